This design comes from an exercise in tuning for small area on the open sky130 flow, not from production work. RTL that was checked went through simulation tests only; none was proved equivalent to the original. Runs are listed by start time; runs that overlapped did not see each other's results, and the first one shown may already differ from the original design. The series may have gaps, and a smaller design here may also do less where the tests do not look. For runs 1 to 3 and 5 to 7, only the layout was checked, not whether the RTL still works. Power figures rest on the tool's default switching activity, not on a simulated workload.

==> flow/design.v <==
`timescale 1ns / 1ps
module mega_alu # (
		parameter  [10 - 1:0]CORE_TYPE = 10'b0111111111
		)(
	input [15:0]inst,
	input [4:0]rda,
	input [15:0]rd,
	input [4:0]rra,
	input [15:0]rr,
	output reg [15:0]R,
	input [7:0]sreg_in,
	output reg[7:0]sreg_out
);
(* use_dsp = "yes" *)
wire [15:0]mul_result_u_int = rd * rr;
wire signed [7:0]mul_s_a = rd;
wire signed [7:0]mul_s_b = rr;
wire signed [8:0]mul_su_b = {1'b0, rr};
(* use_dsp = "yes" *)
wire signed [15:0]mul_result_s_int = mul_s_a * mul_s_b;
(* use_dsp = "yes" *)
wire signed [15:0]mul_result_s_u_int = mul_s_a * mul_su_b;
wire in_addr_1_and_2_equal = rda == rra;
wire RD_8_IS_ZERO = &(~R[7:0]);
wire RD_16_IS_ZERO = &(~R);
always @ *
begin
	sreg_out = sreg_in;
	R = 16'h0000;
	casex({CORE_TYPE, inst})
		{10'bxxxxxxxxx1, 		16'b001011xxxxxxxxxx}: 
		begin
			R[7:0] = rr[7:0];
		end
		{10'bxxxx1xxxxx, 	16'b00000001xxxxxxxx}: 
		begin
			R = rr;
		end
		{10'bxxxx1xxxxx, 	16'b100111xxxxxxxxxx}:
		begin
			R = mul_result_u_int;
			sreg_out[0] = R[15];
			sreg_out[1] = RD_16_IS_ZERO;
		end
		{10'bxxxx1xxxxx, 	16'b00000010xxxxxxxx}:
		begin
			R = mul_result_s_int;
			sreg_out[0] = R[15];
			sreg_out[1] = RD_16_IS_ZERO;
		end
		{10'bxxxx1xxxxx, 	16'b000000110xxx0xxx}:
		begin
			R = mul_result_s_u_int;
			sreg_out[0] = R[15];
			sreg_out[1] = RD_16_IS_ZERO;
		end
		{10'bxxxx1xxxxx, 	16'b000000110xxx1xxx}:
		begin
			{sreg_out[0], R} = {mul_result_u_int, 1'b0};
			sreg_out[1] = RD_16_IS_ZERO;
		end
		{10'bxxxx1xxxxx, 	16'b000000111xxx0xxx}:
		begin
			{sreg_out[0], R} = {mul_result_s_int, 1'b0};
			sreg_out[1] = RD_16_IS_ZERO;
		end
		{10'bxxxx1xxxxx, 	16'b000000111xxx1xxx}:
		begin
			{sreg_out[0], R} = {mul_result_s_u_int, 1'b0};
			sreg_out[1] = RD_16_IS_ZERO;
		end
		{10'bxxxxxxxxx1, 		16'b000110xxxxxxxxxx}: 
		begin
			R[7:0] = rd[7:0] - rr[7:0];
			sreg_out[0] = |{(~rd[7] & rr[7]), (rr[7] & R[7]), (R[7] & ~rd[7])};
			sreg_out[5] = |{(~rd[3] & rr[3]), (rr[3] & R[3]), (R[3] & ~rd[3])};
			sreg_out[3] = |{(&{rd[7], ~rr[7], ~R[7]}), (&{~rd[7], rr[7], R[7]})};
			sreg_out[2] = R[7];
			sreg_out[4] = sreg_out[2] ^ sreg_out[3];
			sreg_out[1] = RD_8_IS_ZERO;
		end
		{10'bxxxxxxxxx1, 		16'b000010xxxxxxxxxx}: 
		begin
			R[7:0] = rd[7:0] - rr[7:0] - sreg_in[0];
			sreg_out[0] = |{(~rd[7] & rr[7]), (rr[7] & R[7]), (R[7] & ~rd[7])};
			sreg_out[5] = |{(~rd[3] & rr[3]), (rr[3] & R[3]), (R[3] & ~rd[3])};
			sreg_out[3] = |{(&{rd[7], ~rr[7], ~R[7]}), (&{~rd[7], rr[7], R[7]})};
			sreg_out[2] = R[7];
			sreg_out[4] = sreg_out[2] ^ sreg_out[3];
			sreg_out[1] = &{~R[7:0], sreg_in[1]};
		end
		{10'bxxxxxxxxx1, 		16'b000011xxxxxxxxxx}:
		begin
			R[7:0] = rd[7:0] + rr[7:0];
			sreg_out[2] = R[7];
			sreg_out[1] = RD_8_IS_ZERO;
			if(in_addr_1_and_2_equal)
			begin  
				sreg_out[0] = rd[7];
				sreg_out[5] = rd[3];
				sreg_out[3] = sreg_out[2] ^ sreg_out[0];
				sreg_out[4] = sreg_out[2] ^ sreg_out[3];
			end
			else
			begin  
				sreg_out[0] = |{(rd[7] & rr[7]), (rr[7] & ~R[7]), (~R[7] & rd[7])};
				sreg_out[5] = |{(rd[3] & rr[3]), (rr[3] & ~R[3]), (~R[3] & rd[3])};
				sreg_out[3] = |{(&{rd[7], rr[7], ~R[7]}), (&{~rd[7], ~rr[7], R[7]})};
				sreg_out[4] = sreg_out[2] ^ sreg_out[3];
			end
		end
		{10'bxxxxxxxxx1, 		16'b000111xxxxxxxxxx}: 
		begin
			R[7:0] = rd[7:0] + rr[7:0] + {7'h0, sreg_in[0]};
			sreg_out[2] = R[7];
			sreg_out[1] = RD_8_IS_ZERO;
			if(in_addr_1_and_2_equal)
			begin  
				sreg_out[0] = rd[7];
				sreg_out[5] = rd[3];
				sreg_out[3] = sreg_out[2] ^ sreg_out[0];
				sreg_out[4] = sreg_out[2] ^ sreg_out[3];
			end
			else
			begin  
				sreg_out[0] = |{(rd[7] & rr[7]), (rr[7] & ~R[7]), (~R[7] & rd[7])};
				sreg_out[5] = |{(rd[3] & rr[3]), (rr[3] & ~R[3]), (~R[3] & rd[3])};
				sreg_out[3] = |{(&{rd[7], rr[7], ~R[7]}), (&{~rd[7], ~rr[7], R[7]})};
				sreg_out[4] = sreg_out[2] ^ sreg_out[3];
			end
		end
		{10'bxxxxxxxxx1, 		16'b001000xxxxxxxxxx}:
		begin  
			R[7:0] = rd[7:0] & rr[7:0];
			sreg_out[3] = 1'b0;
			sreg_out[2] = R[7];
			sreg_out[4] = sreg_out[2] ^ sreg_out[3];
			sreg_out[1] = RD_8_IS_ZERO;
		end
		{10'bxxxxxxxxx1, 		16'b001001xxxxxxxxxx}:
		begin
			R[7:0] = rd[7:0] ^ rr[7:0];
			sreg_out[3] = 1'b0;
			sreg_out[2] = R[7];
			sreg_out[4] = sreg_out[2] ^ sreg_out[3];
			sreg_out[1] = RD_8_IS_ZERO;
		end
		{10'bxxxxxxxxx1, 		16'b001010xxxxxxxxxx}:
		begin
			R[7:0] = rd[7:0] | rr[7:0];
			sreg_out[3] = 1'b0;
			sreg_out[2] = R[7];
			sreg_out[4] = sreg_out[2] ^ sreg_out[3];
			sreg_out[1] = RD_8_IS_ZERO;
		end
		{10'bxxxxxxxx1x, 		16'b0101xxxxxxxxxxxx}:
		begin
			R[7:0] = rd[7:0] - {inst[11:8], inst[3:0]};
			sreg_out[0] = |{(~rd[7] & inst[11]), (inst[11] & R[7]), (R[7] & ~rd[7])};
			sreg_out[5] = |{(~rd[3] & inst[3]), (inst[3] & R[3]), (R[3] & ~rd[3])};
			sreg_out[3] = |{(&{rd[7], ~inst[11], ~R[7]}), (&{~rd[7], inst[11], R[7]})};
			sreg_out[2] = R[7];
			sreg_out[4] = sreg_out[2] ^ sreg_out[3];
			sreg_out[1] = RD_8_IS_ZERO;
		end
		{10'bxxxxxxxx1x, 		16'b0100xxxxxxxxxxxx}:
		begin
			R[7:0] = rd[7:0] - {inst[11:8], inst[3:0]} - {7'h00, sreg_in[0]};
			sreg_out[0] = |{(~rd[7] & inst[11]), (inst[11] & R[7]), (R[7] & ~rd[7])};
			sreg_out[5] = |{(~rd[3] & inst[3]), (inst[3] & R[3]), (R[3] & ~rd[3])};
			sreg_out[3] = |{(&{rd[7], ~inst[11], ~R[7]}), (&{~rd[7], inst[11], R[7]})};
			sreg_out[2] = R[7];
			sreg_out[4] = sreg_out[2] ^ sreg_out[3];
			sreg_out[1] = &{~R[7:0], sreg_in[1]};
		end
		{10'bxxxxxxxx1x, 		16'b0110xxxxxxxxxxxx}:
		begin
			R[7:0] = rd | {inst[11:8], inst[3:0]};
			sreg_out[3] = 1'b0;
			sreg_out[2] = R[7];
			sreg_out[4] = sreg_out[2] ^ sreg_out[3];
			sreg_out[1] = RD_8_IS_ZERO;
		end
		{10'bxxxxxxxx1x, 		16'b0111xxxxxxxxxxxx}:
		begin
			R[7:0] = rd & {inst[11:8], inst[3:0]};
			sreg_out[3] = 1'b0;
			sreg_out[2] = R[7];
			sreg_out[4] = sreg_out[2] ^ sreg_out[3];
			sreg_out[1] = RD_8_IS_ZERO;
		end
		{10'bxxxxxxxx1x, 		16'b1001010xxxxx0000}:
		begin
			R[7:0] = 8'hFF - rd[7:0];
			sreg_out[0] = 1'b1;
			sreg_out[3] = 1'b0;
			sreg_out[2] = R[7];
			sreg_out[4] = sreg_out[2] ^ sreg_out[3];
			sreg_out[1] = RD_8_IS_ZERO;
		end
		{10'bxxxxxxxx1x, 		16'b1001010xxxxx0001}:
		begin
			R[7:0] = 8'h00 - rd[7:0];
			sreg_out[0] = |R[7:0];
			sreg_out[5] = R[3] | ~rd[3];
			sreg_out[3] = &{R[7], ~R[6:0]};
			sreg_out[2] = R[7];
			sreg_out[4] = sreg_out[2] ^ sreg_out[3];
			sreg_out[1] = RD_8_IS_ZERO;
		end
		{10'bxxxxxxxx1x, 		16'b1001010xxxxx0010}:
		begin
			R[7:0] = {rd[3:0] , rd[7:4]};
		end
		{10'bxxxxxxxx1x, 		16'b1001010xxxxx0011}:
		begin
			R[7:0] = rd[7:0] + 8'd1;
			sreg_out[3] = &{R[7], ~R[6:0]};
			sreg_out[2] = R[7];
			sreg_out[4] = sreg_out[2] ^ sreg_out[3];
			sreg_out[1] = RD_8_IS_ZERO;
		end
		{10'bxxxxxxxx1x, 		16'b1001010xxxxx1010}:
		begin
			R[7:0] = rd[7:0] - 8'd1;
			sreg_out[3] = &{~R[7], R[6:0]};
			sreg_out[2] = R[7];
			sreg_out[4] = sreg_out[2] ^ sreg_out[3];
			sreg_out[1] = RD_8_IS_ZERO;
		end
		{10'bxxxxxxxx1x, 		16'b1001010xxxxx0101}:
		begin
			R[7:0] = {rd[7], rd[7:1]};
			sreg_out[0] = rd[0];
			sreg_out[2] = R[7];
			sreg_out[3] = sreg_out[2] ^ sreg_out[0];
			sreg_out[4] = sreg_out[2] ^ sreg_out[3];
			sreg_out[1] = RD_8_IS_ZERO;
		end
		{10'bxxxxxxxxx1, 		16'b1001010xxxxx0110}:
		begin
			R[7:0] = {1'b0, rd[7:1]};
			sreg_out[0] = rd[0];
			sreg_out[2] = 1'b0;
			sreg_out[3] = sreg_out[2] ^ sreg_out[0];
			sreg_out[4] = sreg_out[2] ^ sreg_out[3];
			sreg_out[1] = RD_8_IS_ZERO;
		end
		{10'bxxxxxxxxx1, 		16'b1001010xxxxx0111}:
		begin
			R[7:0] = {sreg_in[0], rd[7:1]};
			sreg_out[0] = rd[0];
			sreg_out[2] = R[7];
			sreg_out[3] = sreg_out[2] ^ sreg_out[0];
			sreg_out[4] = sreg_out[2] ^ sreg_out[3];
			sreg_out[1] = RD_8_IS_ZERO;
		end
		{10'bxxxxxxxxx1, 		16'b000101xxxxxxxxxx}:
		begin
			R[7:0] = rd[7:0] - rr[7:0];
			sreg_out[0] = |{(~rd[7] & rr[7]), (rr[7] & R[7]), (R[7] & ~rd[7])};
			sreg_out[5] = |{(~rd[3] & rr[3]), (rr[3] & R[3]), (R[3] & ~rd[3])};
			sreg_out[3] = |{(&{rd[7], ~rr[7], ~R[7]}), (&{~rd[7], rr[7], R[7]})};
			sreg_out[2] = R[7];
			sreg_out[4] = sreg_out[2] ^ sreg_out[3];
			sreg_out[1] = RD_8_IS_ZERO;
		end
		{10'bxxxxxxxxx1, 		16'b000001xxxxxxxxxx}:
		begin
			R[7:0] = rd[7:0] - rr[7:0] - {7'h00, sreg_in[0]};
			sreg_out[0] = |{(~rd[7] & rr[7]), (rr[7] & R[7]), (R[7] & ~rd[7])};
			sreg_out[5] = |{(~rd[3] & rr[3]), (rr[3] & R[3]), (R[3] & ~rd[3])};
			sreg_out[3] = |{(&{rd[7], ~rr[7], ~R[7]}), (&{~rd[7], rr[7], R[7]})};
			sreg_out[2] = R[7];
			sreg_out[4] = sreg_out[2] ^ sreg_out[3];
			sreg_out[1] = &{~R[7:0], sreg_in[1]};
		end
		{10'bxxxxxxxx1x, 		16'b0011xxxxxxxxxxxx}:
		begin
			R[7:0] = rd[7:0] - {inst[11:8], inst[3:0]};
			sreg_out[0] = |{(~rd[7] & inst[11]), (inst[11] & R[7]), (R[7] & ~rd[7])};
			sreg_out[5] = |{(~rd[3] & inst[3]), (inst[3] & R[3]), (R[3] & ~rd[3])};
			sreg_out[3] = |{(&{rd[7], ~inst[11], ~R[7]}), (&{~rd[7], inst[11], R[7]})};
			sreg_out[2] = R[7];
			sreg_out[4] = sreg_out[2] ^ sreg_out[3];
			sreg_out[1] = RD_8_IS_ZERO;
		end
		{10'bxxxxxxxx1x, 		16'b10010100xxxx1000}:
		begin
			sreg_out[inst[6:4]] = ~inst[7];
		end
		{10'bxxxxxx1xxx, 		16'b10010110xxxxxxxx}:
		begin
			R = {1'b0, rd} + {inst[7:6], inst[3:0]};
			sreg_out[0] = ~R[15] & rd[15];
			sreg_out[3] = R[15] & ~rd[15];
			sreg_out[2] = R[15];
			sreg_out[4] = sreg_out[2] ^ sreg_out[3];
			sreg_out[1] = RD_16_IS_ZERO;
		end
		{10'bxxxxxx1xxx, 		16'b10010111xxxxxxxx}:
		begin
			R = {1'b0, rd} - {inst[7:6], inst[3:0]};
			sreg_out[0] = R[15] & ~rd[15];
			sreg_out[3] = ~R[15] & rd[15];
			sreg_out[2] = R[15];
			sreg_out[4] = sreg_out[2] ^ sreg_out[3];
			sreg_out[1] = RD_16_IS_ZERO;
		end
		{10'bxxxxxxxxx1, 		16'b1110xxxxxxxxxxxx}:
		begin
			R[7:0] = {inst[11:8], inst[3:0]};
		end
		{10'bxxxxxxxx1x, 		16'b1111100xxxxx0xxx}:
		begin
			if(sreg_in[6])
				R[7:0] = rd[7:0] | (2 ** inst[2:0]);
			else
				R[7:0] = rd[7:0] & ~(2 ** inst[2:0]);
		end
		{10'bxxxxxxxx1x, 		16'b1111101xxxxx0xxx}:
		begin
			sreg_out[6] = rd[inst[2:0]];
		end
	endcase
end
endmodule
`timescale 1ns / 1ps
module mega_regs #
	(
	parameter PLATFORM = "XILINX",
	parameter REGISTERED_OUTPUTS = "FALSE"
	)(
	input rst,
	input clk,
	input [4:0]rs1a,
	output reg[15:0]rs1,
	input rs1m,
	input [4:0]rs2a,
	output reg[15:0]rs2,
	input rs2m,
	input [4:0]rda,
	input [15:0]rd,
	input rdw,
	input rdm
	);
generate
if(PLATFORM == "XILINX")
begin
reg [7:0]REGL[0:15];
reg [7:0]REGH[0:15];
wire [3:0]rda_int = rdm ? rda[3:0] : rda[4:1];
wire [3:0]rs1a_int = rs1m ? rs1a[3:0] : rs1a[4:1];
wire [3:0]rs2a_int = rs2m ? rs2a[3:0] : rs2a[4:1];
wire rd_rw_l_int = rdw & ~rdm & ~rda[0];
wire rd_rw_h_int = rdw & ~rdm & rda[0];
always @ (posedge clk)
begin
	case({rdw, rdm, rda[0]})
	3'b100, 3'b110, 3'b111: REGL[rda_int] <= rd[7:0];
	endcase
	case({rdw, rdm, rda[0]})
	3'b101: REGH[rda_int] <= rd[7:0];
	3'b110, 3'b111: REGH[rda_int] <= rd[15:8];
	endcase
end
reg [15:0]REG_1_REG;
reg [15:0]REG_2_REG;
always @ (posedge clk)
begin
	if(REGISTERED_OUTPUTS == "TRUE")
	begin
		REG_1_REG = {REGH[rs1a_int], REGL[rs1a_int]};
		REG_2_REG = {REGH[rs2a_int], REGL[rs2a_int]};
	end
end
always @ *
begin
	if(REGISTERED_OUTPUTS == "TRUE")
	begin
		casex({rs1m, rs1a[0]})
		2'b00: rs1 = {8'h00, REG_1_REG[7:0]};
		2'b01: rs1 = {8'h00, REG_1_REG[15:8]};
		2'b1x: rs1 = REG_1_REG;
		endcase
		casex({rs2m, rs2a[0]})
		2'b00: rs2 = {8'h00, REG_2_REG[7:0]};
		2'b01: rs2 = {8'h00, REG_2_REG[15:8]};
		2'b1x: rs2 = REG_2_REG;
		endcase
	end
	else
	begin
		casex({rs1m, rs1a[0]})
		2'b00: rs1 = {8'h00, REGL[rs1a_int]};
		2'b01: rs1 = {8'h00, REGH[rs1a_int]};
		2'b1x: rs1 = {REGH[rs1a_int], REGL[rs1a_int]};
		endcase
		casex({rs2m, rs2a[0]})
		2'b00: rs2 = {8'h00, REGL[rs2a_int]};
		2'b01: rs2 = {8'h00, REGH[rs2a_int]};
		2'b1x: rs2 = {REGH[rs2a_int], REGL[rs2a_int]};
		endcase
	end
end
end
endgenerate
endmodule
`timescale 1ns / 1ps
module watchdog # (
		parameter CNT_WIDTH = 0
		)(
		input rst,
		input clk,
		input wdt_clk,
		input wdt_rst_in,
		output wdt_rst_out);
reg [CNT_WIDTH:0]wdt_cnt;
reg reset;
reg reset_n;
reg wdt_reset;
reg wdt_reset_n;
reg wdt_rst_out_int;
assign wdt_rst_out = CNT_WIDTH != 0 ? (rst | wdt_rst_out_int) : rst;
always @ (posedge rst or posedge wdt_rst_in)
begin
	if(CNT_WIDTH != 0)
	begin
		if(rst)
			reset <= 1'b0;
		else
			reset <= ~reset_n;
	end
end
always @ (posedge rst or posedge wdt_clk)
begin
	if(CNT_WIDTH != 0)
	begin
		if(rst)
		begin
			reset_n <= 1'b0;
			wdt_reset <=1'b0;
			wdt_cnt <= 'h0000;
		end
		else if(reset != reset_n)
		begin
			reset_n <= reset;
			wdt_cnt <= 'h0000;
		end
		else if(wdt_clk)
		begin
			if(wdt_cnt[CNT_WIDTH])
			begin
				wdt_reset <= ~wdt_reset_n;
				wdt_cnt <= 'h0000;
			end
			else
				wdt_cnt <= wdt_cnt + 1;
		end
	end
end
always @ (posedge rst or posedge clk)
begin
	if(CNT_WIDTH != 0)
	begin
		wdt_rst_out_int <= 1'b0;
		if(rst)
			wdt_reset_n <= 1'b1;
		else if(wdt_reset != wdt_reset_n)
		begin
			wdt_reset_n <= wdt_reset;
			wdt_rst_out_int <= 1'b1;
		end
	end
end
endmodule
module int_encoder # (
		parameter VECTOR_INT_TABLE_SIZE = 0
		)(
		input rst,
		input clk,
		input [((VECTOR_INT_TABLE_SIZE == 0) ? 0 : VECTOR_INT_TABLE_SIZE-1):0]int_sig_in,
		output int_request,
		output reg[((VECTOR_INT_TABLE_SIZE > 127) ? 7 :
					(VECTOR_INT_TABLE_SIZE > 63) ? 6 :
					(VECTOR_INT_TABLE_SIZE > 31) ? 5 :
					(VECTOR_INT_TABLE_SIZE > 15) ? 4 :
					(VECTOR_INT_TABLE_SIZE > 7) ? 3 :
					(VECTOR_INT_TABLE_SIZE > 3) ? 2 :
					(VECTOR_INT_TABLE_SIZE > 1) ? 1 : 0) : 0]int_vect
		);
integer j;
always @ (posedge rst or posedge clk)
begin
	if(VECTOR_INT_TABLE_SIZE != 0)
	begin
		if(rst)
			int_vect <= 0;
		else
		begin
			int_vect <= 0;
			for (j=VECTOR_INT_TABLE_SIZE-1; j>=0; j=j-1)
			if (int_sig_in[j]) 
				int_vect <= j+1;
		end
	end
end
assign int_request = (int_vect != 0 && VECTOR_INT_TABLE_SIZE != 'h0);
endmodule
module mega #(
	parameter PLATFORM = "XILINX",
	parameter  [10 - 1:0]CORE_TYPE = 10'b0111111111,
	parameter ROM_ADDR_WIDTH = 16,
	parameter RAM_ADDR_WIDTH = 16,
	parameter WATCHDOG_CNT_WIDTH = 0,
	parameter VECTOR_INT_TABLE_SIZE = 0
	)(
	input rst,
	output sys_rst_out,
	input clk,
	input clk_wdt,
	input hold,
	output reg[ROM_ADDR_WIDTH - 1:0]pgm_addr,
	input [15:0]pgm_data,
	output reg [RAM_ADDR_WIDTH - 1:0]data_addr,
	output reg [7:0]data_out,
	output reg data_write,
	input [7:0]data_in,
	output reg data_read,
	output reg [5:0]io_addr,
	output reg [7:0]io_out,
	output reg io_write,
	input [7:0]io_in,
	output reg io_read,
	input [(VECTOR_INT_TABLE_SIZE == 0 ? 0 : VECTOR_INT_TABLE_SIZE - 1):0]int_sig,
	output reg [(VECTOR_INT_TABLE_SIZE == 0 ? 0 : VECTOR_INT_TABLE_SIZE - 1):0]int_rst
    );
reg wdt_rst_out;
wire core_rst;
assign sys_rst_out = core_rst;
reg [RAM_ADDR_WIDTH - 1:0]data_addr_int;
reg [7:0]data_out_int;
reg data_write_int;
reg [7:0]data_in_int;
reg data_read_int;
reg [5:0]io_addr_int;
reg [7:0]io_out_int;
reg io_write_int;
reg [7:0]io_in_int;
reg io_read_int;
reg [1:0]state_cnt;
reg [7:0]SREG;
reg [RAM_ADDR_WIDTH - 1:0]SP;
reg [7:0]EIND;
reg [7:0]RAMPZ;
reg [7:0]RAMPY;
reg [7:0]RAMPX;
reg [7:0]RAMPD;
reg [7:0]ramp_bits;
reg [ROM_ADDR_WIDTH - 1:0]PC;
wire [ROM_ADDR_WIDTH:0]PC_x_2 = pgm_addr << 1;
wire [7:0]sreg_out;
reg [15:0]pgm_data_registered;
reg [15:0]pgm_data_int;
reg lsb_lpm_r_p_reg;
reg [4:0]rs1a;
reg [4:0]rs2a;
reg [4:0]rda;
reg [15:0]alu_rs1;
reg [15:0]alu_rs2;
wire [15:0]alu_rd;
wire [15:0]reg_rs1;
reg reg_rs1m;
wire [15:0]reg_rs2;
reg reg_rs2m;
reg [15:0]reg_rd;
reg reg_rdw;
reg reg_rdm;
reg skip_next_clock;
reg [7:0]PC_TMP_H;
wire [ROM_ADDR_WIDTH - 1:0]PC_PLUS_ONE = PC + 1;
wire [ROM_ADDR_WIDTH - 1:0]PC_MINUS_ONE = PC - 1;
wire [RAM_ADDR_WIDTH - 1:0]SP_PLUS_ONE = SP + 1;
reg [ROM_ADDR_WIDTH - 1:0]PC_PLUS_RJMP_RCALL;
reg [ROM_ADDR_WIDTH - 1:0]PC_PLUS_COND_BRANCH;
reg cnt_rst;
reg cnt_rst_n;
reg [15:0]pdr_n;
reg unlock_int_registered_step_2;
wire execute	= (~skip_next_clock & ~cnt_rst);
localparam int_bus_size = (VECTOR_INT_TABLE_SIZE > 127) ? 8 :
							(VECTOR_INT_TABLE_SIZE > 63) ? 7 :
							(VECTOR_INT_TABLE_SIZE > 31) ? 6 :
							(VECTOR_INT_TABLE_SIZE > 15) ? 5 :
							(VECTOR_INT_TABLE_SIZE > 7) ? 4 :
							(VECTOR_INT_TABLE_SIZE > 3) ? 3 :
							(VECTOR_INT_TABLE_SIZE > 1) ? 2 : 1;
wire [int_bus_size - 1 : 0]current_int_vect_request;
reg [int_bus_size - 1 : 0]current_int_vect_registered;
wire int_request;
reg int_registered;
int_encoder # (
	.VECTOR_INT_TABLE_SIZE(VECTOR_INT_TABLE_SIZE)
	)int_encoder_inst(
	.rst(core_rst),
	.clk(clk),
	.int_sig_in(int_sig),
	.int_request(int_request),
	.int_vect(current_int_vect_request)
	);
reg [ROM_ADDR_WIDTH - 1:0]PC_SNAPSHOOT;
always @ *
begin
	pgm_data_int = pgm_data;
	int_registered = 1'b0;
	int_rst = 1'b0;
	if(VECTOR_INT_TABLE_SIZE != 0)
	begin
		if(~skip_next_clock & ~cnt_rst)
		begin
			case({unlock_int_registered_step_2, int_request, sreg_out[7], state_cnt})
				{3'b011, 2'h0}: 
				begin
					current_int_vect_registered = current_int_vect_request;
					pgm_data_int = 16'b1001010000001110;
					int_registered = 1'b1;
					int_rst = 1'b1 << (current_int_vect_request - 1);
					PC_SNAPSHOOT = PC;
				end
				{3'b111, 2'h1}: 
				begin
					pgm_data_int = {current_int_vect_registered, 1'b0};
					int_registered = 1'b1;
				end
			endcase
		end
	end
end
always @ (posedge clk)
begin
	if(cnt_rst)
	begin
		if(ROM_ADDR_WIDTH > 16)
		begin
			EIND <= 8'h00;
			RAMPZ <= 8'h00;
			RAMPY <= 8'h00;
			RAMPX <= 8'h00;
			RAMPD <= 8'h00;
		end
	end
	else
	case({data_addr_int, data_write_int})
		{24'h058, 1'b1}: if(ROM_ADDR_WIDTH > 16) RAMPD <= data_out_int;
		{24'h059, 1'b1}: if(ROM_ADDR_WIDTH > 16) RAMPX <= data_out_int;
		{24'h05A, 1'b1}: if(ROM_ADDR_WIDTH > 16) RAMPY <= data_out_int;
		{24'h05B, 1'b1}: if(ROM_ADDR_WIDTH > 16) RAMPZ <= data_out_int;
		{24'h05C, 1'b1}: if(ROM_ADDR_WIDTH > 16) EIND <= data_out_int;
	endcase
	case({io_addr_int, io_write_int})
		{6'h38, 1'b1}: if(ROM_ADDR_WIDTH > 16) RAMPD <= io_out_int;
		{6'h39, 1'b1}: if(ROM_ADDR_WIDTH > 16) RAMPX <= io_out_int;
		{6'h3A, 1'b1}: if(ROM_ADDR_WIDTH > 16) RAMPY <= io_out_int;
		{6'h3B, 1'b1}: if(ROM_ADDR_WIDTH > 16) RAMPZ <= io_out_int;
		{6'h3C, 1'b1}: if(ROM_ADDR_WIDTH > 16) EIND <= io_out_int;
	endcase
end
always @ *
begin
	alu_rs1 = reg_rs1;
	alu_rs2 = reg_rs2;
	data_addr = data_addr_int;
	data_out = data_out_int;
	data_write = data_write_int;
	data_read = data_read_int;
	data_in_int = data_in;
	case(data_addr_int)
		24'h058: if(ROM_ADDR_WIDTH > 16) data_in_int = RAMPD[7:0];
		24'h059: if(ROM_ADDR_WIDTH > 16) data_in_int = RAMPX[7:0];
		24'h05A: if(ROM_ADDR_WIDTH > 16) data_in_int = RAMPY[7:0];
		24'h05B: if(ROM_ADDR_WIDTH > 16) data_in_int = RAMPZ[7:0];
		24'h05C: if(ROM_ADDR_WIDTH > 16) data_in_int = EIND[7:0];
		24'h05D: data_in_int = SP[7:0];
		24'h05E: 
		begin
			if(RAM_ADDR_WIDTH > 8)
				data_in_int = SP[RAM_ADDR_WIDTH - 1:8];
		end
		24'h05F: data_in_int = SREG;
	endcase
	io_addr = io_addr_int;
	io_out = io_out_int;
	io_write = io_write_int;
	io_read = io_read_int;
	io_in_int = io_in;
	case(io_addr_int)
		6'h38: if(ROM_ADDR_WIDTH > 16) io_in_int = RAMPD[7:0];
		6'h39: if(ROM_ADDR_WIDTH > 16) io_in_int = RAMPX[7:0];
		6'h3A: if(ROM_ADDR_WIDTH > 16) io_in_int = RAMPY[7:0];
		6'h3B: if(ROM_ADDR_WIDTH > 16) io_in_int = RAMPZ[7:0];
		6'h3C: if(ROM_ADDR_WIDTH > 16) io_in_int = EIND[7:0];
		6'h3D: io_in_int = SP[7:0];
		6'h3E: 
		begin
			if(RAM_ADDR_WIDTH > 8)
				io_in_int = SP[RAM_ADDR_WIDTH - 1:8];
		end
		'h3F: io_in_int = SREG;
	endcase
	casex({execute, state_cnt, CORE_TYPE, pgm_data_registered})
		{1'b1, 2'h0, {10'bxxxxxx1xxx, 		16'b1001000xxxxx0000}},
		{1'b1, 2'h0, {10'bxxxxxxx0xx, 	16'b10100xxxxxxxxxxx}},
		{1'b1, 2'h0, {10'bxxxxxx1xxx, 		16'b1001000xxxxx1111}},
		{1'b1, 2'h0, {10'bxxxxxx1xxx, 		16'b10x0xx0xxxxxxxxx}},
		{1'b1, 2'h0, {10'bxxxxxx1xxx, 		16'b1001000xxxxx1100}},
		{1'b1, 2'h0, {10'bxxxxxx1xxx, 		16'b1001000xxxxx1101}},
		{1'b1, 2'h0, {10'bxxxxxx1xxx, 		16'b1001000xxxxxx001}},
		{1'b1, 2'h0, {10'bxxxxxx1xxx, 		16'b1001000xxxxx1110}},
		{1'b1, 2'h0, {10'bxxxxxx1xxx, 		16'b1001000xxxxxx010}}: reg_rd = data_in_int;
		{1'b1, 2'h2, {10'bxxxxxx1xxx, 		16'b1001000xxxxx1101}},
		{1'b1, 2'h1, {10'bxxxxxx1xxx, 		16'b1001001xxxxx1101}}: 
		begin
			if(ROM_ADDR_WIDTH > 16)
				{ramp_bits, reg_rd} = {RAMPX, reg_rs2} + 1;
			else
				reg_rd = reg_rs2 + 1;
		end
		{1'b1, 2'h2, {10'bxxxxxx1xxx, 		16'b1001000xxxxxx001}},
		{1'b1, 2'h1, {10'bxxxxxx1xxx, 		16'b1001001xxxxxx001}}: 
		begin
			if(ROM_ADDR_WIDTH > 16)
				{ramp_bits, reg_rd} = {pgm_data_registered[3] ? RAMPY : RAMPZ, reg_rs2} + 1;
			else
				reg_rd = reg_rs2 + 1;
		end
		{1'b1, 2'h1, {10'bxxxx1xxxxx, 	16'b1001000xxxxx01x1}}: 
		begin
			if(ROM_ADDR_WIDTH > 16)
				{ramp_bits, reg_rd} = {RAMPZ, reg_rs2} + 1;
			else
				reg_rd = reg_rs2 + 1;
		end
		{1'b1, 2'h2, {10'bxxxxxx1xxx, 		16'b1001000xxxxx1110}},
		{1'b1, 2'h2, {10'bxxxxxx1xxx, 		16'b1001001xxxxx1110}}: 
		begin
			if(ROM_ADDR_WIDTH > 16)
				{ramp_bits, reg_rd} = {RAMPX, reg_rs2} - 1;
			else
				reg_rd = reg_rs2 - 1;
		end
		{1'b1, 2'h2, {10'bxxxxxx1xxx, 		16'b1001000xxxxxx010}},
		{1'b1, 2'h2, {10'bxxxxxx1xxx, 		16'b1001001xxxxxx010}}: 
		begin
			if(ROM_ADDR_WIDTH > 16)
				{ramp_bits, reg_rd} = {pgm_data_registered[3] ? RAMPY : RAMPZ, reg_rs2} - 1;
			else
				reg_rd = reg_rs2 - 1;
		end
		{1'b1, 2'h0, {10'bxxxxxxxx1x, 		16'b10110xxxxxxxxxxx}}: reg_rd = io_in_int;
		{1'b1, 2'h2, {10'bxxxxxx1xxx, 		16'b1001000xxxxx01x0}},
		{1'b1, 2'h2, {10'bxxxxxxx1xx, 		16'b10010101110x1000}}: reg_rd = reg_rs2[0] ? pgm_data_int[15:8] : pgm_data_int[7:0];
		{1'b1, 2'h2, {10'bxxxx1xxxxx, 	16'b1001000xxxxx01x1}}: reg_rd = lsb_lpm_r_p_reg ? pgm_data_int[15:8] : pgm_data_int[7:0];
		default: reg_rd = alu_rd;
	endcase
	casex({execute,  state_cnt, CORE_TYPE, pgm_data_registered})
		{1'b1, 2'h1, {10'bxxxxxx1xxx, 		16'b1001000xxxxx01x0}},
		{1'b1, 2'h1, {10'bxxxx1xxxxx, 	16'b1001000xxxxx01x1}},
		{1'b1, 2'h1, {10'bxxxxxxx1xx, 		16'b10010101110x1000}}: 
		begin
			if(ROM_ADDR_WIDTH > 16)
				pgm_addr = {RAMPZ, reg_rs2[15:1]};
			else
				pgm_addr = reg_rs2[15:1];
		end
		default: pgm_addr = PC;
	endcase
end
always @ (posedge clk or posedge core_rst)
begin
	if(core_rst)
	begin
		cnt_rst <= 1'b1;
		PC <= 'h000000;
		state_cnt <= 2'h0;
	end
	else
	begin
		pdr_n = pgm_data_registered;
		cnt_rst_n = cnt_rst;
		PC <= PC_PLUS_ONE;
		data_write_int <= 1'b0;
		data_read_int <= 1'b0;
		skip_next_clock <= 1'b0;
		if(state_cnt == 2'h0 && !skip_next_clock)
		begin
			pdr_n = pgm_data_int;
		end
		if(cnt_rst_n)
		begin
			cnt_rst_n = 1'b0;
			pdr_n = 16'h0000;
		end
		io_write_int <= 1'b0;
		io_read_int <= 1'b0;
		unlock_int_registered_step_2 <= 1'b0;
		rs2a <= {pdr_n[9], pdr_n[3:0]};
		rs1a <= pdr_n[8:4];
		rda <= pdr_n[8:4];
		reg_rs1m <= 1'b0;
		reg_rs2m <= 1'b0;
		reg_rdm <= 1'b0;
		reg_rdw <= 1'b0;
		state_cnt <= 2'h0;
		wdt_rst_out <= 1'b0;
		if(VECTOR_INT_TABLE_SIZE != 0)
		begin
			if(int_registered)
			begin
				unlock_int_registered_step_2 <= 1'b1;
			end
		end
		if(~skip_next_clock & ~cnt_rst_n)
		begin
			SREG <= sreg_out;
			casex({execute, state_cnt, CORE_TYPE, pdr_n})
			{1'b1, 2'h0, {10'bxxxxxxxx1x, 		16'b1001010110101000}}: wdt_rst_out <= 1'b1;
			endcase
			casex({execute, state_cnt, CORE_TYPE, pdr_n})
			{1'b1, 2'h1, {10'bxxxx1xxxxx, 	16'b1001000xxxxx01x1}}: lsb_lpm_r_p_reg <= reg_rs2[0];
			endcase
			casex({execute, state_cnt, CORE_TYPE, pdr_n})
			{1'b1, 2'h1, {10'bxxxxxxxx1x, 		16'b10111xxxxxxxxxxx}},
			{1'b1, 2'h0, {10'bxxxxxxxx1x, 		16'b10110xxxxxxxxxxx}},
			{1'b1, 2'h1, {10'bxxxxxxxx1x, 		16'b10110xxxxxxxxxxx}}: io_addr_int <= {pdr_n[10:9],pdr_n[3:0]};
			{1'b1, 2'h0, {10'bxxxxxxxx1x, 		16'b100110x0xxxxxxxx}},
			{1'b1, 2'h1, {10'bxxxxxxxx1x, 		16'b100110x0xxxxxxxx}},
			{1'b1, 2'h0, {10'bxxxxxxxx1x, 		16'b100110x1xxxxxxxx}},
			{1'b1, 2'h1, {10'bxxxxxxxx1x, 		16'b100110x1xxxxxxxx}}: io_addr_int <= pdr_n[7:3];
			endcase
			casex({execute, state_cnt, CORE_TYPE, pdr_n})
				{1'b1, 2'h1, {10'bxxxxxxxx1x, 		16'b10111xxxxxxxxxxx}}: io_out_int <= reg_rs1;
				{1'b1, 2'h1, {10'bxxxxxxxx1x, 		16'b100110x0xxxxxxxx}}:
				begin
					if(pdr_n[9])
						io_out_int <= io_in | (2 ** pdr_n[2:0]);
					else
						io_out_int <= io_in & ~(2 ** pdr_n[2:0]);
				end
			endcase
			casex({execute, state_cnt, CORE_TYPE, pdr_n})
				{1'b1, 2'h1, {10'bxxxxxxxx1x, 		16'b10110xxxxxxxxxxx}},
				{1'b1, 2'h0, {10'bxxxxxxxx1x, 		16'b100110x0xxxxxxxx}},
				{1'b1, 2'h0, {10'bxxxxxxxx1x, 		16'b100110x1xxxxxxxx}},
				{1'b1, 2'h1, {10'bxxxxxxxx1x, 		16'b100110x1xxxxxxxx}}: io_read_int <= 1'b1;
			endcase
			casex({execute, state_cnt, CORE_TYPE, pdr_n})
				{1'b1, 2'h1, {10'bxxxxxxxx1x, 		16'b10111xxxxxxxxxxx}},
				{1'b1, 2'h1, {10'bxxxxxxxx1x, 		16'b100110x0xxxxxxxx}}: io_write_int <= 1'b1;
			endcase
			casex({execute, state_cnt, CORE_TYPE, pdr_n})
				{1'b1, 2'h1, {10'bxxxxx1xxxx, 	16'b1001010xxxxx111x}}:
				begin
					if(int_registered)
						SREG[7] <= 1'b0;
				end
				{1'b1, 2'h1, {10'bxxxxxx1xxx, 		16'b1001001xxxxx0000}}:
				begin
					case(data_addr_int)
						24'h05F: SREG <= reg_rs1;
					endcase
				end
				{1'b1, 2'h3, {10'bxxxxxxxxx1, 		16'b1001010100001000}},
				{1'b1, 2'h3, {10'bxxxxxxxx1x, 		16'b1001010100011000}}:
				begin
					if(pdr_n[4])
						SREG[7] <= 1'b1;
				end
				{1'b1, 2'h1, {10'bxxxxxxxx1x, 		16'b10111xxxxxxxxxxx}}:
				begin
					case({pdr_n[10:9],pdr_n[3:0]})
						6'h3F: SREG <= reg_rs1;
					endcase
				end
				{1'b1, 2'h1, {10'bxxxxxxxx1x, 		16'b100110x0xxxxxxxx}}:
				begin
					case({pdr_n[10:9],pdr_n[3:0]})
						6'h3F: 
						begin
							if(pdr_n[9])
								SREG <= io_in_int | (2 ** pdr_n[2:0]);
							else
								SREG <= io_in_int & ~(2 ** pdr_n[2:0]);
						end
					endcase
				end
			endcase
			casex({execute, state_cnt, CORE_TYPE, pdr_n})
			{1'b1, 2'h0, {10'bxxxxxxxxx1, 		16'b1101xxxxxxxxxxxx}},
			{1'b1, 2'h1, {10'bxxxxxxxxx1, 		16'b1101xxxxxxxxxxxx}},
			{1'b1, 2'h0, {10'bxxxxx1xxxx, 	16'b1001010xxxxx111x}},
			{1'b1, 2'h1, {10'bxxxxx1xxxx, 	16'b1001010xxxxx111x}},
			{1'b1, 2'h0, {10'bxxxxxx1xxx, 		16'b10010101000x1001}},
			{1'b1, 2'h1, {10'bxxxxxx1xxx, 		16'b10010101000x1001}},
			{1'b1, 2'h1, {10'bxxxxxx1xxx, 		16'b1001001xxxxx1111}}: SP <= SP - 1;
			{1'b1, 2'h0, {10'bxxxxxxxxx1, 		16'b1001010100001000}},
			{1'b1, 2'h0, {10'bxxxxxxxx1x, 		16'b1001010100011000}},
			{1'b1, 2'h1, {10'bxxxxxxxxx1, 		16'b1001010100001000}},
			{1'b1, 2'h1, {10'bxxxxxxxx1x, 		16'b1001010100011000}},
			{1'b1, 2'h0, {10'bxxxxxx1xxx, 		16'b1001000xxxxx1111}}: SP <= SP_PLUS_ONE;
			{1'b1, 2'h1, {10'bxxxxxx1xxx, 		16'b1001001xxxxx0000}}:
			begin
				case(pgm_data_int)
					24'h005D: SP[7:0] <= reg_rs1;
					24'h005E:
					begin
						if(RAM_ADDR_WIDTH > 8)
							SP[RAM_ADDR_WIDTH - 1:8] <= reg_rs1;
					end
				endcase
			end
			{1'b1, 2'h1, {10'bxxxxxxxx1x, 		16'b10111xxxxxxxxxxx}}:
			begin
				case({pdr_n[10:9],pdr_n[3:0]})
					6'h3D: SP[7:0] <= reg_rs1;
					6'h3E: 
					begin
						if(RAM_ADDR_WIDTH > 8)
							SP[RAM_ADDR_WIDTH - 1:8] <= reg_rs1;
					end
				endcase
			end
			{1'b1, 2'h1, {10'bxxxxxxxx1x, 		16'b100110x0xxxxxxxx}}:
			begin
				case({pdr_n[10:9],pdr_n[3:0]})
					6'h3D: SP[7:0] <= io_out_int;
					6'h3E: 
					begin
						if(RAM_ADDR_WIDTH > 8)
							SP[RAM_ADDR_WIDTH - 1:8] <= io_out_int;
					end
				endcase
			end
			endcase
			casex({execute, state_cnt, CORE_TYPE, pdr_n})
				{1'b1, 2'h0, {10'bxxxx1xxxxx, 	16'b00000010xxxxxxxx}}: rs1a[4] <= 1'b1;
				{1'b1, 2'h0, {10'bxxxx1xxxxx, 	16'b000000110xxx1xxx}},
				{1'b1, 2'h0, {10'bxxxx1xxxxx, 	16'b000000111xxx0xxx}},
				{1'b1, 2'h0, {10'bxxxx1xxxxx, 	16'b000000110xxx0xxx}},
				{1'b1, 2'h0, {10'bxxxx1xxxxx, 	16'b000000111xxx1xxx}}: rs1a[4:3] <= 2'b10;
				{1'b1, 2'h0, {10'bxxxxxxxx1x, 		16'b0011xxxxxxxxxxxx}}: rs1a[4] <= 1'b1;
				{1'b1, 2'h0, {10'bxxxxxxxx1x, 		16'b0101xxxxxxxxxxxx}},
				{1'b1, 2'h0, {10'bxxxxxxxx1x, 		16'b0100xxxxxxxxxxxx}},
				{1'b1, 2'h0, {10'bxxxxxxxx1x, 		16'b0110xxxxxxxxxxxx}},
				{1'b1, 2'h0, {10'bxxxxxxxx1x, 		16'b0111xxxxxxxxxxxx}}: rs1a[4] <= 1'b1;
				{1'b1, 2'h0, {10'bxxxxxx1xxx, 		16'b10010110xxxxxxxx}},
				{1'b1, 2'h0, {10'bxxxxxx1xxx, 		16'b10010111xxxxxxxx}}: rs1a[4:2] <= 3'b111;
				{1'b1, 2'h0, {10'bxxxxxx1xxx, 		16'b10010100000x1001}},
				{1'b1, 2'h0, {10'bxxxxxx1xxx, 		16'b10010101000x1001}}: rs1a <= 5'b01111;
			endcase
			casex({execute, state_cnt, CORE_TYPE, pdr_n})
				{1'b1, 2'h0, {10'bxxxxxx1xxx, 		16'b10010110xxxxxxxx}},
				{1'b1, 2'h0, {10'bxxxxxx1xxx, 		16'b10010111xxxxxxxx}},
				{1'b1, 2'h0, {10'bxxxxxx1xxx, 		16'b10010100000x1001}},
				{1'b1, 2'h0, {10'bxxxxxx1xxx, 		16'b10010101000x1001}}: reg_rs1m <= 1'b1;
			endcase
			casex({execute, state_cnt, CORE_TYPE, pdr_n})
				{1'b1, 2'h0, {10'bxxxx1xxxxx, 	16'b00000010xxxxxxxx}}: rs2a[4] <= 1'b1;
				{1'b1, 2'h0, {10'bxxxx1xxxxx, 	16'b000000110xxx1xxx}},
				{1'b1, 2'h0, {10'bxxxx1xxxxx, 	16'b000000111xxx0xxx}},
				{1'b1, 2'h0, {10'bxxxx1xxxxx, 	16'b000000110xxx0xxx}},
				{1'b1, 2'h0, {10'bxxxx1xxxxx, 	16'b000000111xxx1xxx}}: rs2a[4:3] <= 2'b10;
				{1'b1, 2'h0, {10'bxxxxxx1xxx, 		16'b10x0xx0xxxxxxxxx}},
				{1'b1, 2'h0, {10'bxxxxxx1xxx, 		16'b10x0xx1xxxxxxxxx}},
				{1'b1, 2'h0, {10'bxxxxxx1xxx, 		16'b1001000xxxxxx001}},
				{1'b1, 2'h1, {10'bxxxxxx1xxx, 		16'b1001000xxxxxx001}},
				{1'b1, 2'h0, {10'bxxxxxx1xxx, 		16'b1001001xxxxxx001}},
				{1'b1, 2'h1, {10'bxxxxxx1xxx, 		16'b1001001xxxxxx001}},
				{1'b1, 2'h0, {10'bxxxxxx1xxx, 		16'b1001000xxxxxx010}},
				{1'b1, 2'h1, {10'bxxxxxx1xxx, 		16'b1001000xxxxxx010}},
				{1'b1, 2'h0, {10'bxxxxxx1xxx, 		16'b1001001xxxxxx010}},
				{1'b1, 2'h1, {10'bxxxxxx1xxx, 		16'b1001001xxxxxx010}}: rs2a <= {3'b111, ~pdr_n[3]};
				{1'b1, 2'h0, {10'bxxxxxx1xxx, 		16'b1001000xxxxx1100}},
				{1'b1, 2'h1, {10'bxxxxxx1xxx, 		16'b1001000xxxxx1100}},
				{1'b1, 2'h0, {10'bxxxxxx1xxx, 		16'b1001001xxxxx1100}},
				{1'b1, 2'h1, {10'bxxxxxx1xxx, 		16'b1001001xxxxx1100}},
				{1'b1, 2'h0, {10'bxxxxxx1xxx, 		16'b1001000xxxxx1101}},
				{1'b1, 2'h1, {10'bxxxxxx1xxx, 		16'b1001000xxxxx1101}},
				{1'b1, 2'h0, {10'bxxxxxx1xxx, 		16'b1001001xxxxx1101}},
				{1'b1, 2'h1, {10'bxxxxxx1xxx, 		16'b1001001xxxxx1101}},
				{1'b1, 2'h0, {10'bxxxxxx1xxx, 		16'b1001000xxxxx1110}},
				{1'b1, 2'h1, {10'bxxxxxx1xxx, 		16'b1001000xxxxx1110}},
				{1'b1, 2'h0, {10'bxxxxxx1xxx, 		16'b1001001xxxxx1110}},
				{1'b1, 2'h1, {10'bxxxxxx1xxx, 		16'b1001001xxxxx1110}}: rs2a <= 4'b1101;
				{1'b1, 2'h0, {10'bxxxxxx1xxx, 		16'b1001000xxxxx01x0}},
				{1'b1, 2'h1, {10'bxxxxxx1xxx, 		16'b1001000xxxxx01x0}},
				{1'b1, 2'h0, {10'bxxxx1xxxxx, 	16'b1001000xxxxx01x1}},
				{1'b1, 2'h1, {10'bxxxx1xxxxx, 	16'b1001000xxxxx01x1}},
				{1'b1, 2'h0, {10'bxxxxxxx1xx, 		16'b10010101110x1000}},
				{1'b1, 2'h1, {10'bxxxxxxx1xx, 		16'b10010101110x1000}}: rs2a <= 5'b01111;
			endcase
			casex({execute, state_cnt, CORE_TYPE, pdr_n})
				{1'b1, 2'h0, {10'bxxxx1xxxxx, 	16'b00000001xxxxxxxx}},
				{1'b1, 2'h0, {10'bxxxxxx1xxx, 		16'b10x0xx0xxxxxxxxx}},
				{1'b1, 2'h0, {10'bxxxxxx1xxx, 		16'b10x0xx1xxxxxxxxx}},
				{1'b1, 2'h0, {10'bxxxxxx1xxx, 		16'b1001000xxxxxx001}},
				{1'b1, 2'h1, {10'bxxxxxx1xxx, 		16'b1001000xxxxxx001}},
				{1'b1, 2'h0, {10'bxxxxxx1xxx, 		16'b1001001xxxxxx001}},
				{1'b1, 2'h1, {10'bxxxxxx1xxx, 		16'b1001001xxxxxx001}},
				{1'b1, 2'h0, {10'bxxxxxx1xxx, 		16'b1001000xxxxxx010}},
				{1'b1, 2'h1, {10'bxxxxxx1xxx, 		16'b1001000xxxxxx010}},
				{1'b1, 2'h0, {10'bxxxxxx1xxx, 		16'b1001001xxxxxx010}},
				{1'b1, 2'h1, {10'bxxxxxx1xxx, 		16'b1001001xxxxxx010}},
				{1'b1, 2'h0, {10'bxxxxxx1xxx, 		16'b1001000xxxxx1100}},
				{1'b1, 2'h1, {10'bxxxxxx1xxx, 		16'b1001000xxxxx1100}},
				{1'b1, 2'h0, {10'bxxxxxx1xxx, 		16'b1001001xxxxx1100}},
				{1'b1, 2'h1, {10'bxxxxxx1xxx, 		16'b1001001xxxxx1100}},
				{1'b1, 2'h0, {10'bxxxxxx1xxx, 		16'b1001000xxxxx1101}},
				{1'b1, 2'h1, {10'bxxxxxx1xxx, 		16'b1001000xxxxx1101}},
				{1'b1, 2'h0, {10'bxxxxxx1xxx, 		16'b1001001xxxxx1101}},
				{1'b1, 2'h1, {10'bxxxxxx1xxx, 		16'b1001001xxxxx1101}},
				{1'b1, 2'h0, {10'bxxxxxx1xxx, 		16'b1001000xxxxx1110}},
				{1'b1, 2'h1, {10'bxxxxxx1xxx, 		16'b1001000xxxxx1110}},
				{1'b1, 2'h0, {10'bxxxxxx1xxx, 		16'b1001001xxxxx1110}},
				{1'b1, 2'h1, {10'bxxxxxx1xxx, 		16'b1001001xxxxx1110}},
				{1'b1, 2'h0, {10'bxxxxxx1xxx, 		16'b1001000xxxxx01x0}},
				{1'b1, 2'h1, {10'bxxxxxx1xxx, 		16'b1001000xxxxx01x0}},
				{1'b1, 2'h0, {10'bxxxx1xxxxx, 	16'b1001000xxxxx01x1}},
				{1'b1, 2'h1, {10'bxxxx1xxxxx, 	16'b1001000xxxxx01x1}},
				{1'b1, 2'h0, {10'bxxxxxxx1xx, 		16'b10010101110x1000}},
				{1'b1, 2'h1, {10'bxxxxxxx1xx, 		16'b10010101110x1000}}: reg_rs2m <= 1'b1;
			endcase
			casex({execute, state_cnt, CORE_TYPE, pdr_n})
				{1'b1, 2'h0, {10'bxxxxxxxxx1, 		16'b11110xxxxxxxxxxx}}:  
				begin
					if(sreg_out[pdr_n[2:0]] == ~pdr_n[10])
						skip_next_clock <= 1'b1;
				end
				{1'b1, 2'h1, {10'bxxxxxxxx1x, 		16'b000100xxxxxxxxxx}}:
				begin
					if(reg_rs1 == reg_rs2)
					begin
						casex({CORE_TYPE, pgm_data_int})
							{10'bxxxxxx1xxx, 		16'b1001000xxxxx0000},
							{10'bxxxxxx1xxx, 		16'b1001001xxxxx0000},
							{10'bxxxxx1xxxx, 	16'b1001010xxxxx110x},
							{10'bxxxxx1xxxx, 	16'b1001010xxxxx111x}: ;
							default: skip_next_clock <= 1'b1;
						endcase
					end
				end
				{1'b1, 2'h1, {10'bxxxxxxxx1x, 		16'b111111xxxxxx0xxx}}:
				begin
					if(reg_rs1[pdr_n[2:0]] == pdr_n[9])
					begin
						casex({CORE_TYPE, pgm_data_int})
							{10'bxxxxxx1xxx, 		16'b1001000xxxxx0000},
							{10'bxxxxxx1xxx, 		16'b1001001xxxxx0000},
							{10'bxxxxx1xxxx, 	16'b1001010xxxxx110x},
							{10'bxxxxx1xxxx, 	16'b1001010xxxxx111x}: ;
							default: skip_next_clock <= 1'b1;
						endcase
					end
				end
				{1'b1, 2'h1, {10'bxxxxxxxx1x, 		16'b100110x1xxxxxxxx}}:
				begin
					if(io_in_int[pdr_n[2:0]] == pdr_n[9])
					begin
						casex({CORE_TYPE, pgm_data_int})
							{10'bxxxxxx1xxx, 		16'b1001000xxxxx0000},
							{10'bxxxxxx1xxx, 		16'b1001001xxxxx0000},
							{10'bxxxxx1xxxx, 	16'b1001010xxxxx110x},
							{10'bxxxxx1xxxx, 	16'b1001010xxxxx111x}: ;
							default: skip_next_clock <= 1'b1;
						endcase
					end
				end
				{1'b1, 2'h0, {10'bxxxxxxxxx1, 		16'b1100xxxxxxxxxxxx}},
				{1'b1, 2'h1, {10'bxxxxx1xxxx, 	16'b1001010xxxxx110x}},
				{1'b1, 2'h1, {10'bxxxxxx1xxx, 		16'b10010100000x1001}},
				{1'b1, 2'h1, {10'bxxxxxxxxx1, 		16'b1101xxxxxxxxxxxx}},
				{1'b1, 2'h1, {10'bxxxxx1xxxx, 	16'b1001010xxxxx111x}},
				{1'b1, 2'h1, {10'bxxxxxx1xxx, 		16'b10010101000x1001}},
				{1'b1, 2'h3, {10'bxxxxxxxxx1, 		16'b1001010100001000}},
				{1'b1, 2'h3, {10'bxxxxxxxx1x, 		16'b1001010100011000}}: skip_next_clock <= 1'b1;
			endcase
			casex({execute, state_cnt, CORE_TYPE, pdr_n})
				{1'b1, 2'h0, {10'bxxxxxxxxx1, 		16'b1110xxxxxxxxxxxx}}: rda[4] <= 1'b1;
				{1'b1, 2'h0, {10'bxxxx1xxxxx, 	16'b100111xxxxxxxxxx}},
				{1'b1, 2'h0, {10'bxxxx1xxxxx, 	16'b00000010xxxxxxxx}},
				{1'b1, 2'h0, {10'bxxxx1xxxxx, 	16'b000000110xxx1xxx}},
				{1'b1, 2'h0, {10'bxxxx1xxxxx, 	16'b000000111xxx0xxx}},
				{1'b1, 2'h0, {10'bxxxx1xxxxx, 	16'b000000110xxx0xxx}},
				{1'b1, 2'h0, {10'bxxxx1xxxxx, 	16'b000000111xxx1xxx}},
				{1'b1, 2'h1, {10'bxxxxxxx1xx, 		16'b10010101110x1000}}: rda <= 5'h00;
				{1'b1, 2'h0, {10'bxxxxxxxx1x, 		16'b0101xxxxxxxxxxxx}},
				{1'b1, 2'h0, {10'bxxxxxxxx1x, 		16'b0100xxxxxxxxxxxx}},
				{1'b1, 2'h0, {10'bxxxxxxxx1x, 		16'b0110xxxxxxxxxxxx}},
				{1'b1, 2'h0, {10'bxxxxxxxx1x, 		16'b0111xxxxxxxxxxxx}}: rda[4] <= 1'b1;
				{1'b1, 2'h0, {10'bxxxxxx1xxx, 		16'b10010110xxxxxxxx}},
				{1'b1, 2'h0, {10'bxxxxxx1xxx, 		16'b10010111xxxxxxxx}}: rda[4:2] <= 3'b111;
				{1'b1, 2'h1, {10'bxxxxxx1xxx, 		16'b1001000xxxxxx001}},
				{1'b1, 2'h0, {10'bxxxxxx1xxx, 		16'b1001001xxxxxx001}},
				{1'b1, 2'h1, {10'bxxxxxx1xxx, 		16'b1001000xxxxxx010}},
				{1'b1, 2'h1, {10'bxxxxxx1xxx, 		16'b1001001xxxxxx010}}: rda <= {3'b111, ~pdr_n[3]};
				{1'b1, 2'h1, {10'bxxxxxx1xxx, 		16'b1001000xxxxx1101}},
				{1'b1, 2'h0, {10'bxxxxxx1xxx, 		16'b1001001xxxxx1101}},
				{1'b1, 2'h1, {10'bxxxxxx1xxx, 		16'b1001000xxxxx1110}},
				{1'b1, 2'h1, {10'bxxxxxx1xxx, 		16'b1001001xxxxx1110}}: rda <= 4'b1101;
				{1'b1, 2'h0, {10'bxxxx1xxxxx, 	16'b1001000xxxxx01x1}}: rda <= 5'b01111;
			endcase
			casex({execute, state_cnt, CORE_TYPE, pdr_n})
				{1'b1, 2'h0, {10'bxxxx1xxxxx, 	16'b00000001xxxxxxxx}},
				{1'b1, 2'h0, {10'bxxxx1xxxxx, 	16'b100111xxxxxxxxxx}},
				{1'b1, 2'h0, {10'bxxxx1xxxxx, 	16'b00000010xxxxxxxx}},
				{1'b1, 2'h0, {10'bxxxx1xxxxx, 	16'b000000110xxx1xxx}},
				{1'b1, 2'h0, {10'bxxxx1xxxxx, 	16'b000000111xxx0xxx}},
				{1'b1, 2'h0, {10'bxxxx1xxxxx, 	16'b000000110xxx0xxx}},
				{1'b1, 2'h0, {10'bxxxx1xxxxx, 	16'b000000111xxx1xxx}},
				{1'b1, 2'h0, {10'bxxxxxx1xxx, 		16'b10010110xxxxxxxx}},
				{1'b1, 2'h0, {10'bxxxxxx1xxx, 		16'b10010111xxxxxxxx}},
				{1'b1, 2'h1, {10'bxxxxxx1xxx, 		16'b1001000xxxxxx001}},
				{1'b1, 2'h0, {10'bxxxxxx1xxx, 		16'b1001001xxxxxx001}},
				{1'b1, 2'h1, {10'bxxxxxx1xxx, 		16'b1001000xxxxxx010}},
				{1'b1, 2'h1, {10'bxxxxxx1xxx, 		16'b1001001xxxxxx010}},
				{1'b1, 2'h1, {10'bxxxxxx1xxx, 		16'b1001000xxxxx1101}},
				{1'b1, 2'h0, {10'bxxxxxx1xxx, 		16'b1001001xxxxx1101}},
				{1'b1, 2'h1, {10'bxxxxxx1xxx, 		16'b1001000xxxxx1110}},
				{1'b1, 2'h1, {10'bxxxxxx1xxx, 		16'b1001001xxxxx1110}},
				{1'b1, 2'h0, {10'bxxxx1xxxxx, 	16'b1001000xxxxx01x1}}: reg_rdm <= 1'b1;
			endcase
			casex({execute, state_cnt, CORE_TYPE, pdr_n})
				{1'b1, 2'h0, {10'bxxxxxxxxx1, 		16'b1110xxxxxxxxxxxx}},
				{1'b1, 2'h0, {10'bxxxx1xxxxx, 	16'b00000001xxxxxxxx}},
				{1'b1, 2'h0, {10'bxxxx1xxxxx, 	16'b100111xxxxxxxxxx}},
				{1'b1, 2'h0, {10'bxxxx1xxxxx, 	16'b00000010xxxxxxxx}},
				{1'b1, 2'h0, {10'bxxxx1xxxxx, 	16'b000000110xxx1xxx}},
				{1'b1, 2'h0, {10'bxxxx1xxxxx, 	16'b000000111xxx0xxx}},
				{1'b1, 2'h0, {10'bxxxx1xxxxx, 	16'b000000110xxx0xxx}},
				{1'b1, 2'h0, {10'bxxxx1xxxxx, 	16'b000000111xxx1xxx}},
				{1'b1, 2'h0, {10'bxxxxxxxx1x, 		16'b1001010xxxxx0011}},
				{1'b1, 2'h0, {10'bxxxxxxxx1x, 		16'b1001010xxxxx1010}},
				{1'b1, 2'h0, {10'bxxxxxxxx1x, 		16'b1001010xxxxx0101}},
				{1'b1, 2'h0, {10'bxxxxxxxxx1, 		16'b1001010xxxxx0110}},
				{1'b1, 2'h0, {10'bxxxxxxxxx1, 		16'b1001010xxxxx0111}},
				{1'b1, 2'h0, {10'bxxxxxxxxx1, 		16'b000110xxxxxxxxxx}},
				{1'b1, 2'h0, {10'bxxxxxxxxx1, 		16'b000010xxxxxxxxxx}},
				{1'b1, 2'h0, {10'bxxxxxxxxx1, 		16'b000011xxxxxxxxxx}},
				{1'b1, 2'h0, {10'bxxxxxxxxx1, 		16'b000111xxxxxxxxxx}},
				{1'b1, 2'h0, {10'bxxxxxxxx1x, 		16'b1001010xxxxx0010}},
				{1'b1, 2'h0, {10'bxxxxxxxxx1, 		16'b001000xxxxxxxxxx}},
				{1'b1, 2'h0, {10'bxxxxxxxxx1, 		16'b001001xxxxxxxxxx}},
				{1'b1, 2'h0, {10'bxxxxxxxxx1, 		16'b001010xxxxxxxxxx}},
				{1'b1, 2'h0, {10'bxxxxxxxxx1, 		16'b001011xxxxxxxxxx}},
				{1'b1, 2'h0, {10'bxxxxxxxx1x, 		16'b1111100xxxxx0xxx}},
				{1'b1, 2'h0, {10'bxxxxxxxx1x, 		16'b0101xxxxxxxxxxxx}},
				{1'b1, 2'h0, {10'bxxxxxxxx1x, 		16'b0100xxxxxxxxxxxx}},
				{1'b1, 2'h0, {10'bxxxxxxxx1x, 		16'b0110xxxxxxxxxxxx}},
				{1'b1, 2'h0, {10'bxxxxxxxx1x, 		16'b0111xxxxxxxxxxxx}},
				{1'b1, 2'h0, {10'bxxxxxxxx1x, 		16'b1001010xxxxx0000}},
				{1'b1, 2'h0, {10'bxxxxxxxx1x, 		16'b1001010xxxxx0001}},
				{1'b1, 2'h0, {10'bxxxxxx1xxx, 		16'b10010110xxxxxxxx}},
				{1'b1, 2'h0, {10'bxxxxxx1xxx, 		16'b10010111xxxxxxxx}},
				{1'b1, 2'h1, {10'bxxxxxx1xxx, 		16'b1001000xxxxx1111}},
				{1'b1, 2'h2, {10'bxxxxxx1xxx, 		16'b1001000xxxxx0000}},
				{1'b1, 2'h1, {10'bxxxxxxx0xx, 	16'b10100xxxxxxxxxxx}},
				{1'b1, 2'h2, {10'bxxxxxx1xxx, 		16'b10x0xx0xxxxxxxxx}},
				{1'b1, 2'h1, {10'bxxxxxx1xxx, 		16'b1001000xxxxxx001}},
				{1'b1, 2'h2, {10'bxxxxxx1xxx, 		16'b1001000xxxxxx001}},
				{1'b1, 2'h0, {10'bxxxxxx1xxx, 		16'b1001001xxxxxx001}},
				{1'b1, 2'h1, {10'bxxxxxx1xxx, 		16'b1001000xxxxxx010}},
				{1'b1, 2'h2, {10'bxxxxxx1xxx, 		16'b1001000xxxxxx010}},
				{1'b1, 2'h1, {10'bxxxxxx1xxx, 		16'b1001001xxxxxx010}},
				{1'b1, 2'h2, {10'bxxxxxx1xxx, 		16'b1001000xxxxx1100}},
				{1'b1, 2'h1, {10'bxxxxxx1xxx, 		16'b1001000xxxxx1101}},
				{1'b1, 2'h2, {10'bxxxxxx1xxx, 		16'b1001000xxxxx1101}},
				{1'b1, 2'h0, {10'bxxxxxx1xxx, 		16'b1001001xxxxx1101}},
				{1'b1, 2'h1, {10'bxxxxxx1xxx, 		16'b1001000xxxxx1110}},
				{1'b1, 2'h2, {10'bxxxxxx1xxx, 		16'b1001000xxxxx1110}},
				{1'b1, 2'h1, {10'bxxxxxx1xxx, 		16'b1001001xxxxx1110}},
				{1'b1, 2'h1, {10'bxxxxxxxx1x, 		16'b10110xxxxxxxxxxx}},
				{1'b1, 2'h1, {10'bxxxxxx1xxx, 		16'b1001000xxxxx01x0}},
				{1'b1, 2'h0, {10'bxxxx1xxxxx, 	16'b1001000xxxxx01x1}},
				{1'b1, 2'h1, {10'bxxxx1xxxxx, 	16'b1001000xxxxx01x1}},
				{1'b1, 2'h1, {10'bxxxxxxx1xx, 		16'b10010101110x1000}}: reg_rdw <= 1'b1;
			endcase
			casex({execute, state_cnt, CORE_TYPE, pdr_n})
				{1'b1, 2'h0, {10'bxxxxxxxxx1, 		16'b1101xxxxxxxxxxxx}},
				{1'b1, 2'h1, {10'bxxxxxxxxx1, 		16'b1101xxxxxxxxxxxx}},
				{1'b1, 2'h0, {10'bxxxxx1xxxx, 	16'b1001010xxxxx111x}},
				{1'b1, 2'h1, {10'bxxxxx1xxxx, 	16'b1001010xxxxx111x}},
				{1'b1, 2'h0, {10'bxxxxxx1xxx, 		16'b10010101000x1001}},
				{1'b1, 2'h1, {10'bxxxxxx1xxx, 		16'b10010101000x1001}},
				{1'b1, 2'h1, {10'bxxxxxx1xxx, 		16'b1001001xxxxx1111}}: data_addr_int <= SP;
				{1'b1, 2'h0, {10'bxxxxxxxxx1, 		16'b1001010100001000}},
				{1'b1, 2'h0, {10'bxxxxxxxx1x, 		16'b1001010100011000}},
				{1'b1, 2'h1, {10'bxxxxxxxxx1, 		16'b1001010100001000}},
				{1'b1, 2'h1, {10'bxxxxxxxx1x, 		16'b1001010100011000}}: data_addr_int <= SP_PLUS_ONE;
				{1'b1, 2'h2, {10'bxxxxxxxxx1, 		16'b1001010100001000}},
				{1'b1, 2'h2, {10'bxxxxxxxx1x, 		16'b1001010100011000}}: data_addr_int <= SP;
				{1'b1, 2'h0, {10'bxxxxxx1xxx, 		16'b1001000xxxxx1111}}: data_addr_int <= SP_PLUS_ONE;
				{1'b1, 2'h1, {10'bxxxxxx1xxx, 		16'b1001000xxxxx1111}}: data_addr_int <= SP;
				{1'b1, 2'h1, {10'bxxxxxx1xxx, 		16'b1001000xxxxx0000}}: 
				begin
					if(ROM_ADDR_WIDTH > 16) 
						data_addr_int <= {RAMPD, pgm_data_int};
					else
						data_addr_int <= pgm_data_int;
				end
				{1'b1, 2'h2, {10'bxxxxxx1xxx, 		16'b1001000xxxxx0000}}: data_addr_int <= data_addr_int;
				{1'b1, 2'h0, {10'bxxxxxxx0xx, 	16'b10100xxxxxxxxxxx}}: data_addr_int <= {pdr_n[10:8], pdr_n[3:0]};
				{1'b1, 2'h1, {10'bxxxxxxx0xx, 	16'b10100xxxxxxxxxxx}}: data_addr_int <= data_addr_int;
				{1'b1, 2'h1, {10'bxxxxxx1xxx, 		16'b1001001xxxxx0000}}: 
				begin
					if(ROM_ADDR_WIDTH > 16) 
						data_addr_int <= {RAMPD, pgm_data_int};
					else
						data_addr_int <= pgm_data_int;
				end
				{1'b1, 2'h0, {10'bxxxxxxx0xx, 	16'b10101xxxxxxxxxxx}}: data_addr_int <= {pdr_n[10:8], pdr_n[3:0]};
				{1'b1, 2'h1, {10'bxxxxxx1xxx, 		16'b10x0xx0xxxxxxxxx}}:  
				begin
					if(ROM_ADDR_WIDTH > 16) 
						data_addr_int <= {pdr_n[3] ? RAMPY : RAMPZ, reg_rs2} + {pdr_n[13], pdr_n[11:10], pdr_n[2:0]};
					else
						data_addr_int <= reg_rs2 + {pdr_n[13], pdr_n[11:10], pdr_n[2:0]};
				end
				{1'b1, 2'h2, {10'bxxxxxx1xxx, 		16'b10x0xx0xxxxxxxxx}}: data_addr_int <= data_addr_int;
				{1'b1, 2'h1, {10'bxxxxxx1xxx, 		16'b10x0xx1xxxxxxxxx}}: 
				begin
					if(ROM_ADDR_WIDTH > 16) 
						data_addr_int <= {pdr_n[3] ? RAMPY : RAMPZ, reg_rs2} + {pdr_n[13], pdr_n[11:10], pdr_n[2:0]};
					else
						data_addr_int <= reg_rs2 + {pdr_n[13], pdr_n[11:10], pdr_n[2:0]};
				end
				{1'b1, 2'h1, {10'bxxxxxx1xxx, 		16'b1001000xxxxxx001}}: 
				begin
					if(ROM_ADDR_WIDTH > 16) 
						data_addr_int <= {pdr_n[3] ? RAMPY : RAMPZ, reg_rs2};
					else
						data_addr_int <= reg_rs2;
				end
				{1'b1, 2'h2, {10'bxxxxxx1xxx, 		16'b1001000xxxxxx001}}: data_addr_int <= data_addr_int;
				{1'b1, 2'h1, {10'bxxxxxx1xxx, 		16'b1001001xxxxxx001}}: 
				begin
					if(ROM_ADDR_WIDTH > 16) 
						data_addr_int <= {pdr_n[3] ? RAMPY : RAMPZ, reg_rs2};
					else
						data_addr_int <= reg_rs2;
				end
				{1'b1, 2'h1, {10'bxxxxxx1xxx, 		16'b1001000xxxxxx010}}: 
				begin
					if(ROM_ADDR_WIDTH > 16) 
						data_addr_int <= {pdr_n[3] ? RAMPY : RAMPZ, reg_rs2} - 1;
					else
						data_addr_int <= reg_rs2 - 1;
				end
				{1'b1, 2'h2, {10'bxxxxxx1xxx, 		16'b1001000xxxxxx010}}: data_addr_int <= data_addr_int;
				{1'b1, 2'h1, {10'bxxxxxx1xxx, 		16'b1001001xxxxxx010}}: 
				begin
					if(ROM_ADDR_WIDTH > 16) 
						data_addr_int <= {pdr_n[3] ? RAMPY : RAMPZ, reg_rs2} - 1;
					else
						data_addr_int <= reg_rs2 - 1;
				end
				{1'b1, 2'h2, {10'bxxxxxx1xxx, 		16'b1001001xxxxxx010}}: data_addr_int <= data_addr_int;
				{1'b1, 2'h1, {10'bxxxxxx1xxx, 		16'b1001000xxxxx1100}}: 
				begin
					if(ROM_ADDR_WIDTH > 16) 
						data_addr_int <= {RAMPX, reg_rs2};
					else
						data_addr_int <= reg_rs2;
				end
				{1'b1, 2'h2, {10'bxxxxxx1xxx, 		16'b1001000xxxxx1100}}: data_addr_int <= data_addr_int;
				{1'b1, 2'h1, {10'bxxxxxx1xxx, 		16'b1001001xxxxx1100}}: 
				begin
					if(ROM_ADDR_WIDTH > 16) 
						data_addr_int <= {RAMPX, reg_rs2};
					else
						data_addr_int <= reg_rs2;
				end
				{1'b1, 2'h1, {10'bxxxxxx1xxx, 		16'b1001000xxxxx1101}}: 
				begin
					if(ROM_ADDR_WIDTH > 16) 
						data_addr_int <= {RAMPX, reg_rs2};
					else
						data_addr_int <= reg_rs2;
				end
				{1'b1, 2'h2, {10'bxxxxxx1xxx, 		16'b1001000xxxxx1101}}: data_addr_int <= data_addr_int;
				{1'b1, 2'h1, {10'bxxxxxx1xxx, 		16'b1001001xxxxx1101}}: 
				begin
					if(ROM_ADDR_WIDTH > 16) 
						data_addr_int <= {RAMPX, reg_rs2};
					else
						data_addr_int <= reg_rs2;
				end
				{1'b1, 2'h1, {10'bxxxxxx1xxx, 		16'b1001000xxxxx1110}}: 
				begin
					if(ROM_ADDR_WIDTH > 16) 
						data_addr_int <= {RAMPX, reg_rs2} - 1;
					else
						data_addr_int <= reg_rs2 - 1;
				end
				{1'b1, 2'h2, {10'bxxxxxx1xxx, 		16'b1001000xxxxx1110}}: data_addr_int <= data_addr_int;
				{1'b1, 2'h1, {10'bxxxxxx1xxx, 		16'b1001001xxxxx1110}}: 
				begin
					if(ROM_ADDR_WIDTH > 16) 
						data_addr_int <= {RAMPX, reg_rs2} - 1;
					else
						data_addr_int <= reg_rs2 - 1;
				end
				{1'b1, 2'h2, {10'bxxxxxx1xxx, 		16'b1001001xxxxx1110}}: data_addr_int <= data_addr_int;
			endcase
			casex({execute, state_cnt, CORE_TYPE, pdr_n})
				{1'b1, 2'h0, {10'bxxxxxxxxx1, 		16'b1101xxxxxxxxxxxx}}: data_out_int <= PC;
				{1'b1, 2'h1, {10'bxxxxxxxxx1, 		16'b1101xxxxxxxxxxxx}}: data_out_int <= PC[ROM_ADDR_WIDTH - 1:8];
				{1'b1, 2'h0, {10'bxxxxx1xxxx, 	16'b1001010xxxxx111x}}: 
				begin
					data_out_int <= PC_PLUS_ONE;
					if(int_registered)
						data_out_int <= PC_SNAPSHOOT;
				end
				{1'b1, 2'h1, {10'bxxxxx1xxxx, 	16'b1001010xxxxx111x}}: data_out_int <= PC_TMP_H;
				{1'b1, 2'h0, {10'bxxxxxx1xxx, 		16'b10010101000x1001}}: data_out_int <= PC;
				{1'b1, 2'h1, {10'bxxxxxx1xxx, 		16'b10010101000x1001}}: data_out_int <= PC_TMP_H;
				{1'b1, 2'h1, {10'bxxxxxx1xxx, 		16'b1001001xxxxx1111}},
				{1'b1, 2'h1, {10'bxxxxxx1xxx, 		16'b1001001xxxxx0000}},
				{1'b1, 2'h0, {10'bxxxxxxx0xx, 	16'b10101xxxxxxxxxxx}},
				{1'b1, 2'h1, {10'bxxxxxx1xxx, 		16'b10x0xx1xxxxxxxxx}},
				{1'b1, 2'h1, {10'bxxxxxx1xxx, 		16'b1001001xxxxxx001}},
				{1'b1, 2'h2, {10'bxxxxxx1xxx, 		16'b1001001xxxxxx010}},
				{1'b1, 2'h1, {10'bxxxxxx1xxx, 		16'b1001001xxxxx1100}},
				{1'b1, 2'h1, {10'bxxxxxx1xxx, 		16'b1001001xxxxx1101}},
				{1'b1, 2'h2, {10'bxxxxxx1xxx, 		16'b1001001xxxxx1110}}: data_out_int <= reg_rs1;
			endcase
			casex({execute, state_cnt, CORE_TYPE, pdr_n})
				{1'b1, 2'h0, {10'bxxxxxxxxx1, 		16'b1101xxxxxxxxxxxx}},
				{1'b1, 2'h1, {10'bxxxxxxxxx1, 		16'b1101xxxxxxxxxxxx}},
				{1'b1, 2'h0, {10'bxxxxx1xxxx, 	16'b1001010xxxxx111x}},
				{1'b1, 2'h1, {10'bxxxxx1xxxx, 	16'b1001010xxxxx111x}},
				{1'b1, 2'h0, {10'bxxxxxx1xxx, 		16'b10010101000x1001}},
				{1'b1, 2'h1, {10'bxxxxxx1xxx, 		16'b10010101000x1001}},
				{1'b1, 2'h1, {10'bxxxxxx1xxx, 		16'b1001001xxxxx1111}},
				{1'b1, 2'h0, {10'bxxxxxxx0xx, 	16'b10101xxxxxxxxxxx}},
				{1'b1, 2'h1, {10'bxxxxxx1xxx, 		16'b10x0xx1xxxxxxxxx}},
				{1'b1, 2'h1, {10'bxxxxxx1xxx, 		16'b1001001xxxxxx001}},
				{1'b1, 2'h2, {10'bxxxxxx1xxx, 		16'b1001001xxxxxx010}},
				{1'b1, 2'h1, {10'bxxxxxx1xxx, 		16'b1001001xxxxx1100}},
				{1'b1, 2'h1, {10'bxxxxxx1xxx, 		16'b1001001xxxxx1101}},
				{1'b1, 2'h2, {10'bxxxxxx1xxx, 		16'b1001001xxxxx1110}},
				{1'b1, 2'h1, {10'bxxxxxx1xxx, 		16'b1001001xxxxx0000}}: data_write_int <= 1'b1;
			endcase
			casex({execute, state_cnt, CORE_TYPE, pdr_n})
				{1'b1, 2'h1, {10'bxxxxxxxxx1, 		16'b1001010100001000}},
				{1'b1, 2'h1, {10'bxxxxxxxx1x, 		16'b1001010100011000}},
				{1'b1, 2'h2, {10'bxxxxxxxxx1, 		16'b1001010100001000}},
				{1'b1, 2'h2, {10'bxxxxxxxx1x, 		16'b1001010100011000}},
				{1'b1, 2'h1, {10'bxxxxxx1xxx, 		16'b1001000xxxxx1111}},
				{1'b1, 2'h1, {10'bxxxxxxx0xx, 	16'b10100xxxxxxxxxxx}},
				{1'b1, 2'h2, {10'bxxxxxx1xxx, 		16'b10x0xx0xxxxxxxxx}},
				{1'b1, 2'h2, {10'bxxxxxx1xxx, 		16'b1001000xxxxxx001}},
				{1'b1, 2'h2, {10'bxxxxxx1xxx, 		16'b1001000xxxxxx010}},
				{1'b1, 2'h2, {10'bxxxxxx1xxx, 		16'b1001000xxxxx1100}},
				{1'b1, 2'h2, {10'bxxxxxx1xxx, 		16'b1001000xxxxx1101}},
				{1'b1, 2'h2, {10'bxxxxxx1xxx, 		16'b1001000xxxxx1110}},
				{1'b1, 2'h2, {10'bxxxxxx1xxx, 		16'b1001000xxxxx0000}}: data_read_int <= 1'b1;
			endcase
			casex({execute, state_cnt, CORE_TYPE, pdr_n})
				{1'b1, 2'h0, {10'bxxxxx1xxxx, 	16'b1001010xxxxx110x}},
				{1'b1, 2'h0, {10'bxxxxxx1xxx, 		16'b10010100000x1001}},
				{1'b1, 2'h0, {10'bxxxxxxxxx1, 		16'b1101xxxxxxxxxxxx}},
				{1'b1, 2'h0, {10'bxxxxx1xxxx, 	16'b1001010xxxxx111x}},
				{1'b1, 2'h0, {10'bxxxxxx1xxx, 		16'b10010101000x1001}},
				{1'b1, 2'h0, {10'bxxxxxx1xxx, 		16'b1001001xxxxx1111}},
				{1'b1, 2'h0, {10'bxxxxxxxxx1, 		16'b1001010100001000}},
				{1'b1, 2'h0, {10'bxxxxxxxx1x, 		16'b1001010100011000}},
				{1'b1, 2'h0, {10'bxxxxxx1xxx, 		16'b1001000xxxxx1111}},
				{1'b1, 2'h0, {10'bxxxxxxxx1x, 		16'b000100xxxxxxxxxx}},
				{1'b1, 2'h0, {10'bxxxxxxxx1x, 		16'b111111xxxxxx0xxx}},
				{1'b1, 2'h0, {10'bxxxxxx1xxx, 		16'b1001000xxxxx0000}},
				{1'b1, 2'h0, {10'bxxxxxxx0xx, 	16'b10100xxxxxxxxxxx}},
				{1'b1, 2'h0, {10'bxxxxxx1xxx, 		16'b1001001xxxxx0000}},
				{1'b1, 2'h0, {10'bxxxxxx1xxx, 		16'b10x0xx0xxxxxxxxx}},
				{1'b1, 2'h0, {10'bxxxxxx1xxx, 		16'b10x0xx1xxxxxxxxx}},
				{1'b1, 2'h0, {10'bxxxxxx1xxx, 		16'b1001000xxxxxx001}},
				{1'b1, 2'h0, {10'bxxxxxx1xxx, 		16'b1001001xxxxxx001}},
				{1'b1, 2'h0, {10'bxxxxxx1xxx, 		16'b1001000xxxxxx010}},
				{1'b1, 2'h0, {10'bxxxxxx1xxx, 		16'b1001001xxxxxx010}},
				{1'b1, 2'h0, {10'bxxxxxx1xxx, 		16'b1001000xxxxx1100}},
				{1'b1, 2'h0, {10'bxxxxxx1xxx, 		16'b1001001xxxxx1100}},
				{1'b1, 2'h0, {10'bxxxxxx1xxx, 		16'b1001000xxxxx1101}},
				{1'b1, 2'h0, {10'bxxxxxx1xxx, 		16'b1001001xxxxx1101}},
				{1'b1, 2'h0, {10'bxxxxxx1xxx, 		16'b1001000xxxxx1110}},
				{1'b1, 2'h0, {10'bxxxxxx1xxx, 		16'b1001001xxxxx1110}},
				{1'b1, 2'h0, {10'bxxxxxxxx1x, 		16'b10111xxxxxxxxxxx}},
				{1'b1, 2'h0, {10'bxxxxxxxx1x, 		16'b10110xxxxxxxxxxx}},
				{1'b1, 2'h0, {10'bxxxxxxxx1x, 		16'b100110x0xxxxxxxx}},
				{1'b1, 2'h0, {10'bxxxxxxxx1x, 		16'b100110x1xxxxxxxx}},
				{1'b1, 2'h0, {10'bxxxxxx1xxx, 		16'b1001000xxxxx01x0}},
				{1'b1, 2'h0, {10'bxxxx1xxxxx, 	16'b1001000xxxxx01x1}},
				{1'b1, 2'h0, {10'bxxxxxxx1xx, 		16'b10010101110x1000}}: state_cnt <= 2'h1;
				{1'b1, 2'h1, {10'bxxxxxxxxx1, 		16'b1001010100001000}},
				{1'b1, 2'h1, {10'bxxxxxxxx1x, 		16'b1001010100011000}}: state_cnt <= 2'h2;
				{1'b1, 2'h1, {10'bxxxxxxxx1x, 		16'b000100xxxxxxxxxx}}:
				begin
					if(reg_rs1 == reg_rs2)
					begin
						casex({CORE_TYPE, pgm_data_int})
						{10'bxxxxxx1xxx, 		16'b1001000xxxxx0000},
						{10'bxxxxxx1xxx, 		16'b1001001xxxxx0000},
						{10'bxxxxx1xxxx, 	16'b1001010xxxxx110x},
						{10'bxxxxx1xxxx, 	16'b1001010xxxxx111x}: state_cnt <= 2'h2;
						endcase
					end
				end
				{1'b1, 2'h1, {10'bxxxxxxxx1x, 		16'b111111xxxxxx0xxx}}:
				begin
					if(reg_rs1[pdr_n[2:0]] == pdr_n[9])
					begin
						casex({CORE_TYPE, pgm_data_int})
						{10'bxxxxxx1xxx, 		16'b1001000xxxxx0000},
						{10'bxxxxxx1xxx, 		16'b1001001xxxxx0000},
						{10'bxxxxx1xxxx, 	16'b1001010xxxxx110x},
						{10'bxxxxx1xxxx, 	16'b1001010xxxxx111x}: state_cnt <= 2'h2;
						endcase
					end
				end
				{1'b1, 2'h1, {10'bxxxxxxxx1x, 		16'b100110x1xxxxxxxx}}:
				begin
					if(io_in_int[pdr_n[2:0]] == pdr_n[9])
					begin
						casex({CORE_TYPE, pgm_data_int})
						{10'bxxxxxx1xxx, 		16'b1001000xxxxx0000},
						{10'bxxxxxx1xxx, 		16'b1001001xxxxx0000},
						{10'bxxxxx1xxxx, 	16'b1001010xxxxx110x},
						{10'bxxxxx1xxxx, 	16'b1001010xxxxx111x}: state_cnt <= 2'h2;
						endcase
					end
				end
				{1'b1, 2'h1, {10'bxxxxxx1xxx, 		16'b1001000xxxxx0000}},
				{1'b1, 2'h1, {10'bxxxxxx1xxx, 		16'b10x0xx0xxxxxxxxx}},
				{1'b1, 2'h1, {10'bxxxxxx1xxx, 		16'b1001000xxxxxx001}},
				{1'b1, 2'h1, {10'bxxxxxx1xxx, 		16'b1001000xxxxxx010}},
				{1'b1, 2'h1, {10'bxxxxxx1xxx, 		16'b1001001xxxxxx010}},
				{1'b1, 2'h1, {10'bxxxxxx1xxx, 		16'b1001000xxxxx1100}},
				{1'b1, 2'h1, {10'bxxxxxx1xxx, 		16'b1001000xxxxx1101}},
				{1'b1, 2'h1, {10'bxxxxxx1xxx, 		16'b1001000xxxxx1110}},
				{1'b1, 2'h1, {10'bxxxxxx1xxx, 		16'b1001001xxxxx1110}},
				{1'b1, 2'h1, {10'bxxxxxx1xxx, 		16'b1001000xxxxx01x0}},
				{1'b1, 2'h1, {10'bxxxx1xxxxx, 	16'b1001000xxxxx01x1}},
				{1'b1, 2'h1, {10'bxxxxxxx1xx, 		16'b10010101110x1000}}: state_cnt <= 2'h2;
				{1'b1, 2'h2, {10'bxxxxxxxxx1, 		16'b1001010100001000}},
				{1'b1, 2'h2, {10'bxxxxxxxx1x, 		16'b1001010100011000}},
				{1'b1, 2'h2, {10'bxxxxxxxx1x, 		16'b000100xxxxxxxxxx}},
				{1'b1, 2'h2, {10'bxxxxxxxx1x, 		16'b111111xxxxxx0xxx}},
				{1'b1, 2'h2, {10'bxxxxxxxx1x, 		16'b100110x1xxxxxxxx}}: state_cnt <= 2'h3;
			endcase
			casex({execute, state_cnt, CORE_TYPE, pdr_n})
				{1'b1, 2'h0, {10'bxxxxx1xxxx, 	16'b1001010xxxxx111x}}: 
				begin
					PC_TMP_H <= PC_PLUS_ONE[ROM_ADDR_WIDTH - 1:8];
					if(int_registered)
						PC_TMP_H <= PC_SNAPSHOOT[ROM_ADDR_WIDTH - 1:8];
				end
				{1'b1, 2'h0, {10'bxxxxxx1xxx, 		16'b10010101000x1001}}: PC_TMP_H <= PC[ROM_ADDR_WIDTH - 1:8];
				{1'b1, 2'h2, {10'bxxxxxxxxx1, 		16'b1001010100001000}},
				{1'b1, 2'h2, {10'bxxxxxxxx1x, 		16'b1001010100011000}}: PC_TMP_H <= data_in_int;
			endcase
			casex({execute, state_cnt, CORE_TYPE, pdr_n})
				{1'b1, 2'h0, {10'bxxxxxxxxx1, 		16'b1100xxxxxxxxxxxx}}: PC <= PC + {{ROM_ADDR_WIDTH - 11{pdr_n[11]}}, pdr_n[10:0]};
				{1'b1, 2'h0, {10'bxxxxxxxxx1, 		16'b11110xxxxxxxxxxx}}:  
				begin
					if(sreg_out[pdr_n[2:0]] == ~pdr_n[10])
						PC <= PC + {{ROM_ADDR_WIDTH - 6{pdr_n[9]}}, pdr_n[8:3]};
				end
				{1'b1, 2'h1, {10'bxxxxx1xxxx, 	16'b1001010xxxxx110x}}: PC <= {pdr_n[8:4], pdr_n[0], pgm_data_int};
				{1'b1, 2'h1, {10'bxxxxxx1xxx, 		16'b10010100000x1001}}: PC <= reg_rs1;
				{1'b1, 2'h0, {10'bxxxxxxxxx1, 		16'b1101xxxxxxxxxxxx}}:  PC <= PC;
				{1'b1, 2'h1, {10'bxxxxxxxxx1, 		16'b1101xxxxxxxxxxxx}}: PC <= PC + {{ROM_ADDR_WIDTH - 11{pdr_n[11]}}, pdr_n[10:0]};
				{1'b1, 2'h1, {10'bxxxxx1xxxx, 	16'b1001010xxxxx111x}}: PC <= {pdr_n[8:4], pdr_n[0], pgm_data_int};
				{1'b1, 2'h1, {10'bxxxxxx1xxx, 		16'b10010101000x1001}}: PC <= reg_rs1;
				{1'b1, 2'h0, {10'bxxxxxx1xxx, 		16'b1001001xxxxx1111}},
				{1'b1, 2'h0, {10'bxxxxxxxxx1, 		16'b1001010100001000}},
				{1'b1, 2'h0, {10'bxxxxxxxx1x, 		16'b1001010100011000}},
				{1'b1, 2'h1, {10'bxxxxxxxxx1, 		16'b1001010100001000}},
				{1'b1, 2'h1, {10'bxxxxxxxx1x, 		16'b1001010100011000}},
				{1'b1, 2'h2, {10'bxxxxxxxxx1, 		16'b1001010100001000}},
				{1'b1, 2'h2, {10'bxxxxxxxx1x, 		16'b1001010100011000}}: PC <= PC;
				{1'b1, 2'h3, {10'bxxxxxxxxx1, 		16'b1001010100001000}}: PC <= {PC_TMP_H, data_in_int};
				{1'b1, 2'h3, {10'bxxxxxxxx1x, 		16'b1001010100011000}}: PC <= {PC_TMP_H, data_in_int} - 1;
				{1'b1, 2'h0, {10'bxxxxxxxx1x, 		16'b000100xxxxxxxxxx}},
				{1'b1, 2'h0, {10'bxxxxxxxx1x, 		16'b111111xxxxxx0xxx}},
				{1'b1, 2'h0, {10'bxxxxxx1xxx, 		16'b1001000xxxxx1111}},
				{1'b1, 2'h1, {10'bxxxxxx1xxx, 		16'b1001000xxxxx0000}},
				{1'b1, 2'h0, {10'bxxxxxxx0xx, 	16'b10100xxxxxxxxxxx}},
				{1'b1, 2'h0, {10'bxxxxxx1xxx, 		16'b10x0xx0xxxxxxxxx}},
				{1'b1, 2'h1, {10'bxxxxxx1xxx, 		16'b10x0xx0xxxxxxxxx}},
				{1'b1, 2'h0, {10'bxxxxxx1xxx, 		16'b10x0xx1xxxxxxxxx}},
				{1'b1, 2'h0, {10'bxxxxxx1xxx, 		16'b1001000xxxxxx001}},
				{1'b1, 2'h1, {10'bxxxxxx1xxx, 		16'b1001000xxxxxx001}},
				{1'b1, 2'h0, {10'bxxxxxx1xxx, 		16'b1001001xxxxxx001}},
				{1'b1, 2'h0, {10'bxxxxxx1xxx, 		16'b1001000xxxxxx010}},
				{1'b1, 2'h1, {10'bxxxxxx1xxx, 		16'b1001000xxxxxx010}},
				{1'b1, 2'h0, {10'bxxxxxx1xxx, 		16'b1001001xxxxxx010}},
				{1'b1, 2'h1, {10'bxxxxxx1xxx, 		16'b1001001xxxxxx010}},
				{1'b1, 2'h0, {10'bxxxxxx1xxx, 		16'b1001000xxxxx1100}},
				{1'b1, 2'h1, {10'bxxxxxx1xxx, 		16'b1001000xxxxx1100}},
				{1'b1, 2'h0, {10'bxxxxxx1xxx, 		16'b1001001xxxxx1100}},
				{1'b1, 2'h0, {10'bxxxxxx1xxx, 		16'b1001000xxxxx1101}},
				{1'b1, 2'h1, {10'bxxxxxx1xxx, 		16'b1001000xxxxx1101}},
				{1'b1, 2'h0, {10'bxxxxxx1xxx, 		16'b1001001xxxxx1101}},
				{1'b1, 2'h0, {10'bxxxxxx1xxx, 		16'b1001000xxxxx1110}},
				{1'b1, 2'h1, {10'bxxxxxx1xxx, 		16'b1001000xxxxx1110}},
				{1'b1, 2'h0, {10'bxxxxxx1xxx, 		16'b1001001xxxxx1110}},
				{1'b1, 2'h1, {10'bxxxxxx1xxx, 		16'b1001001xxxxx1110}},
				{1'b1, 2'h0, {10'bxxxxxxxx1x, 		16'b10111xxxxxxxxxxx}},
				{1'b1, 2'h0, {10'bxxxxxxxx1x, 		16'b10110xxxxxxxxxxx}},
				{1'b1, 2'h0, {10'bxxxxxxxx1x, 		16'b100110x0xxxxxxxx}},
				{1'b1, 2'h0, {10'bxxxxxxxx1x, 		16'b100110x1xxxxxxxx}},
				{1'b1, 2'h0, {10'bxxxxxx1xxx, 		16'b1001000xxxxx01x0}},
				{1'b1, 2'h1, {10'bxxxxxx1xxx, 		16'b1001000xxxxx01x0}},
				{1'b1, 2'h0, {10'bxxxx1xxxxx, 	16'b1001000xxxxx01x1}},
				{1'b1, 2'h1, {10'bxxxx1xxxxx, 	16'b1001000xxxxx01x1}},
				{1'b1, 2'h0, {10'bxxxxxxx1xx, 		16'b10010101110x1000}},
				{1'b1, 2'h1, {10'bxxxxxxx1xx, 		16'b10010101110x1000}}: PC <= PC;
			endcase
		end
		pgm_data_registered <= pdr_n;
		cnt_rst <= cnt_rst_n;
	end
end
mega_alu #(
	.CORE_TYPE(CORE_TYPE)
)xmega_alu_inst(
	.inst(pgm_data_registered),
	.rda(rs1a),
	.rd(alu_rs1),
	.rra(rs2a),
	.rr(alu_rs2),
	.R(alu_rd),
	.sreg_in(SREG),
	.sreg_out(sreg_out)
);
mega_regs #(
	.PLATFORM(PLATFORM)
)xmega_regs_inst(
	.rst(core_rst),
	.clk(clk),
	.rs1a(rs1a),
	.rs1(reg_rs1),
	.rs1m(reg_rs1m),
	.rs2a(rs2a),
	.rs2(reg_rs2),
	.rs2m(reg_rs2m),
	.rda(rda),
	.rd(reg_rd),
	.rdw(reg_rdw),
	.rdm(reg_rdm)
);
watchdog # (
	.CNT_WIDTH(WATCHDOG_CNT_WIDTH)
	)wdt_inst(
	.rst(rst),
	.clk(clk),
	.wdt_clk(clk_wdt),
	.wdt_rst_in(wdt_rst_out),
	.wdt_rst_out(core_rst)
);
endmodule
`timescale 1ns / 1ps
module avr_core (
	input clk,
	input rst,
	output [15:0]pgm_addr,
	input [15:0]pgm_data,
	output [15:0]data_addr,
	output [7:0]data_out,
	output data_write,
	input [7:0]data_in,
	output data_read,
	output [5:0]io_addr,
	output [7:0]io_out,
	output io_write,
	input [7:0]io_in,
	output io_read
	);
wire sys_rst_out;
wire [0:0]int_rst;
mega # (
	.PLATFORM("XILINX"),
	.CORE_TYPE(10'b0001111111),
	.ROM_ADDR_WIDTH(16),
	.RAM_ADDR_WIDTH(16),
	.WATCHDOG_CNT_WIDTH(0),
	.VECTOR_INT_TABLE_SIZE(0)
	)core(
	.rst(rst),
	.sys_rst_out(sys_rst_out),
	.clk(clk),
	.clk_wdt(clk),
	.hold(1'b0),
	.pgm_addr(pgm_addr),
	.pgm_data(pgm_data),
	.data_addr(data_addr),
	.data_out(data_out),
	.data_write(data_write),
	.data_in(data_in),
	.data_read(data_read),
	.io_addr(io_addr),
	.io_out(io_out),
	.io_write(io_write),
	.io_in(io_in),
	.io_read(io_read),
	.int_sig(1'b0),
	.int_rst(int_rst)
	);
endmodule
==> flow/run.sh <==
#!/bin/bash
# synth_recipe.tcl (not shown) runs the flow's synth.tcl, then flattens the netlist and writes it again
# the make line also repeats each setting of config.mk as NAME=value (left out here)
make -C /OpenROAD-flow-scripts/flow DESIGN_CONFIG=/design/flow/config.mk WORK_HOME=/design/flow/orfs CLKGATE_MAP_FILE= SYNTH_SCRIPT=/design/flow/synth_recipe.tcl finish
==> flow/config.mk <==
export PLATFORM = sky130hd
export DESIGN_NAME = avr_core
export DESIGN_NICKNAME = avr_core
export VERILOG_FILES = /design/flow/design.v
export SDC_FILE = /design/flow/constraint.sdc
export NUM_CORES = 4
export LEC_CHECK = 0
export CAP_MARGIN = 20
export CORE_MARGIN = 2
export CORE_UTILIZATION = 40
export SLEW_MARGIN = 20
==> flow/constraint.sdc <==
create_clock -name core_clock -period 20.0 [get_ports {clk}]
set_input_delay 4.0000 -clock core_clock [delete_from_list [all_inputs] [get_ports {clk}]]
set_output_delay 4.0000 -clock core_clock [all_outputs]
set_load 0.01 [all_outputs]
==> results of run 1 <==
==> worst max-delay path by stage <==
stage | to | cells after the start | from | slack (ns)
6_report | core.PC[0] | 37 | core.reg_rs2m | 7.08
5_1_grt | core.PC[0] | 36 | core.reg_rs2m | 6.88
4_1_cts | core.PC[0] | 37 | core.reg_rs2m | 7.49
3_5_place_dp | core.PC[0] | 36 | core.reg_rs2m | 7.56
3_3_place_gp | core.PC[3] | 37 | core.reg_rs2m | 7.72
2_1_floorplan | pgm_addr[0] | 11 | pgm_data[15] | 9.77
==> critical path: cells and delay by family, from the launching register on <==
family	cells	cell delay (ns)
AOI/OAI and AO/OA	12	3.68
xor gates and xnor gates	3	0.74
buffers and inverters	7	2.48
adders and majority gates	7	2.68
muxes	1	0.82
and+or+nand+nor	7	1.98
DFF	1	0.33
==> kinds of logic after synthesis <==
logic type,count (synthesis)
compound gates,1596
xor+xnor,219
fa+ha+maj,423
buf+inv,805
flops,386
mux,297
other cells,1
simple gates,1672
==> where the power goes <==
part	internal, W	switching (W)
registers	0.000989	0.0000770
clock network	0.000505	0.000415
logic	0.00186	0.00339
total	0.00335	0.00388
==> cell usage after synthesis (23+ instances only) <==
cell type | n | share of area
a211oi_1 | 62 | 0.010
a21o_1 | 51 | 0.0083
a21oi_1 | 320 | 0.035
a221oi_1 | 53 | 0.010
a22oi_1 | 41 | 0.0067
a2bb2oi_1 | 23 | 0.0044
a31oi_1 | 46 | 0.0062
and2_1 | 31 | 0.0042
and3_1 | 54 | 0.0073
buf_1 | 37 | 0.0030
buf_2 | 58 | 0.0063
clkbuf_1 | 250 | 0.020
edfxtp_1 | 367 | 0.24
fa_1 | 194 | 0.084
ha_1 | 227 | 0.062
inv_1 | 405 | 0.033
mux2_2 | 47 | 0.011
mux2i_1 | 227 | 0.049
nand2_1 | 446 | 0.036
nand2b_1 | 57 | 0.0077
nand3_1 | 136 | 0.015
nand4_1 | 44 | 0.0060
nor2_1 | 441 | 0.036
nor2b_1 | 48 | 0.0065
nor3_1 | 149 | 0.016
nor3b_1 | 32 | 0.0052
nor4_1 | 53 | 0.0072
o2111ai_1 | 24 | 0.0046
o211ai_1 | 66 | 0.011
o21a_1 | 33 | 0.0054
o21ai_0 | 276 | 0.030
o21ai_1 | 26 | 0.0028
o21bai_1 | 35 | 0.0057
o221ai_1 | 95 | 0.018
o22a_1 | 25 | 0.0048
o22ai_1 | 113 | 0.015
or2_2 | 34 | 0.0046
or3_1 | 49 | 0.0067
xnor2_1 | 148 | 0.028
xor2_1 | 64 | 0.012
==> layer usage <==
metal  part of all wire  wire [um]
met1               0.38      92700
met2               0.41      99500
met3               0.13      31000
met4              0.075      18100
met5            0.00015         35
==> area by class of cell <==
class | instances | area (um2)
Antenna cell | 5 | 12.5
Clock buffer | 54 | 1240
Clock inverter | 37 | 334
Fill cell | 11300 | 64100
Inverter | 425 | 1600
Multi-Input combinational cell | 4208 | 31400
Sequential cell | 386 | 11500
Tap cell | 1512 | 1890
Timing Repair Buffer | 265 | 2250
==> through the flow <==
stage / worst slack (ns) / instances / instance area (um2) / utilization
after floorplan: 9.77 / 5399 / 46100 / -
after global placement: 7.72 / 6795 / 48600 / 0.425
after detailed placement: 7.56 / 6796 / 48600 / 0.425
after CTS: 7.49 / 6887 / 50200 / 0.439
after global routing: 6.88 / 6887 / 50200 / 0.439
final: 7.08 / 6892 / 50200 / 0.439
==> flow_summary.ini, run 1 <==
[synth]
yosysSeqAreaShare = 0.250
synth-compound-area-share = 0.240
synth_xor_area_frac = 0.0437
postSynthNetCount = 5854
synth_enable_flop_cells = 367
yosysUniqueCellTypes = 122
avgSynthCellArea_um2 = 8.53
ys_warn_count = 5
syn_area_um2 = 46100
synthAdderAreaFrac = 0.146
synth_seq_cells = 386
synth-simple-area-share = 0.177
synthFlopType = edfxtp_1
synth_top_family_by_area = compound AO/OA/AOI/OAI gates
synth_cells = 5399
ys_async_sr_fraction = 0.0492
synthMuxAreaShare = 0.0699

[sta]
relSlewSlack = 0.148
hold_ws_ns = 0.717
min_period_over_period = 0.646
rsz0062_at_grt = no
fmax_mhz = 77.4
finalSetupTns_ns = 0
min_period_ns = 12.92
slew_violations = 0
clock_skew_ns = 0.0272
worst_slew_pin_slew_ns = 1.28
setup_viol = 0
hold_viol_final = 0

[route]
num_vias = 48200
drcViolationCount = 0
routedWlPerCell_um = 35.0
first_pass_iters = 7
drt_iter0_drc = 7893
ant_nets = 0
viasPerCell = 7.00
drt-total-wl_um = 241000

[cts]
cts_buffers = 49
cts-root-buf = clkbuf_16
post_cts_buffers = 0
cts_tree = yes
worst_skew_pair.late_latency_ns = 0.67
cts_resized = 0
holdBufCountCts = 0
cts.sinks = 386
h-tree-depth = 2
clock_path_buffers = 3
clkTransAtPathRegs_ns = 0.07

[grt]
globalRoute.totalOverflow = 0
antenna_found_initial = 5
grt_max_degree = 112
grt_pass1_wl_um = 341000
globalRouteMet3Util = 0.111
grt_pass1_vias = 45500
grt-busiest-layer = met2
track_usage = 0.398
met2_usage = 0.584
met1_usage = 0.522

[worst_setup_path]
r2r_start = core.reg_rs2m
reg2reg_slack_ns = 7.08
arrival_ns = 13.46
max_stage_delay_ns = 0.82
crit_slowest_cell = mux2i_1
path_max_fanout = 55
cp-start-kind = flop
crit_required_ns = 20.55
worstSetupPathType = flop to flop
rr_worst_depth = 37
end_kind = flop
regToRegEndpoint = core.PC[0]

[die]
dieArea_um2 = 118000
fp.dieH_um = 343
initial_utilization = 0.403
rows = 124
io_pins = 92
die-width_um = 343
core_area_um2 = 114000

[finish]
nets = 5790
reg.largest.list = core.xmega_regs_inst.genblk1.REGH x128, core.xmega_regs_inst.genblk1.REGL x128
layout_commonest_cell = nand2_1
final_layout_size_suffix_gt1_frac = 0.0830
syn2layout_area_growth_pct = 8.99
layout_common_cells = nand2_1, nor2_1, inv_1

[pwr]
ir_worst_vdd_v = 0.000164
p_leak_nw = 19.3
powerDensity_nw_per_um2 = 144
totalPowerFinal_w = 0.00724

[placement]
dp_hpwl_um = 177000
gp_congestion = 1.06
port_buffers = 91

[run_status]
status = complete, no violations

[min_path]
hold_path_class = flop to flop
min_to = core.SP[10]
hold_depth = 2
hp-start = core.io_out_int[2]

[run]
cap_viol_max_count = 0
==> run 2: changes to the inputs <==
==> flow/design.v (replaced) <==
`timescale 1ns / 1ps
module mega_alu (
	input [15:0]inst,
	input [15:0]rd,
	input [15:0]rr,
	output reg [15:0]R,
	input [7:0]sreg_in,
	output reg [7:0]sreg_out
);
wire [7:0]a = rd[7:0];
wire [7:0]b = rr[7:0];
wire [7:0]K = {inst[11:8], inst[3:0]};
wire g00 = inst[15:10] == 6'b000000;
wire i_movw   = inst[15:8] == 8'b00000001;
wire i_muls   = inst[15:8] == 8'b00000010;
wire i_mulx   = inst[15:8] == 8'b00000011;	 
wire i_mul    = inst[15:10] == 6'b100111;
wire i_cpc    = inst[15:10] == 6'b000001;
wire i_sbc    = inst[15:10] == 6'b000010;
wire i_add    = inst[15:10] == 6'b000011;
wire i_cp     = inst[15:10] == 6'b000101;
wire i_sub    = inst[15:10] == 6'b000110;
wire i_adc    = inst[15:10] == 6'b000111;
wire i_and    = inst[15:10] == 6'b001000;
wire i_eor    = inst[15:10] == 6'b001001;
wire i_or     = inst[15:10] == 6'b001010;
wire i_mov    = inst[15:10] == 6'b001011;
wire i_cpi    = inst[15:12] == 4'b0011;
wire i_sbci   = inst[15:12] == 4'b0100;
wire i_subi   = inst[15:12] == 4'b0101;
wire i_ori    = inst[15:12] == 4'b0110;
wire i_andi   = inst[15:12] == 4'b0111;
wire i_ldi    = inst[15:12] == 4'b1110;
wire g1op     = inst[15:9] == 7'b1001010;
wire i_com    = g1op & inst[3:0] == 4'b0000;
wire i_neg    = g1op & inst[3:0] == 4'b0001;
wire i_swap   = g1op & inst[3:0] == 4'b0010;
wire i_inc    = g1op & inst[3:0] == 4'b0011;
wire i_asr    = g1op & inst[3:0] == 4'b0101;
wire i_lsr    = g1op & inst[3:0] == 4'b0110;
wire i_ror    = g1op & inst[3:0] == 4'b0111;
wire i_dec    = g1op & inst[3:0] == 4'b1010;
wire i_sex    = inst[15:8] == 8'b10010100 & inst[3:0] == 4'b1000;
wire i_adiw   = inst[15:8] == 8'b10010110;
wire i_sbiw   = inst[15:8] == 8'b10010111;
wire i_bld    = inst[15:9] == 7'b1111100 & ~inst[3];
wire i_bst    = inst[15:9] == 7'b1111101 & ~inst[3];
wire i_mulall = i_muls | i_mulx | i_mul;
wire i_frac   = i_mulx & (inst[7] | inst[3]);
wire sgn_a    = i_muls | i_mulx & (inst[7] | ~inst[3]);
wire sgn_b    = i_muls | i_mulx & inst[7] & ~inst[3];
wire signed [8:0]ma = {sgn_a & a[7], a};
wire signed [8:0]mb = {sgn_b & b[7], b};
wire signed [17:0]mp = ma * mb;
wire [15:0]prod = mp[15:0];
wire [15:0]mres = i_frac ? {prod[14:0], 1'b0} : prod;
wire imm   = i_cpi | i_sbci | i_subi;
wire sub   = i_sub | i_sbc | i_cp | i_cpc | imm | i_neg | i_dec;
wire usec  = i_adc | i_sbc | i_cpc | i_sbci;
wire cin   = usec & sreg_in[0];
wire [7:0]x = i_neg ? 8'h00 : a;
wire [7:0]y = imm ? K : (i_inc | i_dec) ? 8'h01 : i_neg ? a : b;
wire [7:0]yy = sub ? ~y : y;
wire [7:0]s8 = x + yy + {7'h0, cin ^ sub};
wire aC = sub ^ ((x[7] & yy[7]) | (x[7] & ~s8[7]) | (yy[7] & ~s8[7]));
wire aH = sub ^ ((x[3] & yy[3]) | (x[3] & ~s8[3]) | (yy[3] & ~s8[3]));
wire aV = (x[7] ~^ yy[7]) & (s8[7] ^ x[7]);
wire [15:0]w16 = i_sbiw ? rd - {inst[7:6], inst[3:0]} : rd + {inst[7:6], inst[3:0]};
wire [7:0]bmask = 8'h01 << inst[2:0];
wire arith = i_sub | i_sbc | i_cp | i_cpc | imm | i_add | i_adc | i_neg | i_inc | i_dec;
wire logic_op = i_and | i_eor | i_or | i_ori | i_andi;
wire shift = i_asr | i_lsr | i_ror;
always @ *
begin
	R = 16'h0000;
	if (arith) R[7:0] = s8;
	if (i_and) R[7:0] = a & b;
	if (i_eor) R[7:0] = a ^ b;
	if (i_or) R[7:0] = a | b;
	if (i_ori) R[7:0] = a | K;
	if (i_andi) R[7:0] = a & K;
	if (i_com) R[7:0] = ~a;
	if (i_mov) R[7:0] = b;
	if (i_movw) R = rr;
	if (i_ldi) R[7:0] = K;
	if (i_swap) R[7:0] = {a[3:0], a[7:4]};
	if (shift) R[7:0] = {i_asr ? a[7] : i_ror ? sreg_in[0] : 1'b0, a[7:1]};
	if (i_bld) R[7:0] = sreg_in[6] ? (a | bmask) : (a & ~bmask);
	if (i_mulall) R = mres;
	if (i_adiw | i_sbiw) R = w16;
end
wire z8 = R[7:0] == 8'h00;
wire z16 = z8 & (R[15:8] == 8'h00);
always @ *
begin
	sreg_out = sreg_in;
	if (arith) begin
		sreg_out[2] = R[7];
		sreg_out[1] = z8 & (~usec | ~(i_sbc | i_cpc | i_sbci) | sreg_in[1]);
		sreg_out[3] = aV;
		sreg_out[4] = R[7] ^ aV;
		if (~(i_inc | i_dec)) begin
			sreg_out[0] = aC;
			sreg_out[5] = i_neg ? (R[3] | ~a[3]) : aH;
		end
	end
	if (logic_op | i_com) begin
		sreg_out[3] = 1'b0;
		sreg_out[2] = R[7];
		sreg_out[4] = R[7];
		sreg_out[1] = z8;
		if (i_com) sreg_out[0] = 1'b1;
	end
	if (shift) begin
		sreg_out[0] = a[0];
		sreg_out[2] = R[7];
		sreg_out[3] = R[7] ^ a[0];
		sreg_out[4] = a[0];
		sreg_out[1] = z8;
	end
	if (i_mulall) begin
		sreg_out[0] = prod[15];
		sreg_out[1] = z16;
	end
	if (i_adiw | i_sbiw) begin
		sreg_out[0] = i_sbiw ? (R[15] & ~rd[15]) : (~R[15] & rd[15]);
		sreg_out[3] = i_sbiw ? (~R[15] & rd[15]) : (R[15] & ~rd[15]);
		sreg_out[2] = R[15];
		sreg_out[4] = R[15] ^ (i_sbiw ? (~R[15] & rd[15]) : (R[15] & ~rd[15]));
		sreg_out[1] = z16;
	end
	if (i_sex) sreg_out[inst[6:4]] = ~inst[7];
	if (i_bst) sreg_out[6] = a[inst[2:0]];
end
endmodule
`timescale 1ns / 1ps
module mega_regs (
	input clk,
	input [4:0]rs1a,
	output [15:0]rs1,
	input rs1m,
	input [4:0]rs2a,
	output [15:0]rs2,
	input rs2m,
	input [4:0]rda,
	input [15:0]rd,
	input rdw,
	input rdm
	);
reg [7:0]REGL[0:15];
reg [7:0]REGH[0:15];
wire [3:0]rda_int = rdm ? rda[3:0] : rda[4:1];
wire [3:0]rs1a_int = rs1m ? rs1a[3:0] : rs1a[4:1];
wire [3:0]rs2a_int = rs2m ? rs2a[3:0] : rs2a[4:1];
wire wl = rdw & (rdm | ~rda[0]);
wire wh = rdw & (rdm | rda[0]);
wire [7:0]dh = rdm ? rd[15:8] : rd[7:0];
genvar k;
generate
for (k = 0; k < 16; k = k + 1)
begin : pair
	always @ (posedge clk)
	begin
		if(wl && rda_int == k) REGL[k] <= rd[7:0];
		if(wh && rda_int == k) REGH[k] <= dh;
	end
end
endgenerate
reg [7:0]l1, h1, l2, h2;
integer i;
always @ *
begin
	l1 = 8'h00; h1 = 8'h00; l2 = 8'h00; h2 = 8'h00;
	for (i = 0; i < 16; i = i + 1)
	begin
		l1 = l1 | (REGL[i] & {8{rs1a_int == i}});
		h1 = h1 | (REGH[i] & {8{rs1a_int == i}});
		l2 = l2 | (REGL[i] & {8{rs2a_int == i}});
		h2 = h2 | (REGH[i] & {8{rs2a_int == i}});
	end
end
assign rs1 = {rs1m ? h1 : 8'h00, (rs1m | ~rs1a[0]) ? l1 : h1};
assign rs2 = {rs2m ? h2 : 8'h00, (rs2m | ~rs2a[0]) ? l2 : h2};
endmodule
`timescale 1ns / 1ps
module mega (
	input rst,
	input clk,
	output [15:0]pgm_addr,
	input [15:0]pgm_data,
	output [15:0]data_addr,
	output [7:0]data_out,
	output data_write,
	input [7:0]data_in,
	output data_read,
	output [5:0]io_addr,
	output [7:0]io_out,
	output io_write,
	input [7:0]io_in,
	output io_read
	);
reg cnt_rst;
reg [15:0]PC;
reg [1:0]state_cnt;
reg skip_next_clock;
reg [15:0]pgm_data_registered;
reg [4:0]rs1a;
reg [4:0]rs2a;
reg [4:0]rda;
reg reg_rs1m;
reg reg_rs2m;
reg reg_rdm;
reg reg_rdw;
reg [15:0]data_addr_int;
reg [7:0]data_out_int;
reg data_write_int;
reg data_read_int;
reg [5:0]io_addr_int;
reg [7:0]io_out_int;
reg io_write_int;
reg io_read_int;
reg [7:0]SREG;
reg [15:0]SP;
reg [7:0]PC_TMP_H;
reg lsb_lpm_r_p_reg;
wire [15:0]reg_rs1;
wire [15:0]reg_rs2;
reg [15:0]reg_rd;
wire [15:0]alu_rd;
wire [7:0]sreg_out;
assign data_addr = data_addr_int;
assign data_out = data_out_int;
assign data_write = data_write_int;
assign data_read = data_read_int;
assign io_addr = io_addr_int;
assign io_out = io_out_int;
assign io_write = io_write_int;
assign io_read = io_read_int;
wire [7:0]data_in_int = (data_addr_int == 16'h005D) ? SP[7:0] :
			(data_addr_int == 16'h005E) ? SP[15:8] :
			(data_addr_int == 16'h005F) ? SREG : data_in;
wire [7:0]io_in_int = (io_addr_int == 6'h3D) ? SP[7:0] :
			(io_addr_int == 6'h3E) ? SP[15:8] :
			(io_addr_int == 6'h3F) ? SREG : io_in;
wire execute = ~skip_next_clock & ~cnt_rst;
wire st0 = state_cnt == 2'd0;
wire st1 = state_cnt == 2'd1;
wire st2 = state_cnt == 2'd2;
wire st3 = state_cnt == 2'd3;
wire [15:0]I = cnt_rst ? 16'h0000 : (st0 & ~skip_next_clock) ? pgm_data : pgm_data_registered;
wire gld  = I[15:9] == 7'b1001000;
wire gst  = I[15:9] == 7'b1001001;
wire g1op = I[15:9] == 7'b1001010;
wire movw  = I[15:8] == 8'b00000001;
wire muls  = I[15:8] == 8'b00000010;
wire mulx  = I[15:8] == 8'b00000011;
wire mul   = I[15:10] == 6'b100111;
wire cpse  = I[15:10] == 6'b000100;
wire cpi   = I[15:12] == 4'b0011;
wire immop = (I[15:12] == 4'b0011) | (I[15:12] == 4'b0100) | (I[15:12] == 4'b0101) | (I[15:12] == 4'b0110) | (I[15:12] == 4'b0111);
wire ldi   = I[15:12] == 4'b1110;
wire ldd   = I[15:14] == 2'b10 & ~I[12] & ~I[9];
wire std   = I[15:14] == 2'b10 & ~I[12] & I[9];
wire lds   = gld & I[3:0] == 4'b0000;
wire sts   = gst & I[3:0] == 4'b0000;
wire ld_yzp = gld & I[2:0] == 3'b001;
wire st_yzp = gst & I[2:0] == 3'b001;
wire ld_yzn = gld & I[2:0] == 3'b010;
wire st_yzn = gst & I[2:0] == 3'b010;
wire lpm_r  = gld & I[3:2] == 2'b01 & ~I[0];
wire lpm_rp = gld & I[3:2] == 2'b01 & I[0];
wire ld_x   = gld & I[3:0] == 4'b1100;
wire st_x   = gst & I[3:0] == 4'b1100;
wire ld_xp  = gld & I[3:0] == 4'b1101;
wire st_xp  = gst & I[3:0] == 4'b1101;
wire ld_xn  = gld & I[3:0] == 4'b1110;
wire st_xn  = gst & I[3:0] == 4'b1110;
wire pop    = gld & I[3:0] == 4'b1111;
wire push   = gst & I[3:0] == 4'b1111;
wire alu1   = g1op & (I[3:0] == 4'b0000 | I[3:0] == 4'b0001 | I[3:0] == 4'b0010 | I[3:0] == 4'b0011 |
		I[3:0] == 4'b0101 | I[3:0] == 4'b0110 | I[3:0] == 4'b0111 | I[3:0] == 4'b1010);
wire ret    = I == 16'b1001010100001000;
wire reti   = I == 16'b1001010100011000;
wire lpm_e  = I[15:5] == 11'b10010101110 & I[3:0] == 4'b1000;
wire ijmp   = I[15:5] == 11'b10010100000 & I[3:0] == 4'b1001;
wire icall  = I[15:5] == 11'b10010101000 & I[3:0] == 4'b1001;
wire jmp    = g1op & I[3:1] == 3'b110;
wire call   = g1op & I[3:1] == 3'b111;
wire adiw   = I[15:9] == 7'b1001011;
wire cbi    = I[15:10] == 6'b100110 & ~I[8];
wire sbic   = I[15:10] == 6'b100110 & I[8];
wire in_    = I[15:11] == 5'b10110;
wire out_   = I[15:11] == 5'b10111;
wire rjmp   = I[15:12] == 4'b1100;
wire rcall  = I[15:12] == 4'b1101;
wire brch   = I[15:11] == 5'b11110;
wire bld    = I[15:9] == 7'b1111100 & ~I[3];
wire sbrc   = I[15:10] == 6'b111111 & ~I[3];
wire alu2   = I[15:10] == 6'b000010 | I[15:10] == 6'b000011 | I[15:10] == 6'b000110 |
		I[15:10] == 6'b000111 | I[15:12] == 4'b0010;	 
wire mulall = muls | mulx | mul;
wire e0 = execute & st0;
wire e1 = execute & st1;
wire e2 = execute & st2;
wire e3 = execute & st3;
wire [5:0]io_a = {I[10:9], I[3:0]};
wire next2w = (pgm_data[15:10] == 6'b100100 & pgm_data[3:0] == 4'b0000) |
		(pgm_data[15:9] == 7'b1001010 & pgm_data[3:2] == 2'b11);
wire skip_cond = (cpse & (reg_rs1[7:0] == reg_rs2[7:0])) |
		(sbrc & (reg_rs1[I[2:0]] == I[9])) |
		(sbic & (io_in_int[I[2:0]] == I[9]));
wire br_take = sreg_out[I[2:0]] == ~I[10];
wire pc_rel12 = (e0 & rjmp) | (e1 & rcall);
wire pc_rel7 = e0 & brch & br_take;
wire [15:0]pc_off = pc_rel12 ? {{4{I[11]}}, I[11:0]} : pc_rel7 ? {{9{I[9]}}, I[9:3]} : 16'h0001;
wire [15:0]pc_sum = PC + pc_off;
wire [15:0]ret_addr = {PC_TMP_H, data_in_int};
wire sp_dec = ((e0 | e1) & (rcall | call | icall)) | (e1 & push);
wire sp_inc = ((e0 | e1) & (ret | reti)) | (e0 & pop);
wire [15:0]sp_sum = SP + (sp_dec ? 16'hFFFF : 16'h0001);
wire [15:0]P = pgm_data_registered;
wire p_ptrn = (P[15:10] == 6'b100100) & (P[2:0] == 3'b010 | P[3:0] == 4'b1110);
wire ptr_disp = st1 & (ldd | std);
wire ptr_dec = (st1 & (ld_yzn | st_yzn | ld_xn | st_xn)) | (st2 & p_ptrn);
wire [15:0]ptr_sum = reg_rs2 + (ptr_disp ? {10'h000, I[13], I[11:10], I[2:0]} : ptr_dec ? 16'hFFFF : 16'h0001);
wire p_gld = P[15:9] == 7'b1001000;
wire p_ldmem = (p_gld & (P[3:0] == 4'b0000 | P[2:0] == 3'b001 | P[2:0] == 3'b010 | P[3:0] == 4'b1100 |
		P[3:0] == 4'b1101 | P[3:0] == 4'b1110 | P[3:0] == 4'b1111)) |
		(P[15:14] == 2'b10 & ~P[12] & ~P[9]);
wire p_ptrupd = (P[15:10] == 6'b100100) & (P[2:0] == 3'b001 | P[2:0] == 3'b010 | P[3:0] == 4'b1101 | P[3:0] == 4'b1110);
wire p_in = P[15:11] == 5'b10110;
wire p_lpm = (p_gld & P[3:2] == 2'b01) | (P[15:5] == 11'b10010101110 & P[3:0] == 4'b1000);
wire p_lpm_p = p_gld & P[3:2] == 2'b01 & P[0];
wire [15:0]pgm_byte_sel = (p_lpm_p ? lsb_lpm_r_p_reg : reg_rs2[0]) ? pgm_data[15:8] : pgm_data[7:0];
always @ *
begin
	reg_rd = alu_rd;
	if (st0 & p_ldmem) reg_rd = {8'h00, data_in_int};
	if (st0 & p_in) reg_rd = {8'h00, io_in_int};
	if (((st1 | st2) & p_ptrupd) | (st1 & p_lpm_p)) reg_rd = ptr_sum;
	if (st2 & p_lpm) reg_rd = {8'h00, pgm_byte_sel};
end
assign pgm_addr = (execute & st1 & p_lpm) ? {1'b0, reg_rs2[15:1]} : PC;
always @ (posedge clk or posedge rst)
begin
	if(rst)
	begin
		cnt_rst <= 1'b1;
		PC <= 16'h0000;
		state_cnt <= 2'd0;
	end
	else
	begin
		cnt_rst <= 1'b0;
		if (e1 & (jmp | call))
			PC <= pgm_data;
		else if (e1 & (ijmp | icall))
			PC <= reg_rs1;
		else if (e3 & ret)
			PC <= ret_addr;
		else if (e3 & reti)
			PC <= ret_addr - 16'h0001;
		else if ((e0 & (rcall | push | ret | reti | cpse | sbrc | pop | ldd | std | ld_yzp | st_yzp |
				ld_yzn | st_yzn | ld_x | st_x | ld_xp | st_xp | ld_xn | st_xn | out_ | in_ | cbi | sbic |
				lpm_r | lpm_rp | lpm_e)) |
			 (e1 & (ret | reti | lds | ldd | ld_yzp | ld_yzn | st_yzn | ld_x | ld_xp | ld_xn | st_xn |
				lpm_r | lpm_rp | lpm_e)) |
			 (e2 & (ret | reti)))
			PC <= PC;
		else
			PC <= pc_sum;
		if (e0 & (jmp | ijmp | rcall | call | icall | push | ret | reti | pop | cpse | sbrc | lds | sts |
				ldd | std | ld_yzp | st_yzp | ld_yzn | st_yzn | ld_x | st_x | ld_xp | st_xp | ld_xn |
				st_xn | out_ | in_ | cbi | sbic | lpm_r | lpm_rp | lpm_e))
			state_cnt <= 2'd1;
		else if ((e1 & (ret | reti | lds | ldd | ld_yzp | ld_yzn | st_yzn | ld_x | ld_xp | ld_xn | st_xn |
				lpm_r | lpm_rp | lpm_e)) |
			 (e1 & (cpse | sbrc | sbic) & skip_cond & next2w))
			state_cnt <= 2'd2;
		else if (e2 & (ret | reti | cpse | sbrc | sbic))
			state_cnt <= 2'd3;
		else
			state_cnt <= 2'd0;
	end
end
always @ (posedge clk)
begin
	if (~rst)
	begin
		pgm_data_registered <= I;
		skip_next_clock <= (e0 & brch & br_take) |
			(e1 & (cpse | sbrc | sbic) & skip_cond & ~next2w) |
			(e0 & rjmp) | (e1 & (jmp | ijmp | rcall | call | icall)) | (e3 & (ret | reti));
		rs1a <= I[8:4];
		if (e0 & (muls | immop)) rs1a[4] <= 1'b1;
		if (e0 & mulx) rs1a[4:3] <= 2'b10;
		if (e0 & adiw) rs1a[4:2] <= 3'b111;
		if (e0 & (ijmp | icall)) rs1a <= 5'b01111;
		rs2a <= {I[9], I[3:0]};
		if (e0 & muls) rs2a[4] <= 1'b1;
		if (e0 & mulx) rs2a[4:3] <= 2'b10;
		if ((e0 & (ldd | std)) | ((e0 | e1) & (ld_yzp | st_yzp | ld_yzn | st_yzn))) rs2a <= {2'b01, 2'b11, ~I[3]};
		if ((e0 | e1) & (ld_x | st_x | ld_xp | st_xp | ld_xn | st_xn)) rs2a <= 5'b01101;
		if ((e0 | e1) & (lpm_r | lpm_rp | lpm_e)) rs2a <= 5'b01111;
		rda <= I[8:4];
		if (e0 & (ldi | (immop & ~cpi))) rda[4] <= 1'b1;
		if ((e0 & (mul | muls | mulx)) | (e1 & lpm_e)) rda <= 5'h00;
		if (e0 & adiw) rda[4:2] <= 3'b111;
		if ((e1 & (ld_yzp | ld_yzn | st_yzn)) | (e0 & st_yzp)) rda <= {2'b01, 2'b11, ~I[3]};
		if ((e1 & (ld_xp | ld_xn | st_xn)) | (e0 & st_xp)) rda <= 5'b01101;
		if (e0 & lpm_rp) rda <= 5'b01111;
		reg_rs1m <= e0 & (adiw | ijmp | icall);
		reg_rs2m <= (e0 & (movw | ldd | std)) |
			((e0 | e1) & (ld_yzp | st_yzp | ld_yzn | st_yzn | ld_x | st_x | ld_xp | st_xp | ld_xn | st_xn |
				lpm_r | lpm_rp | lpm_e));
		reg_rdm <= (e0 & (movw | mulall | adiw | st_yzp | st_xp | lpm_rp)) |
			(e1 & (ld_yzp | ld_yzn | st_yzn | ld_xp | ld_xn | st_xn));
		reg_rdw <= (e0 & (ldi | movw | mulall | alu1 | alu2 | bld | (immop & ~cpi) | adiw | st_yzp | st_xp | lpm_rp)) |
			(e1 & (pop | ld_yzp | ld_yzn | st_yzn | ld_xp | ld_xn | st_xn | in_ | lpm_r | lpm_rp | lpm_e)) |
			(e2 & (lds | ldd | ld_yzp | ld_yzn | ld_x | ld_xp | ld_xn));
		data_write_int <= ((e0 | e1) & (rcall | call | icall)) |
			(e1 & (push | std | st_yzp | st_x | st_xp | sts)) | (e2 & (st_yzn | st_xn));
		data_read_int <= ((e1 | e2) & (ret | reti)) | (e1 & pop) |
			(e2 & (ldd | ld_yzp | ld_yzn | ld_x | ld_xp | ld_xn | lds));
		io_write_int <= e1 & (out_ | cbi);
		io_read_int <= (e1 & in_) | (e0 & cbi) | ((e0 | e1) & sbic);
		if (sp_dec | (e1 & pop) | (e2 & (ret | reti)))
			data_addr_int <= SP;
		else if (sp_inc)
			data_addr_int <= sp_sum;
		else if (e1 & (lds | sts))
			data_addr_int <= pgm_data;
		else if (e1 & (ld_yzp | st_yzp | ld_x | st_x | ld_xp | st_xp))
			data_addr_int <= reg_rs2;
		else if (e1 & (ldd | std | ld_yzn | st_yzn | ld_xn | st_xn))
			data_addr_int <= ptr_sum;
		if ((e0 & (rcall | icall)))
			data_out_int <= PC[7:0];
		else if (e1 & rcall)
			data_out_int <= PC[15:8];
		else if (e0 & call)
			data_out_int <= pc_sum[7:0];
		else if (e1 & (call | icall))
			data_out_int <= PC_TMP_H;
		else if ((e1 & (push | sts | std | st_yzp | st_x | st_xp)) | (e2 & (st_yzn | st_xn)))
			data_out_int <= reg_rs1[7:0];
		if ((e1 & out_) | ((e0 | e1) & in_))
			io_addr_int <= io_a;
		else if ((e0 | e1) & (cbi | sbic))
			io_addr_int <= {1'b0, I[7:3]};
		if (e1 & out_)
			io_out_int <= reg_rs1[7:0];
		else if (e1 & cbi)
			io_out_int <= I[9] ? (io_in | (8'h01 << I[2:0])) : (io_in & ~(8'h01 << I[2:0]));
		if (~skip_next_clock)
		begin
			if ((e1 & sts & (data_addr_int == 16'h005F)) | (e1 & out_ & (io_a == 6'h3F)))
				SREG <= reg_rs1[7:0];
			else if (e3 & reti)
				SREG <= {1'b1, sreg_out[6:0]};
			else
				SREG <= sreg_out;
		end
		if (sp_dec | sp_inc)
			SP <= sp_sum;
		else if ((e1 & sts & (pgm_data == 16'h005D)) | (e1 & out_ & (io_a == 6'h3D)))
			SP[7:0] <= reg_rs1[7:0];
		else if ((e1 & sts & (pgm_data == 16'h005E)) | (e1 & out_ & (io_a == 6'h3E)))
			SP[15:8] <= reg_rs1[7:0];
		if (e0 & call)
			PC_TMP_H <= pc_sum[15:8];
		else if (e0 & icall)
			PC_TMP_H <= PC[15:8];
		else if (e2 & (ret | reti))
			PC_TMP_H <= data_in_int;
		if (e1 & lpm_rp)
			lsb_lpm_r_p_reg <= reg_rs2[0];
	end
end
mega_alu alu (
	.inst(pgm_data_registered),
	.rd(reg_rs1),
	.rr(reg_rs2),
	.R(alu_rd),
	.sreg_in(SREG),
	.sreg_out(sreg_out)
);
mega_regs regs (
	.clk(clk),
	.rs1a(rs1a),
	.rs1(reg_rs1),
	.rs1m(reg_rs1m),
	.rs2a(rs2a),
	.rs2(reg_rs2),
	.rs2m(reg_rs2m),
	.rda(rda),
	.rd(reg_rd),
	.rdw(reg_rdw),
	.rdm(reg_rdm)
);
endmodule
`timescale 1ns / 1ps
module avr_core (
	input clk,
	input rst,
	output [15:0]pgm_addr,
	input [15:0]pgm_data,
	output [15:0]data_addr,
	output [7:0]data_out,
	output data_write,
	input [7:0]data_in,
	output data_read,
	output [5:0]io_addr,
	output [7:0]io_out,
	output io_write,
	input [7:0]io_in,
	output io_read
	);
mega core(
	.rst(rst),
	.clk(clk),
	.pgm_addr(pgm_addr),
	.pgm_data(pgm_data),
	.data_addr(data_addr),
	.data_out(data_out),
	.data_write(data_write),
	.data_in(data_in),
	.data_read(data_read),
	.io_addr(io_addr),
	.io_out(io_out),
	.io_write(io_write),
	.io_in(io_in),
	.io_read(io_read)
	);
endmodule
--- a/flow/config.mk
+++ b/flow/config.mk
@@ -7,2 +7,3 @@
 export LEC_CHECK = 0
+export ABC_AREA = 1
 export CAP_MARGIN = 20
==> run 2 against run 1 <==
Against the previous run: still clean on timing, DRC and antenna; setup slack worse by 0.60 ns; clock power down 5.3%; critical path depth up 23; non-clock buffer count down 106; register-to-register slack worse by 0.60 ns; clock-buffer cell count down 5; clock skew up 0.0084 ns; die area down 30%; core utilization up 1.1 points; power down 52%; sequential share of layout area up 9.4 points; synthesized cell count down 21%; critical endpoint is now core.PC[14]; largest power group unchanged.
==> flow_summary.ini, run 2 <==
[run_status]
status = complete, no violations

[pwr]
p_clk_frac = 0.249
power_frac_comb = 0.456
ir_worst_vdd_v = 0.0000806
powerDensity_nw_per_um2 = 98.1
pwr-share-seq = 0.295
p_leak_nw = 15.1
p_int_w = 0.00194
swShare = 0.445
power.switching_w = 0.00156

[sta]
relSlewSlack = 0.0654
min_period_ns = 13.52
min_period_over_period = 0.676
setup_viol = 0
clock_skew_ns = 0.0356
slew_violations = 0
fmax_mhz = 73.9
hold_viol_final = 0
finalSetupTns_ns = 0
rsz0062_at_grt = no
worst_slew_pin_slew_ns = 1.39

[grt]
grt_pass1_vias = 30500
grt_pass1_wl_um = 221000
grt_max_degree = 48
antenna_found_initial = 6
track_usage = 0.375
globalRoute.totalOverflow = 0

[placement]
place_area_um2 = 34000
port_buffers = 91
gp_congestion = 1.11
dp_hpwl_um = 124000

[synth]
ys_warn_count = 5
netlist_top_cells_area = edfxtp_1, nand2_1, nor2_1
postSynthNetCount = 4492
synthDominantCellAreaShare = 0.344
synth_enable_flop_cells = 367
yosysSeqAreaShare = 0.359
syn_area_um2 = 32000
synthFlopType = edfxtp_1
synth_cells = 4254
synth.most_common_cell = nand2_1
avgSynthCellArea_um2 = 7.52
ys_async_sr_fraction = 0.0492
ys_top_cells_by_count = nand2_1, nor2_1, inv_1
synth_seq_cells = 386
synth_top_area_cell = edfxtp_1
yosysUniqueCellTypes = 76

[die]
fp.dieH_um = 287
dieArea_um2 = 82300
die-width_um = 287
io_pins = 92
initial_utilization = 0.404
rows = 103
core_area_um2 = 79100

[cts]
clkTransAtPathRegs_ns = 0.06
cts.sinks = 386
holdBufCountCts = 0
cts_tree = yes
clock_path_buffers = 3
cts_resized = 0
post_cts_buffers = 0
worst_skew_pair.late_latency_ns = 0.63
cts_buffers = 46
h-tree-depth = 2
cts-root-buf = clkbuf_16

[run]
cap_viol_max_count = 0

[route]
drt-total-wl_um = 158000
ant_nets = 0
drt_iter0_drc = 4315
num_vias = 32700
routedWlPerCell_um = 29.0
viasPerCell = 6.01
first_pass_iters = 6
drcViolationCount = 0

[worst_setup_path]
max_stage_delay_ns = 0.62
arrival_ns = 14.00
path_max_fanout = 15
end_kind = flop
worstSetupPathType = flop to flop
cpMostUsedCell = o21ai_0
crit_slowest_cell = nand2_1
cp-start-kind = flop
crit_required_ns = 20.47

[finish]
syn2layout_area_growth_pct = 11.3
fillers = 8191
final_layout_size_suffix_gt1_frac = 0.0763
stdcell_area_um2 = 35600
multiInputGateArea_um2 = 17900
reg.largest.list = core.regs.REGH x128, core.regs.REGL x128
layout_common_cells = nand2_1, nor2_1, inv_1
seqCellArea_um2 = 11500
fin_util = 0.450
layout_commonest_cell = nand2_1
nets = 4580

[min_path]
hold_path_class = flop to flop
run 2: cell count changes after synthesis, moves of 77 or more:
cell	previous run	this run
a21oi_1	320	178
clkbuf_1	250	54
fa_1	194	71
ha_1	227	133
mux2i_1	227	0
nand2_1	446	1233
nor3_1	149	71
o221ai_1	95	14
o22ai_1	113	36
xnor2_1	148	20
run 2: worst paths after layout:
check	startpoint	end	slack [ns]	depth (start not counted)
setup / recovery	core.reg_rs2m	core.PC[14]	6.48	60
hold / removal	core.PC[0]	core.PC[0]	0.58	2
setup reg to reg	core.reg_rs2m	core.PC[14]	6.48	60
hold reg to reg	core.PC[0]	core.PC[0]	0.58	2
max in group asynchronous	rst	core.PC[10]	14.71	3
min in group asynchronous	rst	core.state_cnt[1]	4.76	3
run 2: layer usage:
layer | global-route usage | share of wire
met2 | 0.562 | 0.43
met3 | 0.0666 | 0.10
met4 | 0.213 | 0.067
met1 | 0.512 | 0.40
met5 | 0 | 0.00072
run 2: logic make-up after synthesis:
logic type               Yosys count  share of synthesized area
flip-flops                       386                      0.359
adder cells (fa/ha/maj)          204                     0.0964
AND/OR/NAND/NOR                 2206                      0.302
AO/OA/AOI/OAI                    742                      0.136
XOR/XNOR                          89                     0.0244
other                              1                   0.000117
buffers and inverters            626                     0.0821
run 2: final cells by class:
cell class | count | share of cell area
Clock inverter | 37 | 0.0101
Antenna cell | 2 | 0.000141
Clock buffer | 49 | 0.0326
Multi-Input combinational cell | 3242 | 0.503
Timing Repair Buffer | 159 | 0.0401
Sequential cell | 386 | 0.323
Tap cell | 1050 | 0.0369
Inverter | 507 | 0.0539
run 2: critical path, delay by kind of cell, from the launching register on:
family                     cells  cell delay (ns)
DFF                            1             0.61
xor gates and xnor gates       2             0.41
adders and majority gates      8             3.50
and+or+nand+nor               23             4.27
AOI/OAI and AO/OA             20             3.32
buffers and inverters          7             1.23
run 2: per-stage QoR:
step | worst slack [ns] | hold WS [ns] | cells | power [W]
after floorplan | 9.73 | 0.493 | 4254 | 0.00197
after global placement | 6.87 | 0.539 | 5341 | 0.00258
after detailed placement | 6.80 | 0.558 | 5342 | 0.00257
after CTS | 6.76 | 0.573 | 5428 | 0.00344
after global routing | 5.68 | 0.625 | 5430 | 0.00364
final | 6.48 | 0.583 | 5432 | 0.00349
run 2: power groups by stage:
| stage | sequential, W | clock [W] | combinational, W |
|---|---|---|---|
| global route | 0.00103 | 0.000901 | 0.00171 |
| CTS | 0.00103 | 0.000871 | 0.00154 |
| global placement | 0.00105 | 0 | 0.00154 |
| detailed placement | 0.00104 | 0 | 0.00153 |
| floorplan | 0.00102 | 0 | 0.000946 |
| finish | 0.00103 | 0.000870 | 0.00159 |
==> run 3: changes to the inputs <==
--- a/flow/design.v
+++ b/flow/design.v
@@ -1,2 +1,21 @@
 `timescale 1ns / 1ps
+module mega_rca #(
+	parameter W = 8
+	)(
+	input [W-1:0]a,
+	input [W-1:0]b,
+	input ci,
+	output [W-1:0]s,
+	output [W:0]c
+	);
+assign c[0] = ci;
+genvar i;
+generate
+for (i = 0; i < W; i = i + 1)
+begin : bit_
+	assign s[i] = a[i] ^ b[i] ^ c[i];
+	assign c[i + 1] = (a[i] & b[i]) | (c[i] & (a[i] ^ b[i]));
+end
+endgenerate
+endmodule
 module mega_alu (
@@ -12,3 +31,2 @@
 wire [7:0]K = {inst[11:8], inst[3:0]};
-wire g00 = inst[15:10] == 6'b000000;
 wire i_movw   = inst[15:8] == 8'b00000001;
@@ -51,9 +69,24 @@
 wire sgn_b    = i_muls | i_mulx & inst[7] & ~inst[3];
-wire signed [8:0]ma = {sgn_a & a[7], a};
-wire signed [8:0]mb = {sgn_b & b[7], b};
-wire signed [17:0]mp = ma * mb;
-wire [15:0]prod = mp[15:0];
+wire i_w      = i_adiw | i_sbiw;
+wire [7:0]row_s[0:7];
+wire [8:0]row_c[1:7];
+assign row_s[0] = a & {8{b[0]}};
+genvar i;
+generate
+for (i = 1; i < 8; i = i + 1)
+begin : mrow
+	wire [7:0]acc = {(i == 1) ? 1'b0 : row_c[i - 1][8], row_s[i - 1][7:1]};
+	mega_rca #(.W(8)) add (.a(acc), .b(a & {8{b[i]}}), .ci(1'b0), .s(row_s[i]), .c(row_c[i]));
+end
+endgenerate
+wire [15:0]umul = {row_c[7][8], row_s[7], row_s[6][0], row_s[5][0], row_s[4][0], row_s[3][0],
+		row_s[2][0], row_s[1][0], row_s[0][0]};
+wire [7:0]hi1, hi2;
+wire [8:0]hc1, hc2;
+mega_rca #(.W(8)) corra (.a(umul[15:8]), .b(~(b & {8{sgn_a & a[7]}})), .ci(1'b1), .s(hi1), .c(hc1));
+mega_rca #(.W(8)) corrb (.a(hi1), .b(~(a & {8{sgn_b & b[7]}})), .ci(1'b1), .s(hi2), .c(hc2));
+wire [15:0]prod = {hi2, umul[7:0]};
 wire [15:0]mres = i_frac ? {prod[14:0], 1'b0} : prod;
 wire imm   = i_cpi | i_sbci | i_subi;
-wire sub   = i_sub | i_sbc | i_cp | i_cpc | imm | i_neg | i_dec;
+wire sub   = i_sub | i_sbc | i_cp | i_cpc | imm | i_neg | i_dec | i_sbiw;
 wire usec  = i_adc | i_sbc | i_cpc | i_sbci;
@@ -61,9 +94,13 @@
 wire [7:0]x = i_neg ? 8'h00 : a;
-wire [7:0]y = imm ? K : (i_inc | i_dec) ? 8'h01 : i_neg ? a : b;
-wire [7:0]yy = sub ? ~y : y;
-wire [7:0]s8 = x + yy + {7'h0, cin ^ sub};
-wire aC = sub ^ ((x[7] & yy[7]) | (x[7] & ~s8[7]) | (yy[7] & ~s8[7]));
-wire aH = sub ^ ((x[3] & yy[3]) | (x[3] & ~s8[3]) | (yy[3] & ~s8[3]));
-wire aV = (x[7] ~^ yy[7]) & (s8[7] ^ x[7]);
-wire [15:0]w16 = i_sbiw ? rd - {inst[7:6], inst[3:0]} : rd + {inst[7:6], inst[3:0]};
+wire [7:0]y = imm ? K : i_w ? {2'b00, inst[7:6], inst[3:0]} : (i_inc | i_dec) ? 8'h01 : i_neg ? a : b;
+wire [7:0]s8;
+wire [8:0]c8;
+mega_rca #(.W(8)) addsub (.a(x), .b(sub ? ~y : y), .ci(cin ^ sub), .s(s8), .c(c8));
+wire aC = sub ^ c8[8];
+wire aH = sub ^ c8[4];
+wire aV = c8[8] ^ c8[7];
+wire [7:0]wh;
+wire [8:0]whc;
+mega_rca #(.W(8)) addw (.a(rd[15:8]), .b({8{i_sbiw}}), .ci(c8[8]), .s(wh), .c(whc));
+wire [15:0]w16 = {wh, s8};
 wire [7:0]bmask = 8'h01 << inst[2:0];
@@ -89,3 +126,3 @@
 	if (i_mulall) R = mres;
-	if (i_adiw | i_sbiw) R = w16;
+	if (i_w) R = w16;
 end
@@ -98,3 +135,3 @@
 		sreg_out[2] = R[7];
-		sreg_out[1] = z8 & (~usec | ~(i_sbc | i_cpc | i_sbci) | sreg_in[1]);
+		sreg_out[1] = z8 & (~(i_sbc | i_cpc | i_sbci) | sreg_in[1]);
 		sreg_out[3] = aV;
@@ -124,3 +161,3 @@
 	end
-	if (i_adiw | i_sbiw) begin
+	if (i_w) begin
 		sreg_out[0] = i_sbiw ? (R[15] & ~rd[15]) : (~R[15] & rd[15]);
@@ -249,3 +286,3 @@
 wire st3 = state_cnt == 2'd3;
-wire [15:0]I = cnt_rst ? 16'h0000 : (st0 & ~skip_next_clock) ? pgm_data : pgm_data_registered;
+wire [15:0]I = (st0 & ~skip_next_clock) ? pgm_data : pgm_data_registered;
 wire gld  = I[15:9] == 7'b1001000;
@@ -301,2 +338,7 @@
 wire mulall = muls | mulx | mul;
+wire lpm_any = lpm_r | lpm_rp | lpm_e;
+wire ptr_yz = ld_yzp | st_yzp | ld_yzn | st_yzn;
+wire ptr_x = ld_x | st_x | ld_xp | st_xp | ld_xn | st_xn;
+wire ptr_n = ld_yzn | st_yzn | ld_xn | st_xn;
+wire stack = rcall | call | icall | push | ret | reti | pop;
 wire e0 = execute & st0;
@@ -312,15 +354,32 @@
 wire br_take = sreg_out[I[2:0]] == ~I[10];
+wire pc_abs = e1 & (jmp | call | ijmp | icall);
+wire pc_ret = e3 & (ret | reti);
 wire pc_rel12 = (e0 & rjmp) | (e1 & rcall);
 wire pc_rel7 = e0 & brch & br_take;
-wire [15:0]pc_off = pc_rel12 ? {{4{I[11]}}, I[11:0]} : pc_rel7 ? {{9{I[9]}}, I[9:3]} : 16'h0001;
-wire [15:0]pc_sum = PC + pc_off;
-wire [15:0]ret_addr = {PC_TMP_H, data_in_int};
+wire pc_hold = (e0 & (rcall | push | ret | reti | cpse | sbrc | pop | ldd | std | ptr_yz | ptr_x |
+		out_ | in_ | cbi | sbic | lpm_any)) |
+	(e1 & (ret | reti | lds | ldd | ld_yzp | ld_yzn | st_yzn | ld_x | ld_xp | ld_xn | st_xn | lpm_any)) |
+	(e2 & (ret | reti));
+wire [15:0]pc_base = (e1 & (jmp | call)) ? pgm_data :
+			(e1 & (ijmp | icall)) ? reg_rs1 :
+			pc_ret ? {PC_TMP_H, data_in_int} : PC;
+wire [15:0]pc_off = pc_rel12 ? {{4{I[11]}}, I[11:0]} :
+			pc_rel7 ? {{9{I[9]}}, I[9:3]} :
+			(pc_ret & reti) ? 16'hFFFF :
+			(pc_abs | pc_ret | pc_hold) ? 16'h0000 : 16'h0001;
+wire [15:0]pc_next;
+wire [16:0]pc_c;
+mega_rca #(.W(16)) pc_add (.a(pc_base), .b(pc_off), .ci(1'b0), .s(pc_next), .c(pc_c));
 wire sp_dec = ((e0 | e1) & (rcall | call | icall)) | (e1 & push);
 wire sp_inc = ((e0 | e1) & (ret | reti)) | (e0 & pop);
-wire [15:0]sp_sum = SP + (sp_dec ? 16'hFFFF : 16'h0001);
-wire [15:0]P = pgm_data_registered;
-wire p_ptrn = (P[15:10] == 6'b100100) & (P[2:0] == 3'b010 | P[3:0] == 4'b1110);
 wire ptr_disp = st1 & (ldd | std);
-wire ptr_dec = (st1 & (ld_yzn | st_yzn | ld_xn | st_xn)) | (st2 & p_ptrn);
-wire [15:0]ptr_sum = reg_rs2 + (ptr_disp ? {10'h000, I[13], I[11:10], I[2:0]} : ptr_dec ? 16'hFFFF : 16'h0001);
+wire ptr_dec = (st1 | st2) & ptr_n;
+wire [15:0]ad_a = stack ? SP : reg_rs2;
+wire [15:0]ad_off = stack ? (sp_dec ? 16'hFFFF : 16'h0001) :
+			ptr_disp ? {10'h000, I[13], I[11:10], I[2:0]} :
+			ptr_dec ? 16'hFFFF : 16'h0001;
+wire [15:0]ad_sum;
+wire [16:0]ad_c;
+mega_rca #(.W(16)) ad_add (.a(ad_a), .b(ad_off), .ci(1'b0), .s(ad_sum), .c(ad_c));
+wire [15:0]P = pgm_data_registered;
 wire p_gld = P[15:9] == 7'b1001000;
@@ -329,3 +388,2 @@
 		(P[15:14] == 2'b10 & ~P[12] & ~P[9]);
-wire p_ptrupd = (P[15:10] == 6'b100100) & (P[2:0] == 3'b001 | P[2:0] == 3'b010 | P[3:0] == 4'b1101 | P[3:0] == 4'b1110);
 wire p_in = P[15:11] == 5'b10110;
@@ -333,3 +391,3 @@
 wire p_lpm_p = p_gld & P[3:2] == 2'b01 & P[0];
-wire [15:0]pgm_byte_sel = (p_lpm_p ? lsb_lpm_r_p_reg : reg_rs2[0]) ? pgm_data[15:8] : pgm_data[7:0];
+wire [7:0]pgm_byte_sel = (p_lpm_p ? lsb_lpm_r_p_reg : reg_rs2[0]) ? pgm_data[15:8] : pgm_data[7:0];
 always @ *
@@ -339,3 +397,3 @@
 	if (st0 & p_in) reg_rd = {8'h00, io_in_int};
-	if (((st1 | st2) & p_ptrupd) | (st1 & p_lpm_p)) reg_rd = ptr_sum;
+	if (st1 | st2) reg_rd = ad_sum;
 	if (st2 & p_lpm) reg_rd = {8'h00, pgm_byte_sel};
@@ -354,25 +412,8 @@
 		cnt_rst <= 1'b0;
-		if (e1 & (jmp | call))
-			PC <= pgm_data;
-		else if (e1 & (ijmp | icall))
-			PC <= reg_rs1;
-		else if (e3 & ret)
-			PC <= ret_addr;
-		else if (e3 & reti)
-			PC <= ret_addr - 16'h0001;
-		else if ((e0 & (rcall | push | ret | reti | cpse | sbrc | pop | ldd | std | ld_yzp | st_yzp |
-				ld_yzn | st_yzn | ld_x | st_x | ld_xp | st_xp | ld_xn | st_xn | out_ | in_ | cbi | sbic |
-				lpm_r | lpm_rp | lpm_e)) |
-			 (e1 & (ret | reti | lds | ldd | ld_yzp | ld_yzn | st_yzn | ld_x | ld_xp | ld_xn | st_xn |
-				lpm_r | lpm_rp | lpm_e)) |
-			 (e2 & (ret | reti)))
-			PC <= PC;
-		else
-			PC <= pc_sum;
-		if (e0 & (jmp | ijmp | rcall | call | icall | push | ret | reti | pop | cpse | sbrc | lds | sts |
-				ldd | std | ld_yzp | st_yzp | ld_yzn | st_yzn | ld_x | st_x | ld_xp | st_xp | ld_xn |
-				st_xn | out_ | in_ | cbi | sbic | lpm_r | lpm_rp | lpm_e))
+		PC <= pc_next;
+		if (e0 & (jmp | ijmp | stack | cpse | sbrc | lds | sts | ldd | std | ptr_yz | ptr_x |
+				out_ | in_ | cbi | sbic | lpm_any))
 			state_cnt <= 2'd1;
 		else if ((e1 & (ret | reti | lds | ldd | ld_yzp | ld_yzn | st_yzn | ld_x | ld_xp | ld_xn | st_xn |
-				lpm_r | lpm_rp | lpm_e)) |
+				lpm_any)) |
 			 (e1 & (cpse | sbrc | sbic) & skip_cond & next2w))
@@ -387,93 +428,79 @@
 begin
-	if (~rst)
+	pgm_data_registered <= I;
+	skip_next_clock <= (e0 & brch & br_take) |
+		(e1 & (cpse | sbrc | sbic) & skip_cond & ~next2w) |
+		(e0 & rjmp) | (e1 & (jmp | ijmp | rcall | call | icall)) | (e3 & (ret | reti));
+	rs1a <= I[8:4];
+	if (e0 & (muls | immop)) rs1a[4] <= 1'b1;
+	if (e0 & mulx) rs1a[4:3] <= 2'b10;
+	if (e0 & adiw) rs1a[4:2] <= 3'b111;
+	if (e0 & (ijmp | icall)) rs1a <= 5'b01111;
+	rs2a <= {I[9], I[3:0]};
+	if (e0 & muls) rs2a[4] <= 1'b1;
+	if (e0 & mulx) rs2a[4:3] <= 2'b10;
+	if ((e0 & (ldd | std)) | ((e0 | e1) & ptr_yz)) rs2a <= {2'b01, 2'b11, ~I[3]};
+	if ((e0 | e1) & ptr_x) rs2a <= 5'b01101;
+	if ((e0 | e1) & lpm_any) rs2a <= 5'b01111;
+	rda <= I[8:4];
+	if (e0 & (ldi | (immop & ~cpi))) rda[4] <= 1'b1;
+	if ((e0 & mulall) | (e1 & lpm_e)) rda <= 5'h00;
+	if (e0 & adiw) rda[4:2] <= 3'b111;
+	if ((e1 & (ld_yzp | ld_yzn | st_yzn)) | (e0 & st_yzp)) rda <= {2'b01, 2'b11, ~I[3]};
+	if ((e1 & (ld_xp | ld_xn | st_xn)) | (e0 & st_xp)) rda <= 5'b01101;
+	if (e0 & lpm_rp) rda <= 5'b01111;
+	reg_rs1m <= e0 & (adiw | ijmp | icall);
+	reg_rs2m <= (e0 & (movw | ldd | std)) | ((e0 | e1) & (ptr_yz | ptr_x | lpm_any));
+	reg_rdm <= (e0 & (movw | mulall | adiw | st_yzp | st_xp | lpm_rp)) |
+		(e1 & (ld_yzp | ld_yzn | st_yzn | ld_xp | ld_xn | st_xn));
+	reg_rdw <= (e0 & (ldi | movw | mulall | alu1 | alu2 | bld | (immop & ~cpi) | adiw | st_yzp | st_xp | lpm_rp)) |
+		(e1 & (pop | ld_yzp | ld_yzn | st_yzn | ld_xp | ld_xn | st_xn | in_ | lpm_any)) |
+		(e2 & (lds | ldd | ld_yzp | ld_yzn | ld_x | ld_xp | ld_xn));
+	data_write_int <= sp_dec | (e1 & (std | st_yzp | st_x | st_xp | sts)) | (e2 & (st_yzn | st_xn));
+	data_read_int <= ((e1 | e2) & (ret | reti)) | (e1 & pop) |
+		(e2 & (ldd | ld_yzp | ld_yzn | ld_x | ld_xp | ld_xn | lds));
+	io_write_int <= e1 & (out_ | cbi);
+	io_read_int <= (e1 & in_) | (e0 & cbi) | ((e0 | e1) & sbic);
+	if ((e0 & (rcall | icall)))
+		data_out_int <= PC[7:0];
+	else if (e1 & rcall)
+		data_out_int <= PC[15:8];
+	else if (e0 & call)
+		data_out_int <= pc_next[7:0];
+	else if (e1 & (call | icall))
+		data_out_int <= PC_TMP_H;
+	else
+		data_out_int <= reg_rs1[7:0];
+	io_addr_int <= (cbi | sbic) ? {1'b0, I[7:3]} : io_a;
+	io_out_int <= out_ ? reg_rs1[7:0] : I[9] ? (io_in | (8'h01 << I[2:0])) : (io_in & ~(8'h01 << I[2:0]));
+	lsb_lpm_r_p_reg <= reg_rs2[0];
+end
+always @ (posedge clk)
+begin
+	if (sp_dec | (e1 & pop) | (e2 & (ret | reti)) | (e1 & (ld_yzp | st_yzp | ld_x | st_x | ld_xp | st_xp)))
+		data_addr_int <= ad_a;
+	else if (sp_inc | (e1 & (ldd | std | ld_yzn | st_yzn | ld_xn | st_xn)))
+		data_addr_int <= ad_sum;
+	else if (e1 & (lds | sts))
+		data_addr_int <= pgm_data;
+	if (~skip_next_clock)
 	begin
-		pgm_data_registered <= I;
-		skip_next_clock <= (e0 & brch & br_take) |
-			(e1 & (cpse | sbrc | sbic) & skip_cond & ~next2w) |
-			(e0 & rjmp) | (e1 & (jmp | ijmp | rcall | call | icall)) | (e3 & (ret | reti));
-		rs1a <= I[8:4];
-		if (e0 & (muls | immop)) rs1a[4] <= 1'b1;
-		if (e0 & mulx) rs1a[4:3] <= 2'b10;
-		if (e0 & adiw) rs1a[4:2] <= 3'b111;
-		if (e0 & (ijmp | icall)) rs1a <= 5'b01111;
-		rs2a <= {I[9], I[3:0]};
-		if (e0 & muls) rs2a[4] <= 1'b1;
-		if (e0 & mulx) rs2a[4:3] <= 2'b10;
-		if ((e0 & (ldd | std)) | ((e0 | e1) & (ld_yzp | st_yzp | ld_yzn | st_yzn))) rs2a <= {2'b01, 2'b11, ~I[3]};
-		if ((e0 | e1) & (ld_x | st_x | ld_xp | st_xp | ld_xn | st_xn)) rs2a <= 5'b01101;
-		if ((e0 | e1) & (lpm_r | lpm_rp | lpm_e)) rs2a <= 5'b01111;
-		rda <= I[8:4];
-		if (e0 & (ldi | (immop & ~cpi))) rda[4] <= 1'b1;
-		if ((e0 & (mul | muls | mulx)) | (e1 & lpm_e)) rda <= 5'h00;
-		if (e0 & adiw) rda[4:2] <= 3'b111;
-		if ((e1 & (ld_yzp | ld_yzn | st_yzn)) | (e0 & st_yzp)) rda <= {2'b01, 2'b11, ~I[3]};
-		if ((e1 & (ld_xp | ld_xn | st_xn)) | (e0 & st_xp)) rda <= 5'b01101;
-		if (e0 & lpm_rp) rda <= 5'b01111;
-		reg_rs1m <= e0 & (adiw | ijmp | icall);
-		reg_rs2m <= (e0 & (movw | ldd | std)) |
-			((e0 | e1) & (ld_yzp | st_yzp | ld_yzn | st_yzn | ld_x | st_x | ld_xp | st_xp | ld_xn | st_xn |
-				lpm_r | lpm_rp | lpm_e));
-		reg_rdm <= (e0 & (movw | mulall | adiw | st_yzp | st_xp | lpm_rp)) |
-			(e1 & (ld_yzp | ld_yzn | st_yzn | ld_xp | ld_xn | st_xn));
-		reg_rdw <= (e0 & (ldi | movw | mulall | alu1 | alu2 | bld | (immop & ~cpi) | adiw | st_yzp | st_xp | lpm_rp)) |
-			(e1 & (pop | ld_yzp | ld_yzn | st_yzn | ld_xp | ld_xn | st_xn | in_ | lpm_r | lpm_rp | lpm_e)) |
-			(e2 & (lds | ldd | ld_yzp | ld_yzn | ld_x | ld_xp | ld_xn));
-		data_write_int <= ((e0 | e1) & (rcall | call | icall)) |
-			(e1 & (push | std | st_yzp | st_x | st_xp | sts)) | (e2 & (st_yzn | st_xn));
-		data_read_int <= ((e1 | e2) & (ret | reti)) | (e1 & pop) |
-			(e2 & (ldd | ld_yzp | ld_yzn | ld_x | ld_xp | ld_xn | lds));
-		io_write_int <= e1 & (out_ | cbi);
-		io_read_int <= (e1 & in_) | (e0 & cbi) | ((e0 | e1) & sbic);
-		if (sp_dec | (e1 & pop) | (e2 & (ret | reti)))
-			data_addr_int <= SP;
-		else if (sp_inc)
-			data_addr_int <= sp_sum;
-		else if (e1 & (lds | sts))
-			data_addr_int <= pgm_data;
-		else if (e1 & (ld_yzp | st_yzp | ld_x | st_x | ld_xp | st_xp))
-			data_addr_int <= reg_rs2;
-		else if (e1 & (ldd | std | ld_yzn | st_yzn | ld_xn | st_xn))
-			data_addr_int <= ptr_sum;
-		if ((e0 & (rcall | icall)))
-			data_out_int <= PC[7:0];
-		else if (e1 & rcall)
-			data_out_int <= PC[15:8];
-		else if (e0 & call)
-			data_out_int <= pc_sum[7:0];
-		else if (e1 & (call | icall))
-			data_out_int <= PC_TMP_H;
-		else if ((e1 & (push | sts | std | st_yzp | st_x | st_xp)) | (e2 & (st_yzn | st_xn)))
-			data_out_int <= reg_rs1[7:0];
-		if ((e1 & out_) | ((e0 | e1) & in_))
-			io_addr_int <= io_a;
-		else if ((e0 | e1) & (cbi | sbic))
-			io_addr_int <= {1'b0, I[7:3]};
-		if (e1 & out_)
-			io_out_int <= reg_rs1[7:0];
-		else if (e1 & cbi)
-			io_out_int <= I[9] ? (io_in | (8'h01 << I[2:0])) : (io_in & ~(8'h01 << I[2:0]));
-		if (~skip_next_clock)
-		begin
-			if ((e1 & sts & (data_addr_int == 16'h005F)) | (e1 & out_ & (io_a == 6'h3F)))
-				SREG <= reg_rs1[7:0];
-			else if (e3 & reti)
-				SREG <= {1'b1, sreg_out[6:0]};
-			else
-				SREG <= sreg_out;
-		end
-		if (sp_dec | sp_inc)
-			SP <= sp_sum;
-		else if ((e1 & sts & (pgm_data == 16'h005D)) | (e1 & out_ & (io_a == 6'h3D)))
-			SP[7:0] <= reg_rs1[7:0];
-		else if ((e1 & sts & (pgm_data == 16'h005E)) | (e1 & out_ & (io_a == 6'h3E)))
-			SP[15:8] <= reg_rs1[7:0];
-		if (e0 & call)
-			PC_TMP_H <= pc_sum[15:8];
-		else if (e0 & icall)
-			PC_TMP_H <= PC[15:8];
-		else if (e2 & (ret | reti))
-			PC_TMP_H <= data_in_int;
-		if (e1 & lpm_rp)
-			lsb_lpm_r_p_reg <= reg_rs2[0];
+		if ((e1 & sts & (data_addr_int == 16'h005F)) | (e1 & out_ & (io_a == 6'h3F)))
+			SREG <= reg_rs1[7:0];
+		else if (e3 & reti)
+			SREG <= {1'b1, sreg_out[6:0]};
+		else
+			SREG <= sreg_out;
 	end
+	if (sp_dec | sp_inc)
+		SP <= ad_sum;
+	else if ((e1 & sts & (pgm_data == 16'h005D)) | (e1 & out_ & (io_a == 6'h3D)))
+		SP[7:0] <= reg_rs1[7:0];
+	else if ((e1 & sts & (pgm_data == 16'h005E)) | (e1 & out_ & (io_a == 6'h3E)))
+		SP[15:8] <= reg_rs1[7:0];
+	if (e0 & call)
+		PC_TMP_H <= pc_next[15:8];
+	else if (e0 & icall)
+		PC_TMP_H <= PC[15:8];
+	else if (e2 & (ret | reti))
+		PC_TMP_H <= data_in_int;
 end
==> flow/flow/run.sh (new file) <==
#!/bin/bash
# Own layout flow: the standard flow (standard.sh) with
#  - synthesis mapped by an area-oriented ABC script (flow/synth_area.tcl),
#  - port buffers of the smallest buffer cell,
#  - clock tree from small clock buffers, without dummy loads.
# Each tool's full output goes to the ORFS logs under orfs/logs; make's own
# output goes to flow_make.log in the work folder.
set -euo pipefail
W=$(pwd)
bash "$W/standard.sh" \
  "SYNTH_SCRIPT=$W/flow/synth_area.tcl" \
  "BUFFER_PORTS_ARGS=-buffer_cell sky130_fd_sc_hd__buf_1" \
  "CTS_ARGS=-sink_clustering_enable -repair_clock_nets -dont_use_dummy_load -buf_list sky130_fd_sc_hd__clkbuf_4" \
  finish > "$W/flow_make.log" 2>&1
==> flow/flow/area.abc (new file) <==
&get -n
&st
&dch -f
&nf -R 1000 -F 8 -A 4 -p
&put
==> flow/flow/synth_area.tcl (new file) <==
# The standard synthesis (synth_recipe.tcl), with the technology mapping of
# the combinational logic done by an area-oriented ABC script (area.abc beside
# this file) in place of ORFS's delay-oriented one. Everything else, and so
# every register's name and cell type, is as in the standard synthesis.
set area_abc_script [file join [file dirname [file normalize [info script]]] area.abc]
proc synth {args} { yosys synth -nofsm -noshare {*}$args }
proc abc {args} {
  set i [lsearch -exact $args -script]
  if { $i >= 0 } {
    lset args [expr {$i + 1}] $::area_abc_script
  }
  yosys abc {*}$args
}
source $::env(SCRIPTS_DIR)/synth.tcl
# left out here: clear keep_hierarchy, flatten, clean up, hide names made inside functions, write 1_2_yosys.v
==> flow/standard.sh (new file) <==
#!/bin/bash
# synth_recipe.tcl (not shown) runs the flow's synth.tcl, then flattens the netlist and writes it again
# the make line also repeats each setting of config.mk as NAME=value (left out here)
make -C /OpenROAD-flow-scripts/flow DESIGN_CONFIG=/design/flow/config.mk WORK_HOME=/design/flow/orfs CLKGATE_MAP_FILE= SYNTH_SCRIPT=/design/flow/synth_recipe.tcl "${@:-finish}"
--- a/flow/config.mk
+++ b/flow/config.mk
@@ -7,3 +7,2 @@
 export LEC_CHECK = 0
-export ABC_AREA = 1
 export CAP_MARGIN = 20
removed: flow/run.sh
==> run 3 against run 2 <==
Against the previous run: clock-buffer cell count rose by 54; critical path depth is 17 higher; final cell count is 31% lower; hold slack worse by 0.055 ns; now fails the layout checks on negative setup slack.
==> flow_summary.ini, run 3 <==
[synth]
avgSynthCellArea_um2 = 9.90
ys_top_cells_by_count = nand2_1, edfxtp_1, nor2_1
synth.most_common_cell = nand2_1
synth_enable_flop_cells = 304
yosysUniqueCellTypes = 63
synthFlopType = edfxtp_1
postSynthNetCount = 2620
ys_warn_count = 5
synth_seq_cells = 386
synth_cells = 2448
yosysSeqAreaShare = 0.448
syn_area_um2 = 24200
synthDominantCellAreaShare = 0.376
ys_async_sr_fraction = 0.0492
synth_top_area_cell = edfxtp_1
netlist_top_cells_area = edfxtp_1, fa_1, dfxtp_1

[worst_setup_path]
path_depth = 77
worstSetupPathType = flop to flop
cp-start-kind = flop
cpMostUsedCell = fa_2
end_kind = flop
arrival_ns = 20.71
worst-path-buf-inv = 14
rr_worst_depth = 77
path_max_fanout = 6
cp_top_family = adder cells
crit_slowest_cell = fa_2
max_stage_delay_ns = 0.60
crit_required_ns = 20.57

[sta]
setup_viol = 3
fmax_mhz = 49.7
finalSetupTns_ns = -0.318
min_period_ns = 20.14
min_period_over_period = 1.01
rsz0062_at_grt = yes
relSlewSlack = 0.218
slew_violations = 0
worst_slew_pin_slew_ns = 1.17
clock_skew_ns = 0.105
worst_slack_ns = -0.140
hold_viol_final = 0

[die]
dieArea_um2 = 62600
die-width_um = 250
fp.dieH_um = 250
core_area_um2 = 60100
rows = 90
initial_utilization = 0.403
io_pins = 92

[placement]
place_area_um2 = 28200
dp_cells = 3606
gp_congestion = 1.03
dp_slack_ns = -1.15
dp_hpwl_um = 87000
port_buffers = 91

[run_status]
violatedChecks = negative setup slack
status = failed layout checks

[finish]
layout_commonest_cell = nand2_1
syn2layout_area_growth_pct = 22.1
nets = 3126
final_layout_size_suffix_gt1_frac = 0.201
fillers = 5761
layout_common_cells = nand2_1, edfxtp_1, buf_4
fin_cells = 3743
reg.largest.list = core.regs.REGH x128, core.regs.REGL x128
stdcell_area_um2 = 29600

[route]
viasPerCell = 6.63
ant_nets = 0
drt_iter0_drc = 3764
first_pass_iters = 11
routedWlPerCell_um = 30.3
drt-total-wl_um = 113000
drcViolationCount = 0
num_vias = 24800

[cts]
cts_buffers = 103
cts_tree = yes
cts.sinks = 386
h-tree-depth = 3
clkTransAtPathRegs_ns = 0.05
clock_path_buffers = 3
worst_skew_pair.late_latency_ns = 0.92
holdBufCountCts = 0
cts-root-buf = clkbuf_4

[grt]
globalRoute.totalOverflow = 0
grt_pass1_wl_um = 163000
track_usage = 0.353
antenna_found_initial = 10
grt_max_degree = 35
grt_pass1_vias = 24000

[run]
cap_viol_max_count = 0

[min_path]
hold_path_class = flop to flop
hold_depth = 1
==> run 3: final timing paths <==
| check | startpoint | end | slack (ns) |
|---|---|---|---|
| hold / removal | core.PC[3] | core.data_out_int[3] | 0.53 |
| min in group asynchronous | rst | core.PC[9] | 3.18 |
| max in group asynchronous | rst | core.PC[2] | 16.39 |
| setup / recovery | core.reg_rs2m | core.PC_TMP_H[6] | -0.14 |
| hold reg to reg | core.PC[3] | core.data_out_int[3] | 0.53 |
| setup reg to reg | core.reg_rs2m | core.PC_TMP_H[6] | -0.14 |
==> run 3: per-stage QoR <==
stage	hold WS [ns]	utilization
finish	0.527	0.492
global route	0.560	0.492
CTS	0.504	0.488
detailed placement	0.506	0.469
global placement	0.494	0.469
floorplan	0.464	-
==> run 3: repair_timing <==
item / in CTS / in global routing
setup endpoints to repair: 9 / 9
gates resized for setup: 96 / 41
setup buffers: 16 / 10
pin swaps: 50 / 25
endpoints found under the hold margin: 0 / 0
==> run 3: metal layers <==
layer / GRT usage / vias to the layer above / share of wire
li1: - / 10500 / -
met1: 0.434 / 12100 / 0.37
met2: 0.582 / 1773 / 0.47
met3: 0.0795 / 441 / 0.10
met4: 0.186 / 10 / 0.061
met5: 0 / - / 0.00071
==> run 3: cells by family (layout without fill, tap and decap cells) <==
group | Yosys count | count (layout) | synth area share
compound gates | 737 | 737 | 0.205
xor+xnor | 25 | 25 | 0.00903
fa+ha+maj | 138 | 138 | 0.103
buf+inv | 141 | 645 | 0.0218
flops | 386 | 386 | 0.448
mux | 84 | 84 | 0.0352
other cells | 1 | 10 | 0.000155
simple gates | 936 | 936 | 0.178
==> run 3: final cells by class <==
| type | count | area [um2] | share of cell area |
|---|---|---|---|
| antenna | 9 | 22.5 | 0.000761 |
| sequential | 386 | 10900 | 0.367 |
| timing repair buffer | 401 | 2790 | 0.0941 |
| tap | 782 | 978 | 0.0330 |
| clock buffer | 103 | 773 | 0.0261 |
| multi-input combinational | 1921 | 13600 | 0.460 |
| inverter | 141 | 557 | 0.0188 |
Power of run 3 is not shown: default switching activity piles up to over one toggle a cycle in this logic, so the estimate is an artifact.
==> run 4: changes to the inputs <==
--- a/flow/design.v
+++ b/flow/design.v
@@ -70,20 +70,36 @@
 wire i_w      = i_adiw | i_sbiw;
-wire [7:0]row_s[0:7];
-wire [8:0]row_c[1:7];
-assign row_s[0] = a & {8{b[0]}};
+wire [7:0]corr_a = b & {8{sgn_a & a[7]}};
+wire [7:0]corr_b = a & {8{sgn_b & b[7]}};
+wire [15:0]mrow[0:10];
 genvar i;
 generate
-for (i = 1; i < 8; i = i + 1)
-begin : mrow
-	wire [7:0]acc = {(i == 1) ? 1'b0 : row_c[i - 1][8], row_s[i - 1][7:1]};
-	mega_rca #(.W(8)) add (.a(acc), .b(a & {8{b[i]}}), .ci(1'b0), .s(row_s[i]), .c(row_c[i]));
+for (i = 0; i < 8; i = i + 1)
+begin : pp
+	assign mrow[i] = {8'h00, a & {8{b[i]}}} << i;
 end
 endgenerate
-wire [15:0]umul = {row_c[7][8], row_s[7], row_s[6][0], row_s[5][0], row_s[4][0], row_s[3][0],
-		row_s[2][0], row_s[1][0], row_s[0][0]};
-wire [7:0]hi1, hi2;
-wire [8:0]hc1, hc2;
-mega_rca #(.W(8)) corra (.a(umul[15:8]), .b(~(b & {8{sgn_a & a[7]}})), .ci(1'b1), .s(hi1), .c(hc1));
-mega_rca #(.W(8)) corrb (.a(hi1), .b(~(a & {8{sgn_b & b[7]}})), .ci(1'b1), .s(hi2), .c(hc2));
-wire [15:0]prod = {hi2, umul[7:0]};
+assign mrow[8] = {~corr_a, 8'h00};
+assign mrow[9] = {~corr_b, 8'h00};
+assign mrow[10] = 16'h0200;
+wire [15:0]l1as = ((mrow[0]) ^ (mrow[1]) ^ (mrow[2]));
+wire [15:0]l1ac = ({(((mrow[0]) & (mrow[1])) | ((mrow[2]) & ((mrow[0]) ^ (mrow[1])))), 1'b0});
+wire [15:0]l1bs = ((mrow[3]) ^ (mrow[4]) ^ (mrow[5]));
+wire [15:0]l1bc = ({(((mrow[3]) & (mrow[4])) | ((mrow[5]) & ((mrow[3]) ^ (mrow[4])))), 1'b0});
+wire [15:0]l1cs = ((mrow[6]) ^ (mrow[7]) ^ (mrow[8]));
+wire [15:0]l1cc = ({(((mrow[6]) & (mrow[7])) | ((mrow[8]) & ((mrow[6]) ^ (mrow[7])))), 1'b0});
+wire [15:0]l2ds = ((l1as) ^ (l1ac) ^ (l1bs));
+wire [15:0]l2dc = ({(((l1as) & (l1ac)) | ((l1bs) & ((l1as) ^ (l1ac)))), 1'b0});
+wire [15:0]l2es = ((l1bc) ^ (l1cs) ^ (l1cc));
+wire [15:0]l2ec = ({(((l1bc) & (l1cs)) | ((l1cc) & ((l1bc) ^ (l1cs)))), 1'b0});
+wire [15:0]l3fs = ((l2ds) ^ (l2dc) ^ (l2es));
+wire [15:0]l3fc = ({(((l2ds) & (l2dc)) | ((l2es) & ((l2ds) ^ (l2dc)))), 1'b0});
+wire [15:0]l3gs = ((l2ec) ^ (mrow[9]) ^ (mrow[10]));
+wire [15:0]l3gc = ({(((l2ec) & (mrow[9])) | ((mrow[10]) & ((l2ec) ^ (mrow[9])))), 1'b0});
+wire [15:0]l4hs = ((l3fs) ^ (l3fc) ^ (l3gs));
+wire [15:0]l4hc = ({(((l3fs) & (l3fc)) | ((l3gs) & ((l3fs) ^ (l3fc)))), 1'b0});
+wire [15:0]l5s = ((l4hs) ^ (l4hc) ^ (l3gc));
+wire [15:0]l5c = ({(((l4hs) & (l4hc)) | ((l3gc) & ((l4hs) ^ (l4hc)))), 1'b0});
+wire [15:0]prod;
+wire [16:0]prod_c;
+mega_rca #(.W(16)) mcpa (.a(l5s), .b(l5c), .ci(1'b0), .s(prod), .c(prod_c));
 wire [15:0]mres = i_frac ? {prod[14:0], 1'b0} : prod;
@@ -159,3 +175,3 @@
 		sreg_out[0] = prod[15];
-		sreg_out[1] = z16;
+		sreg_out[1] = (a == 8'h00) | (b == 8'h00);
 	end
@@ -468,3 +484,5 @@
 		data_out_int <= pc_next[7:0];
-	else if (e1 & (call | icall))
+	else if (e1 & call)
+		data_out_int <= PC[15:8];	 
+	else if (e1 & icall)
 		data_out_int <= PC_TMP_H;
@@ -499,5 +517,3 @@
 		SP[15:8] <= reg_rs1[7:0];
-	if (e0 & call)
-		PC_TMP_H <= pc_next[15:8];
-	else if (e0 & icall)
+	if (e0 & icall)
 		PC_TMP_H <= PC[15:8];
--- a/flow/flow/run.sh
+++ b/flow/flow/run.sh
@@ -4,3 +4,4 @@
 #  - port buffers of the smallest buffer cell,
-#  - clock tree from small clock buffers, without dummy loads.
+#  - clock tree from mid-size clock buffers in larger sink clusters, without
+#    dummy loads.
 # Each tool's full output goes to the ORFS logs under orfs/logs; make's own
@@ -12,3 +13,3 @@
   "BUFFER_PORTS_ARGS=-buffer_cell sky130_fd_sc_hd__buf_1" \
-  "CTS_ARGS=-sink_clustering_enable -repair_clock_nets -dont_use_dummy_load -buf_list sky130_fd_sc_hd__clkbuf_4" \
+  "CTS_ARGS=-sink_clustering_enable -repair_clock_nets -dont_use_dummy_load -buf_list sky130_fd_sc_hd__clkbuf_8 -sink_clustering_size 20 -sink_clustering_max_diameter 50" \
   finish > "$W/flow_make.log" 2>&1
--- a/flow/config.mk
+++ b/flow/config.mk
@@ -10,2 +10,3 @@
 export CORE_UTILIZATION = 40
+export GPL_TIMING_DRIVEN = 0
 export SLEW_MARGIN = 20
==> run 4 against run 3 <==
Against the previous run: the run now finishes clean; die area grew 0.90%; largest cell class unchanged; first-iteration DRC count increased by 15%; fmax grew 4.0%; critical path depth fell by 11; highest routed layer unchanged.
==> flow_summary.ini, run 4 <==
[run_status]
status = complete, no violations

[run]
cap_viol_max_count = 0

[synth]
synthDominantCellAreaShare = 0.373
synth_seq_cells = 386
ys_top_cells_by_count = edfxtp_1, nand2_1, nor2_1
postSynthNetCount = 2634
syn_area_um2 = 24500
netlist_top_cells_area = edfxtp_1, fa_1, dfxtp_1
synth_cells = 2444
ys_async_sr_fraction = 0.0492
synth_enable_flop_cells = 304
synth.most_common_cell = edfxtp_1
yosysUniqueCellTypes = 64
yosysSeqAreaShare = 0.444
synth_top_area_cell = edfxtp_1
avgSynthCellArea_um2 = 10.0
ys_warn_count = 5
synthFlopType = edfxtp_1

[cts]
clock_path_buffers = 3
h-tree-depth = 2
cts_tree = yes
cts.sinks = 386
holdBufCountCts = 0
clkTransAtPathRegs_ns = 0.10
cts_buffers = 40
cts-root-buf = clkbuf_8
worst_skew_pair.late_latency_ns = 0.69

[finish]
stdcell_area_um2 = 27900
syn2layout_area_growth_pct = 13.8
nets = 2844
reg.largest.list = core.regs.REGH x128, core.regs.REGL x128
fin_util = 0.461
layout_commonest_cell = edfxtp_1
fillers = 5678
final_layout_size_suffix_gt1_frac = 0.0886
layout_common_cells = edfxtp_1, nand2_1, nor2_1

[placement]
place_area_um2 = 27200
port_buffers = 91
dp_slack_ns = -0.329
gp_congestion = 1.02
dp_hpwl_um = 81400

[grt]
grt_pass1_wl_um = 156000
antenna_found_initial = 5
track_usage = 0.337
grt_pass1_vias = 22500
grt_max_degree = 34
globalRoute.totalOverflow = 0

[sta]
relSlewSlack = 0.133
fmax_mhz = 51.7
worst_slew_pin_slew_ns = 1.29
clock_skew_ns = 0.146
worst_slack_ns = 0.640
min_period_over_period = 0.968
slew_violations = 0
rsz0062_at_grt = no
hold_viol_final = 0
min_period_ns = 19.36
setup_viol = 0

[die]
dieArea_um2 = 63200
rows = 90
io_pins = 92
core_area_um2 = 60500
initial_utilization = 0.405
die-width_um = 251
fp.dieH_um = 251

[worst_setup_path]
end_kind = flop
crit_required_ns = 20.44
cp-start-kind = flop
rr_worst_depth = 66
arrival_ns = 19.80
cpMostUsedCell = fa_1
max_stage_delay_ns = 0.56
crit_slowest_cell = fa_1
path_max_fanout = 15
worstSetupPathType = flop to flop

[min_path]
hold_depth = 2
hold_path_class = flop to flop

[route]
drt-total-wl_um = 108000
first_pass_iters = 12
drt_iter0_drc = 4327
num_vias = 23600
drcViolationCount = 0
ant_nets = 0
routedWlPerCell_um = 31.6
viasPerCell = 6.87
## run 4: cells by family (layout without fill, tap and decap cells)
family | after synthesis | in the layout | synth area share
flops | 386 | 386 | 0.444
mux | 90 | 90 | 0.0377
compound gates | 751 | 751 | 0.211
fa+ha+maj | 156 | 156 | 0.110
buf+inv | 128 | 336 | 0.0196
xor+xnor | 26 | 26 | 0.00931
other cells | 1 | 3 | 0.000153
simple gates | 906 | 906 | 0.168
## run 4: final timing paths
kind	startpoint	end	slack, ns
min in group asynchronous	rst	core.PC[14]	3.34
max in group asynchronous	rst	core.cnt_rst	16.16
worst min-delay path	core.PC[7]	core.data_out_int[7]	0.54
worst max-delay path	core.reg_rs1m	core.PC[15]	0.64
worst min register to register	core.PC[7]	core.data_out_int[7]	0.54
worst max register to register	core.reg_rs1m	core.PC[15]	0.64
## run 4: critical path, delay by kind of cell, from the launching register on
family	cells	cell delay, ns
buf+inv	7	1.11
mux	1	0.39
xor+xnor	5	0.78
compound gates	18	4.45
simple gates	7	1.36
fa+ha+maj	28	10.50
flops	1	0.50
## run 4: through the flow
| step | setup TNS [ns] | instances | hold slack, ns |
|---|---|---|---|
| 2_1_floorplan | 0 | 2444 | 0.464 |
| 3_3_place_gp | -29.14 | 3317 | 0.504 |
| 3_5_place_dp | -0.411 | 3392 | 0.510 |
| 4_1_cts | 0 | 3432 | 0.538 |
| 5_1_grt | 0 | 3435 | 0.575 |
| 6_report | 0 | 3436 | 0.540 |
## run 4: final cells by class
cell class | instances | area [um2] | area share
antenna | 2 | 5.00 | 0.000180
inverter | 128 | 494 | 0.0177
tap | 782 | 978 | 0.0351
timing repair buffer | 168 | 1300 | 0.0466
clock buffer | 40 | 551 | 0.0198
multi-input combinational | 1930 | 13700 | 0.490
sequential | 386 | 10900 | 0.390
## run 4: what timing repair did
action,in CTS,in global routing
gates resized for setup,5,10
buffers inserted,0,2
setup endpoints to repair,2,2
## run 4: routing by layer
layer | up-vias | track usage | part of all wire
li1 | 9911 | - | -
met1 | 11500 | 0.468 | 0.39
met2 | 1894 | 0.498 | 0.42
met3 | 318 | 0.0796 | 0.13
met4 | 2 | 0.156 | 0.052
met5 | - | 0 | 0.00045
Power of run 4 is left out for the same reason.
==> run 5: changes to the inputs <==
--- a/flow/design.v
+++ b/flow/design.v
@@ -70,36 +70,4 @@
 wire i_w      = i_adiw | i_sbiw;
-wire [7:0]corr_a = b & {8{sgn_a & a[7]}};
-wire [7:0]corr_b = a & {8{sgn_b & b[7]}};
-wire [15:0]mrow[0:10];
-genvar i;
-generate
-for (i = 0; i < 8; i = i + 1)
-begin : pp
-	assign mrow[i] = {8'h00, a & {8{b[i]}}} << i;
-end
-endgenerate
-assign mrow[8] = {~corr_a, 8'h00};
-assign mrow[9] = {~corr_b, 8'h00};
-assign mrow[10] = 16'h0200;
-wire [15:0]l1as = ((mrow[0]) ^ (mrow[1]) ^ (mrow[2]));
-wire [15:0]l1ac = ({(((mrow[0]) & (mrow[1])) | ((mrow[2]) & ((mrow[0]) ^ (mrow[1])))), 1'b0});
-wire [15:0]l1bs = ((mrow[3]) ^ (mrow[4]) ^ (mrow[5]));
-wire [15:0]l1bc = ({(((mrow[3]) & (mrow[4])) | ((mrow[5]) & ((mrow[3]) ^ (mrow[4])))), 1'b0});
-wire [15:0]l1cs = ((mrow[6]) ^ (mrow[7]) ^ (mrow[8]));
-wire [15:0]l1cc = ({(((mrow[6]) & (mrow[7])) | ((mrow[8]) & ((mrow[6]) ^ (mrow[7])))), 1'b0});
-wire [15:0]l2ds = ((l1as) ^ (l1ac) ^ (l1bs));
-wire [15:0]l2dc = ({(((l1as) & (l1ac)) | ((l1bs) & ((l1as) ^ (l1ac)))), 1'b0});
-wire [15:0]l2es = ((l1bc) ^ (l1cs) ^ (l1cc));
-wire [15:0]l2ec = ({(((l1bc) & (l1cs)) | ((l1cc) & ((l1bc) ^ (l1cs)))), 1'b0});
-wire [15:0]l3fs = ((l2ds) ^ (l2dc) ^ (l2es));
-wire [15:0]l3fc = ({(((l2ds) & (l2dc)) | ((l2es) & ((l2ds) ^ (l2dc)))), 1'b0});
-wire [15:0]l3gs = ((l2ec) ^ (mrow[9]) ^ (mrow[10]));
-wire [15:0]l3gc = ({(((l2ec) & (mrow[9])) | ((mrow[10]) & ((l2ec) ^ (mrow[9])))), 1'b0});
-wire [15:0]l4hs = ((l3fs) ^ (l3fc) ^ (l3gs));
-wire [15:0]l4hc = ({(((l3fs) & (l3fc)) | ((l3gs) & ((l3fs) ^ (l3fc)))), 1'b0});
-wire [15:0]l5s = ((l4hs) ^ (l4hc) ^ (l3gc));
-wire [15:0]l5c = ({(((l4hs) & (l4hc)) | ((l3gc) & ((l4hs) ^ (l4hc)))), 1'b0});
 wire [15:0]prod;
-wire [16:0]prod_c;
-mega_rca #(.W(16)) mcpa (.a(l5s), .b(l5c), .ci(1'b0), .s(prod), .c(prod_c));
+mega_mul mul (.a(a), .b(b), .sa(sgn_a), .sb(sgn_b), .p(prod));
 wire [15:0]mres = i_frac ? {prod[14:0], 1'b0} : prod;
@@ -188,2 +156,124 @@
 endmodule
+module mega_mul (
+	input [7:0]a,
+	input [7:0]b,
+	input sa,
+	input sb,
+	output [15:0]p
+	);
+wire s1 = (a[6] & b[0]) ^ (a[5] & b[1]);
+wire c2 = (a[6] & b[0]) & (a[5] & b[1]);
+wire s3 = ((a[7] & b[0]) ^ sa) ^ (a[6] & b[1]) ^ (a[5] & b[2]);
+wire c4 = (((a[7] & b[0]) ^ sa) & (a[6] & b[1])) | ((a[5] & b[2]) & (((a[7] & b[0]) ^ sa) ^ (a[6] & b[1])));
+wire s5 = (a[4] & b[3]) ^ (a[3] & b[4]) ^ (a[2] & b[5]);
+wire c6 = ((a[4] & b[3]) & (a[3] & b[4])) | ((a[2] & b[5]) & ((a[4] & b[3]) ^ (a[3] & b[4])));
+wire s7 = ((a[7] & b[1]) ^ sa) ^ (a[6] & b[2]) ^ (a[5] & b[3]);
+wire c8 = (((a[7] & b[1]) ^ sa) & (a[6] & b[2])) | ((a[5] & b[3]) & (((a[7] & b[1]) ^ sa) ^ (a[6] & b[2])));
+wire s9 = (a[4] & b[4]) ^ (a[3] & b[5]) ^ (a[2] & b[6]);
+wire c10 = ((a[4] & b[4]) & (a[3] & b[5])) | ((a[2] & b[6]) & ((a[4] & b[4]) ^ (a[3] & b[5])));
+wire s11 = ((a[7] & b[2]) ^ sa) ^ (a[6] & b[3]) ^ (a[5] & b[4]);
+wire c12 = (((a[7] & b[2]) ^ sa) & (a[6] & b[3])) | ((a[5] & b[4]) & (((a[7] & b[2]) ^ sa) ^ (a[6] & b[3])));
+wire s13 = (a[4] & b[0]) ^ (a[3] & b[1]);
+wire c14 = (a[4] & b[0]) & (a[3] & b[1]);
+wire s15 = (a[5] & b[0]) ^ (a[4] & b[1]) ^ (a[3] & b[2]);
+wire c16 = ((a[5] & b[0]) & (a[4] & b[1])) | ((a[3] & b[2]) & ((a[5] & b[0]) ^ (a[4] & b[1])));
+wire s17 = (a[2] & b[3]) ^ (a[1] & b[4]);
+wire c18 = (a[2] & b[3]) & (a[1] & b[4]);
+wire s19 = (a[4] & b[2]) ^ (a[3] & b[3]) ^ (a[2] & b[4]);
+wire c20 = ((a[4] & b[2]) & (a[3] & b[3])) | ((a[2] & b[4]) & ((a[4] & b[2]) ^ (a[3] & b[3])));
+wire s21 = (a[1] & b[5]) ^ (a[0] & b[6]) ^ s1;
+wire c22 = ((a[1] & b[5]) & (a[0] & b[6])) | (s1 & ((a[1] & b[5]) ^ (a[0] & b[6])));
+wire s23 = (a[1] & b[6]) ^ ((a[0] & b[7]) ^ sb) ^ (sa & ~sb);
+wire c24 = ((a[1] & b[6]) & ((a[0] & b[7]) ^ sb)) | ((sa & ~sb) & ((a[1] & b[6]) ^ ((a[0] & b[7]) ^ sb)));
+wire s25 = s3 ^ s5 ^ c2;
+wire c26 = (s3 & s5) | (c2 & (s3 ^ s5));
+wire s27 = ((a[1] & b[7]) ^ sb) ^ (sa & sb) ^ s7;
+wire c28 = (((a[1] & b[7]) ^ sb) & (sa & sb)) | (s7 & (((a[1] & b[7]) ^ sb) ^ (sa & sb)));
+wire s29 = s9 ^ c4 ^ c6;
+wire c30 = (s9 & c4) | (c6 & (s9 ^ c4));
+wire s31 = (a[4] & b[5]) ^ (a[3] & b[6]) ^ ((a[2] & b[7]) ^ sb);
+wire c32 = ((a[4] & b[5]) & (a[3] & b[6])) | (((a[2] & b[7]) ^ sb) & ((a[4] & b[5]) ^ (a[3] & b[6])));
+wire s33 = s11 ^ c8 ^ c10;
+wire c34 = (s11 & c8) | (c10 & (s11 ^ c8));
+wire s35 = ((a[7] & b[3]) ^ sa) ^ (a[6] & b[4]) ^ (a[5] & b[5]);
+wire c36 = (((a[7] & b[3]) ^ sa) & (a[6] & b[4])) | ((a[5] & b[5]) & (((a[7] & b[3]) ^ sa) ^ (a[6] & b[4])));
+wire s37 = (a[4] & b[6]) ^ ((a[3] & b[7]) ^ sb) ^ c12;
+wire c38 = ((a[4] & b[6]) & ((a[3] & b[7]) ^ sb)) | (c12 & ((a[4] & b[6]) ^ ((a[3] & b[7]) ^ sb)));
+wire s39 = ((a[7] & b[4]) ^ sa) ^ (a[6] & b[5]) ^ (a[5] & b[6]);
+wire c40 = (((a[7] & b[4]) ^ sa) & (a[6] & b[5])) | ((a[5] & b[6]) & (((a[7] & b[4]) ^ sa) ^ (a[6] & b[5])));
+wire s41 = (a[3] & b[0]) ^ (a[2] & b[1]);
+wire c42 = (a[3] & b[0]) & (a[2] & b[1]);
+wire s43 = (a[2] & b[2]) ^ (a[1] & b[3]) ^ (a[0] & b[4]);
+wire c44 = ((a[2] & b[2]) & (a[1] & b[3])) | ((a[0] & b[4]) & ((a[2] & b[2]) ^ (a[1] & b[3])));
+wire s45 = (a[0] & b[5]) ^ s15 ^ s17;
+wire c46 = ((a[0] & b[5]) & s15) | (s17 & ((a[0] & b[5]) ^ s15));
+wire s47 = s19 ^ s21 ^ c16;
+wire c48 = (s19 & s21) | (c16 & (s19 ^ s21));
+wire s49 = s23 ^ s25 ^ c20;
+wire c50 = (s23 & s25) | (c20 & (s23 ^ s25));
+wire s51 = s27 ^ s29 ^ c24;
+wire c52 = (s27 & s29) | (c24 & (s27 ^ s29));
+wire s53 = s31 ^ s33 ^ c28;
+wire c54 = (s31 & s33) | (c28 & (s31 ^ s33));
+wire s55 = s35 ^ s37 ^ c32;
+wire c56 = (s35 & s37) | (c32 & (s35 ^ s37));
+wire s57 = ((a[4] & b[7]) ^ sb) ^ s39 ^ c36;
+wire c58 = (((a[4] & b[7]) ^ sb) & s39) | (c36 & (((a[4] & b[7]) ^ sb) ^ s39));
+wire s59 = ((a[7] & b[5]) ^ sa) ^ (a[6] & b[6]) ^ ((a[5] & b[7]) ^ sb);
+wire c60 = (((a[7] & b[5]) ^ sa) & (a[6] & b[6])) | (((a[5] & b[7]) ^ sb) & (((a[7] & b[5]) ^ sa) ^ (a[6] & b[6])));
+wire s61 = (a[2] & b[0]) ^ (a[1] & b[1]);
+wire c62 = (a[2] & b[0]) & (a[1] & b[1]);
+wire s63 = (a[1] & b[2]) ^ (a[0] & b[3]) ^ s41;
+wire c64 = ((a[1] & b[2]) & (a[0] & b[3])) | (s41 & ((a[1] & b[2]) ^ (a[0] & b[3])));
+wire s65 = s13 ^ s43 ^ c42;
+wire c66 = (s13 & s43) | (c42 & (s13 ^ s43));
+wire s67 = c14 ^ s45 ^ c44;
+wire c68 = (c14 & s45) | (c44 & (c14 ^ s45));
+wire s69 = c18 ^ s47 ^ c46;
+wire c70 = (c18 & s47) | (c46 & (c18 ^ s47));
+wire s71 = c22 ^ s49 ^ c48;
+wire c72 = (c22 & s49) | (c48 & (c22 ^ s49));
+wire s73 = c26 ^ s51 ^ c50;
+wire c74 = (c26 & s51) | (c50 & (c26 ^ s51));
+wire s75 = c30 ^ s53 ^ c52;
+wire c76 = (c30 & s53) | (c52 & (c30 ^ s53));
+wire s77 = c34 ^ s55 ^ c54;
+wire c78 = (c34 & s55) | (c54 & (c34 ^ s55));
+wire s79 = c38 ^ s57 ^ c56;
+wire c80 = (c38 & s57) | (c56 & (c38 ^ s57));
+wire s81 = c40 ^ s59 ^ c58;
+wire c82 = (c40 & s59) | (c58 & (c40 ^ s59));
+wire s83 = ((a[7] & b[6]) ^ sa) ^ ((a[6] & b[7]) ^ sb) ^ c60;
+wire c84 = (((a[7] & b[6]) ^ sa) & ((a[6] & b[7]) ^ sb)) | (c60 & (((a[7] & b[6]) ^ sa) ^ ((a[6] & b[7]) ^ sb)));
+wire s85 = (a[1] & b[0]) ^ (a[0] & b[1]);
+wire c86 = (a[1] & b[0]) & (a[0] & b[1]);
+wire s87 = (a[0] & b[2]) ^ s61 ^ c86;
+wire c88 = ((a[0] & b[2]) & s61) | (c86 & ((a[0] & b[2]) ^ s61));
+wire s89 = s63 ^ c62 ^ c88;
+wire c90 = (s63 & c62) | (c88 & (s63 ^ c62));
+wire s91 = s65 ^ c64 ^ c90;
+wire c92 = (s65 & c64) | (c90 & (s65 ^ c64));
+wire s93 = s67 ^ c66 ^ c92;
+wire c94 = (s67 & c66) | (c92 & (s67 ^ c66));
+wire s95 = s69 ^ c68 ^ c94;
+wire c96 = (s69 & c68) | (c94 & (s69 ^ c68));
+wire s97 = s71 ^ c70 ^ c96;
+wire c98 = (s71 & c70) | (c96 & (s71 ^ c70));
+wire s99 = s73 ^ c72 ^ c98;
+wire c100 = (s73 & c72) | (c98 & (s73 ^ c72));
+wire s101 = s75 ^ c74 ^ c100;
+wire c102 = (s75 & c74) | (c100 & (s75 ^ c74));
+wire s103 = s77 ^ c76 ^ c102;
+wire c104 = (s77 & c76) | (c102 & (s77 ^ c76));
+wire s105 = s79 ^ c78 ^ c104;
+wire c106 = (s79 & c78) | (c104 & (s79 ^ c78));
+wire s107 = s81 ^ c80 ^ c106;
+wire c108 = (s81 & c80) | (c106 & (s81 ^ c80));
+wire s109 = s83 ^ c82 ^ c108;
+wire c110 = (s83 & c82) | (c108 & (s83 ^ c82));
+wire s111 = ((a[7] & b[7]) ^ sa ^ sb) ^ c84 ^ c110;
+wire c112 = (((a[7] & b[7]) ^ sa ^ sb) & c84) | (c110 & (((a[7] & b[7]) ^ sa ^ sb) ^ c84));
+wire s113 = sa ^ c112;
+assign p = {s113, s111, s109, s107, s105, s103, s101, s99, s97, s95, s93, s91, s89, s87, s85, (a[0] & b[0])};
+endmodule
 `timescale 1ns / 1ps
--- a/flow/flow/run.sh
+++ b/flow/flow/run.sh
@@ -13,3 +13,3 @@
   "BUFFER_PORTS_ARGS=-buffer_cell sky130_fd_sc_hd__buf_1" \
-  "CTS_ARGS=-sink_clustering_enable -repair_clock_nets -dont_use_dummy_load -buf_list sky130_fd_sc_hd__clkbuf_8 -sink_clustering_size 20 -sink_clustering_max_diameter 50" \
+  "CTS_ARGS=-sink_clustering_enable -repair_clock_nets -dont_use_dummy_load -buf_list sky130_fd_sc_hd__clkbuf_8 -sink_clustering_size 16 -sink_clustering_max_diameter 50" \
   finish > "$W/flow_make.log" 2>&1
--- a/flow/config.mk
+++ b/flow/config.mk
@@ -7,3 +7,3 @@
 export LEC_CHECK = 0
-export CAP_MARGIN = 20
+export CAP_MARGIN = 10
 export CORE_MARGIN = 2
@@ -11,2 +11,2 @@
 export GPL_TIMING_DRIVEN = 0
-export SLEW_MARGIN = 20
+export SLEW_MARGIN = 10
==> run 5 against run 4 <==
Against the previous run: die area is 1.9% lower; global-route usage is 1.3 points lower; clock skew is 0.027 ns lower; synthesized area is 1.9% lower; final cell count is 1.5% lower; register-to-register slack worse by 0.08 ns; via count is 1.9% lower; critical endpoint unchanged.
==> flow_summary.ini, run 5 <==
[sta]
finalSetupTns_ns = 0
hold_viol_final = 0
min_period_over_period = 0.972
worst_slew_pin_slew_ns = 1.29
slew_violations = 0
hold_ws_ns = 0.571
min_period_ns = 19.44
relSlewSlack = 0.137
clock_skew_ns = 0.119
fmax_mhz = 51.4
rsz0062_at_grt = no
setup_viol = 0
worst_slack_ns = 0.559

[worst_setup_path]
crit_slowest_cell = nor2_2
max_stage_delay_ns = 0.82
cp-start-kind = flop
r2r_start = core.reg_rs1m
regToRegEndpoint = core.PC[15]
rr_worst_depth = 58
path_max_fanout = 16
cp-startpoint = core.reg_rs1m
cpMostUsedCell = fa_1
endpoint = core.PC[15]
arrival_ns = 19.95
reg2reg_slack_ns = 0.56
crit_required_ns = 20.51
end_kind = flop
worstSetupPathType = flop to flop

[grt]
globalRoute.totalOverflow = 0
track_usage = 0.324
grt_pass1_vias = 22200
grt_pass1_wl_um = 149000
grt_max_degree = 34
antenna_found_initial = 6

[placement]
dp_slack_ns = 0.920
dp_hpwl_um = 77400
port_buffers = 91
gp_congestion = 1.04

[synth]
synth.most_common_cell = edfxtp_1
synthMuxAreaShare = 0.0370
synth-simple-area-share = 0.168
avgSynthCellArea_um2 = 9.94
yosysUniqueCellTypes = 60
ys_top_cells_by_count = edfxtp_1, nand2_1, nor2_1
synth_xor_area_frac = 0.0128
synth_enable_flop_cells = 304
ys_async_sr_fraction = 0.0492
synthDominantCellAreaShare = 0.380
synth_cells = 2414
synth_top_family_by_area = compound AO/OA/AOI/OAI gates
synthFlopType = edfxtp_1
synth_seq_cells = 386
postSynthNetCount = 2572
synth-compound-area-share = 0.214
synthAdderAreaFrac = 0.0937
yosysSeqAreaShare = 0.453
ys_warn_count = 5
synth_top_area_cell = edfxtp_1
syn_area_um2 = 24000
netlist_top_cells_area = edfxtp_1, fa_1, dfxtp_1

[min_path]
hold_path_class = flop to flop

[finish]
layout_common_cells = edfxtp_1, nand2_1, nor2_1
layout_commonest_cell = edfxtp_1
nets = 2766
reg.largest.list = core.regs.REGH x128, core.regs.REGL x128
fillers = 5663
final_layout_size_suffix_gt1_frac = 0.0817
syn2layout_area_growth_pct = 13.0
multiInputGateArea_um2 = 13100
seqCellArea_um2 = 10900

[run_status]
status = complete, no violations

[route]
viasPerCell = 6.85
routedWlPerCell_um = 30.6
num_vias = 23200
drt_iter0_drc = 3797
ant_nets = 0
first_pass_iters = 8
drt-total-wl_um = 104000
drcViolationCount = 0

[cts]
cts_tree = yes
holdBufCountCts = 0
clock_path_buffers = 3
cts_buffers = 41
post_cts_buffers = 0
cts-root-buf = clkbuf_8
h-tree-depth = 2
clkTransAtPathRegs_ns = 0.11
worst_skew_pair.late_latency_ns = 0.69
cts_resized = 0
cts.sinks = 386

[die]
initial_utilization = 0.406
die-width_um = 249
dieArea_um2 = 62000
io_pins = 92
fp.dieH_um = 249
core_area_um2 = 59100
rows = 89

[run]
cap_viol_max_count = 0
## run 5: per-layer routing
layer | up-vias | global-route usage | part of all wire
met5 | - | 0 | 0.00018
met4 | 2 | 0.153 | 0.055
met3 | 354 | 0.0905 | 0.13
met2 | 1735 | 0.489 | 0.43
met1 | 11300 | 0.432 | 0.38
li1 | 9736 | - | -
## run 5: area by class of cell
cell class | count | share of cell area
Antenna cell | 4 | 0.000369
Clock buffer | 41 | 0.0208
Inverter | 137 | 0.0190
Multi-Input combinational cell | 1891 | 0.484
Sequential cell | 386 | 0.401
Tap cell | 773 | 0.0357
Timing Repair Buffer | 151 | 0.0401
## run 5: through the flow
step,util,std cells,area (um2)
floorplan,-,2414,24000
global placement,0.428,3278,25300
detailed placement,0.448,3334,26500
CTS,0.457,3375,27000
global route,0.459,3380,27100
finish,0.459,3383,27100
## run 5: cell families after synthesis
kind of cell	count (synthesis)
XOR/XNOR	35
AND/OR/NAND/NOR	887
buffers and inverters	137
AO/OA/AOI/OAI	757
adder cells (fa/ha/maj)	124
multiplexers	87
other	1
flip-flops	386
## run 5: how the worst min path moves through the flow
stage                     from              endpoint  slack (ns)  cells after the start
floorplan           core.PC[4]  core.data_out_int[4]        0.51                      2
global placement    core.PC[3]  core.data_out_int[3]        0.56                      2
detailed placement  core.PC[5]  core.data_out_int[5]        0.58                      2
CTS                 core.PC[5]  core.data_out_int[5]        0.58                      2
global route        core.PC[5]  core.data_out_int[5]        0.63                      2
finish              core.PC[5]  core.data_out_int[5]        0.57                      2
## run 5: worst max-delay path: cells and delay by family (launching register included)
| kind | cells | cell delay [ns] |
|---|---|---|
| AO/OA/AOI/OAI | 12 | 3.86 |
| XOR/XNOR | 4 | 0.64 |
| adder cells (fa/ha/maj) | 27 | 10.29 |
| buffers and inverters | 7 | 1.05 |
| flip-flops | 1 | 0.72 |
| multiplexers | 2 | 0.93 |
| AND/OR/NAND/NOR | 6 | 1.80 |
Power of run 5 is left out for the same reason.
==> run 6: changes to the inputs <==
--- a/flow/design.v
+++ b/flow/design.v
@@ -366,3 +366,2 @@
 reg [15:0]SP;
-reg [7:0]PC_TMP_H;
 reg lsb_lpm_r_p_reg;
@@ -381,8 +380,9 @@
 assign io_read = io_read_int;
-wire [7:0]data_in_int = (data_addr_int == 16'h005D) ? SP[7:0] :
-			(data_addr_int == 16'h005E) ? SP[15:8] :
-			(data_addr_int == 16'h005F) ? SREG : data_in;
-wire [7:0]io_in_int = (io_addr_int == 6'h3D) ? SP[7:0] :
-			(io_addr_int == 6'h3E) ? SP[15:8] :
-			(io_addr_int == 6'h3F) ? SREG : io_in;
+wire [15:0]P = pgm_data_registered;
+wire p_in = P[15:11] == 5'b10110;
+wire [7:0]bus_ext = p_in ? io_in : data_in;
+wire bus_spl = p_in ? (io_addr_int == 6'h3D) : (data_addr_int == 16'h005D);
+wire bus_sph = p_in ? (io_addr_int == 6'h3E) : (data_addr_int == 16'h005E);
+wire bus_sreg = p_in ? (io_addr_int == 6'h3F) : (data_addr_int == 16'h005F);
+wire [7:0]bus_in = bus_spl ? SP[7:0] : bus_sph ? SP[15:8] : bus_sreg ? SREG : bus_ext;
 wire execute = ~skip_next_clock & ~cnt_rst;
@@ -458,3 +458,3 @@
 		(sbrc & (reg_rs1[I[2:0]] == I[9])) |
-		(sbic & (io_in_int[I[2:0]] == I[9]));
+		(sbic & (io_in[I[2:0]] == I[9]));	 
 wire br_take = sreg_out[I[2:0]] == ~I[10];
@@ -470,3 +470,3 @@
 			(e1 & (ijmp | icall)) ? reg_rs1 :
-			pc_ret ? {PC_TMP_H, data_in_int} : PC;
+			pc_ret ? {io_out_int, bus_in} : PC;
 wire [15:0]pc_off = pc_rel12 ? {{4{I[11]}}, I[11:0]} :
@@ -489,3 +489,2 @@
 mega_rca #(.W(16)) ad_add (.a(ad_a), .b(ad_off), .ci(1'b0), .s(ad_sum), .c(ad_c));
-wire [15:0]P = pgm_data_registered;
 wire p_gld = P[15:9] == 7'b1001000;
@@ -494,3 +493,2 @@
 		(P[15:14] == 2'b10 & ~P[12] & ~P[9]);
-wire p_in = P[15:11] == 5'b10110;
 wire p_lpm = (p_gld & P[3:2] == 2'b01) | (P[15:5] == 11'b10010101110 & P[3:0] == 4'b1000);
@@ -501,4 +499,3 @@
 	reg_rd = alu_rd;
-	if (st0 & p_ldmem) reg_rd = {8'h00, data_in_int};
-	if (st0 & p_in) reg_rd = {8'h00, io_in_int};
+	if (st0 & (p_ldmem | p_in)) reg_rd = {8'h00, bus_in};
 	if (st1 | st2) reg_rd = ad_sum;
@@ -577,3 +574,3 @@
 	else if (e1 & icall)
-		data_out_int <= PC_TMP_H;
+		data_out_int <= io_out_int;
 	else
@@ -581,3 +578,4 @@
 	io_addr_int <= (cbi | sbic) ? {1'b0, I[7:3]} : io_a;
-	io_out_int <= out_ ? reg_rs1[7:0] : I[9] ? (io_in | (8'h01 << I[2:0])) : (io_in & ~(8'h01 << I[2:0]));
+	io_out_int <= (ret | reti) ? bus_in : icall ? PC[15:8] : out_ ? reg_rs1[7:0] :
+		I[9] ? (io_in | (8'h01 << I[2:0])) : (io_in & ~(8'h01 << I[2:0]));
 	lsb_lpm_r_p_reg <= reg_rs2[0];
@@ -607,6 +605,2 @@
 		SP[15:8] <= reg_rs1[7:0];
-	if (e0 & icall)
-		PC_TMP_H <= PC[15:8];
-	else if (e2 & (ret | reti))
-		PC_TMP_H <= data_in_int;
 end
--- a/flow/config.mk
+++ b/flow/config.mk
@@ -7,3 +7,3 @@
 export LEC_CHECK = 0
-export CAP_MARGIN = 10
+export CAP_MARGIN = 0
 export CORE_MARGIN = 2
@@ -11,2 +11,2 @@
 export GPL_TIMING_DRIVEN = 0
-export SLEW_MARGIN = 10
+export SLEW_MARGIN = 0
==> run 6 against run 5 <==
Against the previous run: the layout now fails its checks (max-capacitance violations, max-slew violations); routed wire length is 1.0% higher; synthesized cell count is 0.79% lower; clock skew is 0.033 ns lower; via count is 1.2% lower; synthesized area is 1.2% lower; register-to-register slack worse by 0.13 ns; core utilization is 0.79 points lower; die area is 1.2% lower; sequential cell count is 8 lower; final cell count is 1.2% lower.
==> flow_summary.ini, run 6 <==
[placement]
gp_congestion = 1.03
port_buffers = 91
place_area_um2 = 25800
dp_cells = 3296
dp_hpwl_um = 76900
dp_slack_ns = -0.573

[synth]
ys_async_sr_fraction = 0.0503
synthDominantCellAreaShare = 0.375
synth_enable_flop_cells = 296
netlist_top_cells_area = edfxtp_1, fa_1, dfxtp_1
synth.most_common_cell = nor2_1
yosysUniqueCellTypes = 69
synth_seq_cells = 378
syn_area_um2 = 23700
ys_warn_count = 5
yosysSeqAreaShare = 0.448
avgSynthCellArea_um2 = 9.90
ys_top_cells_by_count = nor2_1, edfxtp_1, nand2_1
synth_top_area_cell = edfxtp_1
postSynthNetCount = 2553
synthFlopType = edfxtp_1
synth_cells = 2395

[sta]
hold_viol_final = 0
min_period_ns = 19.57
min_period_over_period = 0.978
worst_slack_ns = 0.431
hold_ws_ns = 0.573
relSlewSlack = -0.0729
worst_slew_pin_slew_ns = 1.59
setup_viol = 0
fmax_mhz = 51.1
slew_violations = 11
clock_skew_ns = 0.0862

[die]
initial_utilization = 0.403
io_pins = 92
die-width_um = 247
core_area_um2 = 58800
rows = 89
dieArea_um2 = 61300
fp.dieH_um = 247

[worst_setup_path]
worst-path-buf-inv = 7
crit_slowest_cell = nor2_2
end_kind = flop
regToRegEndpoint = core.PC[15]
cp_top_family = adder cells
path_depth = 61
rr_worst_depth = 61
path_max_fanout = 16
endpoint = core.PC[15]
cp-start-kind = flop
arrival_ns = 20.02
worstSetupPathType = flop to flop
reg2reg_slack_ns = 0.43
cpMostUsedCell = fa_1
max_stage_delay_ns = 0.84
crit_required_ns = 20.45
cp-startpoint = core.reg_rs1m
r2r_start = core.reg_rs1m

[cts]
worst_skew_pair.late_latency_ns = 0.66
cts-root-buf = clkbuf_8
clkTransAtPathRegs_ns = 0.08
cts_tree = yes
clock_path_buffers = 3
cts.sinks = 378
h-tree-depth = 2
post_cts_buffers = 0
holdBufCountCts = 0
cts_resized = 2
cts_buffers = 41

[grt]
track_usage = 0.335
grt_max_degree = 33
globalRoute.totalOverflow = 0
grt_pass1_vias = 21500
grt_pass1_wl_um = 149000
antenna_found_initial = 5

[route]
ant_nets = 0
drcViolationCount = 0
routedWlPerCell_um = 31.3
num_vias = 22900
drt_iter0_drc = 4139
first_pass_iters = 12
viasPerCell = 6.85
drt-total-wl_um = 105000

[finish]
nets = 2727
layout_commonest_cell = edfxtp_1
reg.largest.list = core.regs.REGH x128, core.regs.REGL x128
final_layout_size_suffix_gt1_frac = 0.0682
syn2layout_area_growth_pct = 11.8
fin_cells = 3341
layout_common_cells = edfxtp_1, nor2_1, nand2_1
stdcell_area_um2 = 26500

[run_status]
violatedChecks = max-capacitance violations, max-slew violations
status = failed layout checks

[min_path]
hold_path_class = flop to flop

[run]
cap_viol_max_count = 3
-- run 6: cell types whose count changed after synthesis, sizes merged, moves of 10 or more --
cell,before,now
a21oi,204,187
a22oi,46,63
nand2,297,254
nor2,265,308
o211ai,32,18
o21ai,157,147
-- run 6: layer usage --
layer  track usage  wire [um]  vias to the layer above
li1              -          -                     9626
met1         0.470      41600                    11200
met2         0.498      45200                     1678
met3        0.0631      12100                      328
met4         0.162       5680                        4
met5             0         27                        -
-- run 6: cell type report --
cell class,count,area [um2]
Timing Repair Buffer,131,830
Inverter,137,518
Antenna cell,1,2.50
Tap cell,773,967
Sequential cell,378,10600
Clock buffer,41,564
Multi-Input combinational cell,1880,13000
Fill cell,5627,32300
-- run 6: worst register-to-register path: cells and delay by family (launching register included) --
family,cells,cell delay [ns]
AO/OA/AOI/OAI,13,3.16
adder cells (fa/ha/maj),27,10.45
multiplexers,1,0.46
XOR/XNOR,4,0.75
AND/OR/NAND/NOR,9,2.87
flip-flops,1,0.55
buffers and inverters,7,1.17
-- run 6: how the worst min path moves through the flow --
stage / start / end / slack [ns] / cells past startpoint
finish: core.PC[5] / core.data_out_int[5] / 0.57 / 2
global route: core.PC[7] / core.data_out_int[7] / 0.62 / 2
CTS: core.PC[5] / core.data_out_int[5] / 0.57 / 2
detailed placement: core.PC[5] / core.data_out_int[5] / 0.54 / 2
global placement: core.PC[7] / core.data_out_int[7] / 0.55 / 2
floorplan: core.PC[5] / core.data_out_int[5] / 0.50 / 2
-- run 6: cells by family after synthesis --
logic type | count (synthesis) | share of synthesized area
mux | 92 | 0.0397
buf+inv | 137 | 0.0217
simple gates | 902 | 0.173
compound gates | 723 | 0.209
fa+ha+maj | 124 | 0.0949
other cells | 1 | 0.000158
xor+xnor | 38 | 0.0140
flops | 378 | 0.448
-- run 6: stage by stage --
step	TNS [ns]	util
finish	0	0.451
global route	-0.00560	0.451
CTS	0	0.448
detailed placement	-0.844	0.439
global placement	-13.37	0.426
floorplan	0	-
Power of run 6 is left out for the same reason.
==> run 7: changes to the inputs <==
--- a/flow/design.v
+++ b/flow/design.v
@@ -281,12 +281,15 @@
 	input clk,
-	input [4:0]rs1a,
+	input [3:0]rs1i,	 
+	input rs1h,		 
+	input rs1m,		 
 	output [15:0]rs1,
-	input rs1m,
-	input [4:0]rs2a,
-	output [15:0]rs2,
+	input [3:0]rs2i,
+	input rs2h,
 	input rs2m,
-	input [4:0]rda,
-	input [15:0]rd,
-	input rdw,
-	input rdm
+	output [15:0]rs2,
+	input [3:0]rdi,		 
+	input rdwl,		 
+	input rdwh,		 
+	input rdm,		 
+	input [15:0]rd
 	);
@@ -294,7 +297,2 @@
 reg [7:0]REGH[0:15];
-wire [3:0]rda_int = rdm ? rda[3:0] : rda[4:1];
-wire [3:0]rs1a_int = rs1m ? rs1a[3:0] : rs1a[4:1];
-wire [3:0]rs2a_int = rs2m ? rs2a[3:0] : rs2a[4:1];
-wire wl = rdw & (rdm | ~rda[0]);
-wire wh = rdw & (rdm | rda[0]);
 wire [7:0]dh = rdm ? rd[15:8] : rd[7:0];
@@ -306,4 +304,4 @@
 	begin
-		if(wl && rda_int == k) REGL[k] <= rd[7:0];
-		if(wh && rda_int == k) REGH[k] <= dh;
+		if(rdwl && rdi == k) REGL[k] <= rd[7:0];
+		if(rdwh && rdi == k) REGH[k] <= dh;
 	end
@@ -318,10 +316,10 @@
 	begin
-		l1 = l1 | (REGL[i] & {8{rs1a_int == i}});
-		h1 = h1 | (REGH[i] & {8{rs1a_int == i}});
-		l2 = l2 | (REGL[i] & {8{rs2a_int == i}});
-		h2 = h2 | (REGH[i] & {8{rs2a_int == i}});
+		l1 = l1 | (REGL[i] & {8{rs1i == i}});
+		h1 = h1 | (REGH[i] & {8{rs1i == i}});
+		l2 = l2 | (REGL[i] & {8{rs2i == i}});
+		h2 = h2 | (REGH[i] & {8{rs2i == i}});
 	end
 end
-assign rs1 = {rs1m ? h1 : 8'h00, (rs1m | ~rs1a[0]) ? l1 : h1};
-assign rs2 = {rs2m ? h2 : 8'h00, (rs2m | ~rs2a[0]) ? l2 : h2};
+assign rs1 = {rs1m ? h1 : 8'h00, rs1h ? h1 : l1};
+assign rs2 = {rs2m ? h2 : 8'h00, rs2h ? h2 : l2};
 endmodule
@@ -349,9 +347,12 @@
 reg [15:0]pgm_data_registered;
-reg [4:0]rs1a;
-reg [4:0]rs2a;
-reg [4:0]rda;
+reg [3:0]rs1i;
+reg rs1h;
 reg reg_rs1m;
+reg [3:0]rs2i;
+reg rs2h;
 reg reg_rs2m;
+reg [3:0]rdi;
+reg rdwl;
+reg rdwh;
 reg reg_rdm;
-reg reg_rdw;
 reg [15:0]data_addr_int;
@@ -361,3 +362,2 @@
 reg [5:0]io_addr_int;
-reg [7:0]io_out_int;
 reg io_write_int;
@@ -377,3 +377,3 @@
 assign io_addr = io_addr_int;
-assign io_out = io_out_int;
+assign io_out = data_out_int;	 
 assign io_write = io_write_int;
@@ -470,3 +470,3 @@
 			(e1 & (ijmp | icall)) ? reg_rs1 :
-			pc_ret ? {io_out_int, bus_in} : PC;
+			pc_ret ? {data_out_int, bus_in} : PC;
 wire [15:0]pc_off = pc_rel12 ? {{4{I[11]}}, I[11:0]} :
@@ -504,2 +504,32 @@
 assign pgm_addr = (execute & st1 & p_lpm) ? {1'b0, reg_rs2[15:1]} : PC;
+reg [4:0]n_rs1a, n_rs2a, n_rda;
+reg n_reg_rs1m, n_reg_rs2m, n_reg_rdm, n_reg_rdw;
+always @ *
+begin
+	n_rs1a = I[8:4];
+	if (e0 & (muls | immop)) n_rs1a[4] = 1'b1;
+	if (e0 & mulx) n_rs1a[4:3] = 2'b10;
+	if (e0 & adiw) n_rs1a[4:2] = 3'b111;
+	if (e0 & (ijmp | icall)) n_rs1a = 5'b01111;
+	n_rs2a = {I[9], I[3:0]};
+	if (e0 & muls) n_rs2a[4] = 1'b1;
+	if (e0 & mulx) n_rs2a[4:3] = 2'b10;
+	if ((e0 & (ldd | std)) | ((e0 | e1) & ptr_yz)) n_rs2a = {2'b01, 2'b11, ~I[3]};
+	if ((e0 | e1) & ptr_x) n_rs2a = 5'b01101;
+	if ((e0 | e1) & lpm_any) n_rs2a = 5'b01111;
+	n_rda = I[8:4];
+	if (e0 & (ldi | (immop & ~cpi))) n_rda[4] = 1'b1;
+	if ((e0 & mulall) | (e1 & lpm_e)) n_rda = 5'h00;
+	if (e0 & adiw) n_rda[4:2] = 3'b111;
+	if ((e1 & (ld_yzp | ld_yzn | st_yzn)) | (e0 & st_yzp)) n_rda = {2'b01, 2'b11, ~I[3]};
+	if ((e1 & (ld_xp | ld_xn | st_xn)) | (e0 & st_xp)) n_rda = 5'b01101;
+	if (e0 & lpm_rp) n_rda = 5'b01111;
+	n_reg_rs1m = e0 & (adiw | ijmp | icall);
+	n_reg_rs2m = (e0 & (movw | ldd | std)) | ((e0 | e1) & (ptr_yz | ptr_x | lpm_any));
+	n_reg_rdm = (e0 & (movw | mulall | adiw | st_yzp | st_xp | lpm_rp)) |
+		(e1 & (ld_yzp | ld_yzn | st_yzn | ld_xp | ld_xn | st_xn));
+	n_reg_rdw = (e0 & (ldi | movw | mulall | alu1 | alu2 | bld | (immop & ~cpi) | adiw | st_yzp | st_xp | lpm_rp)) |
+		(e1 & (pop | ld_yzp | ld_yzn | st_yzn | ld_xp | ld_xn | st_xn | in_ | lpm_any)) |
+		(e2 & (lds | ldd | ld_yzp | ld_yzn | ld_x | ld_xp | ld_xn));
+end
 always @ (posedge clk or posedge rst)
@@ -535,27 +565,12 @@
 		(e0 & rjmp) | (e1 & (jmp | ijmp | rcall | call | icall)) | (e3 & (ret | reti));
-	rs1a <= I[8:4];
-	if (e0 & (muls | immop)) rs1a[4] <= 1'b1;
-	if (e0 & mulx) rs1a[4:3] <= 2'b10;
-	if (e0 & adiw) rs1a[4:2] <= 3'b111;
-	if (e0 & (ijmp | icall)) rs1a <= 5'b01111;
-	rs2a <= {I[9], I[3:0]};
-	if (e0 & muls) rs2a[4] <= 1'b1;
-	if (e0 & mulx) rs2a[4:3] <= 2'b10;
-	if ((e0 & (ldd | std)) | ((e0 | e1) & ptr_yz)) rs2a <= {2'b01, 2'b11, ~I[3]};
-	if ((e0 | e1) & ptr_x) rs2a <= 5'b01101;
-	if ((e0 | e1) & lpm_any) rs2a <= 5'b01111;
-	rda <= I[8:4];
-	if (e0 & (ldi | (immop & ~cpi))) rda[4] <= 1'b1;
-	if ((e0 & mulall) | (e1 & lpm_e)) rda <= 5'h00;
-	if (e0 & adiw) rda[4:2] <= 3'b111;
-	if ((e1 & (ld_yzp | ld_yzn | st_yzn)) | (e0 & st_yzp)) rda <= {2'b01, 2'b11, ~I[3]};
-	if ((e1 & (ld_xp | ld_xn | st_xn)) | (e0 & st_xp)) rda <= 5'b01101;
-	if (e0 & lpm_rp) rda <= 5'b01111;
-	reg_rs1m <= e0 & (adiw | ijmp | icall);
-	reg_rs2m <= (e0 & (movw | ldd | std)) | ((e0 | e1) & (ptr_yz | ptr_x | lpm_any));
-	reg_rdm <= (e0 & (movw | mulall | adiw | st_yzp | st_xp | lpm_rp)) |
-		(e1 & (ld_yzp | ld_yzn | st_yzn | ld_xp | ld_xn | st_xn));
-	reg_rdw <= (e0 & (ldi | movw | mulall | alu1 | alu2 | bld | (immop & ~cpi) | adiw | st_yzp | st_xp | lpm_rp)) |
-		(e1 & (pop | ld_yzp | ld_yzn | st_yzn | ld_xp | ld_xn | st_xn | in_ | lpm_any)) |
-		(e2 & (lds | ldd | ld_yzp | ld_yzn | ld_x | ld_xp | ld_xn));
+	rs1i <= n_reg_rs1m ? n_rs1a[3:0] : n_rs1a[4:1];
+	rs1h <= ~n_reg_rs1m & n_rs1a[0];
+	reg_rs1m <= n_reg_rs1m;
+	rs2i <= (e0 & icall) ? PC[11:8] : n_reg_rs2m ? n_rs2a[3:0] : n_rs2a[4:1];
+	rs2h <= ~n_reg_rs2m & n_rs2a[0];
+	reg_rs2m <= n_reg_rs2m;
+	rdi <= (e0 & icall) ? PC[15:12] : n_reg_rdm ? n_rda[3:0] : n_rda[4:1];
+	rdwl <= n_reg_rdw & (n_reg_rdm | ~n_rda[0]);
+	rdwh <= n_reg_rdw & (n_reg_rdm | n_rda[0]);
+	reg_rdm <= n_reg_rdm;
 	data_write_int <= sp_dec | (e1 & (std | st_yzp | st_x | st_xp | sts)) | (e2 & (st_yzn | st_xn));
@@ -567,10 +582,12 @@
 		data_out_int <= PC[7:0];
-	else if (e1 & rcall)
-		data_out_int <= PC[15:8];
+	else if (e1 & (rcall | call))
+		data_out_int <= PC[15:8];	 
 	else if (e0 & call)
 		data_out_int <= pc_next[7:0];
-	else if (e1 & call)
-		data_out_int <= PC[15:8];	 
 	else if (e1 & icall)
-		data_out_int <= io_out_int;
+		data_out_int <= {rdi, rs2i};
+	else if (ret | reti)
+		data_out_int <= bus_in;
+	else if (cbi)
+		data_out_int <= I[9] ? (io_in | (8'h01 << I[2:0])) : (io_in & ~(8'h01 << I[2:0]));
 	else
@@ -578,4 +595,2 @@
 	io_addr_int <= (cbi | sbic) ? {1'b0, I[7:3]} : io_a;
-	io_out_int <= (ret | reti) ? bus_in : icall ? PC[15:8] : out_ ? reg_rs1[7:0] :
-		I[9] ? (io_in | (8'h01 << I[2:0])) : (io_in & ~(8'h01 << I[2:0]));
 	lsb_lpm_r_p_reg <= reg_rs2[0];
@@ -590,11 +605,8 @@
 		data_addr_int <= pgm_data;
-	if (~skip_next_clock)
-	begin
-		if ((e1 & sts & (data_addr_int == 16'h005F)) | (e1 & out_ & (io_a == 6'h3F)))
-			SREG <= reg_rs1[7:0];
-		else if (e3 & reti)
-			SREG <= {1'b1, sreg_out[6:0]};
-		else
-			SREG <= sreg_out;
-	end
+	if ((e1 & sts & (data_addr_int == 16'h005F)) | (e1 & out_ & (io_a == 6'h3F)))
+		SREG <= reg_rs1[7:0];
+	else if (e3 & reti)
+		SREG <= {1'b1, sreg_out[6:0]};
+	else
+		SREG <= sreg_out;
 	if (sp_dec | sp_inc)
@@ -616,11 +628,14 @@
 	.clk(clk),
-	.rs1a(rs1a),
+	.rs1i(rs1i),
+	.rs1h(rs1h),
 	.rs1(reg_rs1),
 	.rs1m(reg_rs1m),
-	.rs2a(rs2a),
+	.rs2i(rs2i),
+	.rs2h(rs2h),
 	.rs2(reg_rs2),
 	.rs2m(reg_rs2m),
-	.rda(rda),
+	.rdi(rdi),
+	.rdwl(rdwl),
+	.rdwh(rdwh),
 	.rd(reg_rd),
-	.rdw(reg_rdw),
 	.rdm(reg_rdm)
--- a/flow/config.mk
+++ b/flow/config.mk
@@ -7,3 +7,3 @@
 export LEC_CHECK = 0
-export CAP_MARGIN = 0
+export CAP_MARGIN = 10
 export CORE_MARGIN = 2
@@ -11,2 +11,2 @@
 export GPL_TIMING_DRIVEN = 0
-export SLEW_MARGIN = 0
+export SLEW_MARGIN = 10
==> run 7 against run 6 <==
Against the previous run: core utilization increased by 0.64 points; synthesized cell count decreased by 0.54%; sequential share of layout area decreased by 0.73 points; critical endpoint unchanged; synthesized area decreased by 1.5%; setup slack improved by 0.69 ns; critical path depth increased by 4; the run now finishes clean; final cell count increased by 0.36%; largest cell class unchanged; first-iteration DRC count decreased by 8.1%.
==> flow_summary.ini, run 7 <==
[run_status]
status = complete, no violations

[synth]
synthAdderAreaFrac = 0.0963
yosysUniqueCellTypes = 64
synthFlopType = edfxtp_1
synth_top_family_by_area = compound AO/OA/AOI/OAI gates
synth_seq_cells = 370
synth-simple-area-share = 0.170
synthDominantCellAreaShare = 0.370
synth-compound-area-share = 0.226
synth_top_area_cell = edfxtp_1
avgSynthCellArea_um2 = 9.81
netlist_top_cells_area = edfxtp_1, fa_1, dfxtp_1
synth_cells = 2382
postSynthNetCount = 2540
ys_top_cells_by_count = nand2_1, edfxtp_1, nor2_1
synth_enable_flop_cells = 288
synth.most_common_cell = nand2_1
synthMuxAreaShare = 0.0245
synth_xor_area_frac = 0.0131
ys_async_sr_fraction = 0.0514
ys_warn_count = 5
syn_area_um2 = 23400
yosysSeqAreaShare = 0.444

[sta]
min_period_ns = 18.88
setup_viol = 0
slew_violations = 0
worst_slew_pin_slew_ns = 1.36
worst_slack_ns = 1.12
hold_viol_final = 0
hold_ws_ns = 0.564
rsz0062_at_grt = no
clock_skew_ns = 0.122
relSlewSlack = 0.0963
fmax_mhz = 53.0
min_period_over_period = 0.944
finalSetupTns_ns = 0

[worst_setup_path]
worstSetupPathType = flop to flop
regToRegEndpoint = core.PC[15]
cpMostUsedCell = fa_1
crit_required_ns = 20.44
reg2reg_slack_ns = 1.12
max_stage_delay_ns = 0.90
r2r_start = core.rs2i[1]
crit_slowest_cell = a21oi_1
cp-start-kind = flop
arrival_ns = 19.32
rr_worst_depth = 65
end_kind = flop
path_max_fanout = 10

[min_path]
hold_path_class = flop to flop
min_to = core.rs2i[3]
hp-start = core.PC[11]
hold_depth = 2

[die]
initial_utilization = 0.405
core_area_um2 = 57700
rows = 88
dieArea_um2 = 60400
die-width_um = 246
io_pins = 92
fp.dieH_um = 246

[grt]
antenna_found_initial = 4
track_usage = 0.341
globalRoute.totalOverflow = 0
grt_pass1_wl_um = 150000
grt_max_degree = 34
grt_pass1_vias = 21700

[finish]
nets = 2747
layout_common_cells = nand2_1, edfxtp_1, nor2_1
final_layout_size_suffix_gt1_frac = 0.0731
layout_commonest_cell = nand2_1
syn2layout_area_growth_pct = 12.9
reg.largest.list = core.regs.REGH x128, core.regs.REGL x128
stdcell_area_um2 = 26400

[route]
drt_iter0_drc = 3804
drt-total-wl_um = 105000
first_pass_iters = 6
routedWlPerCell_um = 31.2
ant_nets = 0
viasPerCell = 6.87
drcViolationCount = 0
num_vias = 23000

[cts]
cts-root-buf = clkbuf_8
cts.sinks = 370
cts_tree = yes
cts_resized = 0
clock_path_buffers = 3
post_cts_buffers = 0
worst_skew_pair.late_latency_ns = 0.68
cts_buffers = 38
clkTransAtPathRegs_ns = 0.07
h-tree-depth = 2
holdBufCountCts = 0

[placement]
dp_slack_ns = 1.28
place_area_um2 = 25800
port_buffers = 91
gp_congestion = 1.00
dp_hpwl_um = 78400

[run]
cap_viol_max_count = 0
run 7: final cells by class:
cell class / count / area, um2
multi-input combinational: 1862 / 12700
sequential: 370 / 10400
inverter: 142 / 533
timing repair buffer: 167 / 1200
antenna: 1 / 2.50
fill: 5592 / 31300
tap: 765 / 957
clock buffer: 38 / 523
buffer: 8 / 60.1
run 7: per-layer routing:
metal / routed length [um] / track usage / vias to the layer above / part of all wire
met4: 4890 / 0.136 / 2 / 0.047
met2: 46200 / 0.524 / 1689 / 0.44
met1: 40800 / 0.464 / 11400 / 0.39
li1: - / - / 9645 / -
met5: 8 / 0 / - / 0.000076
met3: 12900 / 0.0789 / 300 / 0.12
run 7: kinds of logic (layout without fill, tap and decap cells):
logic type	Yosys count	count (layout)
AO/OA/AOI/OAI	774	774
XOR/XNOR	35	35
adder cells (fa/ha/maj)	124	124
buffers and inverters	150	355
flip-flops	370	370
multiplexers	57	57
other	1	2
AND/OR/NAND/NOR	871	871
run 7: through the flow:
step	util	cells
4_1_cts	0.457	3352
3_5_place_dp	0.448	3314
3_3_place_gp	0.428	3238
2_1_floorplan	-	2382
6_report	0.457	3353
5_1_grt	0.457	3353
run 7: worst max-delay path: cells and delay by family (launching register included):
family                   cells  cell delay [ns]
adder cells (fa/ha/maj)     28            10.10
flip-flops                   1             0.64
XOR/XNOR                     3             0.37
AO/OA/AOI/OAI               20             5.53
buffers and inverters        8             1.08
AND/OR/NAND/NOR              6             0.97
run 7: worst max-delay path by stage:
stage | endpoint | start | cells past startpoint | slack, ns
global route | core.PC[15] | core.rs2i[0] | 65 | 0.58
global placement | core.PC[15] | core.rs1i[2] | 63 | -2.81
floorplan | core.PC[15] | core.rs1i[2] | 61 | 3.66
finish | core.PC[15] | core.rs2i[1] | 65 | 1.12
CTS | core.PC[15] | core.rs2i[0] | 65 | 1.37
detailed placement | core.PC[15] | core.rs2i[1] | 65 | 1.28
Power of run 7 is left out for the same reason.
==> run 8: changes to the inputs <==
--- a/flow/design.v
+++ b/flow/design.v
@@ -361,3 +361,2 @@
 reg data_read_int;
-reg [5:0]io_addr_int;
 reg io_write_int;
@@ -366,3 +365,2 @@
 reg [15:0]SP;
-reg lsb_lpm_r_p_reg;
 wire [15:0]reg_rs1;
@@ -376,3 +374,2 @@
 assign data_read = data_read_int;
-assign io_addr = io_addr_int;
 assign io_out = data_out_int;	 
@@ -381,2 +378,5 @@
 wire [15:0]P = pgm_data_registered;
+wire p_iobit = P[15:10] == 6'b100110;
+wire [5:0]io_addr_int = p_iobit ? {1'b0, P[7:3]} : {P[10:9], P[3:0]};
+assign io_addr = io_addr_int;
 wire p_in = P[15:11] == 5'b10110;
@@ -495,3 +495,3 @@
 wire p_lpm_p = p_gld & P[3:2] == 2'b01 & P[0];
-wire [7:0]pgm_byte_sel = (p_lpm_p ? lsb_lpm_r_p_reg : reg_rs2[0]) ? pgm_data[15:8] : pgm_data[7:0];
+wire [7:0]pgm_byte_sel = (p_lpm_p ? rs1h : reg_rs2[0]) ? pgm_data[15:8] : pgm_data[7:0];
 always @ *
@@ -566,3 +566,3 @@
 	rs1i <= n_reg_rs1m ? n_rs1a[3:0] : n_rs1a[4:1];
-	rs1h <= ~n_reg_rs1m & n_rs1a[0];
+	rs1h <= (e1 & lpm_rp) ? reg_rs2[0] : ~n_reg_rs1m & n_rs1a[0];
 	reg_rs1m <= n_reg_rs1m;
@@ -594,4 +594,2 @@
 		data_out_int <= reg_rs1[7:0];
-	io_addr_int <= (cbi | sbic) ? {1'b0, I[7:3]} : io_a;
-	lsb_lpm_r_p_reg <= reg_rs2[0];
 end
--- a/flow/flow/run.sh
+++ b/flow/flow/run.sh
@@ -13,3 +13,3 @@
   "BUFFER_PORTS_ARGS=-buffer_cell sky130_fd_sc_hd__buf_1" \
-  "CTS_ARGS=-sink_clustering_enable -repair_clock_nets -dont_use_dummy_load -buf_list sky130_fd_sc_hd__clkbuf_8 -sink_clustering_size 16 -sink_clustering_max_diameter 50" \
+  "CTS_ARGS=-sink_clustering_enable -repair_clock_nets -dont_use_dummy_load -buf_list sky130_fd_sc_hd__clkbuf_4 -sink_clustering_size 10 -sink_clustering_max_diameter 35" \
   finish > "$W/flow_make.log" 2>&1
==> run 8 against run 7 <==
Against the previous run: core utilization shrank 0.50 points; via count shrank 0.57%; fmax is 2.7% lower; hold slack got worse by 0.015 ns; register-to-register slack worse by 0.52 ns; critical path depth down 2; routed wire length is 4.9% lower.
==> flow_summary.ini, run 8 <==
[sta]
worst_slack_ns = 0.600
finalSetupTns_ns = 0
worst_slew_pin_slew_ns = 1.36
min_period_ns = 19.40
min_period_over_period = 0.970
relSlewSlack = 0.0817
hold_viol_final = 0
rsz0062_at_grt = no
setup_viol = 0
clock_skew_ns = 0.102
slew_violations = 0
fmax_mhz = 51.5

[grt]
antenna_found_initial = 3
grt_max_degree = 31
globalRoute.totalOverflow = 0
grt_pass1_wl_um = 144000
grt-busiest-layer = met2
globalRouteMet3Util = 0.0892
met2_usage = 0.485
met1_usage = 0.442
grt_pass1_vias = 21500
track_usage = 0.325

[route]
ant_nets = 0
num_vias = 22900
drt-total-wl_um = 99700
first_pass_iters = 9
routedWlPerCell_um = 30.0
viasPerCell = 6.88
drcViolationCount = 0
drt_iter0_drc = 3419

[finish]
final_layout_size_suffix_gt1_frac = 0.0812
fin_cells = 3328
fillers = 5518
reg.largest.list = core.regs.REGH x128, core.regs.REGL x128
nets = 2722
stdcell_area_um2 = 26000
layout_commonest_cell = nand2_1
syn2layout_area_growth_pct = 12.0
seqCellArea_um2 = 10200
layout_common_cells = nand2_1, edfxtp_1, nor2_1
multiInputGateArea_um2 = 12800

[synth]
yosysSeqAreaShare = 0.441
synth_seq_cells = 363
syn_area_um2 = 23300
synthDominantCellAreaShare = 0.372
synth.most_common_cell = nand2_1
ys_warn_count = 5
yosysUniqueCellTypes = 67
ys_top_cells_by_count = nand2_1, edfxtp_1, nor2_1
ys_async_sr_fraction = 0.0523
synth_enable_flop_cells = 288
synthFlopType = edfxtp_1
synth_cells = 2346
synth_top_area_cell = edfxtp_1
avgSynthCellArea_um2 = 9.91
netlist_top_cells_area = edfxtp_1, fa_1, nand2_1
postSynthNetCount = 2504

[worst_setup_path]
path_max_fanout = 9
end_kind = flop
arrival_ns = 20.05
rr_worst_depth = 63
crit_required_ns = 20.65
cp-start-kind = flop
crit_slowest_cell = o22ai_2
max_stage_delay_ns = 0.85
worstSetupPathType = flop to flop
cpMostUsedCell = fa_1

[placement]
gp_congestion = 0.998
port_buffers = 91
dp_slack_ns = 0.726
dp_hpwl_um = 74800
place_area_um2 = 25500
dp_cells = 3258

[cts]
clkTransAtPathRegs_ns = 0.10
cts-root-buf = clkbuf_4
cts.sinks = 363
holdBufCountCts = 0
cts_buffers = 67
cts_resized = 0
cts_tree = yes
worst_skew_pair.late_latency_ns = 0.82
clock_path_buffers = 3
post_cts_buffers = 0
h-tree-depth = 3

[die]
dieArea_um2 = 60100
rows = 88
die-width_um = 245
fp.dieH_um = 245
initial_utilization = 0.404
io_pins = 92
core_area_um2 = 57600

[run]
cap_viol_max_count = 0

[min_path]
hold_path_class = flop to flop
hold_depth = 1

[run_status]
status = complete, no violations
-- run 8: through the flow --
| stage | hold slack [ns] | utilization |
|---|---|---|
| floorplan | 0.464 | - |
| global placement | 0.521 | 0.426 |
| detailed placement | 0.524 | 0.443 |
| CTS | 0.545 | 0.452 |
| global route | 0.587 | 0.452 |
| finish | 0.549 | 0.452 |
-- run 8: kinds of logic after synthesis --
family / synth area share
other: 0.000161
adder cells (fa/ha/maj): 0.0967
flip-flops: 0.441
AND/OR/NAND/NOR: 0.173
multiplexers: 0.0330
XOR/XNOR: 0.0143
AO/OA/AOI/OAI: 0.218
buffers and inverters: 0.0239
-- run 8: path summary, 6_finish.rpt --
| kind | slack (ns) | from | to |
|---|---|---|---|
| worst max-delay path | 0.60 | core.rs2i[1] | core.PC[15] |
| worst min-delay path | 0.55 | core.PC[8] | core.rs2i[0] |
| worst max register to register | 0.60 | core.rs2i[1] | core.PC[15] |
| worst min register to register | 0.55 | core.PC[8] | core.rs2i[0] |
| max in group asynchronous | 16.30 | rst | core.cnt_rst |
| min in group asynchronous | 3.24 | rst | core.PC[15] |
-- run 8: final cells by class --
class                      count  area share
timing repair buffer         149      0.0368
buffer                         9     0.00245
sequential                   363       0.393
tap                          765      0.0368
inverter                     131      0.0189
antenna                        1   0.0000961
clock buffer                  67      0.0193
multi-input combinational   1843       0.492
-- run 8: worst max-delay path, delay by kind of cell, from the launching register on --
kind,cells,cell delay (ns)
fa+ha+maj,28,10.43
xor+xnor,3,0.55
compound gates,16,5.02
flops,1,0.60
simple gates,11,1.87
buf+inv,5,0.80
-- run 8: routing by layer --
metal | vias to the layer above | wire, um
met2 | 1716 | 43200
met4 | 6 | 4500
met5 | - | 46
li1 | 9597 | -
met1 | 11300 | 39200
met3 | 310 | 12700
Power of run 8 is left out for the same reason.
==> run 9: changes to the inputs <==
--- a/flow/config.mk
+++ b/flow/config.mk
@@ -11,2 +11,3 @@
 export GPL_TIMING_DRIVEN = 0
+export PLACE_DENSITY = 0.85
 export SLEW_MARGIN = 10
==> run 9 against run 8 <==
Against the previous run: clock skew up 0.044 ns; hold slack worse by 0.0052 ns; critical endpoint unchanged; clock-buffer cell count down 1.
==> flow_summary.ini, run 9 <==
[die]
core_area_um2 = 57600
dieArea_um2 = 60100
io_pins = 92
fp.dieH_um = 245
initial_utilization = 0.404
rows = 88
die-width_um = 245

[route]
drcViolationCount = 0
drt-total-wl_um = 92300
ant_nets = 0
num_vias = 23200
viasPerCell = 6.99
routedWlPerCell_um = 27.8
drt_iter0_drc = 5208
first_pass_iters = 11

[synth]
synth_enable_flop_cells = 288
yosysUniqueCellTypes = 67
synth.most_common_cell = nand2_1
netlist_top_cells_area = edfxtp_1, fa_1, nand2_1
ys_top_cells_by_count = nand2_1, edfxtp_1, nor2_1
yosysSeqAreaShare = 0.441
ys_warn_count = 5
avgSynthCellArea_um2 = 9.91
synth_seq_cells = 363
synthDominantCellAreaShare = 0.372
ys_async_sr_fraction = 0.0523
synth_cells = 2346
syn_area_um2 = 23300
synth_top_area_cell = edfxtp_1
postSynthNetCount = 2504
synthFlopType = edfxtp_1

[sta]
clock_skew_ns = 0.145
setup_viol = 0
worst_slew_pin_slew_ns = 1.37
fmax_mhz = 51.3
hold_viol_final = 0
min_period_ns = 19.51
slew_violations = 0
rsz0062_at_grt = no
relSlewSlack = 0.0623
min_period_over_period = 0.975

[grt]
track_usage = 0.298
antenna_found_initial = 10
met2_usage = 0.438
grt_pass1_wl_um = 134000
grt_max_degree = 31
globalRouteMet3Util = 0.115
met1_usage = 0.384
globalRoute.totalOverflow = 0
grt_pass1_vias = 21500
grt-busiest-layer = met2

[finish]
final_layout_size_suffix_gt1_frac = 0.0756
multiInputGateArea_um2 = 12800
fin_cells = 3322
nets = 2712
syn2layout_area_growth_pct = 11.2
fillers = 5344
layout_common_cells = nand2_1, edfxtp_1, nor2_1
seqCellArea_um2 = 10200
layout_commonest_cell = nand2_1
reg.largest.list = core.regs.REGH x128, core.regs.REGL x128

[worst_setup_path]
worstSetupPathType = flop to flop
max_stage_delay_ns = 0.79
reg2reg_slack_ns = 0.49
cp-start-kind = flop
path_max_fanout = 10
arrival_ns = 20.12
worst-path-buf-inv = 6
rr_worst_depth = 63
cp_top_family = adder cells
crit_slowest_cell = o22ai_2
end_kind = flop
cpMostUsedCell = fa_1
path_depth = 63
crit_required_ns = 20.61

[run]
cap_viol_max_count = 0

[cts]
post_cts_buffers = 0
cts.sinks = 363
holdBufCountCts = 0
clock_path_buffers = 3
clkTransAtPathRegs_ns = 0.06
cts_resized = 0
cts_buffers = 66
worst_skew_pair.late_latency_ns = 0.86
h-tree-depth = 3
cts-root-buf = clkbuf_4
cts_tree = yes

[placement]
dp_hpwl_um = 68200
port_buffers = 91
gp_congestion = 1.07
dp_cells = 3251

[min_path]
hold_path_class = flop to flop
hold_depth = 2

[run_status]
status = complete, no violations
-- run 9: changes by cell type in the layout (fill, tap and decap cells not counted), sizes merged --
cell    change
buf         -8
clkbuf      -2
diode       +4
-- run 9: stage by stage --
step	util	hold WS (ns)	cell area, um2	worst slack [ns]	TNS, ns
final	0.449	0.544	25900	0.491	0
after global routing	0.449	0.552	25900	0.135	0
after CTS	0.448	0.539	25800	0.821	0
after detailed placement	0.439	0.524	25300	0.769	0
after global placement	0.426	0.522	24600	-1.83	-6.50
after floorplan	-	0.464	23300	3.26	0
-- run 9: final cells by class --
cell class                      count  share of cell area
Antenna cell                        5            0.000484
Buffer                              9             0.00247
Clock buffer                       66              0.0192
Inverter                          131              0.0190
Multi-Input combinational cell   1843               0.495
Sequential cell                   363               0.396
Tap cell                          765              0.0370
Timing Repair Buffer              140              0.0309
-- run 9: cells by family (layout without fill, tap and decap cells) --
family,after synthesis,count (layout),synth area share
adder cells (fa/ha/maj),124,124,0.0967
buffers and inverters,140,346,0.0239
flip-flops,363,363,0.441
other,1,6,0.000161
AND/OR/NAND/NOR,869,869,0.173
AO/OA/AOI/OAI,736,736,0.218
XOR/XNOR,38,38,0.0143
multiplexers,75,75,0.0330
-- run 9: layer usage --
| layer | wire [um] | vias to the layer above |
|---|---|---|
| met1 | 31800 | 10900 |
| met4 | 5570 | 16 |
| met2 | 38700 | 2268 |
| met3 | 16000 | 466 |
| li1 | - | 9585 |
| met5 | 136 | - |
-- run 9: tightest hold or removal path: stages, from the launching register on --
cell	delay, ns
dfrtp_1	0.38
nand2_1	0.07
o21ai_0	0.06
-- run 9: worst paths after layout --
| kind | to | startpoint |
|---|---|---|
| max | core.PC[15] | core.rs2i[0] |
| min reg2reg | core.data_out_int[4] | core.PC[4] |
| min | core.data_out_int[4] | core.PC[4] |
| max reg2reg | core.PC[15] | core.rs2i[0] |
| max in group asynchronous | core.PC[2] | rst |
| min in group asynchronous | core.PC[12] | rst |
Power of run 9 is left out for the same reason.
==> run 10: changes to the inputs <==
--- a/flow/config.mk
+++ b/flow/config.mk
@@ -7,3 +7,3 @@
 export LEC_CHECK = 0
-export CAP_MARGIN = 10
+export CAP_MARGIN = 15
 export CORE_MARGIN = 2
@@ -11,3 +11,3 @@
 export GPL_TIMING_DRIVEN = 0
-export PLACE_DENSITY = 0.85
+export PLACE_DENSITY = 0.75
 export SLEW_MARGIN = 10
==> run 10 against run 9 <==
Against the previous run: clock skew fell by 0.040 ns; via count fell by 1.3%; synthesized cell count did not move; sequential cell count did not move; clock-buffer cell count fell by 9; still clean on timing, DRC and antenna.
==> flow_summary.ini, run 10 <==
[run_status]
status = complete, no violations

[synth]
postSynthNetCount = 2504
synth_xor_area_frac = 0.0143
synthMuxAreaShare = 0.0330
synth-compound-area-share = 0.218
synth_cells = 2346
ys_top_cells_by_count = nand2_1, edfxtp_1, nor2_1
synth_top_family_by_area = compound AO/OA/AOI/OAI gates
synth.most_common_cell = nand2_1
syn_area_um2 = 23300
synthDominantCellAreaShare = 0.372
synth_enable_flop_cells = 288
avgSynthCellArea_um2 = 9.91
netlist_top_cells_area = edfxtp_1, fa_1, nand2_1
synthAdderAreaFrac = 0.0967
synth_seq_cells = 363
ys_async_sr_fraction = 0.0523
synth_top_area_cell = edfxtp_1
yosysSeqAreaShare = 0.441
yosysUniqueCellTypes = 67
ys_warn_count = 5
synthFlopType = edfxtp_1
synth-simple-area-share = 0.173

[cts]
cts-root-buf = clkbuf_4
h-tree-depth = 2
worst_skew_pair.late_latency_ns = 0.87
cts_tree = yes
clkTransAtPathRegs_ns = 0.11
cts.sinks = 363
post_cts_buffers = 0
cts_buffers = 57
holdBufCountCts = 0
clock_path_buffers = 3
cts_resized = 0

[finish]
fillers = 5429
multiInputGateArea_um2 = 12800
seqCellArea_um2 = 10200
final_layout_size_suffix_gt1_frac = 0.0770
reg.largest.list = core.regs.REGH x128, core.regs.REGL x128
syn2layout_area_growth_pct = 11.5
layout_commonest_cell = nand2_1
nets = 2718
layout_common_cells = nand2_1, edfxtp_1, nor2_1
stdcell_area_um2 = 25900

[die]
io_pins = 92
core_area_um2 = 57600
fp.dieH_um = 245
die-width_um = 245
initial_utilization = 0.404
dieArea_um2 = 60100
rows = 88

[grt]
globalRoute.totalOverflow = 0
track_usage = 0.315
grt_pass1_wl_um = 140000
grt_pass1_vias = 21300
antenna_found_initial = 2
grt_max_degree = 31

[worst_setup_path]
reg2reg_slack_ns = 0.61
cpMostUsedCell = fa_1
end_kind = flop
crit_required_ns = 20.70
max_stage_delay_ns = 0.63
cp-start-kind = flop
rr_worst_depth = 65
r2r_start = core.rs2i[1]
crit_slowest_cell = dfxtp_1
worstSetupPathType = flop to flop
path_max_fanout = 11
regToRegEndpoint = core.PC[15]
arrival_ns = 20.09

[sta]
rsz0062_at_grt = no
slew_violations = 0
relSlewSlack = 0.0960
setup_viol = 0
clock_skew_ns = 0.105
fmax_mhz = 51.6
min_period_over_period = 0.970
finalSetupTns_ns = 0
hold_viol_final = 0
min_period_ns = 19.39
worst_slew_pin_slew_ns = 1.35
hold_ws_ns = 0.513

[min_path]
min_to = core.rs2i[0]
hp-start = core.PC[8]
hold_depth = 1
hold_path_class = flop to flop

[run]
cap_viol_max_count = 0

[placement]
dp_hpwl_um = 72700
place_area_um2 = 25400
gp_congestion = 0.992
port_buffers = 91

[route]
viasPerCell = 6.88
first_pass_iters = 10
routedWlPerCell_um = 29.3
drt-total-wl_um = 97500
num_vias = 22900
drt_iter0_drc = 4271
drcViolationCount = 0
ant_nets = 0
[run 10: cell counts after synthesis]
Identical to the previous run, type by type.
[run 10: metal layers]
layer  vias up  routed length [um]  track usage
li1       9579                   -            -
met1     11000               35900        0.423
met2      1930               42900        0.479
met3       344               13500       0.0749
met4         2                5170        0.151
met5         -                  13            0
[run 10: worst max-delay path: cells and delay by family, from the launching register on]
family | cells | cell delay (ns)
simple gates | 11 | 1.71
xor+xnor | 3 | 0.54
compound gates | 16 | 4.66
flops | 1 | 0.63
fa+ha+maj | 28 | 10.53
buf+inv | 7 | 1.09
[run 10: area by class of cell]
class,instances,share of cell area
inverters,131,0.0190
flip-flops and latches,363,0.395
well taps,765,0.0369
multi-input cells,1843,0.494
clock buffers,57,0.0165
repair buffers,155,0.0360
plain buffers,9,0.00246
diodes,4,0.000386
[run 10: cell families (layout without fill, tap and decap cells)]
| group | after synthesis | after routing |
|---|---|---|
| other | 1 | 5 |
| DFF | 363 | 363 |
| xor gates and xnor gates | 38 | 38 |
| muxes | 75 | 75 |
| adders and majority gates | 124 | 124 |
| and+or+nand+nor | 869 | 869 |
| buffers and inverters | 140 | 352 |
| AOI/OAI and AO/OA | 736 | 736 |
[run 10: worst max-delay path by stage]
stage | startpoint | endpoint | slack, ns | cells after the start
final | core.rs2i[1] | core.PC[15] | 0.61 | 65
after global routing | core.rs2i[1] | core.PC[15] | 0.05 | 65
after CTS | core.rs2i[1] | core.PC[15] | 0.70 | 65
after detailed placement | core.rs2i[1] | core.PC[15] | 0.76 | 65
after global placement | core.rs1i[3] | core.PC[15] | -2.77 | 63
after floorplan | core.rs1i[3] | core.PC[15] | 3.26 | 61
[run 10: metrics by stage]
| step | instances | utilization | setup WS (ns) |
|---|---|---|---|
| 4_1_cts | 3315 | 0.449 | 0.701 |
| 3_5_place_dp | 3258 | 0.442 | 0.763 |
| 2_1_floorplan | 2346 | - | 3.26 |
| 3_3_place_gp | 3202 | 0.426 | -2.77 |
| 6_report | 3327 | 0.450 | 0.609 |
| 5_1_grt | 3324 | 0.450 | 0.0480 |
Power of run 10 is left out for the same reason.
==> run 11: changes to the inputs <==
--- a/flow/design.v
+++ b/flow/design.v
@@ -24,2 +24,3 @@
 	input [15:0]rr,
+	input [7:0]io_in,
 	output reg [15:0]R,
@@ -65,2 +66,5 @@
 wire i_bst    = inst[15:9] == 7'b1111101 & ~inst[3];
+wire i_cbi    = inst[15:10] == 6'b100110 & ~inst[8];
+wire i_pass   = (inst[15:9] == 7'b1001001) | (inst[15:14] == 2'b10 & ~inst[12] & inst[9]) |
+		(inst[15:11] == 5'b10111);
 wire i_mulall = i_muls | i_mulx | i_mul;
@@ -90,2 +94,4 @@
 wire [7:0]bmask = 8'h01 << inst[2:0];
+wire [7:0]bit_src = i_cbi ? io_in : a;
+wire bit_t = i_cbi ? inst[9] : sreg_in[6];
 wire arith = i_sub | i_sbc | i_cp | i_cpc | imm | i_add | i_adc | i_neg | i_inc | i_dec;
@@ -108,3 +114,4 @@
 	if (shift) R[7:0] = {i_asr ? a[7] : i_ror ? sreg_in[0] : 1'b0, a[7:1]};
-	if (i_bld) R[7:0] = sreg_in[6] ? (a | bmask) : (a & ~bmask);
+	if (i_bld | i_cbi) R[7:0] = bit_t ? (bit_src | bmask) : (bit_src & ~bmask);
+	if (i_pass) R[7:0] = a;
 	if (i_mulall) R = mres;
@@ -283,3 +290,2 @@
 	input rs1h,		 
-	input rs1m,		 
 	output [15:0]rs1,
@@ -287,3 +293,2 @@
 	input rs2h,
-	input rs2m,
 	output [15:0]rs2,
@@ -322,4 +327,4 @@
 end
-assign rs1 = {rs1m ? h1 : 8'h00, rs1h ? h1 : l1};
-assign rs2 = {rs2m ? h2 : 8'h00, rs2h ? h2 : l2};
+assign rs1 = {h1, rs1h ? h1 : l1};
+assign rs2 = {h2, rs2h ? h2 : l2};
 endmodule
@@ -342,3 +347,2 @@
 	);
-reg cnt_rst;
 reg [15:0]PC;
@@ -349,6 +353,4 @@
 reg rs1h;
-reg reg_rs1m;
 reg [3:0]rs2i;
 reg rs2h;
-reg reg_rs2m;
 reg [3:0]rdi;
@@ -387,3 +389,3 @@
 wire [7:0]bus_in = bus_spl ? SP[7:0] : bus_sph ? SP[15:8] : bus_sreg ? SREG : bus_ext;
-wire execute = ~skip_next_clock & ~cnt_rst;
+wire execute = ~skip_next_clock;
 wire st0 = state_cnt == 2'd0;
@@ -538,5 +540,4 @@
 	begin
-		cnt_rst <= 1'b1;
 		PC <= 16'h0000;
-		state_cnt <= 2'd0;
+		skip_next_clock <= 1'b1;
 	end
@@ -544,15 +545,6 @@
 	begin
-		cnt_rst <= 1'b0;
 		PC <= pc_next;
-		if (e0 & (jmp | ijmp | stack | cpse | sbrc | lds | sts | ldd | std | ptr_yz | ptr_x |
-				out_ | in_ | cbi | sbic | lpm_any))
-			state_cnt <= 2'd1;
-		else if ((e1 & (ret | reti | lds | ldd | ld_yzp | ld_yzn | st_yzn | ld_x | ld_xp | ld_xn | st_xn |
-				lpm_any)) |
-			 (e1 & (cpse | sbrc | sbic) & skip_cond & next2w))
-			state_cnt <= 2'd2;
-		else if (e2 & (ret | reti | cpse | sbrc | sbic))
-			state_cnt <= 2'd3;
-		else
-			state_cnt <= 2'd0;
+		skip_next_clock <= (e0 & brch & br_take) |
+			(e1 & (cpse | sbrc | sbic) & skip_cond & ~next2w) |
+			(e0 & rjmp) | (e1 & (jmp | ijmp | rcall | call | icall)) | (e3 & (ret | reti));
 	end
@@ -561,12 +553,18 @@
 begin
+	if (e0 & (jmp | ijmp | stack | cpse | sbrc | lds | sts | ldd | std | ptr_yz | ptr_x |
+			out_ | in_ | cbi | sbic | lpm_any))
+		state_cnt <= 2'd1;
+	else if ((e1 & (ret | reti | lds | ldd | ld_yzp | ld_yzn | st_yzn | ld_x | ld_xp | ld_xn | st_xn |
+			lpm_any)) |
+		 (e1 & (cpse | sbrc | sbic) & skip_cond & next2w))
+		state_cnt <= 2'd2;
+	else if (e2 & (ret | reti | cpse | sbrc | sbic))
+		state_cnt <= 2'd3;
+	else
+		state_cnt <= 2'd0;
 	pgm_data_registered <= I;
-	skip_next_clock <= (e0 & brch & br_take) |
-		(e1 & (cpse | sbrc | sbic) & skip_cond & ~next2w) |
-		(e0 & rjmp) | (e1 & (jmp | ijmp | rcall | call | icall)) | (e3 & (ret | reti));
 	rs1i <= n_reg_rs1m ? n_rs1a[3:0] : n_rs1a[4:1];
 	rs1h <= (e1 & lpm_rp) ? reg_rs2[0] : ~n_reg_rs1m & n_rs1a[0];
-	reg_rs1m <= n_reg_rs1m;
 	rs2i <= (e0 & icall) ? PC[11:8] : n_reg_rs2m ? n_rs2a[3:0] : n_rs2a[4:1];
 	rs2h <= ~n_reg_rs2m & n_rs2a[0];
-	reg_rs2m <= n_reg_rs2m;
 	rdi <= (e0 & icall) ? PC[15:12] : n_reg_rdm ? n_rda[3:0] : n_rda[4:1];
@@ -590,6 +588,4 @@
 		data_out_int <= bus_in;
-	else if (cbi)
-		data_out_int <= I[9] ? (io_in | (8'h01 << I[2:0])) : (io_in & ~(8'h01 << I[2:0]));
 	else
-		data_out_int <= reg_rs1[7:0];
+		data_out_int <= alu_rd[7:0];	 
 end
@@ -620,2 +616,3 @@
 	.rr(reg_rs2),
+	.io_in(io_in),
 	.R(alu_rd),
@@ -629,3 +626,2 @@
 	.rs1(reg_rs1),
-	.rs1m(reg_rs1m),
 	.rs2i(rs2i),
@@ -633,3 +629,2 @@
 	.rs2(reg_rs2),
-	.rs2m(reg_rs2m),
 	.rdi(rdi),
==> run 11 against run 10 <==
Against the previous run: synthesized cell count decreased by 0.38%; sequential share of layout area shrank 0.25 points; core utilization grew 0.067 points; fmax up 1.1%; clock skew rose by 0.023 ns; die area fell by 0.48%; global-route usage about the same; sequential cell count is 3 lower; synthesized area fell by 0.49%.
==> flow_summary.ini, run 11 <==
[route]
viasPerCell = 6.91
first_pass_iters = 9
ant_nets = 0
routedWlPerCell_um = 29.1
num_vias = 23000
drcViolationCount = 0
drt-total-wl_um = 96900
drt_iter0_drc = 4076

[synth]
synth.most_common_cell = edfxtp_1
synthMuxAreaShare = 0.0340
synth_xor_area_frac = 0.0136
synth-compound-area-share = 0.225
synthAdderAreaFrac = 0.0972
postSynthNetCount = 2495
synthFlopType = edfxtp_1
synth_enable_flop_cells = 288
synth-simple-area-share = 0.165
synth_cells = 2337
ys_warn_count = 5
syn_area_um2 = 23100
avgSynthCellArea_um2 = 9.90
yosysSeqAreaShare = 0.440
ys_top_cells_by_count = edfxtp_1, nand2_1, nor2_1
synth_top_area_cell = edfxtp_1
ys_async_sr_fraction = 0.0472
netlist_top_cells_area = edfxtp_1, fa_1, dfxtp_1
synth_top_family_by_area = compound AO/OA/AOI/OAI gates
yosysUniqueCellTypes = 65
synth_seq_cells = 360
synthDominantCellAreaShare = 0.374

[run_status]
status = complete, no violations

[die]
io_pins = 92
dieArea_um2 = 59800
core_area_um2 = 57500
initial_utilization = 0.403
fp.dieH_um = 245
die-width_um = 245
rows = 88

[worst_setup_path]
path_max_fanout = 11
reg2reg_slack_ns = 0.81
crit_required_ns = 20.67
cp-start-kind = flop
regToRegEndpoint = core.PC[15]
cp_top_family = adder cells
cp-startpoint = core.rs2i[1]
rr_worst_depth = 59
arrival_ns = 19.85
crit_slowest_cell = a221oi_1
max_stage_delay_ns = 1.07
worst-path-buf-inv = 4
end_kind = flop
worstSetupPathType = flop to flop
cpMostUsedCell = fa_1
r2r_start = core.rs2i[1]
endpoint = core.PC[15]
path_depth = 59

[sta]
setup_viol = 0
finalSetupTns_ns = 0
clock_skew_ns = 0.128
hold_viol_final = 0
rsz0062_at_grt = no
relSlewSlack = 0.0747
fmax_mhz = 52.1
hold_ws_ns = 0.514
min_period_over_period = 0.959
worst_slew_pin_slew_ns = 1.39
slew_violations = 0
min_period_ns = 19.19

[finish]
nets = 2719
syn2layout_area_growth_pct = 12.0
layout_commonest_cell = edfxtp_1
fin_util = 0.451
fillers = 5454
reg.largest.list = core.regs.REGH x128, core.regs.REGL x128
final_layout_size_suffix_gt1_frac = 0.0778
layout_common_cells = edfxtp_1, nand2_1, nor2_1

[grt]
track_usage = 0.315
grt_max_degree = 34
antenna_found_initial = 2
globalRoute.totalOverflow = 0
grt_pass1_wl_um = 141000
grt_pass1_vias = 22000

[cts]
clock_path_buffers = 3
cts.sinks = 360
cts_resized = 0
cts_buffers = 58
post_cts_buffers = 0
cts_tree = yes
clkTransAtPathRegs_ns = 0.10
h-tree-depth = 2
cts-root-buf = clkbuf_4
worst_skew_pair.late_latency_ns = 0.90
holdBufCountCts = 0

[min_path]
hold_path_class = flop to flop

[placement]
gp_congestion = 1.00
dp_hpwl_um = 71700
port_buffers = 91

[run]
cap_viol_max_count = 0
==> run 11: worst min path at each step <==
| stage | start | endpoint | slack (ns) | depth (start not counted) |
|---|---|---|---|---|
| finish | core.PC[12] | core.rdi[0] | 0.51 | 1 |
| global route | core.PC[12] | core.rdi[0] | 0.50 | 1 |
| CTS | core.PC[12] | core.rdi[0] | 0.50 | 1 |
| detailed placement | core.PC[11] | core.rs2i[3] | 0.53 | 1 |
| global placement | core.PC[9] | core.rs2i[1] | 0.52 | 1 |
| floorplan | core.PC[15] | core.rdi[3] | 0.48 | 2 |
==> run 11: logic make-up (layout without fill, tap and decap cells) <==
logic type | Yosys count | after routing
AND/OR/NAND/NOR | 829 | 829
AO/OA/AOI/OAI | 761 | 761
flip-flops | 360 | 360
buffers and inverters | 150 | 372
adder cells (fa/ha/maj) | 124 | 124
multiplexers | 77 | 77
XOR/XNOR | 36 | 36
other | 0 | 2
==> run 11: final cells by class <==
type | count | area, um2 | area share
antenna | 2 | 5.00 | 0.000193
buffer | 9 | 63.8 | 0.00246
clock buffer | 58 | 435 | 0.0168
inverter | 141 | 529 | 0.0204
multi-input combinational | 1827 | 12600 | 0.488
sequential | 360 | 10200 | 0.393
tap | 765 | 957 | 0.0369
timing repair buffer | 164 | 1110 | 0.0430
==> run 11: per-stage QoR <==
stage          std cells  worst slack (ns)  cell area (um2)
2_1_floorplan       2337              3.51            23100
3_3_place_gp        3193             -1.74            24400
3_5_place_dp        3259              1.20            25400
4_1_cts             3317              1.25            25800
5_1_grt             3325             0.383            25900
6_report            3326             0.812            25900
==> run 11: routing by layer <==
layer,up-vias,track usage,part of all wire
met5,-,0.0131,0.0011
met4,5,0.160,0.057
met3,380,0.0951,0.15
met2,1992,0.471,0.43
met1,11100,0.413,0.36
li1,9548,-,-
Power of run 11 is left out for the same reason.
==> run 12: changes to the inputs <==
--- a/flow/flow/run.sh
+++ b/flow/flow/run.sh
@@ -4,6 +4,2 @@
 #  - port buffers of the smallest buffer cell,
-#  - clock tree from mid-size clock buffers in larger sink clusters, without
-#    dummy loads.
-# Each tool's full output goes to the ORFS logs under orfs/logs; make's own
-# output goes to flow_make.log in the work folder.
 set -euo pipefail
==> run 12 against run 11 <==
Against the previous run: first-iteration DRC count did not move; global-route usage did not move; critical path depth did not move; fmax did not move; clock-buffer cell count did not move; routed wire length did not move; synthesized area did not move; critical endpoint unchanged; largest cell class unchanged.
==> flow_summary.ini, run 12 <==
[run_status]
status = complete, no violations

[cts]
holdBufCountCts = 0
cts_buffers = 58
post_cts_buffers = 0
cts_tree = yes
cts-root-buf = clkbuf_4
clkTransAtPathRegs_ns = 0.10
worst_skew_pair.late_latency_ns = 0.90
clock_path_buffers = 3
h-tree-depth = 2
cts_resized = 0
cts.sinks = 360

[sta]
min_period_over_period = 0.959
slew_violations = 0
setup_viol = 0
worst_slew_pin_slew_ns = 1.39
hold_ws_ns = 0.514
relSlewSlack = 0.0747
fmax_mhz = 52.1
hold_viol_final = 0
rsz0062_at_grt = no
clock_skew_ns = 0.128
min_period_ns = 19.19
finalSetupTns_ns = 0

[min_path]
hp-start = core.PC[12]
min_to = core.rdi[0]
hold_depth = 1
hold_path_class = flop to flop

[die]
die-width_um = 245
rows = 88
io_pins = 92
core_area_um2 = 57500
initial_utilization = 0.403
fp.dieH_um = 245
dieArea_um2 = 59800

[synth]
ys_warn_count = 5
synth_xor_area_frac = 0.0136
yosysUniqueCellTypes = 65
synth_seq_cells = 360
synth-simple-area-share = 0.165
synth_cells = 2337
ys_top_cells_by_count = edfxtp_1, nand2_1, nor2_1
ys_async_sr_fraction = 0.0472
postSynthNetCount = 2495
synth.most_common_cell = edfxtp_1
synthAdderAreaFrac = 0.0972
synth_enable_flop_cells = 288
synthDominantCellAreaShare = 0.374
syn_area_um2 = 23100
yosysSeqAreaShare = 0.440
avgSynthCellArea_um2 = 9.90
synthMuxAreaShare = 0.0340
synth_top_family_by_area = compound AO/OA/AOI/OAI gates
synth-compound-area-share = 0.225
synth_top_area_cell = edfxtp_1
synthFlopType = edfxtp_1
netlist_top_cells_area = edfxtp_1, fa_1, dfxtp_1

[worst_setup_path]
reg2reg_slack_ns = 0.81
crit_required_ns = 20.67
cp-startpoint = core.rs2i[1]
r2r_start = core.rs2i[1]
regToRegEndpoint = core.PC[15]
max_stage_delay_ns = 1.07
cp_top_family = adder cells
worst-path-buf-inv = 4
crit_slowest_cell = a221oi_1
path_max_fanout = 11
cpMostUsedCell = fa_1
arrival_ns = 19.85
worstSetupPathType = flop to flop
rr_worst_depth = 59
cp-start-kind = flop
end_kind = flop
path_depth = 59

[run]
cap_viol_max_count = 0

[finish]
layout_common_cells = edfxtp_1, nand2_1, nor2_1
nets = 2719
multiInputGateArea_um2 = 12600
syn2layout_area_growth_pct = 12.0
fillers = 5454
seqCellArea_um2 = 10200
layout_commonest_cell = edfxtp_1
fin_cells = 3326
final_layout_size_suffix_gt1_frac = 0.0778
reg.largest.list = core.regs.REGH x128, core.regs.REGL x128

[route]
viasPerCell = 6.91
ant_nets = 0
first_pass_iters = 9
drcViolationCount = 0
routedWlPerCell_um = 29.1
drt_iter0_drc = 4076
drt-total-wl_um = 96900
num_vias = 23000

[grt]
grt_max_degree = 34
grt_pass1_wl_um = 141000
track_usage = 0.315
globalRoute.totalOverflow = 0
grt_pass1_vias = 22000
antenna_found_initial = 2

[placement]
dp_hpwl_um = 71700
gp_congestion = 1.00
port_buffers = 91
dp_cells = 3259
## run 12: worst max-delay path by stage
stage                     slack [ns]          end
after detailed placement        1.20  core.PC[15]
after global routing            0.38  core.PC[15]
after floorplan                 3.51  core.PC[15]
after CTS                       1.25  core.PC[15]
after global placement         -1.74  core.PC[15]
final                           0.81  core.PC[15]
## run 12: kinds of logic (layout without fill, tap and decap cells)
logic type	after synthesis	count (layout)
compound gates	761	761
xor+xnor	36	36
fa+ha+maj	124	124
buf+inv	150	372
flops	360	360
mux	77	77
other cells	0	2
simple gates	829	829
## run 12: worst reg2reg max path: cells and delay by family (launching register included)
family / cells / cell delay [ns]
adders and majority gates: 28 / 10.18
AOI/OAI and AO/OA: 15 / 5.03
and+or+nand+nor: 6 / 1.36
buffers and inverters: 4 / 0.89
xor gates and xnor gates: 4 / 0.66
DFF: 1 / 0.64
muxes: 2 / 0.28
## run 12: cell type report
| type | count | area share |
|---|---|---|
| Clock buffer | 58 | 0.0168 |
| Inverter | 141 | 0.0204 |
| Multi-Input combinational cell | 1827 | 0.488 |
| Timing Repair Buffer | 164 | 0.0430 |
| Tap cell | 765 | 0.0369 |
| Buffer | 9 | 0.00246 |
| Antenna cell | 2 | 0.000193 |
| Sequential cell | 360 | 0.393 |
## run 12: layer usage
metal | global-route usage | routed length, um
met1 | 0.413 | 35200
met2 | 0.471 | 41700
met3 | 0.0951 | 14300
met4 | 0.160 | 5540
met5 | 0.0131 | 109
## run 12: per-stage QoR
step	setup WS (ns)	cell area [um2]	util
after floorplan	3.51	23100	-
after global placement	-1.74	24400	0.425
after detailed placement	1.20	25400	0.442
after CTS	1.25	25800	0.450
after global routing	0.383	25900	0.451
final	0.812	25900	0.451
Power of run 12 is left out for the same reason.
==> run 13: changes to the inputs <==
--- a/flow/design.v
+++ b/flow/design.v
@@ -89,5 +89,12 @@
 wire aV = c8[8] ^ c8[7];
-wire [7:0]wh;
-wire [8:0]whc;
-mega_rca #(.W(8)) addw (.a(rd[15:8]), .b({8{i_sbiw}}), .ci(c8[8]), .s(wh), .c(whc));
+wire [8:0]wt;
+assign wt[0] = c8[8] ^ i_sbiw;
+genvar j;
+generate
+for (j = 0; j < 8; j = j + 1)
+begin : incdec
+	assign wt[j + 1] = wt[j] & (rd[8 + j] ^ i_sbiw);
+end
+endgenerate
+wire [7:0]wh = rd[15:8] ^ wt[7:0];
 wire [15:0]w16 = {wh, s8};
@@ -501,5 +508,5 @@
 	reg_rd = alu_rd;
-	if (st0 & (p_ldmem | p_in)) reg_rd = {8'h00, bus_in};
+	if (st0 & (p_ldmem | p_in)) reg_rd[7:0] = bus_in;
 	if (st1 | st2) reg_rd = ad_sum;
-	if (st2 & p_lpm) reg_rd = {8'h00, pgm_byte_sel};
+	if (st2 & p_lpm) reg_rd[7:0] = pgm_byte_sel;
 end
==> run 13 against run 12 <==
Against the previous run: die area fell by 0.45%; still clean on timing, DRC and antenna; final cell count fell by 0.60%; critical path depth rose by 6; synthesized cell count rose by 0.17%; largest cell class unchanged; setup slack got worse by 0.086 ns; routed wire length fell by 0.76%; fmax fell by 0.45%.
==> flow_summary.ini, run 13 <==
[sta]
hold_ws_ns = 0.521
hold_viol_final = 0
fmax_mhz = 51.9
finalSetupTns_ns = 0
setup_viol = 0
relSlewSlack = 0.0680
min_period_over_period = 0.964
slew_violations = 0
rsz0062_at_grt = no
worst_slew_pin_slew_ns = 1.39
clock_skew_ns = 0.156
min_period_ns = 19.27

[cts]
h-tree-depth = 2
cts-root-buf = clkbuf_4
worst_skew_pair.late_latency_ns = 0.83
clock_path_buffers = 3
clkTransAtPathRegs_ns = 0.12
cts_resized = 0
cts_buffers = 54
cts_tree = yes
post_cts_buffers = 0
cts.sinks = 360
holdBufCountCts = 0

[synth]
synth_top_area_cell = edfxtp_1
ys_async_sr_fraction = 0.0472
synth_cells = 2341
synth.most_common_cell = nand2_1
synthAdderAreaFrac = 0.0916
postSynthNetCount = 2492
synth-compound-area-share = 0.227
avgSynthCellArea_um2 = 9.84
synth_top_family_by_area = compound AO/OA/AOI/OAI gates
yosysSeqAreaShare = 0.442
ys_top_cells_by_count = nand2_1, edfxtp_1, nor2_1
ys_warn_count = 5
synthDominantCellAreaShare = 0.375
synth-simple-area-share = 0.177
synthMuxAreaShare = 0.0244
syn_area_um2 = 23000
netlist_top_cells_area = edfxtp_1, fa_1, nand2_1
yosysUniqueCellTypes = 67
synth_xor_area_frac = 0.0198
synth_enable_flop_cells = 288
synth_seq_cells = 360
synthFlopType = edfxtp_1

[die]
dieArea_um2 = 59500
die-width_um = 244
rows = 87
fp.dieH_um = 244
initial_utilization = 0.406
io_pins = 92
core_area_um2 = 56700

[worst_setup_path]
path_max_fanout = 14
rr_worst_depth = 65
crit_slowest_cell = dfxtp_1
path_depth = 65
endpoint = core.PC[15]
cp-startpoint = core.rs1i[1]
arrival_ns = 19.86
cpMostUsedCell = fa_1
worstSetupPathType = flop to flop
regToRegEndpoint = core.PC[15]
cp-start-kind = flop
r2r_start = core.rs1i[1]
crit_required_ns = 20.59
reg2reg_slack_ns = 0.73
max_stage_delay_ns = 0.57
end_kind = flop
cp_top_family = adder cells
worst-path-buf-inv = 5

[min_path]
hold_path_class = flop to flop

[finish]
fin_cells = 3306
stdcell_area_um2 = 25700
reg.largest.list = core.regs.REGH x128, core.regs.REGL x128
syn2layout_area_growth_pct = 11.5
layout_commonest_cell = nand2_1
nets = 2702
layout_common_cells = nand2_1, edfxtp_1, nor2_1
final_layout_size_suffix_gt1_frac = 0.0730

[grt]
antenna_found_initial = 4
globalRoute.totalOverflow = 0
track_usage = 0.313
grt_pass1_wl_um = 141000
grt_pass1_vias = 21900
grt_max_degree = 34

[placement]
dp_cells = 3248
port_buffers = 91
dp_hpwl_um = 71200
gp_congestion = 1.03
place_area_um2 = 25200

[run]
cap_viol_max_count = 0

[route]
num_vias = 23000
routedWlPerCell_um = 29.1
first_pass_iters = 8
drt_iter0_drc = 4429
drcViolationCount = 0
ant_nets = 0
viasPerCell = 6.96
drt-total-wl_um = 96200

[run_status]
status = complete, no violations
## run 13: worst reg2reg max path: cells and delay by family, from the launching register on
family	cells	cell delay, ns
buf+inv	5	0.87
fa+ha+maj	28	10.33
xor+xnor	3	0.87
simple gates	10	2.01
compound gates	19	4.43
flops	1	0.57
## run 13: per-stage QoR
step                       util  setup slack [ns]
final                     0.453             0.726
after CTS                 0.452             0.873
after floorplan               -              2.92
after global routing      0.453             0.221
after detailed placement  0.445             0.892
after global placement    0.429             -1.82
## run 13: cell families (layout without fill, tap and decap cells)
family,after synthesis,in the layout
mux,55,55
xor+xnor,52,52
other cells,0,1
fa+ha+maj,117,117
flops,360,360
simple gates,889,889
compound gates,764,764
buf+inv,104,312
## run 13: worst min-delay path by stage
stage	startpoint	endpoint	slack (ns)	cells past startpoint
floorplan	core.PC[15]	core.rdi[3]	0.48	2
global placement	core.PC[15]	core.rdi[3]	0.52	2
detailed placement	core.PC[15]	core.rdi[3]	0.52	2
CTS	core.PC[14]	core.rdi[2]	0.52	1
global route	core.PC[14]	core.rdi[2]	0.54	1
finish	core.PC[14]	core.rdi[2]	0.52	1
## run 13: layout make-up
cell class / count / area [um2]
Clock buffer: 54 / 405
Fill cell: 5321 / 31000
Antenna cell: 1 / 2.50
Timing Repair Buffer: 154 / 1020
Buffer: 9 / 63.8
Tap cell: 756 / 946
Inverter: 95 / 357
Sequential cell: 360 / 10200
Multi-Input combinational cell: 1877 / 12700
## run 13: layer usage
layer | track usage | vias up | routed length [um]
met1 | 0.420 | 11000 | 35600
met4 | 0.152 | 4 | 5740
met2 | 0.477 | 2030 | 41600
met3 | 0.0742 | 431 | 13200
met5 | 0 | - | 27
li1 | - | 9554 | -
Power of run 13 is left out for the same reason.
==> run 14: changes to the inputs <==
--- a/flow/config.mk
+++ b/flow/config.mk
@@ -9,3 +9,3 @@
 export CORE_MARGIN = 2
-export CORE_UTILIZATION = 40
+export CORE_UTILIZATION = 50
 export GPL_TIMING_DRIVEN = 0
==> run 14 against run 13 <==
Against the previous run: hold slack better by 0.027 ns; non-clock buffer count is 4 lower; global-route usage is 7.4 points higher; via count is 0.70% higher.
==> flow_summary.ini, run 14 <==
[synth]
avgSynthCellArea_um2 = 9.84
ys_async_sr_fraction = 0.0472
synthMuxAreaShare = 0.0244
synthAdderAreaFrac = 0.0916
yosysUniqueCellTypes = 67
synth.most_common_cell = nand2_1
ys_warn_count = 5
synth_top_family_by_area = compound AO/OA/AOI/OAI gates
synth_cells = 2341
synthFlopType = edfxtp_1
synth-simple-area-share = 0.177
netlist_top_cells_area = edfxtp_1, fa_1, nand2_1
ys_top_cells_by_count = nand2_1, edfxtp_1, nor2_1
synth_xor_area_frac = 0.0198
synth_enable_flop_cells = 288
yosysSeqAreaShare = 0.442
synth_seq_cells = 360
postSynthNetCount = 2492
syn_area_um2 = 23000
synth_top_area_cell = edfxtp_1
synthDominantCellAreaShare = 0.375
synth-compound-area-share = 0.227

[cts]
post_cts_buffers = 0
h-tree-depth = 2
clkTransAtPathRegs_ns = 0.11
cts_tree = yes
clock_path_buffers = 3
cts-root-buf = clkbuf_4
cts_buffers = 54
worst_skew_pair.late_latency_ns = 0.84
holdBufCountCts = 0
cts.sinks = 360
cts_resized = 0

[finish]
layout_commonest_cell = nand2_1
layout_common_cells = nand2_1, edfxtp_1, nor2_1
reg.largest.list = core.regs.REGH x128, core.regs.REGL x128
fin_cells = 3146
syn2layout_area_growth_pct = 10.3
nets = 2698
final_layout_size_suffix_gt1_frac = 0.0707

[die]
io_pins = 92
rows = 78
dieArea_um2 = 47800
core_area_um2 = 45400
fp.dieH_um = 219
initial_utilization = 0.508
die-width_um = 219

[worst_setup_path]
cp_top_family = adder cells
crit_required_ns = 20.68
path_max_fanout = 20
max_stage_delay_ns = 0.83
arrival_ns = 19.83
end_kind = flop
cpMostUsedCell = fa_1
worstSetupPathType = flop to flop
cp-start-kind = flop
worst-path-buf-inv = 4
crit_slowest_cell = o21ai_4

[grt]
grt_pass1_vias = 21800
globalRoute.totalOverflow = 0
grt_max_degree = 34
grt_pass1_wl_um = 137000
antenna_found_initial = 2
track_usage = 0.387

[route]
num_vias = 23200
drcViolationCount = 0
drt_iter0_drc = 4398
drt-total-wl_um = 94200
first_pass_iters = 10
routedWlPerCell_um = 29.9
ant_nets = 0
viasPerCell = 7.36

[sta]
setup_viol = 0
fmax_mhz = 52.2
worst_slew_pin_slew_ns = 1.39
relSlewSlack = 0.0752
hold_ws_ns = 0.548
slew_violations = 0
rsz0062_at_grt = no
min_period_over_period = 0.957
min_period_ns = 19.14
hold_viol_final = 0
clock_skew_ns = 0.191

[placement]
gp_congestion = 1.05
port_buffers = 91
dp_hpwl_um = 69100
dp_cells = 3085

[run_status]
status = complete, no violations

[min_path]
hold_path_class = flop to flop

[run]
cap_viol_max_count = 0
run 14: area by class of cell:
cell class	count	area [um2]
antenna	1	2.50
fill	3969	20000
multi-input combinational	1877	12700
buffer	9	63.8
sequential	360	10200
tap	600	751
clock buffer	54	405
timing repair buffer	150	917
inverter	95	357
run 14: worst register-to-register path: cells and delay by family (launching register included):
kind / cells / cell delay [ns]
buf+inv: 4 / 0.82
flops: 1 / 0.55
fa+ha+maj: 28 / 10.17
xor+xnor: 3 / 0.72
compound gates: 19 / 4.86
simple gates: 10 / 1.94
run 14: path summary, 6_finish.rpt:
path / startpoint / end / slack [ns] / depth (start not counted)
setup / recovery: core.rs1i[1] / core.PC[15] / 0.86 / 64
hold / removal: core.PC[13] / core.rdi[1] / 0.55 / 1
setup reg to reg: core.rs1i[1] / core.PC[15] / 0.86 / 64
hold reg to reg: core.PC[13] / core.rdi[1] / 0.55 / 1
max in group asynchronous: rst / core.skip_next_clock / 16.35 / 2
min in group asynchronous: rst / core.PC[10] / 3.22 / 2
run 14: cells by family (layout without fill, tap and decap cells):
kind of cell    after synthesis  count (layout)
simple gates                889             889
compound gates              764             764
flops                       360             360
fa+ha+maj                   117             117
buf+inv                     104             308
mux                          55              55
xor+xnor                     52              52
other cells                   0               1
run 14: metal layers:
layer,global-route usage,up-vias,part of all wire
met3,0.101,460,0.15
met5,0,-,0.00013
met1,0.524,11000,0.36
met4,0.203,2,0.061
li1,-,9561,-
met2,0.572,2159,0.43
run 14: stage by stage:
| step | setup TNS (ns) | area, um2 | worst slack (ns) | utilization |
|---|---|---|---|---|
| final | 0 | 25400 | 0.857 | 0.560 |
| after global routing | 0 | 25400 | 0.289 | 0.560 |
| after CTS | 0 | 25400 | 1.18 | 0.559 |
| after detailed placement | 0 | 24900 | 1.18 | 0.550 |
| after global placement | -7.15 | 24100 | -1.90 | 0.532 |
| after floorplan | 0 | 23000 | 2.92 | - |
Power of run 14 is left out for the same reason.
==> run 15: changes to the inputs <==
--- a/flow/config.mk
+++ b/flow/config.mk
@@ -9,5 +9,5 @@
 export CORE_MARGIN = 2
-export CORE_UTILIZATION = 50
+export CORE_UTILIZATION = 60
 export GPL_TIMING_DRIVEN = 0
-export PLACE_DENSITY = 0.75
+export PLACE_DENSITY = 0.8
 export SLEW_MARGIN = 10
==> run 15 against run 14 <==
Against the previous run: still clean on timing, DRC and antenna; die area down 16%; setup slack worse by 0.079 ns; clock-buffer cell count increased by 12; non-clock buffer count rose by 5.
==> flow_summary.ini, run 15 <==
[sta]
setup_viol = 0
clock_skew_ns = 0.138
worst_slew_pin_slew_ns = 1.29
hold_viol_final = 0
relSlewSlack = 0.133
rsz0062_at_grt = no
min_period_over_period = 0.961
slew_violations = 0
fmax_mhz = 52.0
min_period_ns = 19.22

[route]
ant_nets = 0
wl_met1_um = 32300
drt-total-wl_um = 96700
routedWlPerCell_um = 31.4
highest_layer = met5
viasPerCell = 7.58
num_vias = 23300
first_pass_iters = 9
dr_wl_met3_um = 15600
dr_wl_met2_um = 40300
drt_iter0_drc = 4374
drcViolationCount = 0

[cts]
cts_buffers = 66
cts-root-buf = clkbuf_4
worst_skew_pair.late_latency_ns = 0.84
clock_path_buffers = 3
holdBufCountCts = 0
cts_tree = yes
cts.sinks = 360
clkTransAtPathRegs_ns = 0.10
h-tree-depth = 3

[placement]
dp_hpwl_um = 70300
gp_congestion = 1.04
port_buffers = 91

[worst_setup_path]
crit_required_ns = 20.68
rr_worst_depth = 64
path_max_fanout = 9
end_kind = flop
arrival_ns = 19.90
cpMostUsedCell = fa_1
max_stage_delay_ns = 0.82
worstSetupPathType = flop to flop
cp-start-kind = flop
crit_slowest_cell = o22ai_2

[finish]
fin_util = 0.677
reg.largest.list = core.regs.REGH x128, core.regs.REGL x128
final_layout_size_suffix_gt1_frac = 0.0769
nets = 2715
syn2layout_area_growth_pct = 10.9
seqCellArea_um2 = 10200
fillers = 2967
multiInputGateArea_um2 = 12800
layout_common_cells = nand2_1, edfxtp_1, nor2_1
layout_commonest_cell = nand2_1

[synth]
synth_enable_flop_cells = 288
ys_top_cells_by_count = nand2_1, edfxtp_1, nor2_1
netlist_top_cells_area = edfxtp_1, fa_1, nand2_1
synth.most_common_cell = nand2_1
yosysUniqueCellTypes = 67
synth_cells = 2341
avgSynthCellArea_um2 = 9.84
synth_top_area_cell = edfxtp_1
synthFlopType = edfxtp_1
ys_warn_count = 5
yosysSeqAreaShare = 0.442
ys_async_sr_fraction = 0.0472
synthDominantCellAreaShare = 0.375
synth_seq_cells = 360
postSynthNetCount = 2492
syn_area_um2 = 23000

[die]
core_area_um2 = 37800
io_pins = 92
fp.dieH_um = 200
rows = 71
initial_utilization = 0.610
die-width_um = 200
dieArea_um2 = 40000

[grt]
grt_max_degree = 34
antenna_found_initial = 4
grt_pass1_vias = 21700
globalRoute.totalOverflow = 0
track_usage = 0.484
grt_pass1_wl_um = 139000

[run_status]
status = complete, no violations

[run]
cap_viol_max_count = 0

[min_path]
hold_depth = 1
hold_path_class = flop to flop
## run 15: per-layer routing
layer | vias up | track usage
li1 | 9598 | -
met1 | 10900 | 0.610
met2 | 2296 | 0.711
met3 | 569 | 0.162
met4 | 4 | 0.325
met5 | - | 0
## run 15: cells by family (layout without fill, tap and decap cells)
family          count (synthesis)  in the layout  share of synthesized area
simple gates                  889            889                      0.177
compound gates                764            764                      0.227
flops                         360            360                      0.442
fa+ha+maj                     117            117                     0.0916
buf+inv                       104            325                     0.0182
mux                            55             55                     0.0244
xor+xnor                       52             52                     0.0198
other cells                     0              5                          0
## run 15: repair_timing
item / in CTS / in global routing
endpoints found under the setup margin: 0 / 1
buffers inserted: 0 / 0
gates resized for setup: 0 / 1
## run 15: final cells by class
| cell class | count | share of cell area |
|---|---|---|
| diodes | 5 | 0.000490 |
| inverters | 95 | 0.0140 |
| multi-input cells | 1877 | 0.499 |
| plain buffers | 9 | 0.00250 |
| repair buffers | 155 | 0.0409 |
| well taps | 511 | 0.0250 |
| flip-flops and latches | 360 | 0.398 |
| clock buffers | 66 | 0.0194 |
## run 15: critical path, delay by kind of cell, from the launching register on
kind / cells / cell delay, ns
XOR/XNOR: 3 / 0.81
AO/OA/AOI/OAI: 18 / 4.39
flip-flops: 1 / 0.61
AND/OR/NAND/NOR: 10 / 1.84
buffers and inverters: 5 / 1.02
adder cells (fa/ha/maj): 28 / 10.42
## run 15: path summary, 6_finish.rpt
kind / start / endpoint / slack, ns
min: core.PC[11] / core.rs2i[3] / 0.54
min reg2reg: core.PC[11] / core.rs2i[3] / 0.54
min in group asynchronous: rst / core.PC[9] / 3.21
max: core.rs2i[3] / core.PC[15] / 0.78
max in group asynchronous: rst / core.PC[13] / 16.37
max reg2reg: core.rs2i[3] / core.PC[15] / 0.78
## run 15: stage by stage
step                worst slack, ns  cell area, um2  std cells  hold WS (ns)  TNS (ns)
global placement              -2.27           24000       2943         0.524     -9.51
detailed placement             1.03           25000       3004         0.526         0
global route                  0.464           25500       3076         0.549         0
floorplan                      2.92           23000       2341         0.477         0
finish                        0.778           25500       3078         0.543         0
CTS                           0.924           25500       3070         0.533         0
Power of run 15 is left out for the same reason.
==> run 16: changes to the inputs <==
--- a/flow/config.mk
+++ b/flow/config.mk
@@ -9,5 +9,6 @@
 export CORE_MARGIN = 2
-export CORE_UTILIZATION = 60
+export CORE_UTILIZATION = 50
+export GPL_ROUTABILITY_DRIVEN = 0
 export GPL_TIMING_DRIVEN = 0
-export PLACE_DENSITY = 0.8
+export PLACE_DENSITY = 0.75
 export SLEW_MARGIN = 10
==> run 16 against run 15 <==
Against the previous run: synthesized cell count unchanged; die area increased by 20%; non-clock buffer count decreased by 1; core utilization decreased by 12 points; first-iteration DRC count increased by 21%; setup slack improved by 0.11 ns; clock-buffer cell count decreased by 11; cell area decreased by 0.30%; critical path type unchanged; critical endpoint unchanged.
==> flow_summary.ini, run 16 <==
[run_status]
status = complete, no violations

[sta]
min_period_over_period = 0.956
rsz0062_at_grt = no
min_period_ns = 19.12
setup_viol = 0
hold_ws_ns = 0.586
clock_skew_ns = 0.163
worst_slack_ns = 0.884
fmax_mhz = 52.3
slew_violations = 0
hold_viol_final = 0
relSlewSlack = 0.107
worst_slew_pin_slew_ns = 1.33

[finish]
reg.largest.list = core.regs.REGH x128, core.regs.REGL x128
layout_common_cells = nand2_1, edfxtp_1, nor2_1
final_layout_size_suffix_gt1_frac = 0.0722
nets = 2703
fin_cells = 3153
syn2layout_area_growth_pct = 10.5
layout_commonest_cell = nand2_1
fin_util = 0.561

[synth]
syn_area_um2 = 23000
synth_top_area_cell = edfxtp_1
synth_cells = 2341
synthDominantCellAreaShare = 0.375
postSynthNetCount = 2492
yosysUniqueCellTypes = 67
netlist_top_cells_area = edfxtp_1, fa_1, nand2_1
yosysSeqAreaShare = 0.442
avgSynthCellArea_um2 = 9.84
synth_enable_flop_cells = 288
ys_top_cells_by_count = nand2_1, edfxtp_1, nor2_1
synth_seq_cells = 360
synthFlopType = edfxtp_1
ys_async_sr_fraction = 0.0472
synth.most_common_cell = nand2_1
ys_warn_count = 5

[worst_setup_path]
max_stage_delay_ns = 0.94
regToRegEndpoint = core.PC[15]
reg2reg_slack_ns = 0.88
r2r_start = core.rs2i[1]
crit_required_ns = 20.63
rr_worst_depth = 62
cpMostUsedCell = fa_1
crit_slowest_cell = a221oi_1
cp_top_family = adder cells
end_kind = flop
worst-path-buf-inv = 3
arrival_ns = 19.74
path_max_fanout = 8
cp-start-kind = flop
worstSetupPathType = flop to flop

[min_path]
hold_depth = 2
hold_path_class = flop to flop
min_to = core.data_out_int[0]
hp-start = core.PC[0]

[cts]
h-tree-depth = 2
cts-root-buf = clkbuf_4
clock_path_buffers = 3
cts.sinks = 360
cts_resized = 0
worst_skew_pair.late_latency_ns = 0.84
post_cts_buffers = 0
holdBufCountCts = 0
clkTransAtPathRegs_ns = 0.11
cts_buffers = 55
cts_tree = yes

[route]
drcViolationCount = 0
routedWlPerCell_um = 29.0
drt-total-wl_um = 91400
first_pass_iters = 11
ant_nets = 0
viasPerCell = 7.41
drt_iter0_drc = 5294
num_vias = 23400

[grt]
antenna_found_initial = 3
globalRoute.totalOverflow = 0
grt_max_degree = 34
grt_pass1_wl_um = 133000
grt_pass1_vias = 21900
track_usage = 0.373

[die]
dieArea_um2 = 47800
io_pins = 92
core_area_um2 = 45400
initial_utilization = 0.508
fp.dieH_um = 219
die-width_um = 219
rows = 78

[placement]
dp_hpwl_um = 66800
dp_cells = 3091
port_buffers = 91
dp_slack_ns = 1.35

[run]
cap_viol_max_count = 0
==> run 16: worst max path at each step <==
| stage | startpoint | end | slack (ns) | depth (start not counted) |
|---|---|---|---|---|
| 2_1_floorplan | core.rs1i[1] | core.PC[15] | 2.92 | 64 |
| 3_3_place_gp | core.rs1i[1] | core.PC[15] | -1.30 | 64 |
| 3_5_place_dp | core.rs2i[1] | core.PC[15] | 1.35 | 62 |
| 4_1_cts | core.rs2i[1] | core.PC[15] | 1.31 | 62 |
| 5_1_grt | core.rs2i[1] | core.PC[15] | 0.25 | 62 |
| 6_report | core.rs2i[1] | core.PC[15] | 0.88 | 62 |
==> run 16: final cells by class <==
type                       count  area, um2
antenna                        3       7.51
buffer                         9       63.8
clock buffer                  55        413
fill                        3947      19900
inverter                      95        357
multi-input combinational   1877      12700
sequential                   360      10200
tap                          600        751
timing repair buffer         154        991
==> run 16: cell families (layout without fill, tap and decap cells) <==
kind of cell / Yosys count / after routing / share of synthesized area
other: 0 / 3 / 0
xor gates and xnor gates: 52 / 52 / 0.0198
adders and majority gates: 117 / 117 / 0.0916
AOI/OAI and AO/OA: 764 / 764 / 0.227
and+or+nand+nor: 889 / 889 / 0.177
buffers and inverters: 104 / 313 / 0.0182
muxes: 55 / 55 / 0.0244
DFF: 360 / 360 / 0.442
==> run 16: worst min-delay path, cell delays in order (launching register included) <==
cell and delay, ns:
dfrtp_1 0.41, nor2_1 0.12, a21oi_1 0.07
==> run 16: through the flow <==
stage          area, um2  TNS [ns]
2_1_floorplan      23000         0
3_3_place_gp       24100     -3.90
3_5_place_dp       25000         0
4_1_cts            25400         0
5_1_grt            25500         0
6_report           25500         0
==> run 16: routing by layer <==
| metal | GRT usage | up-vias | share of wire | wire length, um |
|---|---|---|---|---|
| li1 | - | 9552 | - | - |
| met1 | 0.494 | 10900 | 0.34 | 31200 |
| met2 | 0.534 | 2331 | 0.42 | 38100 |
| met3 | 0.107 | 576 | 0.16 | 15000 |
| met4 | 0.239 | 0 | 0.078 | 7160 |
| met5 | 0 | - | 0 | 0 |
Power of run 16 is left out for the same reason.

-- afterwards: timing with drivers on the ports --
In the flow no input, the clock included, has a driving cell. The finished layouts below were timed again as built, in two steps. Step 1 (the two cells are an assumption about what drives the block):
set clk [get_ports {clk}]
set_driving_cell -lib_cell sky130_fd_sc_hd__clkbuf_16 $clk
set_driving_cell -lib_cell sky130_fd_sc_hd__buf_2 [delete_from_list [all_inputs] $clk]
Step 2, shift: input delay + t, output delay - t, t = (earliest + latest rising clock arrival at the registers) / 2. This alone moves slack from input paths to output paths. Three values: ideal ports, drivers, drivers and shift; two values: the first two.
run | t (ns) | slack for setup (ns) | worst register clock-pin slew, ns | cell pins on the clock port's net
run 1 | 0.740 | 7.082 / 7.082 / 7.082 | 0.07 / 0.07 | 1
run 2 | 0.687 | 6.477 / 6.477 / 6.477 | 0.07 / 0.07 | 1
run 3 | 0.924 | -0.140 / -0.140 / -0.140 | 0.08 / 0.08 | 1
run 4 | 0.676 | 0.640 / 0.640 / 0.640 | 0.12 / 0.12 | 1
run 5 | 0.685 | 0.559 / 0.559 / 0.559 | 0.11 / 0.11 | 1
run 6 | 0.675 | 0.431 / 0.431 / 0.431 | 0.11 / 0.11 | 1
run 7 | 0.676 | 1.123 / 1.123 / 1.123 | 0.10 / 0.10 | 1
run 8 | 0.822 | 0.600 / 0.600 / 0.600 | 0.11 / 0.11 | 1
run 9 | 0.841 | 0.491 / 0.491 / 0.491 | 0.12 / 0.12 | 1
run 10 | 0.869 | 0.609 / 0.609 / 0.609 | 0.11 / 0.11 | 1
run 11 | 0.885 | 0.812 / 0.812 / 0.812 | 0.11 / 0.11 | 1
run 12 | 0.885 | 0.812 / 0.812 / 0.812 | 0.11 / 0.11 | 1
run 13 | 0.799 | 0.726 / 0.726 / 0.726 | 0.12 / 0.12 | 1
run 14 | 0.800 | 0.857 / 0.857 / 0.857 | 0.12 / 0.12 | 1
run 15 | 0.817 | 0.778 / 0.778 / 0.778 | 0.11 / 0.11 | 1
run 16 | 0.809 | 0.884 / 0.884 / 0.884 | 0.11 / 0.11 | 1
